This design comes from an exercise in tuning for small area on the open sky130 flow, not from production work. RTL that was checked went through simulation tests only; none was proved equivalent to the original. Order is by start time. A run may have started before the one above it ended, and the first run may already hold edits. Some runs may be left out. An edit can pass the tests and still lose a function that they never use. No functional check of the RTL was part of runs 5 to 8.

--- design/flow/design.v ---
module clk_divider #(
    parameter integer INPUT_FREQ = 50_000_000
) (
    input  wire clk,
    input  wire rst,
    output reg  tick_1hz,
    output reg  tick_10hz,
    output reg  tick_1khz
);
    localparam integer DIV_1HZ   = INPUT_FREQ;
    localparam integer DIV_10HZ  = INPUT_FREQ / 10;
    localparam integer DIV_1KHZ  = INPUT_FREQ / 1000;
    integer cnt_1hz;
    integer cnt_10hz;
    integer cnt_1khz;
    always @(posedge clk or posedge rst) begin
        if (rst) begin
            cnt_1hz  <= 0;
            tick_1hz <= 1'b0;
        end else if (cnt_1hz >= DIV_1HZ - 1) begin
            cnt_1hz  <= 0;
            tick_1hz <= 1'b1;
        end else begin
            cnt_1hz  <= cnt_1hz + 1;
            tick_1hz <= 1'b0;
        end
    end
    always @(posedge clk or posedge rst) begin
        if (rst) begin
            cnt_10hz  <= 0;
            tick_10hz <= 1'b0;
        end else if (cnt_10hz >= DIV_10HZ - 1) begin
            cnt_10hz  <= 0;
            tick_10hz <= 1'b1;
        end else begin
            cnt_10hz  <= cnt_10hz + 1;
            tick_10hz <= 1'b0;
        end
    end
    always @(posedge clk or posedge rst) begin
        if (rst) begin
            cnt_1khz  <= 0;
            tick_1khz <= 1'b0;
        end else if (cnt_1khz >= DIV_1KHZ - 1) begin
            cnt_1khz  <= 0;
            tick_1khz <= 1'b1;
        end else begin
            cnt_1khz  <= cnt_1khz + 1;
            tick_1khz <= 1'b0;
        end
    end
endmodule
module button_debouncer #(
    parameter integer STABLE_COUNT = 5
) (
    input  wire clk,
    input  wire rst,
    input  wire tick_1khz,
    input  wire btn_in,
    output reg  btn_state,
    output reg  btn_rise,
    output reg  btn_fall
);
    reg sync_0;
    reg sync_1;
    reg prev_state;
    integer stable_cnt;
    always @(posedge clk or posedge rst) begin
        if (rst) begin
            sync_0 <= 1'b0;
            sync_1 <= 1'b0;
        end else begin
            sync_0 <= btn_in;
            sync_1 <= sync_0;
        end
    end
    always @(posedge clk or posedge rst) begin
        if (rst) begin
            stable_cnt <= 0;
            btn_state  <= 1'b0;
            prev_state <= 1'b0;
            btn_rise   <= 1'b0;
            btn_fall   <= 1'b0;
        end else begin
            btn_rise <= 1'b0;
            btn_fall <= 1'b0;
            if (tick_1khz) begin
                if (sync_1 == btn_state) begin
                    stable_cnt <= 0;
                end else begin
                    if (stable_cnt >= STABLE_COUNT) begin
                        btn_state  <= sync_1;
                        btn_rise   <= (sync_1 & ~btn_state);
                        btn_fall   <= (~sync_1 & btn_state);
                        stable_cnt <= 0;
                    end else begin
                        stable_cnt <= stable_cnt + 1;
                    end
                end
            end
            prev_state <= btn_state;
        end
    end
endmodule
module gear_selector (
    input  wire rst,
    input  wire [5:0] gear_sw,
    output reg  [2:0] gear_level
);
    always @(*) begin
        if (rst) begin
            gear_level = 3'd0;
        end else if (gear_sw[5]) begin
            gear_level = 3'd6;
        end else if (gear_sw[4]) begin
            gear_level = 3'd5;
        end else if (gear_sw[3]) begin
            gear_level = 3'd4;
        end else if (gear_sw[2]) begin
            gear_level = 3'd3;
        end else if (gear_sw[1]) begin
            gear_level = 3'd2;
        end else if (gear_sw[0]) begin
            gear_level = 3'd1;
        end else begin
            gear_level = 3'd0;
        end
    end
endmodule
module engine_model #(
    parameter integer SPEED_MAX      = 400,
    parameter integer IDLE_RPM       = 800,
    parameter integer WARNING_RPM    = 5500,
    parameter integer OVERLOAD_RPM   = 7000,
    parameter integer RPM_LIMIT      = 8000
) (
    input  wire        clk,
    input  wire        rst,
    input  wire        tick_10hz,
    input  wire        throttle,
    input  wire        brake,
    input  wire [2:0]  gear,
    output reg  [8:0]  speed_kmh,
    output reg  [13:0] rpm,
    output wire        overload
);
    reg [8:0] next_speed;
    localparam integer FINAL_DRIVE = 41;     
    localparam integer WHEEL_PER   = 6000;   
    localparam integer GEAR1 = 360;
    localparam integer GEAR2 = 219;
    localparam integer GEAR3 = 141;
    localparam integer GEAR4 = 100;
    localparam integer GEAR5 = 83;
    localparam integer GEAR6 = 72;
    function [13:0] calc_rpm;
        input [8:0] speed;
        input [2:0] g;
        reg [63:0] wheel_rpm_fp;  
        integer    gear_fp;
        reg [63:0] result_fp;
        begin
            if (g == 0) begin
                calc_rpm = IDLE_RPM;
            end else begin
                wheel_rpm_fp = speed * WHEEL_PER;
                case (g)
                    3'd1: gear_fp = GEAR1;
                    3'd2: gear_fp = GEAR2;
                    3'd3: gear_fp = GEAR3;
                    3'd4: gear_fp = GEAR4;
                    3'd5: gear_fp = GEAR5;
                    default: gear_fp = GEAR6;
                endcase
                result_fp = wheel_rpm_fp * FINAL_DRIVE * gear_fp;
                result_fp = result_fp / 1_000_000;
                if (result_fp < IDLE_RPM) begin
                    calc_rpm = IDLE_RPM;
                end else if (result_fp > RPM_LIMIT) begin
                    calc_rpm = RPM_LIMIT;
                end else begin
                    calc_rpm = result_fp[13:0];
                end
            end
        end
    endfunction
    function [3:0] accel_step;
        input [2:0] g;
        begin
            case (g)
                3'd1: accel_step = 4'd2;
                3'd2: accel_step = 4'd3;
                3'd3: accel_step = 4'd4;
                3'd4: accel_step = 4'd5;
                3'd5: accel_step = 4'd6;
                3'd6: accel_step = 4'd6;
                default: accel_step = 4'd0;
            endcase
        end
    endfunction
    function [3:0] brake_step;
        input [2:0] g;
        begin
            case (g)
                3'd1: brake_step = 4'd4;
                3'd2: brake_step = 4'd5;
                3'd3: brake_step = 4'd6;
                3'd4: brake_step = 4'd7;
                3'd5: brake_step = 4'd7;
                default: brake_step = 4'd8;
            endcase
        end
    endfunction
    function [8:0] gear_speed_max;
        input [2:0] g;
        begin
            case (g)
                3'd1: gear_speed_max = 9'd30;
                3'd2: gear_speed_max = 9'd70;
                3'd3: gear_speed_max = 9'd130;
                3'd4: gear_speed_max = 9'd200;
                3'd5: gear_speed_max = 9'd300;
                3'd6: gear_speed_max = 9'd400;
                default: gear_speed_max = SPEED_MAX[8:0];
            endcase
        end
    endfunction
    always @(posedge clk or posedge rst) begin
        if (rst) begin
            speed_kmh <= 9'd0;
            rpm       <= IDLE_RPM;
        end else if (tick_10hz) begin
            next_speed = speed_kmh;
            if (brake) begin
                if (speed_kmh <= brake_step(gear))
                    next_speed = 9'd0;
                else
                    next_speed = speed_kmh - brake_step(gear);
            end else if (throttle) begin
                if (speed_kmh < gear_speed_max(gear)) begin
                    if (speed_kmh + accel_step(gear) >= gear_speed_max(gear))
                        next_speed = gear_speed_max(gear);
                    else
                        next_speed = speed_kmh + accel_step(gear);
                end else if (speed_kmh + accel_step(gear) >= SPEED_MAX) begin
                    next_speed = SPEED_MAX[8:0];
                end else begin
                    next_speed = speed_kmh + accel_step(gear);
                end
            end else begin
                if (speed_kmh > 0)
                    next_speed = speed_kmh - 1'b1;
            end
            speed_kmh <= next_speed;
            rpm       <= calc_rpm(next_speed, gear);
        end
    end
    assign overload = (rpm >= OVERLOAD_RPM);
endmodule
module seg7_decoder (
    input  wire [3:0] value,
    output reg  [7:0] seg
);
    reg [7:0] seg_active_low;
    always @(*) begin
        case (value)
            4'd0: seg_active_low = 8'b1100_0000;
            4'd1: seg_active_low = 8'b1111_1001;
            4'd2: seg_active_low = 8'b1010_0100;
            4'd3: seg_active_low = 8'b1011_0000;
            4'd4: seg_active_low = 8'b1001_1001;
            4'd5: seg_active_low = 8'b1001_0010;
            4'd6: seg_active_low = 8'b1000_0010;
            4'd7: seg_active_low = 8'b1111_1000;
            4'd8: seg_active_low = 8'b1000_0000;
            4'd9: seg_active_low = 8'b1001_0000;
            default: seg_active_low = 8'b1111_1111;
        endcase
        seg = ~seg_active_low;  
    end
endmodule
module seven_seg_display (
    input  wire        clk,
    input  wire        rst,
    input  wire        tick_1khz,
    input  wire [31:0] value,
    output reg  [7:0]  seg,
    output reg  [7:0]  an
);
    reg [1:0] digit_idx;
    wire [2:0] active_digit;
    wire [3:0] digit_val;
    function [3:0] nibble;
        input [31:0] v;
        input [1:0]  idx;
        begin
            case (idx)
                2'd0: nibble = v[11:8];  
                2'd1: nibble = v[7:4];   
                default: nibble = v[3:0];  
            endcase
        end
    endfunction
    wire [7:0] decoded;
    seg7_decoder decoder(
        .value(digit_val),
        .seg(decoded)
    );
    always @(posedge clk or posedge rst) begin
        if (rst) begin
            digit_idx <= 2'd0;
            seg       <= 8'hff;
            an        <= 8'hff;
        end else if (tick_1khz) begin
            if (digit_idx == 2'd2)
                digit_idx <= 2'd0;
            else
                digit_idx <= digit_idx + 1'b1;
            seg <= decoded;
            an  <= ~(8'b1 << active_digit);
        end
    end
    assign active_digit = 3'd5 + digit_idx;  
    assign digit_val    = nibble(value, digit_idx);
endmodule
module servo_driver #(
    parameter integer FRAME_TICKS     = 1_000_000,  
    parameter integer MIN_PULSE_TICK  = 50_000,     
    parameter integer MAX_PULSE_TICK  = 100_000     
) (
    input  wire        clk,
    input  wire        rst,          
    input  wire [9:0]  duty_level,   
    output wire        pwm_out
);
    reg [19:0] cnt;  
    wire [31:0] high_count;
    assign high_count = MIN_PULSE_TICK +
                        ((MAX_PULSE_TICK - MIN_PULSE_TICK) * duty_level) / 1000;
    always @(posedge clk or posedge rst) begin
        if (rst) begin
            cnt <= 20'd0;
        end else if (cnt == FRAME_TICKS - 1) begin
            cnt <= 20'd0;
        end else begin
            cnt <= cnt + 20'd1;
        end
    end
    assign pwm_out = (cnt < high_count);
endmodule
module piezo_beeper #(
    parameter integer INPUT_FREQ = 50_000_000,
    parameter integer FREQ_MIN   = 50,    
    parameter integer FREQ_MAX   = 500    
) (
    input  wire        clk,
    input  wire        rst,
    input  wire [13:0] rpm,
    output reg         piezo_out
);
    integer divider;
    integer counter;
    function integer clamp_freq;
        input [13:0] rpm_val;
        integer freq;
        begin
            freq = FREQ_MIN + (rpm_val * (FREQ_MAX - FREQ_MIN)) / 8000;
            if (freq < FREQ_MIN) freq = FREQ_MIN;
            if (freq > FREQ_MAX) freq = FREQ_MAX;
            clamp_freq = freq;
        end
    endfunction
    always @(posedge clk or posedge rst) begin
        if (rst) begin
            divider   <= INPUT_FREQ / (2 * FREQ_MIN);
            counter   <= 0;
            piezo_out <= 1'b0;
        end else begin
            divider <= INPUT_FREQ / (2 * clamp_freq(rpm));
            if (counter >= divider) begin
                counter   <= 0;
                piezo_out <= ~piezo_out;
            end else begin
                counter <= counter + 1;
            end
        end
    end
endmodule
module car_dashboard_top (
    input  wire clk_50mhz,
    input  wire dip_sw8_reset,
    input  wire [5:0] dip_sw_gears,
    input  wire key_accel_n,
    input  wire key_brake_n,
    output wire [7:0] led_rpm,
    output wire [7:0] seg_single,
    output wire [7:0] ar_seg,
    output wire [7:0] ar_sel,
    output wire servo_ctrl,
    output wire piezo_out,
    output wire f_led1_r,
    output wire f_led1_g,
    output wire f_led1_b,
    output wire f_led2_r,
    output wire f_led2_g,
    output wire f_led2_b,
    output wire f_led3_r,
    output wire f_led3_g,
    output wire f_led3_b,
    output wire f_led4_r,
    output wire f_led4_g,
    output wire f_led4_b
);
    wire rst = dip_sw8_reset;
    localparam integer CLK_FREQ = 100_000;
    wire tick_1hz;
    wire tick_10hz;
    wire tick_1khz;
    clk_divider #(
        .INPUT_FREQ(CLK_FREQ)
    ) u_divider (
        .clk(clk_50mhz),
        .rst(rst),
        .tick_1hz(tick_1hz),
        .tick_10hz(tick_10hz),
        .tick_1khz(tick_1khz)
    );
    wire deb_accel;
    wire deb_brake;
    button_debouncer u_accel (
        .clk(clk_50mhz),
        .rst(rst),
        .tick_1khz(tick_1khz),
        .btn_in(~key_accel_n),
        .btn_state(deb_accel),
        .btn_rise(),
        .btn_fall()
    );
    button_debouncer u_brake (
        .clk(clk_50mhz),
        .rst(rst),
        .tick_1khz(tick_1khz),
        .btn_in(~key_brake_n),
        .btn_state(deb_brake),
        .btn_rise(),
        .btn_fall()
    );
    wire [2:0] gear_level;
    gear_selector u_gear (
        .rst(rst),
        .gear_sw(dip_sw_gears),
        .gear_level(gear_level)
    );
    wire [8:0] speed_kmh;
    wire [13:0] rpm;
    wire overload;
    engine_model u_engine (
        .clk(clk_50mhz),
        .rst(rst),
        .tick_10hz(tick_10hz),
        .throttle(deb_accel),
        .brake(deb_brake),
        .gear(gear_level),
        .speed_kmh(speed_kmh),
        .rpm(rpm),
        .overload(overload)
    );
    reg [7:0] led_level;
    always @(*) begin
        if (rpm < 1000)
            led_level = 8'b0000_0001;
        else if (rpm < 2500)
            led_level = 8'b0000_0011;
        else if (rpm < 4000)
            led_level = 8'b0000_0111;
        else if (rpm < 5500)
            led_level = 8'b0000_1111;
        else if (rpm < 6500)
            led_level = 8'b0001_1111;
        else if (rpm < 7200)
            led_level = 8'b0011_1111;
        else if (rpm < 7800)
            led_level = 8'b0111_1111;
        else
            led_level = 8'b1111_1111;
    end
    assign led_rpm = led_level;
    reg color_r;
    reg color_g;
    reg color_b;
    always @(*) begin
        if (rpm < 5500) begin
            color_r = 1'b0;
            color_g = 1'b1;
            color_b = 1'b1;
        end else if (rpm < 7000) begin
            color_r = 1'b1;
            color_g = 1'b1;
            color_b = 1'b0;
        end else begin
            color_r = 1'b1;
            color_g = 1'b0;
            color_b = 1'b0;
        end
    end
    assign f_led1_r = color_r;
    assign f_led1_g = color_g;
    assign f_led1_b = color_b;
    assign f_led2_r = color_r;
    assign f_led2_g = color_g;
    assign f_led2_b = color_b;
    assign f_led3_r = color_r;
    assign f_led3_g = color_g;
    assign f_led3_b = color_b;
    assign f_led4_r = color_r;
    assign f_led4_g = color_g;
    assign f_led4_b = color_b;
    wire [7:0] gear_seg;
    seg7_decoder u_gear_seg (
        .value({1'b0, gear_level}),
        .seg(gear_seg)
    );
    assign seg_single = gear_seg;
    reg [31:0] speed_value;
    always @(*) begin
        speed_value = 32'hffff_ffff;
        speed_value[3:0]  = speed_kmh % 10;
        speed_value[7:4]  = (speed_kmh / 10) % 10;
        speed_value[11:8] = (speed_kmh / 100) % 10;
    end
    seven_seg_display u_speed (
        .clk(clk_50mhz),
        .rst(rst),
        .tick_1khz(tick_1khz),
        .value(speed_value),
        .seg(ar_seg),
        .an(ar_sel)
    );
    wire [9:0] servo_level = (rpm >= 8000) ? 10'd1000 : (rpm * 32'd1000) / 32'd8000;
    servo_driver #(
        .FRAME_TICKS(CLK_FREQ / 50),
        .MIN_PULSE_TICK(CLK_FREQ / 1000),
        .MAX_PULSE_TICK(CLK_FREQ / 500)
    ) u_servo (
        .clk(clk_50mhz),
        .rst(rst),
        .duty_level(servo_level),
        .pwm_out(servo_ctrl)
    );
    piezo_beeper #(
        .INPUT_FREQ(CLK_FREQ)
    ) u_piezo (
        .clk(clk_50mhz),
        .rst(rst),
        .rpm(rpm),
        .piezo_out(piezo_out)
    );
endmodule
--- design/flow/run.sh ---
#!/bin/bash
# synth_recipe.tcl (not shown) runs the flow's synth.tcl, then flattens the netlist and writes it again
# the make line also repeats each setting of config.mk as NAME=value (left out here)
make -C /OpenROAD-flow-scripts/flow DESIGN_CONFIG=/design/flow/config.mk WORK_HOME=/design/flow/orfs CLKGATE_MAP_FILE= SYNTH_SCRIPT=/design/flow/synth_recipe.tcl finish
--- design/flow/config.mk ---
export PLATFORM = sky130hd
export DESIGN_NAME = car_dashboard_top
export DESIGN_NICKNAME = car_dashboard_top
export VERILOG_FILES = /design/flow/design.v
export SDC_FILE = /design/flow/constraint.sdc
export NUM_CORES = 4
export LEC_CHECK = 0
export CAP_MARGIN = 20
export CORE_MARGIN = 2
export CORE_UTILIZATION = 40
export SLEW_MARGIN = 20
--- design/flow/constraint.sdc ---
create_clock -name core_clock -period 120.0 [get_ports {clk_50mhz}]
set_input_delay 24.0000 -clock core_clock [delete_from_list [all_inputs] [get_ports {clk_50mhz}]]
set_output_delay 24.0000 -clock core_clock [all_outputs]
set_load 0.01 [all_outputs]
==> impl_metrics.env, run 1 <==
export IMPL_status="complete, no violations"
export IMPL_startpoint="u_engine.rpm[3]"
export IMPL_finalNetCount=10900
export IMPL_postRouteAntennaNets=0
export IMPL_cts_root_buf="clkbuf_16"
export IMPL_cts_tree="done"
export IMPL_globalRouteMet1Util=0.306
export IMPL_cp_common_cell="a21o_1"
export IMPL_endpoint_kind="flop"
export IMPL_setup_ws_ns=18.88
export IMPL_min_path_cells=0
export IMPL_yosys_area_top_type="ha_1"
export IMPL_critical_path_top_delay_family="compound AO/OA/AOI/OAI gates"
export IMPL_hold_path_startpoint="u_brake.sync_0"
export IMPL_dieArea_um2=186000
export IMPL_r2r_setup_slack_ns=18.88
export IMPL_netlist_instances=9881
export IMPL_die_w_um=432
export IMPL_synth_cell_types=164
export IMPL_setup_viol=0
export IMPL_yosysSeqAreaShare=0.0896
export IMPL_rsz0062_at_grt="false"
export IMPL_syn_area_per_cell_um2=7.41
export IMPL_reg2reg_to="u_piezo.divider[0]"
export IMPL_postCtsSetupBuffers=0
export IMPL_num_vias=72000
export IMPL_grt_use_total=0.217
export IMPL_critPathBufInv=30
export IMPL_pre_cts_slack_ns=20.04
export IMPL_areaGrowthSynthToFinish_pct=5.77
export IMPL_port_buffers=53
export IMPL_netlist_area_um2=73200
export IMPL_slowest_stage="nor4_2"
export IMPL_holdWs_ns=0.359
export IMPL_synth_edf_count=0
export IMPL_row_count=157
export IMPL_start_util=0.401
export IMPL_crit_path_max_fanout=34
export IMPL_drv_cap=0
export IMPL_drtIter0Drc=5461
export IMPL_async_flop_share=1.00
export IMPL_worst_pin_slew_ns=1.15
export IMPL_cpPeakStageDelay_ns=0.84
export IMPL_antenna_found_initial=0
export IMPL_drive_above_1_share=0.0595
export IMPL_yosysMostFrequentCell="nor2_1"
export IMPL_routed_wl_mm=209
export IMPL_ctsHoldBuffers=0
export IMPL_slew_violations=0
export IMPL_yosys_warnings=9
export IMPL_place_gp_congestion=0.900
export IMPL_grt_pass1_wl_mm=348
export IMPL_cts_sinks=261
export IMPL_clk_path_buf_depth=3
export IMPL_viasPerCell=5.89
export IMPL_synthFlopType="dfrtp_1"
export IMPL_die_h_um=432
export IMPL_grtUsageMet2=0.366
export IMPL_critPathLaunchType="flop"
export IMPL_cts_made_buffers=35
export IMPL_cts_resized=0
export IMPL_timing_rr_start="u_engine.rpm[3]"
export IMPL_post_dp_hpwl_mm=165
export IMPL_reg2reg_depth=452
export IMPL_grt_ovfl_total=0
export IMPL_clk_latency_ns=0.60
export IMPL_dr_pass1_iters=6
export IMPL_finClkSkew_ns=0.0170
export IMPL_synth_top_area_share=0.140
export IMPL_io_pin_count=56
export IMPL_finalCritPeriodShare=0.843
export IMPL_design_core_area_um2=182000
export IMPL_synthTopCellsByCount="nor2_1, nand2_1, ha_1, inv_1, a21oi_1"
export IMPL_max_slew_margin_rel=0.229
export IMPL_grt_pass1_vias=68900
export IMPL_wire_per_inst_um=17.1
export IMPL_ys_seq_elements=261
export IMPL_crit_end="u_piezo.divider[0]"
export IMPL_hold_path_class="flop to flop"
export IMPL_cp_data_required_time_ns=120.46
export IMPL_cp_depth=452
export IMPL_fmax_mhz=9.89
export IMPL_busiest_layer="met2"
export IMPL_setup_tns_final_ns=0
export IMPL_finalHoldViolations=0
export IMPL_synth_area_leaders="ha_1, dfrtp_1, fa_1"
export IMPL_clk_pin_slew_worst_paths_ns=0.06
export IMPL_cp_arrival_ns=101.58
export IMPL_grt_util_met3=0.0125
export IMPL_finalCriticalPeriod_ns=101.12
export IMPL_crit_type="flop to flop"
export IMPL_grt_max_degree=96
export IMPL_nFillCells=18700
export IMPL_htreeDepth=2
export IMPL_route_detailed_drc=0
## worst reg2reg max path: cells and delay by family, from the launching register on
family | cells | cell delay [ns]
AOI/OAI and AO/OA | 227 | 47.40
and+or+nand+nor | 150 | 30.96
adders and majority gates | 32 | 10.91
buffers and inverters | 30 | 6.83
muxes | 9 | 2.91
xor gates and xnor gates | 4 | 1.39
DFF | 1 | 0.54
## final cells by class
cell class,instances,area [µm²],share of cell area
Antenna cell,1,2.50,0.0000323
Timing Repair Buffer,111,970,0.0125
Inverter,769,2890,0.0374
Clock inverter,19,193,0.00249
Sequential cell,261,6560,0.0848
Multi-Input combinational cell,8641,62900,0.812
Clock buffer,45,973,0.0126
Tap cell,2385,2980,0.0385
## layer usage
| metal | wire length (µm) | share of wire | vias up |
|---|---|---|---|
| li1 | - | - | 35700 |
| met1 | 101000 | 0.48 | 34400 |
| met2 | 96500 | 0.46 | 1666 |
| met3 | 8040 | 0.039 | 212 |
| met4 | 3300 | 0.016 | 0 |
| met5 | 0 | 0 | - |
## logic make-up after synthesis
logic type	after synthesis	share of synthesized area
AOI/OAI and AO/OA	2890	0.271
xor gates and xnor gates	754	0.0920
adders and majority gates	1112	0.217
buffers and inverters	1053	0.0567
DFF	261	0.0896
muxes	194	0.0285
other	2	0.000103
and+or+nand+nor	3615	0.245
## metrics by stage
step | util | std cells | instance area, µm²
4_1_cts | 0.424 | 12200 | 77400
3_3_place_gp | 0.418 | 12200 | 76300
6_report | 0.424 | 12200 | 77400
2_1_floorplan | - | 9955 | 73500
5_1_grt | 0.424 | 12200 | 77400
3_5_place_dp | 0.418 | 12200 | 76300
## placed cells by master (no fill, tap or decap), types with 70 or more instances in the layout
cell / count
a211oi_1: 101
a21o_1: 218
a21oi_1: 639
a31oi_1: 142
and2_1: 164
and3_1: 169
conb_1: 76
dfrtp_1: 235
fa_1: 268
ha_1: 819
inv_1: 745
mux2_2: 77
mux2i_1: 97
nand2_1: 879
nand2b_1: 167
nand3_1: 289
nand4_1: 113
nor2_1: 988
nor2b_1: 101
nor3_1: 266
nor4_1: 90
o211ai_1: 96
o21a_1: 130
o21ai_0: 557
o21ai_1: 72
o31ai_1: 91
or3_1: 70
xnor2_1: 475
xor2_1: 263
## worst min path at each step
stage	endpoint
6_report	u_brake.sync_1
5_1_grt	u_brake.sync_1
4_1_cts	u_brake.sync_1
3_5_place_dp	u_brake.sync_1
3_3_place_gp	u_brake.sync_1
2_1_floorplan	u_accel.sync_1
## state kept, by name, summed over array words and instances (netlist names), 9 cells and up
name	count
u_accel.stable_cnt	32
u_brake.stable_cnt	32
u_divider.cnt_10hz	32
u_divider.cnt_1khz	32
u_piezo.counter	32
u_piezo.divider	31
u_servo.cnt	20
u_engine.rpm	14
u_engine.speed_kmh	9
Power of run 1 is not shown: default switching activity piles up to over one toggle a cycle in this logic, so the estimate is an artifact.
==> inputs of run 2 (changes only) <==
==> design/flow/design.v (replaced) <==
module car_dashboard_top (
    input  wire clk_50mhz,
    input  wire dip_sw8_reset,
    input  wire [5:0] dip_sw_gears,
    input  wire key_accel_n,
    input  wire key_brake_n,
    output wire [7:0] led_rpm,
    output wire [7:0] seg_single,
    output wire [7:0] ar_seg,
    output wire [7:0] ar_sel,
    output wire servo_ctrl,
    output wire piezo_out,
    output wire f_led1_r,
    output wire f_led1_g,
    output wire f_led1_b,
    output wire f_led2_r,
    output wire f_led2_g,
    output wire f_led2_b,
    output wire f_led3_r,
    output wire f_led3_g,
    output wire f_led3_b,
    output wire f_led4_r,
    output wire f_led4_g,
    output wire f_led4_b
);
    wire clk = clk_50mhz;
    wire rst = dip_sw8_reset;
    reg [6:0] c_lo;
    reg [6:0] c_hi;
    wire tick_1k = (c_lo == 7'd0);
    wire tick_10 = tick_1k & (c_hi == 7'd99);
    always @(posedge clk or posedge rst) begin
        if (rst) begin
            c_lo <= 7'd100;
            c_hi <= 7'd0;
        end else begin
            c_lo <= tick_1k ? 7'd99 : c_lo - 7'd1;
            if (tick_1k)
                c_hi <= (c_hi == 7'd99) ? 7'd0 : c_hi + 7'd1;
        end
    end
    reg [1:0] a_sync, b_sync;
    reg       a_st, b_st;
    reg [2:0] a_cnt, b_cnt;
    always @(posedge clk or posedge rst) begin
        if (rst) begin
            a_sync <= 2'b00;
            b_sync <= 2'b00;
            a_st   <= 1'b0;
            b_st   <= 1'b0;
            a_cnt  <= 3'd0;
            b_cnt  <= 3'd0;
        end else begin
            a_sync <= {a_sync[0], ~key_accel_n};
            b_sync <= {b_sync[0], ~key_brake_n};
            if (tick_1k) begin
                if (a_sync[1] == a_st) begin
                    a_cnt <= 3'd0;
                end else if (a_cnt == 3'd5) begin
                    a_st  <= ~a_st;
                    a_cnt <= 3'd0;
                end else begin
                    a_cnt <= a_cnt + 3'd1;
                end
                if (b_sync[1] == b_st) begin
                    b_cnt <= 3'd0;
                end else if (b_cnt == 3'd5) begin
                    b_st  <= ~b_st;
                    b_cnt <= 3'd0;
                end else begin
                    b_cnt <= b_cnt + 3'd1;
                end
            end
        end
    end
    reg [2:0] gear_sw;
    always @(*) begin
        casez (dip_sw_gears)
            6'b1?????: gear_sw = 3'd6;
            6'b01????: gear_sw = 3'd5;
            6'b001???: gear_sw = 3'd4;
            6'b0001??: gear_sw = 3'd3;
            6'b00001?: gear_sw = 3'd2;
            6'b000001: gear_sw = 3'd1;
            default:   gear_sw = 3'd0;
        endcase
    end
    wire [2:0] gear = rst ? 3'd0 : gear_sw;
    reg [8:0] speed;
    reg [2:0] gear_l;
    reg [3:0] astep, bstep;
    reg [8:0] gmax;
    always @(*) begin
        case (gear_sw)
            3'd1: begin astep = 4'd2; bstep = 4'd4; gmax = 9'd30;  end
            3'd2: begin astep = 4'd3; bstep = 4'd5; gmax = 9'd70;  end
            3'd3: begin astep = 4'd4; bstep = 4'd6; gmax = 9'd130; end
            3'd4: begin astep = 4'd5; bstep = 4'd7; gmax = 9'd200; end
            3'd5: begin astep = 4'd6; bstep = 4'd7; gmax = 9'd300; end
            3'd6: begin astep = 4'd6; bstep = 4'd8; gmax = 9'd400; end
            default: begin astep = 4'd0; bstep = 4'd8; gmax = 9'd400; end
        endcase
    end
    wire [8:0] s_add = speed + astep;
    wire [8:0] s_lim = (speed < gmax) ? gmax : 9'd400;
    reg  [8:0] next_speed;
    always @(*) begin
        if (b_st)
            next_speed = (speed <= bstep) ? 9'd0 : speed - bstep;
        else if (a_st)
            next_speed = (s_add >= s_lim) ? s_lim : s_add;
        else
            next_speed = (speed != 9'd0) ? speed - 9'd1 : 9'd0;
    end
    always @(posedge clk or posedge rst) begin
        if (rst) begin
            speed  <= 9'd0;
            gear_l <= 3'd0;
        end else if (tick_10) begin
            speed  <= next_speed;
            gear_l <= gear_sw;
        end
    end
    reg [21:0] rc;
    always @(*) begin
        case (gear_l)
            3'd1: rc = 22'd2901935;
            3'd2: rc = 22'd1765342;
            3'd3: rc = 22'd1136591;
            3'd4: rc = 22'd806093;
            3'd5: rc = 22'd669057;
            default: rc = 22'd580387;
        endcase
    end
    wire [30:0] rp = speed * rc;
    wire [15:0] rq = rp[30:15];
    wire [12:0] rpm = (gear_l == 3'd0 || rq < 16'd800) ? 13'd800 :
                      (rq > 16'd8000) ? 13'd8000 : rq[12:0];
    assign led_rpm = {rpm >= 13'd7800, rpm >= 13'd7200, rpm >= 13'd6500, rpm >= 13'd5500,
                      rpm >= 13'd4000, rpm >= 13'd2500, rpm >= 13'd1000, 1'b1};
    wire col_r = (rpm >= 13'd5500);
    wire col_g = (rpm < 13'd7000);
    wire col_b = (rpm < 13'd5500);
    assign {f_led1_r, f_led1_g, f_led1_b} = {col_r, col_g, col_b};
    assign {f_led2_r, f_led2_g, f_led2_b} = {col_r, col_g, col_b};
    assign {f_led3_r, f_led3_g, f_led3_b} = {col_r, col_g, col_b};
    assign {f_led4_r, f_led4_g, f_led4_b} = {col_r, col_g, col_b};
    function [7:0] seg7;
        input [3:0] v;
        begin
            case (v)
                4'd0: seg7 = 8'b0011_1111;
                4'd1: seg7 = 8'b0000_0110;
                4'd2: seg7 = 8'b0101_1011;
                4'd3: seg7 = 8'b0100_1111;
                4'd4: seg7 = 8'b0110_0110;
                4'd5: seg7 = 8'b0110_1101;
                4'd6: seg7 = 8'b0111_1101;
                4'd7: seg7 = 8'b0000_0111;
                4'd8: seg7 = 8'b0111_1111;
                4'd9: seg7 = 8'b0110_1111;
                default: seg7 = 8'b1111_1111;
            endcase
        end
    endfunction
    assign seg_single = seg7({1'b0, gear});
    reg [1:0] disp;
    reg [3:0] dig;
    wire [3:0] d_hun = speed / 100;
    wire [3:0] d_ten = (speed / 10) % 10;
    wire [3:0] d_one = speed % 10;
    wire [3:0] d_sel = (disp == 2'd1) ? d_ten : (disp == 2'd2) ? d_one : d_hun;
    always @(posedge clk or posedge rst) begin
        if (rst) begin
            disp <= 2'd0;
            dig  <= 4'd15;
        end else if (tick_1k) begin
            disp <= (disp == 2'd3) ? 2'd1 : disp + 2'd1;
            dig  <= d_sel;
        end
    end
    assign ar_seg = seg7(dig);
    assign ar_sel = {disp != 2'd3, disp != 2'd2, disp != 2'd1, 5'b11111};
    wire [6:0] sv_r = rpm / 80;
    wire [4:0] h20 = c_hi % 20;
    assign servo_ctrl = (h20 == 5'd0) |
                        ((h20 == 5'd1) & ({1'b0, c_lo} + {1'b0, sv_r} >= 8'd101)) |
                        ((h20 == 5'd19) & tick_1k);
    wire [8:0] pf = 9'd50 + (rpm * 9) / 160;
    wire [9:0] pd = 50000 / pf;
    reg  [9:0] pc;
    reg        pp;
    reg        pz;
    wire [9:0] pc_inc = pc + 10'd1;
    always @(posedge clk or posedge rst) begin
        if (rst) begin
            pc <= 10'd0;
            pp <= 1'b0;
            pz <= 1'b0;
        end else begin
            pc <= pp ? 10'd0 : pc_inc;
            pp <= ~pp & (pc_inc >= pd);
            pz <= pz ^ pp;
        end
    end
    assign piezo_out = pz;
endmodule
==> run 2 against run 1 <==
Flip-flop and latch count shrank 205; die area shrank 49%; area after synthesis shrank 49%; clock-buffer cell count shrank 40; global-route usage grew 1.1 points; first-iteration DRC count shrank 40%; critical path type unchanged; critical endpoint is now pp; highest routed layer unchanged.
==> impl_metrics.env, run 2 <==
export IMPL_start_util=0.402
export IMPL_synthFlopType="dfrtp_1"
export IMPL_synth_top_area_share=0.126
export IMPL_grt_use_total=0.228
export IMPL_wire_per_inst_um=17.7
export IMPL_htreeDepth=2
export IMPL_rsz0062_at_grt="false"
export IMPL_postRouteAntennaNets=0
export IMPL_row_count=112
export IMPL_cts_resized=0
export IMPL_critPathBufInv=20
export IMPL_largest_reg_flops=10
export IMPL_finalCriticalPeriod_ns=107.20
export IMPL_endpoint_kind="flop"
export IMPL_yosysSeqAreaShare=0.0377
export IMPL_drive_above_1_share=0.0593
export IMPL_top_regs="pc (10), speed (9)"
export IMPL_clk_path_buf_depth=2
export IMPL_cp_data_required_time_ns=120.21
export IMPL_clk_pin_slew_worst_paths_ns=0.08
export IMPL_num_vias=39000
export IMPL_areaGrowthSynthToFinish_pct=4.42
export IMPL_syn_area_per_cell_um2=7.08
export IMPL_place_gp_congestion=0.931
export IMPL_die_h_um=310
export IMPL_worst_pin_slew_ns=1.02
export IMPL_synth_cell_types=147
export IMPL_async_flop_share=1.00
export IMPL_layout_commonest_cell="nand2_1"
export IMPL_design_core_area_um2=93000
export IMPL_route_detailed_drc=0
export IMPL_slowest_stage="or4_1"
export IMPL_critPathLaunchType="flop"
export IMPL_yosys_area_top_type="ha_1"
export IMPL_drtIter0Drc=3290
export IMPL_routed_wl_mm=114
export IMPL_setup_tns_final_ns=0
export IMPL_critical_path_top_delay_family="compound AO/OA/AOI/OAI gates"
export IMPL_drv_cap=0
export IMPL_synth_edf_count=0
export IMPL_max_slew_margin_rel=0.322
export IMPL_finalCritPeriodShare=0.893
export IMPL_grt_max_degree=60
export IMPL_pre_cts_slack_ns=14.31
export IMPL_dr_pass1_iters=6
export IMPL_port_buffers=48
export IMPL_holdWs_ns=0.360
export IMPL_crit_path_max_fanout=41
export IMPL_netlist_instances=5283
export IMPL_hold_path_class="flop to flop"
export IMPL_finClkSkew_ns=0.0122
export IMPL_synth_area_leaders="ha_1, fa_1, a21oi_1"
export IMPL_setup_ws_ns=12.80
export IMPL_cp_arrival_ns=107.41
export IMPL_ctsHoldBuffers=0
export IMPL_grt_ovfl_total=0
export IMPL_top_register="pc"
export IMPL_postCtsSetupBuffers=0
export IMPL_antenna_cells=0
export IMPL_yosysMostFrequentCell="nand2_1"
export IMPL_layout_common_cells="nand2_1, nor2_1, a21oi_1, ha_1, inv_1"
export IMPL_grt_pass1_vias=36200
export IMPL_die_w_um=310
export IMPL_viasPerCell=6.07
export IMPL_cpPeakStageDelay_ns=0.95
export IMPL_cts_root_buf="clkbuf_16"
export IMPL_post_dp_hpwl_mm=90.4
export IMPL_crit_type="flop to flop"
export IMPL_fmax_mhz=9.33
export IMPL_synthTopCellsByCount="nand2_1, nor2_1, a21oi_1, ha_1, inv_1"
export IMPL_status="complete, no violations"
export IMPL_cp_common_cell="a21o_1"
export IMPL_cts_sinks=56
export IMPL_yosys_warnings=1
export IMPL_netlist_area_um2=37400
export IMPL_setup_viol=0
export IMPL_finalHoldViolations=0
export IMPL_cts_tree="done"
export IMPL_slew_violations=0
export IMPL_antenna_found_initial=0
export IMPL_dieArea_um2=96000
export IMPL_finalNetCount=5703
export IMPL_grt_pass1_wl_mm=185
export IMPL_clk_latency_ns=0.35
export IMPL_cts_made_buffers=5
export IMPL_io_pin_count=56
export IMPL_ys_seq_elements=56
## run 2: changes by cell type in the layout (fill, tap and decap cells not counted), moves of 157 or more
cell | previous run | this run
ha_1 | 819 | 376
dfrtp_1 | 235 | 49
xnor2_1 | 475 | 182
a21oi_1 | 639 | 386
xor2_1 | 263 | 106
inv_1 | 745 | 335
nor2_1 | 988 | 468
nand2_1 | 879 | 507
o21ai_0 | 557 | 287
## run 2: path summary, 6_finish.rpt
kind	from	cells past startpoint	to	slack, ns
min in group asynchronous	dip_sw8_reset	3	speed[5]	24.33
worst min register to register	a_sync[0]	0	a_sync[1]	0.36
worst max register to register	gear_l[1]	476	pp	12.80
worst max-delay path	gear_l[1]	476	pp	12.80
max in group asynchronous	dip_sw8_reset	3	pz	95.08
worst min-delay path	a_sync[0]	0	a_sync[1]	0.36
## run 2: worst reg2reg max path: cells and delay by family, from the launching register on
kind            cells  cell delay (ns)
compound gates    249            51.15
fa+ha+maj          40            14.06
buf+inv            20             3.30
flops               1             0.77
mux                 6             1.65
simple gates      161            36.08
## run 2: metrics by stage
step	instance area [µm²]	std cells	utilization
2_1_floorplan	37400	5288	-
3_3_place_gp	38900	6420	0.418
3_5_place_dp	38900	6420	0.418
4_1_cts	39100	6428	0.420
5_1_grt	39100	6430	0.420
6_report	39100	6430	0.420
## run 2: cell families (layout without fill, tap and decap cells)
logic type | Yosys count | after routing | synth area share
and+or+nand+nor | 2019 | 2019 | 0.280
AOI/OAI and AO/OA | 1724 | 1724 | 0.318
buffers and inverters | 558 | 446 | 0.0603
adders and majority gates | 523 | 523 | 0.203
xor gates and xnor gates | 296 | 296 | 0.0701
muxes | 105 | 105 | 0.0301
DFF | 56 | 56 | 0.0377
other | 2 | 7 | 0.000201
## run 2: area by class of cell
type                            count  area (µm²)
Multi-Input combinational cell   4674       33900
Clock buffer                        5         125
Fill cell                        9861       54000
Clock inverter                      3        22.5
Inverter                          352        1320
Sequential cell                    56        1410
Tap cell                         1254        1570
Timing Repair Buffer               86         763
## run 2: per-layer routing
| layer | GRT usage | vias to the layer above | share of wire |
|---|---|---|---|
| li1 | - | 19300 | - |
| met1 | 0.309 | 18500 | 0.46 |
| met5 | 0 | - | 0 |
| met2 | 0.394 | 1131 | 0.47 |
| met4 | 0.0545 | 0 | 0.021 |
| met3 | 0.0162 | 160 | 0.045 |
Power of run 2 is not shown: the default activity estimate is doubtful for this run.
==> inputs of run 3 (changes only) <==
==> design/flow/design.v (replaced) <==
module car_dashboard_top (
    input  wire clk_50mhz,
    input  wire dip_sw8_reset,
    input  wire [5:0] dip_sw_gears,
    input  wire key_accel_n,
    input  wire key_brake_n,
    output wire [7:0] led_rpm,
    output wire [7:0] seg_single,
    output wire [7:0] ar_seg,
    output wire [7:0] ar_sel,
    output wire servo_ctrl,
    output wire piezo_out,
    output wire f_led1_r,
    output wire f_led1_g,
    output wire f_led1_b,
    output wire f_led2_r,
    output wire f_led2_g,
    output wire f_led2_b,
    output wire f_led3_r,
    output wire f_led3_g,
    output wire f_led3_b,
    output wire f_led4_r,
    output wire f_led4_g,
    output wire f_led4_b
);
    wire clk = clk_50mhz;
    wire rst = dip_sw8_reset;
    wire tick_1k, tick_10, sv_h0, sv_h1, sv_h19;
    wire [6:0] c_lo;
    dash_timebase u_tb (
        .clk(clk), .rst(rst), .tick_1k(tick_1k), .tick_10(tick_10), .c_lo(c_lo),
        .sv_h0(sv_h0), .sv_h1(sv_h1), .sv_h19(sv_h19)
    );
    wire a_st, b_st;
    dash_debounce u_acc (.clk(clk), .rst(rst), .tick_1k(tick_1k), .key_n(key_accel_n), .st(a_st));
    dash_debounce u_brk (.clk(clk), .rst(rst), .tick_1k(tick_1k), .key_n(key_brake_n), .st(b_st));
    reg [2:0] gear_sw;
    always @(*) begin
        casez (dip_sw_gears)
            6'b1?????: gear_sw = 3'd6;
            6'b01????: gear_sw = 3'd5;
            6'b001???: gear_sw = 3'd4;
            6'b0001??: gear_sw = 3'd3;
            6'b00001?: gear_sw = 3'd2;
            6'b000001: gear_sw = 3'd1;
            default:   gear_sw = 3'd0;
        endcase
    end
    wire [2:0] gear = rst ? 3'd0 : gear_sw;
    assign seg_single = seg7({1'b0, gear});
    wire [2:0] sp_h;
    wire [3:0] sp_t, sp_o;
    wire [2:0] g_l;
    dash_engine u_eng (
        .clk(clk), .rst(rst), .tick_10(tick_10), .thr(a_st), .brk(b_st), .gear(gear_sw),
        .sp_h(sp_h), .sp_t(sp_t), .sp_o(sp_o), .g_l(g_l)
    );
    wire [12:0] rpm;
    dash_rpm u_rpm (.g(g_l), .sp_h(sp_h), .sp_t(sp_t), .sp_o(sp_o), .rpm(rpm));
    wire [6:0] sv_r;
    wire [8:0] phi;
    wire r5500, r7000;
    dash_rpm_out u_ro (.rpm(rpm), .led(led_rpm), .r5500(r5500), .r7000(r7000), .sv_r(sv_r), .phi(phi));
    assign {f_led1_r, f_led1_g, f_led1_b} = {r5500, ~r7000, ~r5500};
    assign {f_led2_r, f_led2_g, f_led2_b} = {r5500, ~r7000, ~r5500};
    assign {f_led3_r, f_led3_g, f_led3_b} = {r5500, ~r7000, ~r5500};
    assign {f_led4_r, f_led4_g, f_led4_b} = {r5500, ~r7000, ~r5500};
    dash_display u_disp (
        .clk(clk), .rst(rst), .tick_1k(tick_1k), .sp_h(sp_h), .sp_t(sp_t), .sp_o(sp_o),
        .seg(ar_seg), .an(ar_sel)
    );
    assign servo_ctrl = sv_h0 | (sv_h1 & ge8(add8({1'b0, c_lo}, {1'b0, sv_r}, 1'b0), 8'd101)) |
                        (sv_h19 & tick_1k);
    dash_piezo u_pz (.clk(clk), .rst(rst), .phi(phi), .pz(piezo_out));
    function [7:0] add8;
        input [7:0] a;
        input [7:0] b;
        input ci;
        integer i;
        reg c;
        begin
            c = ci;
            for (i = 0; i < 8; i = i + 1) begin
                add8[i] = a[i] ^ b[i] ^ c;
                c = (a[i] & b[i]) | (c & (a[i] | b[i]));
            end
        end
    endfunction
    function ge8;
        input [7:0] a;
        input [7:0] b;
        integer i;
        reg c;
        begin
            c = 1'b1;
            for (i = 0; i < 8; i = i + 1)
                c = (a[i] & ~b[i]) | (c & (a[i] | ~b[i]));
            ge8 = c;
        end
    endfunction
    function [7:0] seg7;
        input [3:0] v;
        begin
            case (v)
                4'd0: seg7 = 8'b0011_1111;
                4'd1: seg7 = 8'b0000_0110;
                4'd2: seg7 = 8'b0101_1011;
                4'd3: seg7 = 8'b0100_1111;
                4'd4: seg7 = 8'b0110_0110;
                4'd5: seg7 = 8'b0110_1101;
                4'd6: seg7 = 8'b0111_1101;
                4'd7: seg7 = 8'b0000_0111;
                4'd8: seg7 = 8'b0111_1111;
                4'd9: seg7 = 8'b0110_1111;
                default: seg7 = 8'b1111_1111;
            endcase
        end
    endfunction
endmodule
module dash_timebase (
    input  wire clk,
    input  wire rst,
    output wire tick_1k,
    output wire tick_10,
    output reg  [6:0] c_lo,
    output wire sv_h0,
    output wire sv_h1,
    output wire sv_h19
);
    reg [4:0] k20;
    reg [2:0] k5;
    assign tick_1k = (c_lo == 7'd0);
    wire k20_last = (k20 == 5'd19);
    wire k5_last = (k5 == 3'd4);
    assign tick_10 = tick_1k & k20_last & k5_last;
    assign sv_h0 = (k20 == 5'd0);
    assign sv_h1 = (k20 == 5'd1);
    assign sv_h19 = k20_last;
    always @(posedge clk or posedge rst) begin
        if (rst) begin
            c_lo <= 7'd100;
            k20  <= 5'd0;
            k5   <= 3'd0;
        end else begin
            c_lo <= tick_1k ? 7'd99 : add7(c_lo, 7'h7f, 1'b0);
            if (tick_1k) begin
                k20 <= k20_last ? 5'd0 : add5(k20, 5'd0, 1'b1);
                if (k20_last)
                    k5 <= k5_last ? 3'd0 : add3(k5, 3'd0, 1'b1);
            end
        end
    end
    function [6:0] add7;
        input [6:0] a;
        input [6:0] b;
        input ci;
        integer i;
        reg c;
        begin
            c = ci;
            for (i = 0; i < 7; i = i + 1) begin
                add7[i] = a[i] ^ b[i] ^ c;
                c = (a[i] & b[i]) | (c & (a[i] | b[i]));
            end
        end
    endfunction
    function [4:0] add5;
        input [4:0] a;
        input [4:0] b;
        input ci;
        integer i;
        reg c;
        begin
            c = ci;
            for (i = 0; i < 5; i = i + 1) begin
                add5[i] = a[i] ^ b[i] ^ c;
                c = (a[i] & b[i]) | (c & (a[i] | b[i]));
            end
        end
    endfunction
    function [2:0] add3;
        input [2:0] a;
        input [2:0] b;
        input ci;
        integer i;
        reg c;
        begin
            c = ci;
            for (i = 0; i < 3; i = i + 1) begin
                add3[i] = a[i] ^ b[i] ^ c;
                c = (a[i] & b[i]) | (c & (a[i] | b[i]));
            end
        end
    endfunction
endmodule
module dash_debounce (
    input  wire clk,
    input  wire rst,
    input  wire tick_1k,
    input  wire key_n,
    output reg  st
);
    reg [1:0] sync;
    reg [2:0] cnt;
    always @(posedge clk or posedge rst) begin
        if (rst) begin
            sync <= 2'b00;
            st   <= 1'b0;
            cnt  <= 3'd0;
        end else begin
            sync <= {sync[0], ~key_n};
            if (tick_1k) begin
                if (sync[1] == st) begin
                    cnt <= 3'd0;
                end else if (cnt == 3'd5) begin
                    st  <= ~st;
                    cnt <= 3'd0;
                end else begin
                    cnt <= add3(cnt, 3'd0, 1'b1);
                end
            end
        end
    end
    function [2:0] add3;
        input [2:0] a;
        input [2:0] b;
        input ci;
        integer i;
        reg c;
        begin
            c = ci;
            for (i = 0; i < 3; i = i + 1) begin
                add3[i] = a[i] ^ b[i] ^ c;
                c = (a[i] & b[i]) | (c & (a[i] | b[i]));
            end
        end
    endfunction
endmodule
module dash_engine (
    input  wire clk,
    input  wire rst,
    input  wire tick_10,
    input  wire thr,
    input  wire brk,
    input  wire [2:0] gear,
    output reg  [2:0] sp_h,
    output reg  [3:0] sp_t,
    output reg  [3:0] sp_o,
    output reg  [2:0] g_l
);
    reg [4:0] d_acc, d_brk;
    reg [2:0] gm_h;
    reg [3:0] gm_t;
    always @(*) begin
        case (gear)
            3'd1: begin d_acc = 5'd2; d_brk = 5'd28; gm_h = 3'd0; gm_t = 4'd3; end
            3'd2: begin d_acc = 5'd3; d_brk = 5'd27; gm_h = 3'd0; gm_t = 4'd7; end
            3'd3: begin d_acc = 5'd4; d_brk = 5'd26; gm_h = 3'd1; gm_t = 4'd3; end
            3'd4: begin d_acc = 5'd5; d_brk = 5'd25; gm_h = 3'd2; gm_t = 4'd0; end
            3'd5: begin d_acc = 5'd6; d_brk = 5'd25; gm_h = 3'd3; gm_t = 4'd0; end
            3'd6: begin d_acc = 5'd6; d_brk = 5'd24; gm_h = 3'd4; gm_t = 4'd0; end
            default: begin d_acc = 5'd0; d_brk = 5'd24; gm_h = 3'd4; gm_t = 4'd0; end
        endcase
    end
    wire [4:0] delta = brk ? d_brk : thr ? d_acc : 5'h1f;
    wire [4:0] ox = add5({1'b0, sp_o}, delta, 1'b0);    
    wire o_neg = ox[4];
    wire o_big = ~ox[4] & ox[3] & (ox[2] | ox[1]);       
    wire [3:0] n_o = o_neg ? add4(ox[3:0], 4'd10, 1'b0) :
                     o_big ? add4(ox[3:0], 4'd6, 1'b0) : ox[3:0];
    wire t_zero = (sp_t == 4'd0);
    wire t_nine = (sp_t == 4'd9);
    wire [3:0] n_t = o_neg ? (t_zero ? 4'd9 : add4(sp_t, 4'hf, 1'b0)) :
                     o_big ? (t_nine ? 4'd0 : add4(sp_t, 4'd0, 1'b1)) : sp_t;
    wire t_bor = o_neg & t_zero;
    wire t_car = o_big & t_nine;
    wire [2:0] n_h = t_bor ? add3(sp_h, 3'h7, 1'b0) :
                     t_car ? add3(sp_h, 3'd0, 1'b1) : sp_h;
    wire below0 = t_bor & (sp_h == 3'd0);                
    wire s_lt_gm = ~ge3(sp_h, gm_h) | ((sp_h == gm_h) & ~ge4(sp_t, gm_t));
    wire [2:0] lim_h = s_lt_gm ? gm_h : 3'd4;
    wire [3:0] lim_t = s_lt_gm ? gm_t : 4'd0;
    wire n_lt_lim = ~ge3(n_h, lim_h) | ((n_h == lim_h) & ~ge4(n_t, lim_t));
    wire clamp_hi = thr & ~brk & ~n_lt_lim;
    always @(posedge clk or posedge rst) begin
        if (rst) begin
            sp_h <= 3'd0;
            sp_t <= 4'd0;
            sp_o <= 4'd0;
            g_l  <= 3'd0;
        end else if (tick_10) begin
            g_l <= gear;
            if (below0) begin
                sp_h <= 3'd0;
                sp_t <= 4'd0;
                sp_o <= 4'd0;
            end else if (clamp_hi) begin
                sp_h <= lim_h;
                sp_t <= lim_t;
                sp_o <= 4'd0;
            end else begin
                sp_h <= n_h;
                sp_t <= n_t;
                sp_o <= n_o;
            end
        end
    end
    function [4:0] add5;
        input [4:0] a;
        input [4:0] b;
        input ci;
        integer i;
        reg c;
        begin
            c = ci;
            for (i = 0; i < 5; i = i + 1) begin
                add5[i] = a[i] ^ b[i] ^ c;
                c = (a[i] & b[i]) | (c & (a[i] | b[i]));
            end
        end
    endfunction
    function [3:0] add4;
        input [3:0] a;
        input [3:0] b;
        input ci;
        integer i;
        reg c;
        begin
            c = ci;
            for (i = 0; i < 4; i = i + 1) begin
                add4[i] = a[i] ^ b[i] ^ c;
                c = (a[i] & b[i]) | (c & (a[i] | b[i]));
            end
        end
    endfunction
    function [2:0] add3;
        input [2:0] a;
        input [2:0] b;
        input ci;
        integer i;
        reg c;
        begin
            c = ci;
            for (i = 0; i < 3; i = i + 1) begin
                add3[i] = a[i] ^ b[i] ^ c;
                c = (a[i] & b[i]) | (c & (a[i] | b[i]));
            end
        end
    endfunction
    function ge4;
        input [3:0] a;
        input [3:0] b;
        integer i;
        reg c;
        begin
            c = 1'b1;
            for (i = 0; i < 4; i = i + 1)
                c = (a[i] & ~b[i]) | (c & (a[i] | ~b[i]));
            ge4 = c;
        end
    endfunction
    function ge3;
        input [2:0] a;
        input [2:0] b;
        integer i;
        reg c;
        begin
            c = 1'b1;
            for (i = 0; i < 3; i = i + 1)
                c = (a[i] & ~b[i]) | (c & (a[i] | ~b[i]));
            ge3 = c;
        end
    endfunction
endmodule
module dash_rpm (
    input  wire [2:0] g,
    input  wire [2:0] sp_h,
    input  wire [3:0] sp_t,
    input  wire [3:0] sp_o,
    output wire [12:0] rpm
);
    wire [21:0] vh = tab_h(g, {1'b0, sp_h});
    wire [21:0] vt = tab_t(g, sp_t);
    wire [18:0] vo = tab_o(g, sp_o);
    wire [10:0] fsum = add11(add11({2'd0, vh[8:0]}, {2'd0, vt[8:0]}, 1'b0), {2'd0, vo[8:0]}, 1'b0);
    wire fc1 = ge11(fsum, 11'd500);
    wire fc2 = ge11(fsum, 11'd1000);
    wire [14:0] rsum = add15(add15({2'd0, vh[21:9]}, {2'd0, vt[21:9]}, fc1), {5'd0, vo[18:9]}, fc2);
    assign rpm = ~ge15(rsum, 15'd800) ? 13'd800 :
                 ge15(rsum, 15'd8001) ? 13'd8000 : rsum[12:0];
    function [21:0] tab_h;
        input [2:0] g;
        input [3:0] d;
        begin
            case ({g, d})
                {3'd1, 4'd0}: tab_h = {13'd0, 9'd0};
                {3'd1, 4'd1}: tab_h = {13'd8001, 9'd0};
                {3'd1, 4'd2}: tab_h = {13'd8001, 9'd0};
                {3'd1, 4'd3}: tab_h = {13'd8001, 9'd0};
                {3'd1, 4'd4}: tab_h = {13'd8001, 9'd0};
                {3'd2, 4'd0}: tab_h = {13'd0, 9'd0};
                {3'd2, 4'd1}: tab_h = {13'd5387, 9'd200};
                {3'd2, 4'd2}: tab_h = {13'd8001, 9'd400};
                {3'd2, 4'd3}: tab_h = {13'd8001, 9'd100};
                {3'd2, 4'd4}: tab_h = {13'd8001, 9'd300};
                {3'd3, 4'd0}: tab_h = {13'd0, 9'd0};
                {3'd3, 4'd1}: tab_h = {13'd3468, 9'd300};
                {3'd3, 4'd2}: tab_h = {13'd6937, 9'd100};
                {3'd3, 4'd3}: tab_h = {13'd8001, 9'd400};
                {3'd3, 4'd4}: tab_h = {13'd8001, 9'd200};
                {3'd4, 4'd0}: tab_h = {13'd0, 9'd0};
                {3'd4, 4'd1}: tab_h = {13'd2460, 9'd0};
                {3'd4, 4'd2}: tab_h = {13'd4920, 9'd0};
                {3'd4, 4'd3}: tab_h = {13'd7380, 9'd0};
                {3'd4, 4'd4}: tab_h = {13'd8001, 9'd0};
                {3'd5, 4'd0}: tab_h = {13'd0, 9'd0};
                {3'd5, 4'd1}: tab_h = {13'd2041, 9'd400};
                {3'd5, 4'd2}: tab_h = {13'd4083, 9'd300};
                {3'd5, 4'd3}: tab_h = {13'd6125, 9'd200};
                {3'd5, 4'd4}: tab_h = {13'd8001, 9'd100};
                {3'd6, 4'd0}: tab_h = {13'd0, 9'd0};
                {3'd6, 4'd1}: tab_h = {13'd1771, 9'd100};
                {3'd6, 4'd2}: tab_h = {13'd3542, 9'd200};
                {3'd6, 4'd3}: tab_h = {13'd5313, 9'd300};
                {3'd6, 4'd4}: tab_h = {13'd7084, 9'd400};
                default: tab_h = 22'd0;
            endcase
        end
    endfunction
    function [21:0] tab_t;
        input [2:0] g;
        input [3:0] d;
        begin
            case ({g, d})
                {3'd1, 4'd0}: tab_t = {13'd0, 9'd0};
                {3'd1, 4'd1}: tab_t = {13'd885, 9'd300};
                {3'd1, 4'd2}: tab_t = {13'd1771, 9'd100};
                {3'd1, 4'd3}: tab_t = {13'd2656, 9'd400};
                {3'd1, 4'd4}: tab_t = {13'd3542, 9'd200};
                {3'd1, 4'd5}: tab_t = {13'd4428, 9'd0};
                {3'd1, 4'd6}: tab_t = {13'd5313, 9'd300};
                {3'd1, 4'd7}: tab_t = {13'd6199, 9'd100};
                {3'd1, 4'd8}: tab_t = {13'd7084, 9'd400};
                {3'd1, 4'd9}: tab_t = {13'd7970, 9'd200};
                {3'd2, 4'd0}: tab_t = {13'd0, 9'd0};
                {3'd2, 4'd1}: tab_t = {13'd538, 9'd370};
                {3'd2, 4'd2}: tab_t = {13'd1077, 9'd240};
                {3'd2, 4'd3}: tab_t = {13'd1616, 9'd110};
                {3'd2, 4'd4}: tab_t = {13'd2154, 9'd480};
                {3'd2, 4'd5}: tab_t = {13'd2693, 9'd350};
                {3'd2, 4'd6}: tab_t = {13'd3232, 9'd220};
                {3'd2, 4'd7}: tab_t = {13'd3771, 9'd90};
                {3'd2, 4'd8}: tab_t = {13'd4309, 9'd460};
                {3'd2, 4'd9}: tab_t = {13'd4848, 9'd330};
                {3'd3, 4'd0}: tab_t = {13'd0, 9'd0};
                {3'd3, 4'd1}: tab_t = {13'd346, 9'd430};
                {3'd3, 4'd2}: tab_t = {13'd693, 9'd360};
                {3'd3, 4'd3}: tab_t = {13'd1040, 9'd290};
                {3'd3, 4'd4}: tab_t = {13'd1387, 9'd220};
                {3'd3, 4'd5}: tab_t = {13'd1734, 9'd150};
                {3'd3, 4'd6}: tab_t = {13'd2081, 9'd80};
                {3'd3, 4'd7}: tab_t = {13'd2428, 9'd10};
                {3'd3, 4'd8}: tab_t = {13'd2774, 9'd440};
                {3'd3, 4'd9}: tab_t = {13'd3121, 9'd370};
                {3'd4, 4'd0}: tab_t = {13'd0, 9'd0};
                {3'd4, 4'd1}: tab_t = {13'd246, 9'd0};
                {3'd4, 4'd2}: tab_t = {13'd492, 9'd0};
                {3'd4, 4'd3}: tab_t = {13'd738, 9'd0};
                {3'd4, 4'd4}: tab_t = {13'd984, 9'd0};
                {3'd4, 4'd5}: tab_t = {13'd1230, 9'd0};
                {3'd4, 4'd6}: tab_t = {13'd1476, 9'd0};
                {3'd4, 4'd7}: tab_t = {13'd1722, 9'd0};
                {3'd4, 4'd8}: tab_t = {13'd1968, 9'd0};
                {3'd4, 4'd9}: tab_t = {13'd2214, 9'd0};
                {3'd5, 4'd0}: tab_t = {13'd0, 9'd0};
                {3'd5, 4'd1}: tab_t = {13'd204, 9'd90};
                {3'd5, 4'd2}: tab_t = {13'd408, 9'd180};
                {3'd5, 4'd3}: tab_t = {13'd612, 9'd270};
                {3'd5, 4'd4}: tab_t = {13'd816, 9'd360};
                {3'd5, 4'd5}: tab_t = {13'd1020, 9'd450};
                {3'd5, 4'd6}: tab_t = {13'd1225, 9'd40};
                {3'd5, 4'd7}: tab_t = {13'd1429, 9'd130};
                {3'd5, 4'd8}: tab_t = {13'd1633, 9'd220};
                {3'd5, 4'd9}: tab_t = {13'd1837, 9'd310};
                {3'd6, 4'd0}: tab_t = {13'd0, 9'd0};
                {3'd6, 4'd1}: tab_t = {13'd177, 9'd60};
                {3'd6, 4'd2}: tab_t = {13'd354, 9'd120};
                {3'd6, 4'd3}: tab_t = {13'd531, 9'd180};
                {3'd6, 4'd4}: tab_t = {13'd708, 9'd240};
                {3'd6, 4'd5}: tab_t = {13'd885, 9'd300};
                {3'd6, 4'd6}: tab_t = {13'd1062, 9'd360};
                {3'd6, 4'd7}: tab_t = {13'd1239, 9'd420};
                {3'd6, 4'd8}: tab_t = {13'd1416, 9'd480};
                {3'd6, 4'd9}: tab_t = {13'd1594, 9'd40};
                default: tab_t = 22'd0;
            endcase
        end
    endfunction
    function [18:0] tab_o;
        input [2:0] g;
        input [3:0] d;
        begin
            case ({g, d})
                {3'd1, 4'd0}: tab_o = {10'd0, 9'd0};
                {3'd1, 4'd1}: tab_o = {10'd88, 9'd280};
                {3'd1, 4'd2}: tab_o = {10'd177, 9'd60};
                {3'd1, 4'd3}: tab_o = {10'd265, 9'd340};
                {3'd1, 4'd4}: tab_o = {10'd354, 9'd120};
                {3'd1, 4'd5}: tab_o = {10'd442, 9'd400};
                {3'd1, 4'd6}: tab_o = {10'd531, 9'd180};
                {3'd1, 4'd7}: tab_o = {10'd619, 9'd460};
                {3'd1, 4'd8}: tab_o = {10'd708, 9'd240};
                {3'd1, 4'd9}: tab_o = {10'd797, 9'd20};
                {3'd2, 4'd0}: tab_o = {10'd0, 9'd0};
                {3'd2, 4'd1}: tab_o = {10'd53, 9'd437};
                {3'd2, 4'd2}: tab_o = {10'd107, 9'd374};
                {3'd2, 4'd3}: tab_o = {10'd161, 9'd311};
                {3'd2, 4'd4}: tab_o = {10'd215, 9'd248};
                {3'd2, 4'd5}: tab_o = {10'd269, 9'd185};
                {3'd2, 4'd6}: tab_o = {10'd323, 9'd122};
                {3'd2, 4'd7}: tab_o = {10'd377, 9'd59};
                {3'd2, 4'd8}: tab_o = {10'd430, 9'd496};
                {3'd2, 4'd9}: tab_o = {10'd484, 9'd433};
                {3'd3, 4'd0}: tab_o = {10'd0, 9'd0};
                {3'd3, 4'd1}: tab_o = {10'd34, 9'd343};
                {3'd3, 4'd2}: tab_o = {10'd69, 9'd186};
                {3'd3, 4'd3}: tab_o = {10'd104, 9'd29};
                {3'd3, 4'd4}: tab_o = {10'd138, 9'd372};
                {3'd3, 4'd5}: tab_o = {10'd173, 9'd215};
                {3'd3, 4'd6}: tab_o = {10'd208, 9'd58};
                {3'd3, 4'd7}: tab_o = {10'd242, 9'd401};
                {3'd3, 4'd8}: tab_o = {10'd277, 9'd244};
                {3'd3, 4'd9}: tab_o = {10'd312, 9'd87};
                {3'd4, 4'd0}: tab_o = {10'd0, 9'd0};
                {3'd4, 4'd1}: tab_o = {10'd24, 9'd300};
                {3'd4, 4'd2}: tab_o = {10'd49, 9'd100};
                {3'd4, 4'd3}: tab_o = {10'd73, 9'd400};
                {3'd4, 4'd4}: tab_o = {10'd98, 9'd200};
                {3'd4, 4'd5}: tab_o = {10'd123, 9'd0};
                {3'd4, 4'd6}: tab_o = {10'd147, 9'd300};
                {3'd4, 4'd7}: tab_o = {10'd172, 9'd100};
                {3'd4, 4'd8}: tab_o = {10'd196, 9'd400};
                {3'd4, 4'd9}: tab_o = {10'd221, 9'd200};
                {3'd5, 4'd0}: tab_o = {10'd0, 9'd0};
                {3'd5, 4'd1}: tab_o = {10'd20, 9'd209};
                {3'd5, 4'd2}: tab_o = {10'd40, 9'd418};
                {3'd5, 4'd3}: tab_o = {10'd61, 9'd127};
                {3'd5, 4'd4}: tab_o = {10'd81, 9'd336};
                {3'd5, 4'd5}: tab_o = {10'd102, 9'd45};
                {3'd5, 4'd6}: tab_o = {10'd122, 9'd254};
                {3'd5, 4'd7}: tab_o = {10'd142, 9'd463};
                {3'd5, 4'd8}: tab_o = {10'd163, 9'd172};
                {3'd5, 4'd9}: tab_o = {10'd183, 9'd381};
                {3'd6, 4'd0}: tab_o = {10'd0, 9'd0};
                {3'd6, 4'd1}: tab_o = {10'd17, 9'd356};
                {3'd6, 4'd2}: tab_o = {10'd35, 9'd212};
                {3'd6, 4'd3}: tab_o = {10'd53, 9'd68};
                {3'd6, 4'd4}: tab_o = {10'd70, 9'd424};
                {3'd6, 4'd5}: tab_o = {10'd88, 9'd280};
                {3'd6, 4'd6}: tab_o = {10'd106, 9'd136};
                {3'd6, 4'd7}: tab_o = {10'd123, 9'd492};
                {3'd6, 4'd8}: tab_o = {10'd141, 9'd348};
                {3'd6, 4'd9}: tab_o = {10'd159, 9'd204};
                default: tab_o = 19'd0;
            endcase
        end
    endfunction
    function [10:0] add11;
        input [10:0] a;
        input [10:0] b;
        input ci;
        integer i;
        reg c;
        begin
            c = ci;
            for (i = 0; i < 11; i = i + 1) begin
                add11[i] = a[i] ^ b[i] ^ c;
                c = (a[i] & b[i]) | (c & (a[i] | b[i]));
            end
        end
    endfunction
    function [14:0] add15;
        input [14:0] a;
        input [14:0] b;
        input ci;
        integer i;
        reg c;
        begin
            c = ci;
            for (i = 0; i < 15; i = i + 1) begin
                add15[i] = a[i] ^ b[i] ^ c;
                c = (a[i] & b[i]) | (c & (a[i] | b[i]));
            end
        end
    endfunction
    function ge11;
        input [10:0] a;
        input [10:0] b;
        integer i;
        reg c;
        begin
            c = 1'b1;
            for (i = 0; i < 11; i = i + 1)
                c = (a[i] & ~b[i]) | (c & (a[i] | ~b[i]));
            ge11 = c;
        end
    endfunction
    function ge15;
        input [14:0] a;
        input [14:0] b;
        integer i;
        reg c;
        begin
            c = 1'b1;
            for (i = 0; i < 15; i = i + 1)
                c = (a[i] & ~b[i]) | (c & (a[i] | ~b[i]));
            ge15 = c;
        end
    endfunction
endmodule
module dash_rpm_out (
    input  wire [12:0] rpm,
    output wire [7:0] led,
    output wire r5500,
    output wire r7000,
    output wire [6:0] sv_r,
    output wire [8:0] phi
);
    assign r5500 = ge13(rpm, 13'd5500);
    assign r7000 = ge13(rpm, 13'd7000);
    assign led = {ge13(rpm, 13'd7800), ge13(rpm, 13'd7200), ge13(rpm, 13'd6500), r5500,
                  ge13(rpm, 13'd4000), ge13(rpm, 13'd2500), ge13(rpm, 13'd1000), 1'b1};
    reg [7:0] a;
    reg [2:0] r;
    integer i;
    always @(*) begin
        r = 3'd0;
        for (i = 7; i >= 0; i = i - 1) begin
            {a[i], r} = step5({r, rpm[5 + i]});
        end
    end
    wire [7:0] b = {r, rpm[4:0]};
    wire b80 = (r == 3'd4) | (r == 3'd3) | ((r == 3'd2) & rpm[4]);
    assign sv_r = {a[5:0], b80};
    assign phi = add9(add9({a[5:0], 3'd0}, {3'd0, a[5:0]}, 1'b0), {5'd0, ninth(b)}, 1'b0);
    function [3:0] step5;
        input [3:0] v;
        begin
            case (v)
                4'd0: step5 = {1'b0, 3'd0};
                4'd1: step5 = {1'b0, 3'd1};
                4'd2: step5 = {1'b0, 3'd2};
                4'd3: step5 = {1'b0, 3'd3};
                4'd4: step5 = {1'b0, 3'd4};
                4'd5: step5 = {1'b1, 3'd0};
                4'd6: step5 = {1'b1, 3'd1};
                4'd7: step5 = {1'b1, 3'd2};
                4'd8: step5 = {1'b1, 3'd3};
                4'd9: step5 = {1'b1, 3'd4};
                default: step5 = 4'bxxxx;
            endcase
        end
    endfunction
    function [3:0] ninth;
        input [7:0] b;
        begin
            case (b)
                8'd0: ninth = 4'd0;
                8'd1: ninth = 4'd0;
                8'd2: ninth = 4'd0;
                8'd3: ninth = 4'd0;
                8'd4: ninth = 4'd0;
                8'd5: ninth = 4'd0;
                8'd6: ninth = 4'd0;
                8'd7: ninth = 4'd0;
                8'd8: ninth = 4'd0;
                8'd9: ninth = 4'd0;
                8'd10: ninth = 4'd0;
                8'd11: ninth = 4'd0;
                8'd12: ninth = 4'd0;
                8'd13: ninth = 4'd0;
                8'd14: ninth = 4'd0;
                8'd15: ninth = 4'd0;
                8'd16: ninth = 4'd0;
                8'd17: ninth = 4'd0;
                8'd18: ninth = 4'd1;
                8'd19: ninth = 4'd1;
                8'd20: ninth = 4'd1;
                8'd21: ninth = 4'd1;
                8'd22: ninth = 4'd1;
                8'd23: ninth = 4'd1;
                8'd24: ninth = 4'd1;
                8'd25: ninth = 4'd1;
                8'd26: ninth = 4'd1;
                8'd27: ninth = 4'd1;
                8'd28: ninth = 4'd1;
                8'd29: ninth = 4'd1;
                8'd30: ninth = 4'd1;
                8'd31: ninth = 4'd1;
                8'd32: ninth = 4'd1;
                8'd33: ninth = 4'd1;
                8'd34: ninth = 4'd1;
                8'd35: ninth = 4'd1;
                8'd36: ninth = 4'd2;
                8'd37: ninth = 4'd2;
                8'd38: ninth = 4'd2;
                8'd39: ninth = 4'd2;
                8'd40: ninth = 4'd2;
                8'd41: ninth = 4'd2;
                8'd42: ninth = 4'd2;
                8'd43: ninth = 4'd2;
                8'd44: ninth = 4'd2;
                8'd45: ninth = 4'd2;
                8'd46: ninth = 4'd2;
                8'd47: ninth = 4'd2;
                8'd48: ninth = 4'd2;
                8'd49: ninth = 4'd2;
                8'd50: ninth = 4'd2;
                8'd51: ninth = 4'd2;
                8'd52: ninth = 4'd2;
                8'd53: ninth = 4'd2;
                8'd54: ninth = 4'd3;
                8'd55: ninth = 4'd3;
                8'd56: ninth = 4'd3;
                8'd57: ninth = 4'd3;
                8'd58: ninth = 4'd3;
                8'd59: ninth = 4'd3;
                8'd60: ninth = 4'd3;
                8'd61: ninth = 4'd3;
                8'd62: ninth = 4'd3;
                8'd63: ninth = 4'd3;
                8'd64: ninth = 4'd3;
                8'd65: ninth = 4'd3;
                8'd66: ninth = 4'd3;
                8'd67: ninth = 4'd3;
                8'd68: ninth = 4'd3;
                8'd69: ninth = 4'd3;
                8'd70: ninth = 4'd3;
                8'd71: ninth = 4'd3;
                8'd72: ninth = 4'd4;
                8'd73: ninth = 4'd4;
                8'd74: ninth = 4'd4;
                8'd75: ninth = 4'd4;
                8'd76: ninth = 4'd4;
                8'd77: ninth = 4'd4;
                8'd78: ninth = 4'd4;
                8'd79: ninth = 4'd4;
                8'd80: ninth = 4'd4;
                8'd81: ninth = 4'd4;
                8'd82: ninth = 4'd4;
                8'd83: ninth = 4'd4;
                8'd84: ninth = 4'd4;
                8'd85: ninth = 4'd4;
                8'd86: ninth = 4'd4;
                8'd87: ninth = 4'd4;
                8'd88: ninth = 4'd4;
                8'd89: ninth = 4'd5;
                8'd90: ninth = 4'd5;
                8'd91: ninth = 4'd5;
                8'd92: ninth = 4'd5;
                8'd93: ninth = 4'd5;
                8'd94: ninth = 4'd5;
                8'd95: ninth = 4'd5;
                8'd96: ninth = 4'd5;
                8'd97: ninth = 4'd5;
                8'd98: ninth = 4'd5;
                8'd99: ninth = 4'd5;
                8'd100: ninth = 4'd5;
                8'd101: ninth = 4'd5;
                8'd102: ninth = 4'd5;
                8'd103: ninth = 4'd5;
                8'd104: ninth = 4'd5;
                8'd105: ninth = 4'd5;
                8'd106: ninth = 4'd5;
                8'd107: ninth = 4'd6;
                8'd108: ninth = 4'd6;
                8'd109: ninth = 4'd6;
                8'd110: ninth = 4'd6;
                8'd111: ninth = 4'd6;
                8'd112: ninth = 4'd6;
                8'd113: ninth = 4'd6;
                8'd114: ninth = 4'd6;
                8'd115: ninth = 4'd6;
                8'd116: ninth = 4'd6;
                8'd117: ninth = 4'd6;
                8'd118: ninth = 4'd6;
                8'd119: ninth = 4'd6;
                8'd120: ninth = 4'd6;
                8'd121: ninth = 4'd6;
                8'd122: ninth = 4'd6;
                8'd123: ninth = 4'd6;
                8'd124: ninth = 4'd6;
                8'd125: ninth = 4'd7;
                8'd126: ninth = 4'd7;
                8'd127: ninth = 4'd7;
                8'd128: ninth = 4'd7;
                8'd129: ninth = 4'd7;
                8'd130: ninth = 4'd7;
                8'd131: ninth = 4'd7;
                8'd132: ninth = 4'd7;
                8'd133: ninth = 4'd7;
                8'd134: ninth = 4'd7;
                8'd135: ninth = 4'd7;
                8'd136: ninth = 4'd7;
                8'd137: ninth = 4'd7;
                8'd138: ninth = 4'd7;
                8'd139: ninth = 4'd7;
                8'd140: ninth = 4'd7;
                8'd141: ninth = 4'd7;
                8'd142: ninth = 4'd7;
                8'd143: ninth = 4'd8;
                8'd144: ninth = 4'd8;
                8'd145: ninth = 4'd8;
                8'd146: ninth = 4'd8;
                8'd147: ninth = 4'd8;
                8'd148: ninth = 4'd8;
                8'd149: ninth = 4'd8;
                8'd150: ninth = 4'd8;
                8'd151: ninth = 4'd8;
                8'd152: ninth = 4'd8;
                8'd153: ninth = 4'd8;
                8'd154: ninth = 4'd8;
                8'd155: ninth = 4'd8;
                8'd156: ninth = 4'd8;
                8'd157: ninth = 4'd8;
                8'd158: ninth = 4'd8;
                8'd159: ninth = 4'd8;
                default: ninth = 4'd0;
            endcase
        end
    endfunction
    function [8:0] add9;
        input [8:0] a;
        input [8:0] b;
        input ci;
        integer i;
        reg c;
        begin
            c = ci;
            for (i = 0; i < 9; i = i + 1) begin
                add9[i] = a[i] ^ b[i] ^ c;
                c = (a[i] & b[i]) | (c & (a[i] | b[i]));
            end
        end
    endfunction
    function ge13;
        input [12:0] a;
        input [12:0] b;
        integer i;
        reg c;
        begin
            c = 1'b1;
            for (i = 0; i < 13; i = i + 1)
                c = (a[i] & ~b[i]) | (c & (a[i] | ~b[i]));
            ge13 = c;
        end
    endfunction
endmodule
module dash_display (
    input  wire clk,
    input  wire rst,
    input  wire tick_1k,
    input  wire [2:0] sp_h,
    input  wire [3:0] sp_t,
    input  wire [3:0] sp_o,
    output wire [7:0] seg,
    output wire [7:0] an
);
    reg [1:0] disp;
    reg [3:0] dig;
    wire [3:0] d_sel = (disp == 2'd1) ? sp_t : (disp == 2'd2) ? sp_o : {1'b0, sp_h};
    always @(posedge clk or posedge rst) begin
        if (rst) begin
            disp <= 2'd0;
            dig  <= 4'd15;
        end else if (tick_1k) begin
            disp <= (disp == 2'd3) ? 2'd1 : add2(disp, 2'd0, 1'b1);
            dig  <= d_sel;
        end
    end
    assign seg = seg7(dig);
    assign an = {disp != 2'd3, disp != 2'd2, disp != 2'd1, 5'b11111};
    function [1:0] add2;
        input [1:0] a;
        input [1:0] b;
        input ci;
        integer i;
        reg c;
        begin
            c = ci;
            for (i = 0; i < 2; i = i + 1) begin
                add2[i] = a[i] ^ b[i] ^ c;
                c = (a[i] & b[i]) | (c & (a[i] | b[i]));
            end
        end
    endfunction
    function [7:0] seg7;
        input [3:0] v;
        begin
            case (v)
                4'd0: seg7 = 8'b0011_1111;
                4'd1: seg7 = 8'b0000_0110;
                4'd2: seg7 = 8'b0101_1011;
                4'd3: seg7 = 8'b0100_1111;
                4'd4: seg7 = 8'b0110_0110;
                4'd5: seg7 = 8'b0110_1101;
                4'd6: seg7 = 8'b0111_1101;
                4'd7: seg7 = 8'b0000_0111;
                4'd8: seg7 = 8'b0111_1111;
                4'd9: seg7 = 8'b0110_1111;
                default: seg7 = 8'b1111_1111;
            endcase
        end
    endfunction
endmodule
module dash_piezo (
    input  wire clk,
    input  wire rst,
    input  wire [8:0] phi,
    output reg  pz
);
    reg [9:0] pc;
    reg [8:0] qr;
    reg       pp;
    always @(posedge clk or posedge rst) begin
        if (rst) begin
            pc <= 10'd0;
            qr <= 9'd450;
            pp <= 1'b0;
            pz <= 1'b0;
        end else begin
            pz <= pz ^ pp;
            pp <= ~pp & ~ge9(qr, phi);
            if (pp) begin
                pc <= 10'd0;
                qr <= 9'd450;
            end else begin
                pc <= add10(pc, 10'd0, 1'b1);
                qr <= add9(qr, ~{6'd0, q_step(pc)}, 1'b1);
            end
        end
    end
    function [2:0] q_step;
        input [9:0] c;
        begin
            case (c)
                10'd98: q_step = 3'd5;
                10'd99: q_step = 3'd5;
                10'd100: q_step = 3'd5;
                10'd101: q_step = 3'd5;
                10'd102: q_step = 3'd4;
                10'd103: q_step = 3'd5;
                10'd104: q_step = 3'd4;
                10'd105: q_step = 3'd5;
                10'd106: q_step = 3'd4;
                10'd107: q_step = 3'd4;
                10'd108: q_step = 3'd4;
                10'd109: q_step = 3'd4;
                10'd110: q_step = 3'd4;
                10'd111: q_step = 3'd4;
                10'd112: q_step = 3'd4;
                10'd113: q_step = 3'd3;
                10'd114: q_step = 3'd4;
                10'd115: q_step = 3'd4;
                10'd116: q_step = 3'd3;
                10'd117: q_step = 3'd4;
                10'd118: q_step = 3'd3;
                10'd119: q_step = 3'd4;
                10'd120: q_step = 3'd3;
                10'd121: q_step = 3'd3;
                10'd122: q_step = 3'd3;
                10'd123: q_step = 3'd4;
                10'd124: q_step = 3'd3;
                10'd125: q_step = 3'd3;
                10'd126: q_step = 3'd3;
                10'd127: q_step = 3'd3;
                10'd128: q_step = 3'd3;
                10'd129: q_step = 3'd3;
                10'd130: q_step = 3'd3;
                10'd131: q_step = 3'd2;
                10'd132: q_step = 3'd3;
                10'd133: q_step = 3'd3;
                10'd134: q_step = 3'd3;
                10'd135: q_step = 3'd2;
                10'd136: q_step = 3'd3;
                10'd137: q_step = 3'd2;
                10'd138: q_step = 3'd3;
                10'd139: q_step = 3'd2;
                10'd140: q_step = 3'd3;
                10'd141: q_step = 3'd2;
                10'd142: q_step = 3'd3;
                10'd143: q_step = 3'd2;
                10'd144: q_step = 3'd2;
                10'd145: q_step = 3'd3;
                10'd146: q_step = 3'd2;
                10'd147: q_step = 3'd2;
                10'd148: q_step = 3'd2;
                10'd149: q_step = 3'd3;
                10'd150: q_step = 3'd2;
                10'd151: q_step = 3'd2;
                10'd152: q_step = 3'd2;
                10'd153: q_step = 3'd2;
                10'd154: q_step = 3'd2;
                10'd155: q_step = 3'd2;
                10'd156: q_step = 3'd2;
                10'd157: q_step = 3'd2;
                10'd158: q_step = 3'd2;
                10'd159: q_step = 3'd2;
                10'd160: q_step = 3'd2;
                10'd161: q_step = 3'd2;
                10'd162: q_step = 3'd1;
                10'd163: q_step = 3'd2;
                10'd164: q_step = 3'd2;
                10'd165: q_step = 3'd2;
                10'd166: q_step = 3'd2;
                10'd167: q_step = 3'd1;
                10'd168: q_step = 3'd2;
                10'd169: q_step = 3'd2;
                10'd170: q_step = 3'd1;
                10'd171: q_step = 3'd2;
                10'd172: q_step = 3'd2;
                10'd173: q_step = 3'd1;
                10'd174: q_step = 3'd2;
                10'd175: q_step = 3'd2;
                10'd176: q_step = 3'd1;
                10'd177: q_step = 3'd2;
                10'd178: q_step = 3'd1;
                10'd179: q_step = 3'd2;
                10'd180: q_step = 3'd1;
                10'd181: q_step = 3'd2;
                10'd182: q_step = 3'd1;
                10'd183: q_step = 3'd2;
                10'd184: q_step = 3'd1;
                10'd185: q_step = 3'd2;
                10'd186: q_step = 3'd1;
                10'd187: q_step = 3'd1;
                10'd188: q_step = 3'd2;
                10'd189: q_step = 3'd1;
                10'd190: q_step = 3'd1;
                10'd191: q_step = 3'd2;
                10'd192: q_step = 3'd1;
                10'd193: q_step = 3'd1;
                10'd194: q_step = 3'd2;
                10'd195: q_step = 3'd1;
                10'd196: q_step = 3'd1;
                10'd197: q_step = 3'd1;
                10'd198: q_step = 3'd2;
                10'd199: q_step = 3'd1;
                10'd200: q_step = 3'd1;
                10'd201: q_step = 3'd1;
                10'd202: q_step = 3'd2;
                10'd203: q_step = 3'd1;
                10'd204: q_step = 3'd1;
                10'd205: q_step = 3'd1;
                10'd206: q_step = 3'd1;
                10'd207: q_step = 3'd1;
                10'd208: q_step = 3'd2;
                10'd209: q_step = 3'd1;
                10'd210: q_step = 3'd1;
                10'd211: q_step = 3'd1;
                10'd212: q_step = 3'd1;
                10'd213: q_step = 3'd1;
                10'd214: q_step = 3'd1;
                10'd215: q_step = 3'd1;
                10'd216: q_step = 3'd1;
                10'd217: q_step = 3'd1;
                10'd218: q_step = 3'd1;
                10'd219: q_step = 3'd1;
                10'd220: q_step = 3'd1;
                10'd221: q_step = 3'd1;
                10'd222: q_step = 3'd1;
                10'd223: q_step = 3'd1;
                10'd224: q_step = 3'd1;
                10'd225: q_step = 3'd1;
                10'd226: q_step = 3'd1;
                10'd227: q_step = 3'd1;
                10'd228: q_step = 3'd1;
                10'd229: q_step = 3'd1;
                10'd230: q_step = 3'd1;
                10'd231: q_step = 3'd1;
                10'd232: q_step = 3'd1;
                10'd233: q_step = 3'd1;
                10'd234: q_step = 3'd1;
                10'd236: q_step = 3'd1;
                10'd237: q_step = 3'd1;
                10'd238: q_step = 3'd1;
                10'd239: q_step = 3'd1;
                10'd240: q_step = 3'd1;
                10'd241: q_step = 3'd1;
                10'd243: q_step = 3'd1;
                10'd244: q_step = 3'd1;
                10'd245: q_step = 3'd1;
                10'd246: q_step = 3'd1;
                10'd248: q_step = 3'd1;
                10'd249: q_step = 3'd1;
                10'd250: q_step = 3'd1;
                10'd251: q_step = 3'd1;
                10'd253: q_step = 3'd1;
                10'd254: q_step = 3'd1;
                10'd255: q_step = 3'd1;
                10'd257: q_step = 3'd1;
                10'd258: q_step = 3'd1;
                10'd259: q_step = 3'd1;
                10'd261: q_step = 3'd1;
                10'd262: q_step = 3'd1;
                10'd263: q_step = 3'd1;
                10'd265: q_step = 3'd1;
                10'd266: q_step = 3'd1;
                10'd268: q_step = 3'd1;
                10'd269: q_step = 3'd1;
                10'd271: q_step = 3'd1;
                10'd272: q_step = 3'd1;
                10'd274: q_step = 3'd1;
                10'd275: q_step = 3'd1;
                10'd277: q_step = 3'd1;
                10'd278: q_step = 3'd1;
                10'd280: q_step = 3'd1;
                10'd282: q_step = 3'd1;
                10'd283: q_step = 3'd1;
                10'd285: q_step = 3'd1;
                10'd287: q_step = 3'd1;
                10'd288: q_step = 3'd1;
                10'd290: q_step = 3'd1;
                10'd292: q_step = 3'd1;
                10'd293: q_step = 3'd1;
                10'd295: q_step = 3'd1;
                10'd297: q_step = 3'd1;
                10'd299: q_step = 3'd1;
                10'd301: q_step = 3'd1;
                10'd302: q_step = 3'd1;
                10'd304: q_step = 3'd1;
                10'd306: q_step = 3'd1;
                10'd308: q_step = 3'd1;
                10'd310: q_step = 3'd1;
                10'd312: q_step = 3'd1;
                10'd314: q_step = 3'd1;
                10'd316: q_step = 3'd1;
                10'd318: q_step = 3'd1;
                10'd320: q_step = 3'd1;
                10'd322: q_step = 3'd1;
                10'd324: q_step = 3'd1;
                10'd326: q_step = 3'd1;
                10'd329: q_step = 3'd1;
                10'd331: q_step = 3'd1;
                10'd333: q_step = 3'd1;
                10'd335: q_step = 3'd1;
                10'd338: q_step = 3'd1;
                10'd340: q_step = 3'd1;
                10'd342: q_step = 3'd1;
                10'd345: q_step = 3'd1;
                10'd347: q_step = 3'd1;
                10'd350: q_step = 3'd1;
                10'd352: q_step = 3'd1;
                10'd355: q_step = 3'd1;
                10'd357: q_step = 3'd1;
                10'd360: q_step = 3'd1;
                10'd362: q_step = 3'd1;
                10'd365: q_step = 3'd1;
                10'd368: q_step = 3'd1;
                10'd371: q_step = 3'd1;
                10'd373: q_step = 3'd1;
                10'd376: q_step = 3'd1;
                10'd379: q_step = 3'd1;
                10'd382: q_step = 3'd1;
                10'd385: q_step = 3'd1;
                10'd388: q_step = 3'd1;
                10'd391: q_step = 3'd1;
                10'd394: q_step = 3'd1;
                10'd398: q_step = 3'd1;
                10'd401: q_step = 3'd1;
                10'd404: q_step = 3'd1;
                10'd407: q_step = 3'd1;
                10'd411: q_step = 3'd1;
                10'd414: q_step = 3'd1;
                10'd418: q_step = 3'd1;
                10'd421: q_step = 3'd1;
                10'd425: q_step = 3'd1;
                10'd429: q_step = 3'd1;
                10'd432: q_step = 3'd1;
                10'd436: q_step = 3'd1;
                10'd440: q_step = 3'd1;
                10'd444: q_step = 3'd1;
                10'd448: q_step = 3'd1;
                10'd452: q_step = 3'd1;
                10'd456: q_step = 3'd1;
                10'd460: q_step = 3'd1;
                10'd465: q_step = 3'd1;
                10'd469: q_step = 3'd1;
                10'd474: q_step = 3'd1;
                10'd478: q_step = 3'd1;
                10'd483: q_step = 3'd1;
                10'd488: q_step = 3'd1;
                10'd493: q_step = 3'd1;
                10'd498: q_step = 3'd1;
                10'd503: q_step = 3'd1;
                10'd508: q_step = 3'd1;
                10'd513: q_step = 3'd1;
                10'd518: q_step = 3'd1;
                10'd524: q_step = 3'd1;
                default: q_step = 3'd0;
            endcase
        end
    endfunction
    function [9:0] add10;
        input [9:0] a;
        input [9:0] b;
        input ci;
        integer i;
        reg c;
        begin
            c = ci;
            for (i = 0; i < 10; i = i + 1) begin
                add10[i] = a[i] ^ b[i] ^ c;
                c = (a[i] & b[i]) | (c & (a[i] | b[i]));
            end
        end
    endfunction
    function [8:0] add9;
        input [8:0] a;
        input [8:0] b;
        input ci;
        integer i;
        reg c;
        begin
            c = ci;
            for (i = 0; i < 9; i = i + 1) begin
                add9[i] = a[i] ^ b[i] ^ c;
                c = (a[i] & b[i]) | (c & (a[i] | b[i]));
            end
        end
    endfunction
    function ge9;
        input [8:0] a;
        input [8:0] b;
        integer i;
        reg c;
        begin
            c = 1'b1;
            for (i = 0; i < 9; i = i + 1)
                c = (a[i] & ~b[i]) | (c & (a[i] | ~b[i]));
            ge9 = c;
        end
    endfunction
endmodule
--- a/design/flow/config.mk
+++ b/design/flow/config.mk
@@ -5,7 +5,9 @@
 export SDC_FILE = /design/flow/constraint.sdc
 export NUM_CORES = 4
 export LEC_CHECK = 0
+export ABC_AREA = 1
+export ABC_CLOCK_PERIOD_IN_PS = 120000
 export CAP_MARGIN = 20
 export CORE_MARGIN = 2
-export CORE_UTILIZATION = 40
+export CORE_UTILIZATION = 60
 export SLEW_MARGIN = 20
==> run 3 against run 2 <==
Critical path depth fell by 465; area after synthesis down 71%; first-iteration DRC count down 70%; via count fell by 71%; global-route usage is 9.3 points higher.
==> impl_metrics.env, run 3 <==
export IMPL_status="complete, no violations"
export IMPL_row_count=49
export IMPL_finalHoldViolations=0
export IMPL_yosysSeqAreaShare=0.157
export IMPL_postCtsSetupBuffers=0
export IMPL_finalNetCount=1816
export IMPL_routed_wl_mm=31.4
export IMPL_finClkSkew_ns=0.00634
export IMPL_htreeDepth=3
export IMPL_layout_common_cells="nand2_1, inv_1, nor2_1, o21ai_0, ha_1"
export IMPL_setup_tns_final_ns=0
export IMPL_netlist_instances=1658
export IMPL_clk_pin_slew_worst_paths_ns=0.05
export IMPL_finalCriticalPeriod_ns=50.72
export IMPL_fmax_mhz=19.7
export IMPL_ys_seq_elements=68
export IMPL_async_flop_share=1.00
export IMPL_port_buffers=48
export IMPL_clk_latency_ns=0.34
export IMPL_max_slew_margin_rel=0.402
export IMPL_drtIter0Drc=1000
export IMPL_crit_type="input pin to output pin"
export IMPL_num_vias=11300
export IMPL_yosysMostFrequentCell="nand2_1"
export IMPL_io_pin_count=56
export IMPL_route_detailed_drc=0
export IMPL_slew_violations=0
export IMPL_cts_resized=0
export IMPL_ctsHoldBuffers=0
export IMPL_die_w_um=139
export IMPL_grt_pass1_wl_mm=51.4
export IMPL_cp_arrival_ns=26.72
export IMPL_drive_above_1_share=0.0659
export IMPL_place_gp_congestion=0.977
export IMPL_post_dp_hpwl_mm=24.2
export IMPL_critPathLaunchType="input pin"
export IMPL_wire_per_inst_um=16.7
export IMPL_grt_pass1_vias=10300
export IMPL_drv_cap=0
export IMPL_antenna_found_initial=0
export IMPL_cts_made_buffers=9
export IMPL_grt_ovfl_total=0
export IMPL_setup_viol=0
export IMPL_die_h_um=139
export IMPL_cp_data_required_time_ns=96.00
export IMPL_finalCritPeriodShare=0.423
export IMPL_netlist_area_um2=10900
export IMPL_antenna_cells=0
export IMPL_layout_commonest_cell="nand2_1"
export IMPL_yosys_warnings=8
export IMPL_design_core_area_um2=17900
export IMPL_yosys_area_top_type="dfrtp_1"
export IMPL_grt_max_degree=62
export IMPL_synthTopCellsByCount="nand2_1, inv_1, nor2_1, o21ai_0, ha_1"
export IMPL_cts_tree="done"
export IMPL_top_register="u_pz.pc"
export IMPL_crit_path_max_fanout=5
export IMPL_synth_area_leaders="dfrtp_1, ha_1, nand2_1"
export IMPL_areaGrowthSynthToFinish_pct=6.79
export IMPL_cts_root_buf="clkbuf_16"
export IMPL_synth_top_area_share=0.131
export IMPL_synth_edf_count=0
export IMPL_top_regs="u_pz.pc (10), u_pz.qr (9), u_tb.c_lo (7)"
export IMPL_rsz0062_at_grt="false"
export IMPL_cts_sinks=68
export IMPL_dr_pass1_iters=6
export IMPL_viasPerCell=5.99
export IMPL_syn_area_per_cell_um2=6.57
export IMPL_clk_path_buf_depth=2
export IMPL_worst_pin_slew_ns=0.895
export IMPL_grt_use_total=0.322
export IMPL_hold_path_class="flop to flop"
export IMPL_synthFlopType="dfrtp_1"
export IMPL_largest_reg_flops=10
export IMPL_start_util=0.609
export IMPL_postRouteAntennaNets=0
export IMPL_synth_cell_types=59
export IMPL_endpoint_kind="output pin"
export IMPL_dieArea_um2=19300
==> run 3: cell types whose count changed after synthesis, moves of 122 or more <==
cell | previous run | this run
xnor2_1 | 184 | 4
ha_1 | 376 | 104
nor2_1 | 468 | 194
a21oi_1 | 387 | 89
a21o_1 | 219 | 0
nand2_1 | 507 | 287
o21ai_0 | 287 | 165
nor3_1 | 174 | 23
==> run 3: path summary, 6_finish.rpt <==
kind                       slack (ns)       startpoint  cells after the start            end
max                             69.28  dip_sw_gears[5]                     11  seg_single[3]
min                              0.37    u_brk.sync[0]                      0  u_brk.sync[1]
max reg2reg                    103.32    u_eng.sp_t[3]                     70        u_pz.pp
min reg2reg                      0.37    u_brk.sync[0]                      0  u_brk.sync[1]
max in group asynchronous       95.04    dip_sw8_reset                      3  u_eng.sp_o[1]
min in group asynchronous       23.97    dip_sw8_reset                      2   u_eng.g_l[0]
==> run 3: worst max-delay path, stage by stage <==
cell and delay, ns:
clkdlybuf4s50_1 0.45, inv_1 0.09, nand2_1 0.07, nor2_1 0.27, a21oi_1 0.21, nor2_1 0.27, inv_1 0.15, ha_1 0.30
or2_2 0.32, nand2_1 0.06, clkdlybuf4s50_1 0.54
==> run 3: cells by family (layout without fill, tap and decap cells) <==
| family | count (synthesis) | after routing | synth area share |
|---|---|---|---|
| AO/OA/AOI/OAI | 387 | 387 | 0.212 |
| XOR/XNOR | 12 | 12 | 0.00965 |
| adder cells (fa/ha/maj) | 156 | 156 | 0.215 |
| buffers and inverters | 361 | 353 | 0.133 |
| flip-flops | 68 | 68 | 0.157 |
| other | 2 | 7 | 0.000689 |
| AND/OR/NAND/NOR | 672 | 672 | 0.273 |
==> run 3: per-layer routing <==
layer | GRT usage | part of all wire | routed length, µm | up-vias
met2 | 0.541 | 0.47 | 14900 | 563
met3 | 0.0404 | 0.081 | 2560 | 91
met1 | 0.426 | 0.41 | 12900 | 5209
met4 | 0.123 | 0.034 | 1080 | 0
met5 | 0 | 0 | 0 | -
li1 | - | - | - | 5425
==> run 3: layout make-up <==
cell class                      count  area (µm²)
Sequential cell                    68        1720
Fill cell                        1724        6270
Clock buffer                       12         256
Clock inverter                      4        23.8
Inverter                          280        1050
Multi-Input combinational cell   1234        7750
Tap cell                          229         287
Timing Repair Buffer               57         548
==> run 3: per-stage QoR <==
| step | instances | hold slack [ns] | setup WS, ns | utilization | instance area [µm²] |
|---|---|---|---|---|---|
| final | 1884 | 0.366 | 69.28 | 0.650 | 11600 |
| after global routing | 1884 | 0.374 | 69.10 | 0.650 | 11600 |
| after CTS | 1884 | 0.369 | 69.30 | 0.650 | 11600 |
| after detailed placement | 1868 | 0.356 | 69.30 | 0.634 | 11400 |
| after global placement | 1868 | 0.334 | 69.46 | 0.634 | 11400 |
| after floorplan | 1663 | 0.331 | 70.51 | - | 10900 |
Power of run 3 is not shown: the default activity estimate is doubtful for this run.
==> inputs of run 4 (changes only) <==
==> design/flow/flow/run.sh (new file) <==
#!/bin/bash
# Layout flow: the standard flow (standard.sh) with two changes to its
# synthesis, both in the combinational mapping only (registers untouched):
#  - yosys extract_fa is skipped, so adders are mapped by ABC like the rest
#    of the logic instead of being forced onto fa/ha cells;
#  - the final ABC mapping uses flow/abc_area.script (area-recovery mapping
#    with &nf) instead of ORFS's abc_area.script.
# Everything else (floorplan, placement, CTS, routing, finishing) is
# standard.sh unchanged. Each tool's output goes to a log file here.
set -euo pipefail
W=$(pwd)
ABC_SCRIPT="$W/flow/abc_area.script"

# synthesis script: synth_recipe.tcl with the two overrides inserted before
# it sources ORFS's synth.tcl
{
  head -n 1 synth_recipe.tcl
  cat <<EOS
proc extract_fa {args} { puts "flow: extract_fa skipped" }
proc abc {args} {
  set i [lsearch -exact \$args -script]
  if {\$i >= 0} { set args [lreplace \$args [expr {\$i + 1}] [expr {\$i + 1}] $ABC_SCRIPT] }
  set i [lsearch -exact \$args -D]
  if {\$i >= 0} { set args [lreplace \$args \$i [expr {\$i + 1}]] }
  puts "flow: abc \$args"
  yosys abc {*}\$args
}
EOS
  tail -n +2 synth_recipe.tcl
} > flow_synth.tcl

sed "s|SYNTH_SCRIPT=[^ ]*|SYNTH_SCRIPT=$W/flow_synth.tcl|" standard.sh > flow_standard.sh
grep -q "SYNTH_SCRIPT=$W/flow_synth.tcl" flow_standard.sh

bash flow_standard.sh > flow_make.log 2>&1
==> design/flow/flow/abc_area.script (new file) <==
strash
&get -n
&fraig -x
&put
dc2
strash
&get -n
&dch -f
&nf -R 1000
&put
==> design/flow/standard.sh (new file) <==
#!/bin/bash
# synth_recipe.tcl (not shown) runs the flow's synth.tcl, then flattens the netlist and writes it again
# the make line also repeats each setting of config.mk as NAME=value (left out here)
make -C /OpenROAD-flow-scripts/flow DESIGN_CONFIG=/design/flow/config.mk WORK_HOME=/design/flow/orfs CLKGATE_MAP_FILE= SYNTH_SCRIPT=/design/flow/synth_recipe.tcl "${@:-finish}"
--- a/design/flow/config.mk
+++ b/design/flow/config.mk
@@ -6,7 +6,6 @@
 export NUM_CORES = 4
 export LEC_CHECK = 0
 export ABC_AREA = 1
-export ABC_CLOCK_PERIOD_IN_PS = 120000
 export CAP_MARGIN = 20
 export CORE_MARGIN = 2
 export CORE_UTILIZATION = 60
removed: design/flow/run.sh
==> run 4 against run 3 <==
Still clean on timing, DRC and antenna; clock-buffer cell count did not move; flip-flop and latch count unchanged; hold slack got worse by 0.016 ns; critical path type unchanged.
==> impl_metrics.env, run 4 <==
export IMPL_postRouteAntennaNets=0
export IMPL_synthFlopType="dfrtp_1"
export IMPL_critPathLaunchType="input pin"
export IMPL_grt_max_degree=68
export IMPL_yosysSeqAreaShare=0.188
export IMPL_die_h_um=127
export IMPL_netlist_instances=1431
export IMPL_yosysMostFrequentCell="nand2_1"
export IMPL_cts_tree="done"
export IMPL_cts_resized=0
export IMPL_areaGrowthSynthToFinish_pct=11.0
export IMPL_cts_made_buffers=9
export IMPL_port_buffers=48
export IMPL_slowest_stage="nor4_1"
export IMPL_antenna_cells=0
export IMPL_worst_pin_slew_ns=1.03
export IMPL_grt_ovfl_total=0
export IMPL_cts_sinks=68
export IMPL_grt_pass1_vias=10100
export IMPL_synth_top_area_share=0.156
export IMPL_row_count=45
export IMPL_clk_pin_slew_worst_paths_ns=0.05
export IMPL_finalHoldViolations=0
export IMPL_status="complete, no violations"
export IMPL_endpoint_kind="output pin"
export IMPL_setup_tns_final_ns=0
export IMPL_drtIter0Drc=1132
export IMPL_critPathBufInv=2
export IMPL_wire_per_inst_um=17.5
export IMPL_clk_path_buf_depth=2
export IMPL_cp_data_required_time_ns=96.00
export IMPL_async_flop_share=1.00
export IMPL_cts_root_buf="clkbuf_16"
export IMPL_synth_area_leaders="dfrtp_1, nand2_1, nor2_1"
export IMPL_layout_common_cells="nand2_1, nor2_1, a21oi_1, o21ai_0, xnor2_1"
export IMPL_grt_pass1_wl_mm=48.2
export IMPL_clk_latency_ns=0.34
export IMPL_hold_path_class="flop to flop"
export IMPL_syn_area_per_cell_um2=6.39
export IMPL_critical_path_top_delay_family="buffers and inverters"
export IMPL_cp_common_cell="clkdlybuf4s50_1"
export IMPL_io_pin_count=56
export IMPL_yosys_area_top_type="dfrtp_1"
export IMPL_design_core_area_um2=15000
export IMPL_top_register="u_pz.pc"
export IMPL_synth_cell_types=63
export IMPL_cpPeakStageDelay_ns=0.64
export IMPL_crit_type="input pin to output pin"
export IMPL_route_detailed_drc=0
export IMPL_post_dp_hpwl_mm=21.4
export IMPL_crit_path_max_fanout=8
export IMPL_start_util=0.609
export IMPL_htreeDepth=3
export IMPL_synth_edf_count=0
export IMPL_finalCritPeriodShare=0.424
export IMPL_finClkSkew_ns=0.0114
export IMPL_dr_pass1_iters=6
export IMPL_dieArea_um2=16300
export IMPL_cp_arrival_ns=26.83
export IMPL_path_cells="clkdlybuf4s50_1 > nor4_1 > nand2_1 > o22ai_1 > a21oi_1 > nor2b_1 > o21ai_0 > clkdlybuf4s50_1"
export IMPL_postCtsSetupBuffers=0
export IMPL_rsz0062_at_grt="false"
export IMPL_viasPerCell=6.53
export IMPL_finalNetCount=1497
export IMPL_fmax_mhz=19.7
export IMPL_ys_seq_elements=68
export IMPL_drv_cap=0
export IMPL_finalCriticalPeriod_ns=50.83
export IMPL_max_slew_margin_rel=0.307
export IMPL_die_w_um=127
export IMPL_layout_commonest_cell="nand2_1"
export IMPL_place_gp_congestion=1.02
export IMPL_synthTopCellsByCount="nand2_1, nor2_1, a21oi_1, o21ai_0, xnor2_1"
export IMPL_drive_above_1_share=0.0295
export IMPL_grt_use_total=0.358
export IMPL_antenna_found_initial=0
export IMPL_num_vias=11000
export IMPL_setup_viol=0
export IMPL_netlist_area_um2=9150
export IMPL_ctsHoldBuffers=0
export IMPL_yosys_warnings=8
export IMPL_slew_violations=0
export IMPL_routed_wl_mm=29.4
export IMPL_top_regs="u_pz.pc (10), u_pz.qr (9), u_tb.c_lo (7)"
export IMPL_largest_reg_flops=10
run 4: changes by cell type in the layout (fill, tap and decap cells not counted), sizes merged, moves of 52 or more:
cell,before,now
ha,104,0
inv,276,1
nand2,301,240
a21oi,90,156
nand3,99,46
xnor2,4,59
fa,52,0
run 4: cell families (layout without fill, tap and decap cells):
logic type                 after synthesis  in the layout  share of synthesized area
adders and majority gates               20             20                     0.0219
and+or+nand+nor                        670            670                      0.324
muxes                                    6              6                    0.00697
xor gates and xnor gates                92             92                     0.0896
buffers and inverters                   73            129                     0.0394
AOI/OAI and AO/OA                      500            500                      0.329
other                                    2              7                   0.000821
DFF                                     68             68                      0.188
run 4: cell type report:
cell class	count	area, µm²
Multi-Input combinational cell	1295	7100
Timing Repair Buffer	63	593
Tap cell	188	235
Sequential cell	68	1720
Clock buffer	12	246
Fill cell	1430	4880
Inverter	50	188
Clock inverter	4	72.6
run 4: per-layer routing:
metal | share of wire | global-route usage | vias up
met2 | 0.45 | 0.583 | 592
met5 | 0 | 0 | -
met3 | 0.094 | 0.0632 | 135
met1 | 0.41 | 0.468 | 4939
li1 | - | - | 5304
met4 | 0.043 | 0.154 | 0
run 4: path summary, 6_finish.rpt:
| check | start | end | slack [ns] | cells past startpoint |
|---|---|---|---|---|
| max | dip_sw_gears[5] | seg_single[1] | 69.17 | 8 |
| min | u_acc.sync[0] | u_acc.sync[1] | 0.35 | 0 |
| max reg2reg | u_eng.g_l[1] | u_pz.pp | 104.65 | 62 |
| min reg2reg | u_acc.sync[0] | u_acc.sync[1] | 0.35 | 0 |
| max in group asynchronous | dip_sw8_reset | u_tb.k20[0] | 94.99 | 3 |
| min in group asynchronous | dip_sw8_reset | u_eng.sp_t[2] | 23.99 | 2 |
run 4: stage by stage:
step	utilization	hold WS [ns]	worst slack, ns	instances	area (µm²)
after floorplan	-	0.331	69.98	1436	9170
after global placement	0.654	0.334	69.42	1664	9830
after detailed placement	0.654	0.338	69.22	1664	9830
after CTS	0.675	0.350	69.21	1680	10200
after global routing	0.675	0.353	69.01	1680	10200
final	0.675	0.350	69.17	1680	10200
Power of run 4 is not shown: the default activity estimate is doubtful for this run.
==> inputs of run 5 (changes only) <==
--- a/design/flow/design.v
+++ b/design/flow/design.v
@@ -212,29 +212,15 @@
             if (tick_1k) begin
                 if (sync[1] == st) begin
                     cnt <= 3'd0;
-                end else if (cnt == 3'd5) begin
+                end else if (cnt == 3'b100) begin
                     st  <= ~st;
                     cnt <= 3'd0;
                 end else begin
-                    cnt <= add3(cnt, 3'd0, 1'b1);
+                    cnt <= {cnt[1:0], ~cnt[2]};
                 end
             end
         end
     end
-    function [2:0] add3;
-        input [2:0] a;
-        input [2:0] b;
-        input ci;
-        integer i;
-        reg c;
-        begin
-            c = ci;
-            for (i = 0; i < 3; i = i + 1) begin
-                add3[i] = a[i] ^ b[i] ^ c;
-                c = (a[i] & b[i]) | (c & (a[i] | b[i]));
-            end
-        end
-    endfunction
 endmodule
 module dash_engine (
     input  wire clk,
@@ -386,7 +372,7 @@
     wire fc1 = ge11(fsum, 11'd500);
     wire fc2 = ge11(fsum, 11'd1000);
     wire [14:0] rsum = add15(add15({2'd0, vh[21:9]}, {2'd0, vt[21:9]}, fc1), {5'd0, vo[18:9]}, fc2);
-    assign rpm = ~ge15(rsum, 15'd800) ? 13'd800 :
+    assign rpm = (g == 3'd0) | ~ge15(rsum, 15'd800) ? 13'd800 :
                  ge15(rsum, 15'd8001) ? 13'd8000 : rsum[12:0];
     function [21:0] tab_h;
         input [2:0] g;
@@ -423,7 +409,7 @@
                 {3'd6, 4'd2}: tab_h = {13'd3542, 9'd200};
                 {3'd6, 4'd3}: tab_h = {13'd5313, 9'd300};
                 {3'd6, 4'd4}: tab_h = {13'd7084, 9'd400};
-                default: tab_h = 22'd0;
+                default: tab_h = 22'bx;
             endcase
         end
     endfunction
@@ -492,7 +478,7 @@
                 {3'd6, 4'd7}: tab_t = {13'd1239, 9'd420};
                 {3'd6, 4'd8}: tab_t = {13'd1416, 9'd480};
                 {3'd6, 4'd9}: tab_t = {13'd1594, 9'd40};
-                default: tab_t = 22'd0;
+                default: tab_t = 22'bx;
             endcase
         end
     endfunction
@@ -561,7 +547,7 @@
                 {3'd6, 4'd7}: tab_o = {10'd123, 9'd492};
                 {3'd6, 4'd8}: tab_o = {10'd141, 9'd348};
                 {3'd6, 4'd9}: tab_o = {10'd159, 9'd204};
-                default: tab_o = 19'd0;
+                default: tab_o = 19'bx;
             endcase
         end
     endfunction
--- a/design/flow/flow/run.sh
+++ b/design/flow/flow/run.sh
@@ -3,8 +3,9 @@
 # synthesis, both in the combinational mapping only (registers untouched):
 #  - yosys extract_fa is skipped, so adders are mapped by ABC like the rest
 #    of the logic instead of being forced onto fa/ha cells;
-#  - the final ABC mapping uses flow/abc_area.script (area-recovery mapping
-#    with &nf) instead of ORFS's abc_area.script.
+#  - the final ABC mapping uses flow/abc_area.script (AIG resynthesis with
+#    &deepsyn for up to 2 minutes, then area-recovery mapping with &nf)
+#    instead of ORFS's abc_area.script.
 # Everything else (floorplan, placement, CTS, routing, finishing) is
 # standard.sh unchanged. Each tool's output goes to a log file here.
 set -euo pipefail
==> design/flow/flow/abc_area.script (replaced) <==
strash
&get -n
&fraig -x
&deepsyn -T 120 -S 1
&dch -f
&nf -R 1000 -p
&put
--- a/design/flow/config.mk
+++ b/design/flow/config.mk
@@ -9,4 +9,6 @@
 export CAP_MARGIN = 20
 export CORE_MARGIN = 2
 export CORE_UTILIZATION = 60
+export CTS_BUF_LIST = sky130_fd_sc_hd__clkbuf_4 sky130_fd_sc_hd__clkbuf_8
+export CTS_CLUSTER_SIZE = 20
 export SLEW_MARGIN = 20
==> run 5 against run 4 <==
Non-clock buffer count grew 1; global-route usage is 2.6 points lower; clock skew about the same; critical path type unchanged.
==> impl_metrics.env, run 5 <==
export IMPL_whs_endpoint="u_acc.sync[1]"
export IMPL_async_flop_share=1.00
export IMPL_path_cells="clkdlybuf4s50_1 > or3_1 > nor3_1 > nand2_1 > and2_0 > nand2_1 > nand2_1 > nand2b_1 > clkdlybuf4s50_1"
export IMPL_synth_area_leaders="dfrtp_1, nor2_1, xnor2_1"
export IMPL_synthFlopType="dfrtp_1"
export IMPL_wire_per_inst_um=17.2
export IMPL_rsz0062_at_grt="false"
export IMPL_synth_cell_types=62
export IMPL_cts_root_buf="clkbuf_8"
export IMPL_cp_data_required_time_ns=96.00
export IMPL_finalNetCount=1209
export IMPL_cp_common_cell="nand2_1"
export IMPL_busiest_layer="met2"
export IMPL_synth_top_area_share=0.180
export IMPL_drive_above_1_share=0.0374
export IMPL_fin_util=0.691
export IMPL_fmax_mhz=19.8
export IMPL_finalCritPeriodShare=0.421
export IMPL_die_w_um=119
export IMPL_reg2reg_depth=71
export IMPL_clk_pin_slew_worst_paths_ns=0.07
export IMPL_seq_area_um2=1720
export IMPL_hold_path_class="flop to flop"
export IMPL_grt_pass1_vias=7972
export IMPL_slowest_stage="clkdlybuf4s50_1"
export IMPL_postRouteAntennaNets=0
export IMPL_finClkSkew_ns=0.0112
export IMPL_finalCriticalPeriod_ns=50.58
export IMPL_drtIter0Drc=1161
export IMPL_place_area_um2=8570
export IMPL_reg2reg_to="u_pz.pp"
export IMPL_dr_pass1_iters=7
export IMPL_multi_input_area_um2=5890
export IMPL_drv_cap=0
export IMPL_synth_edf_count=0
export IMPL_worst_pin_slew_ns=1.24
export IMPL_setup_tns_final_ns=0
export IMPL_start_util=0.621
export IMPL_post_dp_hpwl_mm=17.9
export IMPL_antenna_cells=0
export IMPL_grt_use_total=0.331
export IMPL_netlist_instances=1142
export IMPL_routed_wl_mm=23.7
export IMPL_cts_made_buffers=9
export IMPL_grtUsageMet2=0.533
export IMPL_place_gp_congestion=0.988
export IMPL_clk_path_buf_depth=2
export IMPL_clk_latency_ns=0.35
export IMPL_top_register="u_pz.pc"
export IMPL_htreeDepth=3
export IMPL_setup_viol=0
export IMPL_min_path_cells=0
export IMPL_syn_area_per_cell_um2=6.92
export IMPL_viasPerCell=6.39
export IMPL_cts_tree="done"
export IMPL_yosys_area_top_type="dfrtp_1"
export IMPL_grt_max_degree=73
export IMPL_layout_commonest_cell="nor2_1"
export IMPL_antenna_found_initial=0
export IMPL_crit_path_max_fanout=6
export IMPL_yosysSeqAreaShare=0.217
export IMPL_design_core_area_um2=12700
export IMPL_cts_resized=0
export IMPL_crit_type="input pin to output pin"
export IMPL_critPathLaunchType="input pin"
export IMPL_num_vias=8795
export IMPL_r2r_setup_slack_ns=102.68
export IMPL_grt_ovfl_total=0
export IMPL_route_detailed_drc=0
export IMPL_yosys_warnings=8
export IMPL_layout_common_cells="nor2_1, nand2_1, o21ai_0, a21oi_1, xnor2_1"
export IMPL_yosysMostFrequentCell="nor2_1"
export IMPL_port_buffers=48
export IMPL_max_slew_margin_rel=0.149
export IMPL_hold_path_startpoint="u_acc.sync[0]"
export IMPL_ys_seq_elements=68
export IMPL_timing_rr_start="u_eng.g_l[2]"
export IMPL_postCtsSetupBuffers=0
export IMPL_synthTopCellsByCount="nor2_1, nand2_1, o21ai_0, a21oi_1, xnor2_1"
export IMPL_netlist_area_um2=7900
export IMPL_status="complete, no violations"
export IMPL_nFillCells=1161
export IMPL_ctsHoldBuffers=0
export IMPL_largest_reg_flops=10
export IMPL_die_h_um=119
export IMPL_row_count=41
export IMPL_cpPeakStageDelay_ns=0.51
export IMPL_dieArea_um2=14100
export IMPL_grt_pass1_wl_mm=38.7
export IMPL_cp_arrival_ns=26.58
export IMPL_fin_area_um2=8790
export IMPL_slew_violations=0
export IMPL_finalHoldViolations=0
export IMPL_top_regs="u_pz.pc (10), u_pz.qr (9), u_tb.c_lo (7)"
export IMPL_io_pin_count=56
export IMPL_cts_sinks=68
export IMPL_globalRouteMet1Util=0.450
export IMPL_endpoint_kind="output pin"
export IMPL_grt_util_met3=0.0603
export IMPL_areaGrowthSynthToFinish_pct=11.3
==> run 5: changes by cell type in the layout (fill, tap and decap cells not counted), moves of 12 or more <==
cell | previous run | this run
nand3_1 | 46 | 19
a21oi_1 | 156 | 81
nor2_1 | 216 | 167
nand2b_1 | 22 | 43
nand2_1 | 240 | 161
o21ai_0 | 152 | 85
a21o_1 | 15 | 3
==> run 5: through the flow <==
step | setup WS, ns | hold slack [ns] | std cells
final | 69.42 | 0.352 | 1376
after global routing | 69.24 | 0.358 | 1376
after CTS | 69.45 | 0.352 | 1376
after detailed placement | 69.45 | 0.336 | 1360
after global placement | 69.48 | 0.333 | 1360
after floorplan | 69.73 | 0.331 | 1147
==> run 5: area by class of cell <==
type,count,share of cell area
sequential,68,0.195
clock inverter,7,0.0112
tap,172,0.0245
clock buffer,9,0.0141
timing repair buffer,64,0.0683
multi-input combinational,1017,0.670
inverter,39,0.0166
==> run 5: layer usage <==
| metal | share of wire | vias up |
|---|---|---|
| met5 | 0 | - |
| met2 | 0.45 | 463 |
| li1 | - | 4240 |
| met3 | 0.091 | 94 |
| met1 | 0.42 | 3998 |
| met4 | 0.036 | 0 |
==> run 5: worst max path at each step <==
stage | depth (start not counted) | to | slack [ns] | startpoint
floorplan | 3 | seg_single[0] | 69.73 | dip_sw8_reset
global placement | 9 | seg_single[3] | 69.48 | dip_sw_gears[5]
detailed placement | 9 | seg_single[3] | 69.45 | dip_sw_gears[4]
CTS | 9 | seg_single[3] | 69.45 | dip_sw_gears[4]
global route | 9 | seg_single[3] | 69.24 | dip_sw_gears[4]
finish | 9 | seg_single[3] | 69.42 | dip_sw_gears[4]
==> run 5: worst max-delay path: cells and delay by family <==
kind / cells / cell delay, ns
buffers and inverters: 2 / 1.01
and+or+nand+nor: 7 / 1.58
==> run 5: kinds of logic after synthesis <==
family	after synthesis	share of synthesized area
AO/OA/AOI/OAI	350	0.282
AND/OR/NAND/NOR	535	0.313
flip-flops	68	0.217
adder cells (fa/ha/maj)	22	0.0279
XOR/XNOR	100	0.114
multiplexers	3	0.00396
other	2	0.000950
buffers and inverters	62	0.0404
Power of run 5 is not shown: the default activity estimate is doubtful for this run.
==> inputs of run 6 (changes only) <==
--- a/design/flow/config.mk
+++ b/design/flow/config.mk
@@ -9,6 +9,6 @@
 export CAP_MARGIN = 20
 export CORE_MARGIN = 2
 export CORE_UTILIZATION = 60
-export CTS_BUF_LIST = sky130_fd_sc_hd__clkbuf_4 sky130_fd_sc_hd__clkbuf_8
-export CTS_CLUSTER_SIZE = 20
+export CTS_BUF_LIST = sky130_fd_sc_hd__clkbuf_2 sky130_fd_sc_hd__clkbuf_4
+export CTS_CLUSTER_SIZE = 12
 export SLEW_MARGIN = 20
==> run 6 against run 5 <==
Still clean; hold slack gained 0.0075 ns; global-route usage shrank 0.10 points; final cell count is the same; largest cell class unchanged.
==> impl_metrics.env, run 6 <==
export IMPL_finalHoldViolations=0
export IMPL_synthFlopType="dfrtp_1"
export IMPL_antenna_cells=0
export IMPL_synth_top_area_share=0.180
export IMPL_hold_path_class="flop to flop"
export IMPL_wire_per_inst_um=17.2
export IMPL_htreeDepth=3
export IMPL_die_w_um=119
export IMPL_worst_pin_slew_ns=1.25
export IMPL_place_gp_congestion=0.988
export IMPL_ctsHoldBuffers=0
export IMPL_crit_type="input pin to output pin"
export IMPL_cp_arrival_ns=26.57
export IMPL_cts_root_buf="clkbuf_4"
export IMPL_hold_path_startpoint="u_acc.sync[0]"
export IMPL_timing_rr_start="u_eng.g_l[2]"
export IMPL_finalCritPeriodShare=0.421
export IMPL_reg2reg_to="u_pz.pp"
export IMPL_whs_endpoint="u_acc.sync[1]"
export IMPL_status="complete, no violations"
export IMPL_top_register="u_pz.pc"
export IMPL_synthTopCellsByCount="nor2_1, nand2_1, o21ai_0, a21oi_1, xnor2_1"
export IMPL_layout_commonest_cell="nor2_1"
export IMPL_antenna_found_initial=0
export IMPL_rsz0062_at_grt="false"
export IMPL_clk_pin_slew_worst_paths_ns=0.10
export IMPL_fin_area_um2=8740
export IMPL_layout_common_cells="nor2_1, nand2_1, o21ai_0, a21oi_1, xnor2_1"
export IMPL_num_vias=8825
export IMPL_finClkSkew_ns=0.0189
export IMPL_max_slew_margin_rel=0.148
export IMPL_post_dp_hpwl_mm=17.9
export IMPL_critPathLaunchType="input pin"
export IMPL_design_core_area_um2=12700
export IMPL_reg2reg_depth=71
export IMPL_start_util=0.621
export IMPL_async_flop_share=1.00
export IMPL_cts_tree="done"
export IMPL_port_buffers=48
export IMPL_route_detailed_drc=0
export IMPL_fmax_mhz=19.8
export IMPL_yosys_area_top_type="dfrtp_1"
export IMPL_largest_reg_flops=10
export IMPL_cts_made_buffers=9
export IMPL_synth_area_leaders="dfrtp_1, nor2_1, xnor2_1"
export IMPL_row_count=41
export IMPL_setup_tns_final_ns=0
export IMPL_netlist_instances=1142
export IMPL_postRouteAntennaNets=0
export IMPL_setup_viol=0
export IMPL_crit_path_max_fanout=6
export IMPL_areaGrowthSynthToFinish_pct=10.6
export IMPL_min_path_cells=0
export IMPL_drtIter0Drc=1214
export IMPL_finalCriticalPeriod_ns=50.57
export IMPL_routed_wl_mm=23.7
export IMPL_clk_latency_ns=0.42
export IMPL_clk_path_buf_depth=2
export IMPL_grt_ovfl_total=0
export IMPL_drive_above_1_share=0.0374
export IMPL_die_h_um=119
export IMPL_cts_resized=0
export IMPL_viasPerCell=6.41
export IMPL_synth_edf_count=0
export IMPL_synth_cell_types=62
export IMPL_grt_pass1_wl_mm=38.6
export IMPL_yosysMostFrequentCell="nor2_1"
export IMPL_yosysSeqAreaShare=0.217
export IMPL_endpoint_kind="output pin"
export IMPL_dr_pass1_iters=6
export IMPL_ys_seq_elements=68
export IMPL_r2r_setup_slack_ns=102.72
export IMPL_dieArea_um2=14100
export IMPL_slew_violations=0
export IMPL_cp_data_required_time_ns=96.00
export IMPL_place_area_um2=8570
export IMPL_top_regs="u_pz.pc (10), u_pz.qr (9), u_tb.c_lo (7)"
export IMPL_finalNetCount=1209
export IMPL_grt_max_degree=73
export IMPL_postCtsSetupBuffers=0
export IMPL_syn_area_per_cell_um2=6.92
export IMPL_grt_use_total=0.330
export IMPL_io_pin_count=56
export IMPL_grt_pass1_vias=7963
export IMPL_drv_cap=0
export IMPL_netlist_area_um2=7900
export IMPL_cts_sinks=68
export IMPL_yosys_warnings=8
## run 6: changes by cell type in the layout (fill, tap and decap cells not counted)
| cell | previous run | this run |
|---|---|---|
| clkbuf_4 | 0 | 9 |
| clkbuf_8 | 9 | 0 |
## run 6: routing by layer
| layer | global-route usage | share of wire | vias up |
|---|---|---|---|
| met4 | 0.104 | 0.032 | 0 |
| met5 | 0 | 0 | - |
| li1 | - | - | 4236 |
| met2 | 0.532 | 0.45 | 483 |
| met1 | 0.448 | 0.42 | 4030 |
| met3 | 0.0618 | 0.094 | 76 |
## run 6: worst max-delay path by stage
stage                          endpoint             from
after CTS                 seg_single[3]  dip_sw_gears[4]
after floorplan           seg_single[0]    dip_sw8_reset
final                     seg_single[3]  dip_sw_gears[4]
after global placement    seg_single[3]  dip_sw_gears[5]
after global routing      seg_single[3]  dip_sw_gears[4]
after detailed placement  seg_single[3]  dip_sw_gears[4]
## run 6: logic make-up after synthesis
logic type               synth area share
adder cells (fa/ha/maj)            0.0279
flip-flops                          0.217
AO/OA/AOI/OAI                       0.282
other                            0.000950
XOR/XNOR                            0.114
buffers and inverters              0.0404
AND/OR/NAND/NOR                     0.313
multiplexers                      0.00396
## run 6: worst max-delay path: stages
cell             delay [ns]
clkdlybuf4s50_1        0.50
or3_1                  0.44
nor3_1                 0.41
nand2_1                0.19
and2_0                 0.21
nand2_1                0.06
nand2_1                0.07
nand2b_1               0.19
clkdlybuf4s50_1        0.50
## run 6: stage by stage
| stage | hold slack [ns] | util | worst slack, ns | std cells |
|---|---|---|---|---|
| 6_report | 0.359 | 0.687 | 69.43 | 1376 |
| 5_1_grt | 0.368 | 0.687 | 69.24 | 1376 |
| 4_1_cts | 0.361 | 0.687 | 69.45 | 1376 |
| 3_5_place_dp | 0.336 | 0.674 | 69.45 | 1360 |
| 3_3_place_gp | 0.333 | 0.674 | 69.48 | 1360 |
| 2_1_floorplan | 0.331 | - | 69.73 | 1147 |
## run 6: final cells by class
class                   count  area, µm²
clock inverters             7       98.8
flip-flops and latches     68       1720
fillers                  1165       3990
repair buffers             64        601
clock buffers               9       67.6
well taps                 172        215
multi-input cells        1017       5890
inverters                  39        146
Power of run 6 is not shown: the default activity estimate is doubtful for this run.
==> inputs of run 7 (changes only) <==
--- a/design/flow/flow/run.sh
+++ b/design/flow/flow/run.sh
@@ -6,8 +6,9 @@
 #  - the final ABC mapping uses flow/abc_area.script (AIG resynthesis with
 #    &deepsyn for up to 2 minutes, then area-recovery mapping with &nf)
 #    instead of ORFS's abc_area.script.
-# Everything else (floorplan, placement, CTS, routing, finishing) is
-# standard.sh unchanged. Each tool's output goes to a log file here.
+# The ports are buffered as in the standard flow, with the smallest buffer
+# (buf_1) instead of the one ORFS picks. Everything else (floorplan,
+# placement, CTS, routing, finishing) is standard.sh unchanged. Each tool's output goes to a log file here.
 set -euo pipefail
 W=$(pwd)
 ABC_SCRIPT="$W/flow/abc_area.script"
@@ -30,7 +31,7 @@
   tail -n +2 synth_recipe.tcl
 } > flow_synth.tcl
 
-sed "s|SYNTH_SCRIPT=[^ ]*|SYNTH_SCRIPT=$W/flow_synth.tcl|" standard.sh > flow_standard.sh
+sed "s|SYNTH_SCRIPT=[^ ]*|SYNTH_SCRIPT=$W/flow_synth.tcl BUFFER_PORTS_ARGS='-buffer_cell sky130_fd_sc_hd__buf_1' MIN_BUF_CELL_AND_PORTS='sky130_fd_sc_hd__buf_1 A X'|" standard.sh > flow_standard.sh
 grep -q "SYNTH_SCRIPT=$W/flow_synth.tcl" flow_standard.sh
 
 bash flow_standard.sh > flow_make.log 2>&1
--- a/design/flow/config.mk
+++ b/design/flow/config.mk
@@ -9,6 +9,6 @@
 export CAP_MARGIN = 20
 export CORE_MARGIN = 2
 export CORE_UTILIZATION = 60
-export CTS_BUF_LIST = sky130_fd_sc_hd__clkbuf_2 sky130_fd_sc_hd__clkbuf_4
-export CTS_CLUSTER_SIZE = 12
+export CTS_BUF_LIST = sky130_fd_sc_hd__clkbuf_4 sky130_fd_sc_hd__clkbuf_8
+export CTS_CLUSTER_SIZE = 20
 export SLEW_MARGIN = 20
==> run 7 against run 6 <==
Non-clock buffer count increased by 1; flip-flop and latch count is the same; global-route usage up 0.36 points.
==> impl_metrics.env, run 7 <==
export IMPL_row_count=41
export IMPL_rsz0062_at_grt="false"
export IMPL_postCtsSetupBuffers=0
export IMPL_crit_path_max_fanout=6
export IMPL_finalCritPeriodShare=0.416
export IMPL_largest_reg_flops=10
export IMPL_netlist_instances=1142
export IMPL_route_detailed_drc=0
export IMPL_r2r_setup_slack_ns=102.87
export IMPL_slew_violations=0
export IMPL_worst_pin_slew_ns=0.984
export IMPL_grt_pass1_wl_mm=38.6
export IMPL_synth_area_leaders="dfrtp_1, nor2_1, xnor2_1"
export IMPL_yosysSeqAreaShare=0.219
export IMPL_yosysMostFrequentCell="nor2_1"
export IMPL_endpoint_kind="output pin"
export IMPL_finalNetCount=1210
export IMPL_cts_root_buf="clkbuf_8"
export IMPL_post_dp_hpwl_mm=17.8
export IMPL_port_buffers=48
export IMPL_hold_path_startpoint="u_brk.sync[0]"
export IMPL_clk_latency_ns=0.36
export IMPL_dieArea_um2=14000
export IMPL_num_vias=8845
export IMPL_routed_wl_mm=23.8
export IMPL_antenna_found_initial=0
export IMPL_syn_area_per_cell_um2=6.84
export IMPL_grt_use_total=0.334
export IMPL_place_gp_congestion=1.02
export IMPL_nFillCells=1196
export IMPL_cp_arrival_ns=25.90
export IMPL_wire_per_inst_um=17.3
export IMPL_timing_rr_start="u_eng.g_l[2]"
export IMPL_finalHoldViolations=0
export IMPL_dr_pass1_iters=7
export IMPL_hold_path_class="flop to flop"
export IMPL_die_w_um=118
export IMPL_yosys_area_top_type="dfrtp_1"
export IMPL_min_path_cells=0
export IMPL_design_core_area_um2=12700
export IMPL_clk_pin_slew_worst_paths_ns=0.08
export IMPL_netlist_area_um2=7820
export IMPL_grt_pass1_vias=7890
export IMPL_cts_made_buffers=9
export IMPL_ctsHoldBuffers=0
export IMPL_ys_seq_elements=68
export IMPL_synthTopCellsByCount="nor2_1, nand2_1, o21ai_0, a21oi_1, xnor2_1"
export IMPL_setup_tns_final_ns=0
export IMPL_critPathLaunchType="input pin"
export IMPL_postRouteAntennaNets=0
export IMPL_htreeDepth=3
export IMPL_layout_common_cells="nor2_1, nand2_1, o21ai_0, a21oi_1, xnor2_1"
export IMPL_cts_sinks=68
export IMPL_cts_tree="done"
export IMPL_max_slew_margin_rel=0.342
export IMPL_synth_top_area_share=0.182
export IMPL_status="complete, no violations"
export IMPL_drv_cap=0
export IMPL_synth_edf_count=0
export IMPL_yosys_warnings=8
export IMPL_reg2reg_to="u_pz.pp"
export IMPL_reg2reg_depth=71
export IMPL_drtIter0Drc=1184
export IMPL_finClkSkew_ns=0.00423
export IMPL_cts_resized=0
export IMPL_drive_above_1_share=0.0382
export IMPL_top_regs="u_pz.pc (10), u_pz.qr (9), u_tb.c_lo (7)"
export IMPL_io_pin_count=56
export IMPL_areaGrowthSynthToFinish_pct=8.58
export IMPL_whs_endpoint="u_brk.sync[1]"
export IMPL_viasPerCell=6.42
export IMPL_async_flop_share=1.00
export IMPL_top_register="u_pz.pc"
export IMPL_start_util=0.617
export IMPL_setup_viol=0
export IMPL_clk_path_buf_depth=2
export IMPL_grt_ovfl_total=0
export IMPL_antenna_cells=0
export IMPL_synth_cell_types=62
export IMPL_finalCriticalPeriod_ns=49.90
export IMPL_fmax_mhz=20.0
export IMPL_crit_type="input pin to output pin"
export IMPL_grt_max_degree=73
export IMPL_die_h_um=118
export IMPL_cp_data_required_time_ns=96.00
export IMPL_layout_commonest_cell="nor2_1"
export IMPL_synthFlopType="dfrtp_1"
-- run 7: kinds of logic after synthesis --
kind of cell	synth area share
xor+xnor	0.116
fa+ha+maj	0.0282
buf+inv	0.0298
simple gates	0.317
flops	0.219
compound gates	0.285
other cells	0.000961
mux	0.00400
-- run 7: worst max-delay path by stage --
stage	from	endpoint	slack (ns)	cells past startpoint
finish	dip_sw_gears[5]	seg_single[3]	70.10	9
global route	dip_sw_gears[5]	seg_single[3]	69.90	9
CTS	dip_sw_gears[5]	seg_single[3]	70.12	9
detailed placement	dip_sw_gears[5]	seg_single[3]	70.12	9
global placement	dip_sw_gears[5]	seg_single[0]	70.20	9
floorplan	dip_sw8_reset	seg_single[0]	69.73	3
-- run 7: layout make-up --
| cell class | instances | area (µm²) | share of cell area |
|---|---|---|---|
| multi-input cells | 1017 | 5890 | 0.695 |
| well taps | 172 | 215 | 0.0254 |
| clock inverters | 7 | 83.8 | 0.00988 |
| inverters | 39 | 146 | 0.0172 |
| repair buffers | 65 | 308 | 0.0363 |
| flip-flops and latches | 68 | 1720 | 0.202 |
| clock buffers | 9 | 124 | 0.0146 |
-- run 7: metal layers --
metal,part of all wire,global-route usage,vias to the layer above
met4,0.038,0.117,0
met3,0.098,0.0734,112
met2,0.44,0.531,521
li1,-,-,4248
met1,0.42,0.448,3964
met5,0,0,-
-- run 7: critical path, stage by stage --
cell and delay [ns]:
buf_1 0.13, or3_1 0.46, nor3_1 0.44, nand2_1 0.20
and2_0 0.21, nand2_1 0.06, nand2_1 0.07, nand2b_1 0.19
buf_1 0.14
-- run 7: stage by stage --
| stage | hold slack (ns) | worst slack, ns | area, µm² | utilization | instances |
|---|---|---|---|---|---|
| after floorplan | 0.331 | 69.73 | 7840 | - | 1147 |
| after global placement | 0.332 | 70.20 | 8280 | 0.653 | 1361 |
| after detailed placement | 0.335 | 70.12 | 8280 | 0.653 | 1361 |
| after CTS | 0.353 | 70.12 | 8490 | 0.670 | 1377 |
| after global routing | 0.368 | 69.90 | 8490 | 0.670 | 1377 |
| final | 0.351 | 70.10 | 8490 | 0.670 | 1377 |
Power of run 7 is not shown: the default activity estimate is doubtful for this run.
==> inputs of run 8 (changes only) <==
--- a/design/flow/flow/run.sh
+++ b/design/flow/flow/run.sh
@@ -6,9 +6,8 @@
 #  - the final ABC mapping uses flow/abc_area.script (AIG resynthesis with
 #    &deepsyn for up to 2 minutes, then area-recovery mapping with &nf)
 #    instead of ORFS's abc_area.script.
-# The ports are buffered as in the standard flow, with the smallest buffer
-# (buf_1) instead of the one ORFS picks. Everything else (floorplan,
-# placement, CTS, routing, finishing) is standard.sh unchanged. Each tool's output goes to a log file here.
+# Everything else (floorplan, placement, CTS, routing, finishing) is
+# standard.sh unchanged. Each tool's output goes to a log file here.
 set -euo pipefail
 W=$(pwd)
 ABC_SCRIPT="$W/flow/abc_area.script"
@@ -31,7 +30,7 @@
   tail -n +2 synth_recipe.tcl
 } > flow_synth.tcl
 
-sed "s|SYNTH_SCRIPT=[^ ]*|SYNTH_SCRIPT=$W/flow_synth.tcl BUFFER_PORTS_ARGS='-buffer_cell sky130_fd_sc_hd__buf_1' MIN_BUF_CELL_AND_PORTS='sky130_fd_sc_hd__buf_1 A X'|" standard.sh > flow_standard.sh
+sed "s|SYNTH_SCRIPT=[^ ]*|SYNTH_SCRIPT=$W/flow_synth.tcl|" standard.sh > flow_standard.sh
 grep -q "SYNTH_SCRIPT=$W/flow_synth.tcl" flow_standard.sh
 
 bash flow_standard.sh > flow_make.log 2>&1
--- a/design/flow/config.mk
+++ b/design/flow/config.mk
@@ -9,6 +9,7 @@
 export CAP_MARGIN = 20
 export CORE_MARGIN = 2
 export CORE_UTILIZATION = 60
-export CTS_BUF_LIST = sky130_fd_sc_hd__clkbuf_4 sky130_fd_sc_hd__clkbuf_8
-export CTS_CLUSTER_SIZE = 20
+export CTS_BUF_LIST = sky130_fd_sc_hd__clkbuf_8 sky130_fd_sc_hd__clkbuf_16
+export CTS_CLUSTER_DIAMETER = 100
+export CTS_CLUSTER_SIZE = 35
 export SLEW_MARGIN = 20
==> run 8 against run 7 <==
Still clean; hold slack worse by 0.0046 ns; clock-buffer cell count stayed put; utilization is 2.9 points higher; area after synthesis is 1.1% higher; clock skew is 0.0014 ns higher; critical path depth stayed put; largest cell class unchanged.
==> impl_metrics.env, run 8 <==
export IMPL_nFillCells=1144
export IMPL_cts_resized=0
export IMPL_cts_made_buffers=9
export IMPL_layout_common_cells="nor2_1, nand2_1, o21ai_0, a21oi_1, xnor2_1"
export IMPL_crit_type="input pin to output pin"
export IMPL_setup_tns_final_ns=0
export IMPL_areaGrowthSynthToFinish_pct=12.6
export IMPL_synth_top_area_share=0.180
export IMPL_yosys_warnings=8
export IMPL_netlist_area_um2=7900
export IMPL_finalNonFillerCells=1376
export IMPL_dp_cells=1360
export IMPL_yosys_area_top_type="dfrtp_1"
export IMPL_crit_path_max_fanout=6
export IMPL_yosysMostFrequentCell="nor2_1"
export IMPL_antenna_cells=0
export IMPL_viasPerCell=6.45
export IMPL_num_vias=8877
export IMPL_max_slew_margin_rel=0.157
export IMPL_cp_arrival_ns=26.57
export IMPL_drtIter0Drc=1356
export IMPL_design_core_area_um2=12700
export IMPL_synthFlopType="dfrtp_1"
export IMPL_setup_viol=0
export IMPL_synth_cell_types=62
export IMPL_die_w_um=119
export IMPL_grt_use_total=0.335
export IMPL_route_detailed_drc=0
export IMPL_hold_path_class="flop to flop"
export IMPL_cts_tree="done"
export IMPL_clk_latency_ns=0.33
export IMPL_wire_per_inst_um=17.5
export IMPL_fmax_mhz=19.8
export IMPL_dieArea_um2=14100
export IMPL_die_h_um=119
export IMPL_yosysSeqAreaShare=0.217
export IMPL_syn_area_per_cell_um2=6.92
export IMPL_netlist_instances=1142
export IMPL_finalNetCount=1209
export IMPL_grt_max_degree=73
export IMPL_multi_input_area_um2=5890
export IMPL_port_buffers=48
export IMPL_status="complete, no violations"
export IMPL_finalCritPeriodShare=0.421
export IMPL_cts_root_buf="clkbuf_16"
export IMPL_pre_cts_slack_ns=69.45
export IMPL_finalHoldViolations=0
export IMPL_place_gp_congestion=0.988
export IMPL_grt_pass1_wl_mm=39.0
export IMPL_start_util=0.621
export IMPL_dr_pass1_iters=6
export IMPL_postCtsSetupBuffers=0
export IMPL_worst_pin_slew_ns=1.23
export IMPL_grt_ovfl_total=0
export IMPL_postRouteAntennaNets=0
export IMPL_drv_cap=0
export IMPL_largest_reg_flops=10
export IMPL_seq_area_um2=1720
export IMPL_ys_seq_elements=68
export IMPL_clk_pin_slew_worst_paths_ns=0.05
export IMPL_finClkSkew_ns=0.00562
export IMPL_rsz0062_at_grt="false"
export IMPL_antenna_found_initial=0
export IMPL_top_regs="u_pz.pc (10), u_pz.qr (9), u_tb.c_lo (7)"
export IMPL_layout_commonest_cell="nor2_1"
export IMPL_critPathLaunchType="input pin"
export IMPL_routed_wl_mm=24.0
export IMPL_htreeDepth=3
export IMPL_clk_path_buf_depth=2
export IMPL_grt_pass1_vias=7980
export IMPL_top_register="u_pz.pc"
export IMPL_drive_above_1_share=0.0374
export IMPL_endpoint_kind="output pin"
export IMPL_async_flop_share=1.00
export IMPL_synthTopCellsByCount="nor2_1, nand2_1, o21ai_0, a21oi_1, xnor2_1"
export IMPL_slew_violations=0
export IMPL_io_pin_count=56
export IMPL_post_dp_hpwl_mm=17.9
export IMPL_row_count=41
export IMPL_setup_ws_ns=69.43
export IMPL_synth_area_leaders="dfrtp_1, nor2_1, xnor2_1"
export IMPL_finalCriticalPeriod_ns=50.57
export IMPL_cts_sinks=68
export IMPL_cp_data_required_time_ns=96.00
export IMPL_synth_edf_count=0
export IMPL_ctsHoldBuffers=0
[run 8: cell count changes in the layout (fill, tap and decap cells not counted), sizes merged]
cell           previous run  this run
clkinv                   40        41
inv                       4         2
bufinv                    1         2
clkdlybuf4s50             0        48
buf                      65        16
[run 8: worst paths after layout]
kind | from | endpoint | slack, ns | depth (start not counted)
worst max register to register | u_eng.g_l[2] | u_pz.pp | 102.67 | 71
worst min register to register | u_acc.sync[0] | u_acc.sync[1] | 0.35 | 0
max in group asynchronous | dip_sw8_reset | u_tb.c_lo[3] | 95.16 | 3
worst min-delay path | u_acc.sync[0] | u_acc.sync[1] | 0.35 | 0
worst max-delay path | dip_sw_gears[4] | seg_single[3] | 69.43 | 9
min in group asynchronous | dip_sw8_reset | u_eng.sp_t[1] | 24.27 | 3
[run 8: kinds of logic (layout without fill, tap and decap cells)]
family,Yosys count,after routing,synth area share
mux,3,3,0.00396
other cells,2,7,0.000950
fa+ha+maj,22,22,0.0279
compound gates,350,350,0.282
simple gates,535,535,0.313
buf+inv,62,119,0.0404
xor+xnor,100,100,0.114
flops,68,68,0.217
[run 8: per-stage QoR]
step	cell area, µm²	util	hold WS (ns)
detailed placement	8570	0.674	0.336
finish	8890	0.699	0.346
CTS	8890	0.699	0.348
global route	8890	0.699	0.353
global placement	8570	0.674	0.333
floorplan	7920	-	0.331
[run 8: critical path, stage by stage]
cell	delay, ns
clkdlybuf4s50_1	0.50
or3_1	0.44
nor3_1	0.40
nand2_1	0.20
and2_0	0.21
nand2_1	0.06
nand2_1	0.07
nand2b_1	0.19
clkdlybuf4s50_1	0.50
[run 8: final cells by class]
class / instances / share of cell area
repair buffers: 64 / 0.0675
well taps: 172 / 0.0242
multi-input cells: 1017 / 0.663
flip-flops and latches: 68 / 0.193
inverters: 39 / 0.0165
clock buffers: 9 / 0.0253
clock inverters: 7 / 0.0111
[run 8: layer usage]
metal  GRT usage  vias to the layer above  share of wire
met3      0.0608                       97          0.098
met4       0.109                        0          0.040
met5           0                        -              0
met1       0.456                     4038           0.41
met2       0.536                      505           0.45
li1            -                     4237              -
Power of run 8 is not shown: the default activity estimate is doubtful for this run.
==> inputs of run 9 (changes only) <==
--- a/design/flow/design.v
+++ b/design/flow/design.v
@@ -365,232 +365,204 @@
     input  wire [3:0] sp_o,
     output wire [12:0] rpm
 );
-    wire [21:0] vh = tab_h(g, {1'b0, sp_h});
-    wire [21:0] vt = tab_t(g, sp_t);
-    wire [18:0] vo = tab_o(g, sp_o);
-    wire [10:0] fsum = add11(add11({2'd0, vh[8:0]}, {2'd0, vt[8:0]}, 1'b0), {2'd0, vo[8:0]}, 1'b0);
-    wire fc1 = ge11(fsum, 11'd500);
-    wire fc2 = ge11(fsum, 11'd1000);
-    wire [14:0] rsum = add15(add15({2'd0, vh[21:9]}, {2'd0, vt[21:9]}, fc1), {5'd0, vo[18:9]}, fc2);
+    wire [17:0] vh = {2'b0, tab_h(g, {1'b0, sp_h})};
+    wire [17:0] vt = {2'b0, tab_t(g, sp_t)};
+    wire [17:0] vo = {2'b0, tab_o(g, sp_o)};
+    wire [17:0] sum = add18(add18(vh, vt, 1'b0), vo, 1'b0);
+    wire [14:0] rsum = sum[17:3];
     assign rpm = (g == 3'd0) | ~ge15(rsum, 15'd800) ? 13'd800 :
                  ge15(rsum, 15'd8001) ? 13'd8000 : rsum[12:0];
-    function [21:0] tab_h;
+    function [15:0] tab_h;
         input [2:0] g;
         input [3:0] d;
         begin
             case ({g, d})
-                {3'd1, 4'd0}: tab_h = {13'd0, 9'd0};
-                {3'd1, 4'd1}: tab_h = {13'd8001, 9'd0};
-                {3'd1, 4'd2}: tab_h = {13'd8001, 9'd0};
-                {3'd1, 4'd3}: tab_h = {13'd8001, 9'd0};
-                {3'd1, 4'd4}: tab_h = {13'd8001, 9'd0};
-                {3'd2, 4'd0}: tab_h = {13'd0, 9'd0};
-                {3'd2, 4'd1}: tab_h = {13'd5387, 9'd200};
-                {3'd2, 4'd2}: tab_h = {13'd8001, 9'd400};
-                {3'd2, 4'd3}: tab_h = {13'd8001, 9'd100};
-                {3'd2, 4'd4}: tab_h = {13'd8001, 9'd300};
-                {3'd3, 4'd0}: tab_h = {13'd0, 9'd0};
-                {3'd3, 4'd1}: tab_h = {13'd3468, 9'd300};
-                {3'd3, 4'd2}: tab_h = {13'd6937, 9'd100};
-                {3'd3, 4'd3}: tab_h = {13'd8001, 9'd400};
-                {3'd3, 4'd4}: tab_h = {13'd8001, 9'd200};
-                {3'd4, 4'd0}: tab_h = {13'd0, 9'd0};
-                {3'd4, 4'd1}: tab_h = {13'd2460, 9'd0};
-                {3'd4, 4'd2}: tab_h = {13'd4920, 9'd0};
-                {3'd4, 4'd3}: tab_h = {13'd7380, 9'd0};
-                {3'd4, 4'd4}: tab_h = {13'd8001, 9'd0};
-                {3'd5, 4'd0}: tab_h = {13'd0, 9'd0};
-                {3'd5, 4'd1}: tab_h = {13'd2041, 9'd400};
-                {3'd5, 4'd2}: tab_h = {13'd4083, 9'd300};
-                {3'd5, 4'd3}: tab_h = {13'd6125, 9'd200};
-                {3'd5, 4'd4}: tab_h = {13'd8001, 9'd100};
-                {3'd6, 4'd0}: tab_h = {13'd0, 9'd0};
-                {3'd6, 4'd1}: tab_h = {13'd1771, 9'd100};
-                {3'd6, 4'd2}: tab_h = {13'd3542, 9'd200};
-                {3'd6, 4'd3}: tab_h = {13'd5313, 9'd300};
-                {3'd6, 4'd4}: tab_h = {13'd7084, 9'd400};
-                default: tab_h = 22'bx;
+                {3'd1, 4'd0}: tab_h = 16'd0;
+                {3'd1, 4'd1}: tab_h = 16'd64008;
+                {3'd1, 4'd2}: tab_h = 16'd64008;
+                {3'd1, 4'd3}: tab_h = 16'd64008;
+                {3'd1, 4'd4}: tab_h = 16'd64008;
+                {3'd2, 4'd0}: tab_h = 16'd0;
+                {3'd2, 4'd1}: tab_h = 16'd43099;
+                {3'd2, 4'd2}: tab_h = 16'd64008;
+                {3'd2, 4'd3}: tab_h = 16'd64008;
+                {3'd2, 4'd4}: tab_h = 16'd64008;
+                {3'd3, 4'd0}: tab_h = 16'd0;
+                {3'd3, 4'd1}: tab_h = 16'd27748;
+                {3'd3, 4'd2}: tab_h = 16'd55497;
+                {3'd3, 4'd3}: tab_h = 16'd64008;
+                {3'd3, 4'd4}: tab_h = 16'd64008;
+                {3'd4, 4'd0}: tab_h = 16'd0;
+                {3'd4, 4'd1}: tab_h = 16'd19680;
+                {3'd4, 4'd2}: tab_h = 16'd39360;
+                {3'd4, 4'd3}: tab_h = 16'd59040;
+                {3'd4, 4'd4}: tab_h = 16'd64008;
+                {3'd5, 4'd0}: tab_h = 16'd0;
+                {3'd5, 4'd1}: tab_h = 16'd16334;
+                {3'd5, 4'd2}: tab_h = 16'd32668;
+                {3'd5, 4'd3}: tab_h = 16'd49003;
+                {3'd5, 4'd4}: tab_h = 16'd64008;
+                {3'd6, 4'd0}: tab_h = 16'd0;
+                {3'd6, 4'd1}: tab_h = 16'd14169;
+                {3'd6, 4'd2}: tab_h = 16'd28339;
+                {3'd6, 4'd3}: tab_h = 16'd42508;
+                {3'd6, 4'd4}: tab_h = 16'd56678;
+                default: tab_h = 16'bx;
             endcase
         end
     endfunction
-    function [21:0] tab_t;
+    function [15:0] tab_t;
         input [2:0] g;
         input [3:0] d;
         begin
             case ({g, d})
-                {3'd1, 4'd0}: tab_t = {13'd0, 9'd0};
-                {3'd1, 4'd1}: tab_t = {13'd885, 9'd300};
-                {3'd1, 4'd2}: tab_t = {13'd1771, 9'd100};
-                {3'd1, 4'd3}: tab_t = {13'd2656, 9'd400};
-                {3'd1, 4'd4}: tab_t = {13'd3542, 9'd200};
-                {3'd1, 4'd5}: tab_t = {13'd4428, 9'd0};
-                {3'd1, 4'd6}: tab_t = {13'd5313, 9'd300};
-                {3'd1, 4'd7}: tab_t = {13'd6199, 9'd100};
-                {3'd1, 4'd8}: tab_t = {13'd7084, 9'd400};
-                {3'd1, 4'd9}: tab_t = {13'd7970, 9'd200};
-                {3'd2, 4'd0}: tab_t = {13'd0, 9'd0};
-                {3'd2, 4'd1}: tab_t = {13'd538, 9'd370};
-                {3'd2, 4'd2}: tab_t = {13'd1077, 9'd240};
-                {3'd2, 4'd3}: tab_t = {13'd1616, 9'd110};
-                {3'd2, 4'd4}: tab_t = {13'd2154, 9'd480};
-                {3'd2, 4'd5}: tab_t = {13'd2693, 9'd350};
-                {3'd2, 4'd6}: tab_t = {13'd3232, 9'd220};
-                {3'd2, 4'd7}: tab_t = {13'd3771, 9'd90};
-                {3'd2, 4'd8}: tab_t = {13'd4309, 9'd460};
-                {3'd2, 4'd9}: tab_t = {13'd4848, 9'd330};
-                {3'd3, 4'd0}: tab_t = {13'd0, 9'd0};
-                {3'd3, 4'd1}: tab_t = {13'd346, 9'd430};
-                {3'd3, 4'd2}: tab_t = {13'd693, 9'd360};
-                {3'd3, 4'd3}: tab_t = {13'd1040, 9'd290};
-                {3'd3, 4'd4}: tab_t = {13'd1387, 9'd220};
-                {3'd3, 4'd5}: tab_t = {13'd1734, 9'd150};
-                {3'd3, 4'd6}: tab_t = {13'd2081, 9'd80};
-                {3'd3, 4'd7}: tab_t = {13'd2428, 9'd10};
-                {3'd3, 4'd8}: tab_t = {13'd2774, 9'd440};
-                {3'd3, 4'd9}: tab_t = {13'd3121, 9'd370};
-                {3'd4, 4'd0}: tab_t = {13'd0, 9'd0};
-                {3'd4, 4'd1}: tab_t = {13'd246, 9'd0};
-                {3'd4, 4'd2}: tab_t = {13'd492, 9'd0};
-                {3'd4, 4'd3}: tab_t = {13'd738, 9'd0};
-                {3'd4, 4'd4}: tab_t = {13'd984, 9'd0};
-                {3'd4, 4'd5}: tab_t = {13'd1230, 9'd0};
-                {3'd4, 4'd6}: tab_t = {13'd1476, 9'd0};
-                {3'd4, 4'd7}: tab_t = {13'd1722, 9'd0};
-                {3'd4, 4'd8}: tab_t = {13'd1968, 9'd0};
-                {3'd4, 4'd9}: tab_t = {13'd2214, 9'd0};
-                {3'd5, 4'd0}: tab_t = {13'd0, 9'd0};
-                {3'd5, 4'd1}: tab_t = {13'd204, 9'd90};
-                {3'd5, 4'd2}: tab_t = {13'd408, 9'd180};
-                {3'd5, 4'd3}: tab_t = {13'd612, 9'd270};
-                {3'd5, 4'd4}: tab_t = {13'd816, 9'd360};
-                {3'd5, 4'd5}: tab_t = {13'd1020, 9'd450};
-                {3'd5, 4'd6}: tab_t = {13'd1225, 9'd40};
-                {3'd5, 4'd7}: tab_t = {13'd1429, 9'd130};
-                {3'd5, 4'd8}: tab_t = {13'd1633, 9'd220};
-                {3'd5, 4'd9}: tab_t = {13'd1837, 9'd310};
-                {3'd6, 4'd0}: tab_t = {13'd0, 9'd0};
-                {3'd6, 4'd1}: tab_t = {13'd177, 9'd60};
-                {3'd6, 4'd2}: tab_t = {13'd354, 9'd120};
-                {3'd6, 4'd3}: tab_t = {13'd531, 9'd180};
-                {3'd6, 4'd4}: tab_t = {13'd708, 9'd240};
-                {3'd6, 4'd5}: tab_t = {13'd885, 9'd300};
-                {3'd6, 4'd6}: tab_t = {13'd1062, 9'd360};
-                {3'd6, 4'd7}: tab_t = {13'd1239, 9'd420};
-                {3'd6, 4'd8}: tab_t = {13'd1416, 9'd480};
-                {3'd6, 4'd9}: tab_t = {13'd1594, 9'd40};
-                default: tab_t = 22'bx;
+                {3'd1, 4'd0}: tab_t = 16'd0;
+                {3'd1, 4'd1}: tab_t = 16'd7084;
+                {3'd1, 4'd2}: tab_t = 16'd14169;
+                {3'd1, 4'd3}: tab_t = 16'd21254;
+                {3'd1, 4'd4}: tab_t = 16'd28339;
+                {3'd1, 4'd5}: tab_t = 16'd35424;
+                {3'd1, 4'd6}: tab_t = 16'd42508;
+                {3'd1, 4'd7}: tab_t = 16'd49593;
+                {3'd1, 4'd8}: tab_t = 16'd56678;
+                {3'd1, 4'd9}: tab_t = 16'd63763;
+                {3'd2, 4'd0}: tab_t = 16'd0;
+                {3'd2, 4'd1}: tab_t = 16'd4309;
+                {3'd2, 4'd2}: tab_t = 16'd8619;
+                {3'd2, 4'd3}: tab_t = 16'd12929;
+                {3'd2, 4'd4}: tab_t = 16'd17239;
+                {3'd2, 4'd5}: tab_t = 16'd21549;
+                {3'd2, 4'd6}: tab_t = 16'd25859;
+                {3'd2, 4'd7}: tab_t = 16'd30169;
+                {3'd2, 4'd8}: tab_t = 16'd34479;
+                {3'd2, 4'd9}: tab_t = 16'd38789;
+                {3'd3, 4'd0}: tab_t = 16'd0;
+                {3'd3, 4'd1}: tab_t = 16'd2774;
+                {3'd3, 4'd2}: tab_t = 16'd5549;
+                {3'd3, 4'd3}: tab_t = 16'd8324;
+                {3'd3, 4'd4}: tab_t = 16'd11099;
+                {3'd3, 4'd5}: tab_t = 16'd13874;
+                {3'd3, 4'd6}: tab_t = 16'd16649;
+                {3'd3, 4'd7}: tab_t = 16'd19424;
+                {3'd3, 4'd8}: tab_t = 16'd22199;
+                {3'd3, 4'd9}: tab_t = 16'd24973;
+                {3'd4, 4'd0}: tab_t = 16'd0;
+                {3'd4, 4'd1}: tab_t = 16'd1968;
+                {3'd4, 4'd2}: tab_t = 16'd3936;
+                {3'd4, 4'd3}: tab_t = 16'd5904;
+                {3'd4, 4'd4}: tab_t = 16'd7872;
+                {3'd4, 4'd5}: tab_t = 16'd9840;
+                {3'd4, 4'd6}: tab_t = 16'd11808;
+                {3'd4, 4'd7}: tab_t = 16'd13776;
+                {3'd4, 4'd8}: tab_t = 16'd15744;
+                {3'd4, 4'd9}: tab_t = 16'd17712;
+                {3'd5, 4'd0}: tab_t = 16'd0;
+                {3'd5, 4'd1}: tab_t = 16'd1633;
+                {3'd5, 4'd2}: tab_t = 16'd3266;
+                {3'd5, 4'd3}: tab_t = 16'd4900;
+                {3'd5, 4'd4}: tab_t = 16'd6533;
+                {3'd5, 4'd5}: tab_t = 16'd8167;
+                {3'd5, 4'd6}: tab_t = 16'd9800;
+                {3'd5, 4'd7}: tab_t = 16'd11434;
+                {3'd5, 4'd8}: tab_t = 16'd13067;
+                {3'd5, 4'd9}: tab_t = 16'd14700;
+                {3'd6, 4'd0}: tab_t = 16'd0;
+                {3'd6, 4'd1}: tab_t = 16'd1416;
+                {3'd6, 4'd2}: tab_t = 16'd2833;
+                {3'd6, 4'd3}: tab_t = 16'd4250;
+                {3'd6, 4'd4}: tab_t = 16'd5667;
+                {3'd6, 4'd5}: tab_t = 16'd7084;
+                {3'd6, 4'd6}: tab_t = 16'd8501;
+                {3'd6, 4'd7}: tab_t = 16'd9918;
+                {3'd6, 4'd8}: tab_t = 16'd11335;
+                {3'd6, 4'd9}: tab_t = 16'd12752;
+                default: tab_t = 16'bx;
             endcase
         end
     endfunction
-    function [18:0] tab_o;
+    function [15:0] tab_o;
         input [2:0] g;
         input [3:0] d;
         begin
             case ({g, d})
-                {3'd1, 4'd0}: tab_o = {10'd0, 9'd0};
-                {3'd1, 4'd1}: tab_o = {10'd88, 9'd280};
-                {3'd1, 4'd2}: tab_o = {10'd177, 9'd60};
-                {3'd1, 4'd3}: tab_o = {10'd265, 9'd340};
-                {3'd1, 4'd4}: tab_o = {10'd354, 9'd120};
-                {3'd1, 4'd5}: tab_o = {10'd442, 9'd400};
-                {3'd1, 4'd6}: tab_o = {10'd531, 9'd180};
-                {3'd1, 4'd7}: tab_o = {10'd619, 9'd460};
-                {3'd1, 4'd8}: tab_o = {10'd708, 9'd240};
-                {3'd1, 4'd9}: tab_o = {10'd797, 9'd20};
-                {3'd2, 4'd0}: tab_o = {10'd0, 9'd0};
-                {3'd2, 4'd1}: tab_o = {10'd53, 9'd437};
-                {3'd2, 4'd2}: tab_o = {10'd107, 9'd374};
-                {3'd2, 4'd3}: tab_o = {10'd161, 9'd311};
-                {3'd2, 4'd4}: tab_o = {10'd215, 9'd248};
-                {3'd2, 4'd5}: tab_o = {10'd269, 9'd185};
-                {3'd2, 4'd6}: tab_o = {10'd323, 9'd122};
-                {3'd2, 4'd7}: tab_o = {10'd377, 9'd59};
-                {3'd2, 4'd8}: tab_o = {10'd430, 9'd496};
-                {3'd2, 4'd9}: tab_o = {10'd484, 9'd433};
-                {3'd3, 4'd0}: tab_o = {10'd0, 9'd0};
-                {3'd3, 4'd1}: tab_o = {10'd34, 9'd343};
-                {3'd3, 4'd2}: tab_o = {10'd69, 9'd186};
-                {3'd3, 4'd3}: tab_o = {10'd104, 9'd29};
-                {3'd3, 4'd4}: tab_o = {10'd138, 9'd372};
-                {3'd3, 4'd5}: tab_o = {10'd173, 9'd215};
-                {3'd3, 4'd6}: tab_o = {10'd208, 9'd58};
-                {3'd3, 4'd7}: tab_o = {10'd242, 9'd401};
-                {3'd3, 4'd8}: tab_o = {10'd277, 9'd244};
-                {3'd3, 4'd9}: tab_o = {10'd312, 9'd87};
-                {3'd4, 4'd0}: tab_o = {10'd0, 9'd0};
-                {3'd4, 4'd1}: tab_o = {10'd24, 9'd300};
-                {3'd4, 4'd2}: tab_o = {10'd49, 9'd100};
-                {3'd4, 4'd3}: tab_o = {10'd73, 9'd400};
-                {3'd4, 4'd4}: tab_o = {10'd98, 9'd200};
-                {3'd4, 4'd5}: tab_o = {10'd123, 9'd0};
-                {3'd4, 4'd6}: tab_o = {10'd147, 9'd300};
-                {3'd4, 4'd7}: tab_o = {10'd172, 9'd100};
-                {3'd4, 4'd8}: tab_o = {10'd196, 9'd400};
-                {3'd4, 4'd9}: tab_o = {10'd221, 9'd200};
-                {3'd5, 4'd0}: tab_o = {10'd0, 9'd0};
-                {3'd5, 4'd1}: tab_o = {10'd20, 9'd209};
-                {3'd5, 4'd2}: tab_o = {10'd40, 9'd418};
-                {3'd5, 4'd3}: tab_o = {10'd61, 9'd127};
-                {3'd5, 4'd4}: tab_o = {10'd81, 9'd336};
-                {3'd5, 4'd5}: tab_o = {10'd102, 9'd45};
-                {3'd5, 4'd6}: tab_o = {10'd122, 9'd254};
-                {3'd5, 4'd7}: tab_o = {10'd142, 9'd463};
-                {3'd5, 4'd8}: tab_o = {10'd163, 9'd172};
-                {3'd5, 4'd9}: tab_o = {10'd183, 9'd381};
-                {3'd6, 4'd0}: tab_o = {10'd0, 9'd0};
-                {3'd6, 4'd1}: tab_o = {10'd17, 9'd356};
-                {3'd6, 4'd2}: tab_o = {10'd35, 9'd212};
-                {3'd6, 4'd3}: tab_o = {10'd53, 9'd68};
-                {3'd6, 4'd4}: tab_o = {10'd70, 9'd424};
-                {3'd6, 4'd5}: tab_o = {10'd88, 9'd280};
-                {3'd6, 4'd6}: tab_o = {10'd106, 9'd136};
-                {3'd6, 4'd7}: tab_o = {10'd123, 9'd492};
-                {3'd6, 4'd8}: tab_o = {10'd141, 9'd348};
-                {3'd6, 4'd9}: tab_o = {10'd159, 9'd204};
-                default: tab_o = 19'bx;
+                {3'd1, 4'd0}: tab_o = 16'd0;
+                {3'd1, 4'd1}: tab_o = 16'd709;
+                {3'd1, 4'd2}: tab_o = 16'd1417;
+                {3'd1, 4'd3}: tab_o = 16'd2126;
+                {3'd1, 4'd4}: tab_o = 16'd2834;
+                {3'd1, 4'd5}: tab_o = 16'd3543;
+                {3'd1, 4'd6}: tab_o = 16'd4251;
+                {3'd1, 4'd7}: tab_o = 16'd4960;
+                {3'd1, 4'd8}: tab_o = 16'd5668;
+                {3'd1, 4'd9}: tab_o = 16'd6377;
+                {3'd2, 4'd0}: tab_o = 16'd0;
+                {3'd2, 4'd1}: tab_o = 16'd431;
+                {3'd2, 4'd2}: tab_o = 16'd862;
+                {3'd2, 4'd3}: tab_o = 16'd1293;
+                {3'd2, 4'd4}: tab_o = 16'd1724;
+                {3'd2, 4'd5}: tab_o = 16'd2155;
+                {3'd2, 4'd6}: tab_o = 16'd2586;
+                {3'd2, 4'd7}: tab_o = 16'd3017;
+                {3'd2, 4'd8}: tab_o = 16'd3448;
+                {3'd2, 4'd9}: tab_o = 16'd3879;
+                {3'd3, 4'd0}: tab_o = 16'd0;
+                {3'd3, 4'd1}: tab_o = 16'd278;
+                {3'd3, 4'd2}: tab_o = 16'd555;
+                {3'd3, 4'd3}: tab_o = 16'd833;
+                {3'd3, 4'd4}: tab_o = 16'd1110;
+                {3'd3, 4'd5}: tab_o = 16'd1388;
+                {3'd3, 4'd6}: tab_o = 16'd1665;
+                {3'd3, 4'd7}: tab_o = 16'd1943;
+                {3'd3, 4'd8}: tab_o = 16'd2220;
+                {3'd3, 4'd9}: tab_o = 16'd2498;
+                {3'd4, 4'd0}: tab_o = 16'd0;
+                {3'd4, 4'd1}: tab_o = 16'd197;
+                {3'd4, 4'd2}: tab_o = 16'd394;
+                {3'd4, 4'd3}: tab_o = 16'd591;
+                {3'd4, 4'd4}: tab_o = 16'd788;
+                {3'd4, 4'd5}: tab_o = 16'd984;
+                {3'd4, 4'd6}: tab_o = 16'd1181;
+                {3'd4, 4'd7}: tab_o = 16'd1378;
+                {3'd4, 4'd8}: tab_o = 16'd1575;
+                {3'd4, 4'd9}: tab_o = 16'd1772;
+                {3'd5, 4'd0}: tab_o = 16'd0;
+                {3'd5, 4'd1}: tab_o = 16'd164;
+                {3'd5, 4'd2}: tab_o = 16'd327;
+                {3'd5, 4'd3}: tab_o = 16'd491;
+                {3'd5, 4'd4}: tab_o = 16'd654;
+                {3'd5, 4'd5}: tab_o = 16'd817;
+                {3'd5, 4'd6}: tab_o = 16'd981;
+                {3'd5, 4'd7}: tab_o = 16'd1144;
+                {3'd5, 4'd8}: tab_o = 16'd1307;
+                {3'd5, 4'd9}: tab_o = 16'd1471;
+                {3'd6, 4'd0}: tab_o = 16'd0;
+                {3'd6, 4'd1}: tab_o = 16'd142;
+                {3'd6, 4'd2}: tab_o = 16'd284;
+                {3'd6, 4'd3}: tab_o = 16'd426;
+                {3'd6, 4'd4}: tab_o = 16'd567;
+                {3'd6, 4'd5}: tab_o = 16'd709;
+                {3'd6, 4'd6}: tab_o = 16'd851;
+                {3'd6, 4'd7}: tab_o = 16'd992;
+                {3'd6, 4'd8}: tab_o = 16'd1134;
+                {3'd6, 4'd9}: tab_o = 16'd1276;
+                default: tab_o = 16'bx;
             endcase
         end
     endfunction
-    function [10:0] add11;
-        input [10:0] a;
-        input [10:0] b;
+    function [17:0] add18;
+        input [17:0] a;
+        input [17:0] b;
         input ci;
         integer i;
         reg c;
         begin
             c = ci;
-            for (i = 0; i < 11; i = i + 1) begin
-                add11[i] = a[i] ^ b[i] ^ c;
+            for (i = 0; i < 18; i = i + 1) begin
+                add18[i] = a[i] ^ b[i] ^ c;
                 c = (a[i] & b[i]) | (c & (a[i] | b[i]));
             end
         end
     endfunction
-    function [14:0] add15;
-        input [14:0] a;
-        input [14:0] b;
-        input ci;
-        integer i;
-        reg c;
-        begin
-            c = ci;
-            for (i = 0; i < 15; i = i + 1) begin
-                add15[i] = a[i] ^ b[i] ^ c;
-                c = (a[i] & b[i]) | (c & (a[i] | b[i]));
-            end
-        end
-    endfunction
-    function ge11;
-        input [10:0] a;
-        input [10:0] b;
-        integer i;
-        reg c;
-        begin
-            c = 1'b1;
-            for (i = 0; i < 11; i = i + 1)
-                c = (a[i] & ~b[i]) | (c & (a[i] | ~b[i]));
-            ge11 = c;
-        end
-    endfunction
     function ge15;
         input [14:0] a;
         input [14:0] b;
--- a/design/flow/config.mk
+++ b/design/flow/config.mk
@@ -9,7 +9,6 @@
 export CAP_MARGIN = 20
 export CORE_MARGIN = 2
 export CORE_UTILIZATION = 60
-export CTS_BUF_LIST = sky130_fd_sc_hd__clkbuf_8 sky130_fd_sc_hd__clkbuf_16
-export CTS_CLUSTER_DIAMETER = 100
-export CTS_CLUSTER_SIZE = 35
+export CTS_BUF_LIST = sky130_fd_sc_hd__clkbuf_4 sky130_fd_sc_hd__clkbuf_8
+export CTS_CLUSTER_SIZE = 20
 export SLEW_MARGIN = 20
==> run 9 against run 8 <==
Hold slack improved by 0.0084 ns; routed wire length shrank 7.4%; critical path type unchanged; via count down 3.1%; clock skew up 0.0071 ns; synthesized cell count is 3.2% lower; clock-buffer cell count stayed put; critical path depth is 2 lower; flip-flop and latch count unchanged; highest routed layer unchanged; area after synthesis fell by 3.4%; largest cell class unchanged.
==> impl_metrics.env, run 9 <==
export IMPL_die_w_um=117
export IMPL_finalHoldViolations=0
export IMPL_synth_edf_count=0
export IMPL_top_register="u_pz.pc"
export IMPL_route_detailed_drc=0
export IMPL_post_dp_hpwl_mm=16.5
export IMPL_clk_path_buf_depth=2
export IMPL_critPathLaunchType="input pin"
export IMPL_synthTopCellsByCount="nand2_1, nor2_1, a21oi_1, o21ai_0, xnor2_1"
export IMPL_die_h_um=117
export IMPL_setup_viol=0
export IMPL_slew_violations=0
export IMPL_syn_area_per_cell_um2=6.91
export IMPL_worst_pin_slew_ns=0.910
export IMPL_crit_path_max_fanout=9
export IMPL_crit_end="seg_single[4]"
export IMPL_place_gp_congestion=1.06
export IMPL_reg2reg_depth=60
export IMPL_r2r_setup_slack_ns=105.22
export IMPL_postCtsSetupBuffers=0
export IMPL_routed_wl_mm=22.3
export IMPL_io_pin_count=56
export IMPL_yosys_area_top_type="dfrtp_1"
export IMPL_synth_area_leaders="dfrtp_1, nand2_1, xnor2_1"
export IMPL_cp_arrival_ns=26.06
export IMPL_critical_path_top_delay_family="buffers and inverters"
export IMPL_largest_reg_flops=10
export IMPL_layout_common_cells="nand2_1, nor2_1, a21oi_1, o21ai_0, xnor2_1"
export IMPL_synth_cell_types=60
export IMPL_cts_root_buf="clkbuf_8"
export IMPL_num_vias=8603
export IMPL_row_count=41
export IMPL_dieArea_um2=13600
export IMPL_cts_made_buffers=9
export IMPL_top_regs="u_pz.pc (10), u_pz.qr (9), u_tb.c_lo (7)"
export IMPL_cts_tree="done"
export IMPL_drive_above_1_share=0.0311
export IMPL_layout_commonest_cell="nand2_1"
export IMPL_max_slew_margin_rel=0.392
export IMPL_port_buffers=48
export IMPL_design_core_area_um2=12500
export IMPL_cts_sinks=68
export IMPL_grt_use_total=0.333
export IMPL_status="complete, no violations"
export IMPL_netlist_instances=1106
export IMPL_cts_resized=0
export IMPL_min_path_cells=0
export IMPL_startpoint="dip_sw_gears[4]"
export IMPL_clk_latency_ns=0.36
export IMPL_fmax_mhz=20.0
export IMPL_dr_pass1_iters=8
export IMPL_crit_type="input pin to output pin"
export IMPL_cp_data_required_time_ns=96.00
export IMPL_yosysSeqAreaShare=0.225
export IMPL_viasPerCell=6.46
export IMPL_finClkSkew_ns=0.0127
export IMPL_htreeDepth=3
export IMPL_path_cells="clkdlybuf4s50_1 > or3_1 > nor3_1 > nand2_1 > nand3_1 > nand2_1 > clkdlybuf4s50_1"
export IMPL_finalCritPeriodShare=0.417
export IMPL_critPathBufInv=2
export IMPL_rsz0062_at_grt="false"
export IMPL_reg2reg_to="u_pz.pp"
export IMPL_setup_ws_ns=69.94
export IMPL_endpoint_kind="output pin"
export IMPL_ctsHoldBuffers=0
export IMPL_synthFlopType="dfrtp_1"
export IMPL_synth_top_area_share=0.187
export IMPL_grt_max_degree=75
export IMPL_drtIter0Drc=964
export IMPL_async_flop_share=1.00
export IMPL_grt_pass1_vias=7575
export IMPL_cpPeakStageDelay_ns=0.53
export IMPL_cp_depth=7
export IMPL_setup_tns_final_ns=0
export IMPL_grt_ovfl_total=0
export IMPL_drv_cap=0
export IMPL_clk_pin_slew_worst_paths_ns=0.08
export IMPL_yosys_warnings=8
export IMPL_pre_cts_slack_ns=69.96
export IMPL_timing_rr_start="u_eng.sp_t[3]"
export IMPL_slowest_stage="clkdlybuf4s50_1"
export IMPL_antenna_found_initial=0
export IMPL_ys_seq_elements=68
export IMPL_wire_per_inst_um=16.7
export IMPL_postRouteAntennaNets=0
export IMPL_start_util=0.610
export IMPL_finalNetCount=1164
export IMPL_hold_path_class="flop to flop"
export IMPL_antenna_cells=0
export IMPL_fin_util=0.675
export IMPL_yosysMostFrequentCell="nand2_1"
export IMPL_finalCriticalPeriod_ns=50.06
export IMPL_areaGrowthSynthToFinish_pct=10.6
export IMPL_grt_pass1_wl_mm=36.5
export IMPL_netlist_area_um2=7640
[run 9: worst min path at each step]
stage,from,endpoint,slack [ns]
finish,u_brk.sync[0],u_brk.sync[1],0.35
floorplan,u_acc.sync[0],u_acc.sync[1],0.33
CTS,u_brk.sync[0],u_brk.sync[1],0.36
detailed placement,u_acc.sync[0],u_acc.sync[1],0.34
global placement,u_brk.sync[0],u_brk.sync[1],0.34
global route,u_brk.sync[0],u_brk.sync[1],0.36
[run 9: cells by family (layout without fill, tap and decap cells)]
kind of cell / Yosys count / count (layout) / synth area share
xor+xnor: 86 / 86 / 0.0986
flops: 68 / 68 / 0.225
mux: 5 / 5 / 0.00688
other cells: 2 / 7 / 0.000983
compound gates: 340 / 340 / 0.277
simple gates: 533 / 533 / 0.329
buf+inv: 53 / 101 / 0.0374
fa+ha+maj: 19 / 19 / 0.0249
[run 9: metal layers]
layer | wire (µm) | global-route usage
met1 | 9570 | 0.450
met2 | 9620 | 0.514
met3 | 2150 | 0.0711
met4 | 927 | 0.152
met5 | 0 | 0
[run 9: final cells by class]
type                    instances  area (µm²)
clock buffers                   9         124
well taps                     172         215
inverters                      30         113
fillers                      1200        4070
repair buffers                 55         533
flip-flops and latches         68        1720
clock inverters                 7        83.8
multi-input cells             990        5660
[run 9: through the flow]
step           hold WS [ns]  std cells  area (µm²)
2_1_floorplan         0.331       1111        7660
3_3_place_gp          0.341       1315        8240
3_5_place_dp          0.338       1315        8240
4_1_cts               0.357       1331        8450
5_1_grt               0.357       1331        8450
6_report              0.355       1331        8450
Power of run 9 is not shown: the default activity estimate is doubtful for this run.
==> inputs of run 10 (changes only) <==
--- a/design/flow/flow/run.sh
+++ b/design/flow/flow/run.sh
@@ -6,8 +6,9 @@
 #  - the final ABC mapping uses flow/abc_area.script (AIG resynthesis with
 #    &deepsyn for up to 2 minutes, then area-recovery mapping with &nf)
 #    instead of ORFS's abc_area.script.
-# Everything else (floorplan, placement, CTS, routing, finishing) is
-# standard.sh unchanged. Each tool's output goes to a log file here.
+# The ports are buffered as in the standard flow, with the smallest buffer
+# (buf_1) instead of the one ORFS picks. Everything else (floorplan,
+# placement, CTS, routing, finishing) is standard.sh unchanged. Each tool's output goes to a log file here.
 set -euo pipefail
 W=$(pwd)
 ABC_SCRIPT="$W/flow/abc_area.script"
@@ -30,7 +31,7 @@
   tail -n +2 synth_recipe.tcl
 } > flow_synth.tcl
 
-sed "s|SYNTH_SCRIPT=[^ ]*|SYNTH_SCRIPT=$W/flow_synth.tcl|" standard.sh > flow_standard.sh
+sed "s|SYNTH_SCRIPT=[^ ]*|SYNTH_SCRIPT=$W/flow_synth.tcl BUFFER_PORTS_ARGS='-buffer_cell sky130_fd_sc_hd__buf_1' MIN_BUF_CELL_AND_PORTS='sky130_fd_sc_hd__buf_1 A X'|" standard.sh > flow_standard.sh
 grep -q "SYNTH_SCRIPT=$W/flow_synth.tcl" flow_standard.sh
 
 bash flow_standard.sh > flow_make.log 2>&1
--- a/design/flow/config.mk
+++ b/design/flow/config.mk
@@ -11,4 +11,5 @@
 export CORE_UTILIZATION = 60
 export CTS_BUF_LIST = sky130_fd_sc_hd__clkbuf_4 sky130_fd_sc_hd__clkbuf_8
 export CTS_CLUSTER_SIZE = 20
+export GPL_TIMING_DRIVEN = 0
 export SLEW_MARGIN = 20
==> run 10 against run 9 <==
Via count is 2.1% lower; final cell count grew 0.98%; critical path depth unchanged; synthesized cell count did not move; critical path type unchanged; area after synthesis down 1.1%; die area decreased by 1.1%; highest routed layer unchanged; register-to-register slack worse by 0.48 ns.
==> impl_metrics.env, run 10 <==
export IMPL_place_area_um2=7980
export IMPL_grt_pass1_vias=7421
export IMPL_cts_root_buf="clkbuf_8"
export IMPL_drtIter0Drc=1120
export IMPL_cts_resized=0
export IMPL_synthFlopType="dfrtp_1"
export IMPL_place_gp_congestion=1.07
export IMPL_drive_above_1_share=0.0281
export IMPL_yosys_area_top_type="dfrtp_1"
export IMPL_clk_latency_ns=0.37
export IMPL_fin_area_um2=8200
export IMPL_synth_compound_area_share=0.280
export IMPL_setup_viol=0
export IMPL_yosysMostFrequentCell="nand2_1"
export IMPL_ctsHoldBuffers=0
export IMPL_yosys_warnings=8
export IMPL_finalCriticalPeriod_ns=49.32
export IMPL_cp_arrival_ns=25.32
export IMPL_async_flop_share=1.00
export IMPL_viasPerCell=6.27
export IMPL_routed_wl_mm=21.7
export IMPL_status="complete, no violations"
export IMPL_layout_common_cells="nand2_1, nor2_1, a21oi_1, o21ai_0, buf_1"
export IMPL_row_count=40
export IMPL_clk_pin_slew_worst_paths_ns=0.08
export IMPL_synth_area_leaders="dfrtp_1, nand2_1, xnor2_1"
export IMPL_clk_path_buf_depth=2
export IMPL_setup_tns_final_ns=0
export IMPL_cp_data_required_time_ns=96.00
export IMPL_reg2reg_depth=60
export IMPL_path_cells="buf_1 > or3_1 > nor3_1 > nand2_1 > nand3_1 > nand2_1 > buf_1"
export IMPL_finalCritPeriodShare=0.411
export IMPL_netlist_area_um2=7550
export IMPL_synth_edf_count=0
export IMPL_r2r_setup_slack_ns=104.74
export IMPL_dr_pass1_iters=6
export IMPL_rsz0062_at_grt="false"
export IMPL_top_regs="u_pz.pc (10), u_pz.qr (9), u_tb.c_lo (7)"
export IMPL_slew_violations=0
export IMPL_ys_seq_elements=68
export IMPL_holdWs_ns=0.359
export IMPL_largest_reg_flops=10
export IMPL_port_buffers=48
export IMPL_nFillCells=1140
export IMPL_max_slew_margin_rel=0.317
export IMPL_wire_per_inst_um=16.2
export IMPL_crit_type="input pin to output pin"
export IMPL_synth_cell_types=60
export IMPL_fmax_mhz=20.3
export IMPL_globalRouteMet1Util=0.462
export IMPL_post_dp_hpwl_mm=16.0
export IMPL_multi_input_area_um2=5660
export IMPL_route_detailed_drc=0
export IMPL_drv_cap=0
export IMPL_min_path_cells=0
export IMPL_areaGrowthSynthToFinish_pct=8.63
export IMPL_dp_cells=1328
export IMPL_grt_util_met3=0.0716
export IMPL_synth_top_area_share=0.189
export IMPL_finClkSkew_ns=0.0159
export IMPL_cts_made_buffers=9
export IMPL_grt_use_total=0.327
export IMPL_busiest_layer="met2"
export IMPL_hold_path_class="flop to flop"
export IMPL_die_h_um=116
export IMPL_grt_max_degree=75
export IMPL_antenna_found_initial=0
export IMPL_finalNetCount=1181
export IMPL_endpoint_kind="output pin"
export IMPL_slowest_stage="or3_1"
export IMPL_design_core_area_um2=12200
export IMPL_finalNonFillerCells=1344
export IMPL_cpPeakStageDelay_ns=0.41
export IMPL_muxShareOfSynthArea=0.00696
export IMPL_die_w_um=116
export IMPL_io_pin_count=56
export IMPL_num_vias=8423
export IMPL_finalHoldViolations=0
export IMPL_netlist_instances=1106
export IMPL_antenna_cells=0
export IMPL_cts_sinks=68
export IMPL_postCtsSetupBuffers=0
export IMPL_synthSimpleGateAreaFrac=0.333
export IMPL_timing_rr_start="u_eng.sp_t[0]"
export IMPL_critPathLaunchType="input pin"
export IMPL_dieArea_um2=13500
export IMPL_whs_endpoint="u_acc.sync[1]"
export IMPL_grtUsageMet2=0.498
export IMPL_syn_area_per_cell_um2=6.83
export IMPL_postRouteAntennaNets=0
export IMPL_grt_ovfl_total=0
export IMPL_yosysSeqAreaShare=0.227
export IMPL_reg2reg_to="u_pz.pp"
export IMPL_synth_xor_area_share=0.0998
export IMPL_grt_pass1_wl_mm=35.8
export IMPL_hold_path_startpoint="u_acc.sync[0]"
export IMPL_crit_path_max_fanout=9
export IMPL_worst_pin_slew_ns=1.02
export IMPL_seq_area_um2=1720
export IMPL_layout_commonest_cell="nand2_1"
export IMPL_top_register="u_pz.pc"
export IMPL_htreeDepth=3
export IMPL_synthAdderAreaFrac=0.0252
export IMPL_synthTopCellsByCount="nand2_1, nor2_1, a21oi_1, o21ai_0, xnor2_1"
export IMPL_synth_top_family_by_area="simple AND/OR/NAND/NOR gates"
export IMPL_cts_tree="done"
export IMPL_start_util=0.621
-- run 10: how the worst max path moves through the flow --
stage,from,slack (ns),to
2_1_floorplan,dip_sw8_reset,69.81,seg_single[1]
5_1_grt,dip_sw_gears[4],70.53,seg_single[3]
3_5_place_dp,dip_sw_gears[4],70.69,seg_single[3]
6_report,dip_sw_gears[4],70.68,seg_single[4]
4_1_cts,dip_sw_gears[4],70.68,seg_single[3]
3_3_place_gp,dip_sw8_reset,69.12,seg_single[1]
-- run 10: cells by family after synthesis --
logic type | after synthesis
buffers and inverters | 53
other | 2
AND/OR/NAND/NOR | 533
flip-flops | 68
AO/OA/AOI/OAI | 340
XOR/XNOR | 86
adder cells (fa/ha/maj) | 19
multiplexers | 5
-- run 10: per-stage QoR --
stage                     worst slack (ns)  utilization
after floorplan                      69.81            -
after global placement               69.12        0.655
after detailed placement             70.69        0.656
after CTS                            70.68        0.674
after global routing                 70.53        0.674
final                                70.68        0.674
-- run 10: area by class of cell --
| cell class | count | area share |
|---|---|---|
| inverter | 30 | 0.0143 |
| buffer | 23 | 0.0105 |
| timing repair buffer | 49 | 0.0226 |
| clock inverter | 7 | 0.0121 |
| tap | 168 | 0.0256 |
| multi-input combinational | 990 | 0.690 |
| clock buffer | 9 | 0.0151 |
| sequential | 68 | 0.210 |
-- run 10: metal layers --
layer / share of wire / wire (µm)
met5: 0 / 0
met4: 0.029 / 641
met3: 0.10 / 2180
met2: 0.43 / 9290
met1: 0.44 / 9630
-- run 10: worst max-delay path: cells and delay by family --
family,cells,cell delay (ns)
buf+inv,2,0.31
simple gates,5,1.01
Power of run 10 is not shown: the default activity estimate is doubtful for this run.
==> inputs of run 11 (changes only) <==
--- a/design/flow/config.mk
+++ b/design/flow/config.mk
@@ -9,7 +9,8 @@
 export CAP_MARGIN = 20
 export CORE_MARGIN = 2
 export CORE_UTILIZATION = 60
-export CTS_BUF_LIST = sky130_fd_sc_hd__clkbuf_4 sky130_fd_sc_hd__clkbuf_8
-export CTS_CLUSTER_SIZE = 20
+export CTS_BUF_LIST = sky130_fd_sc_hd__clkbuf_8
+export CTS_CLUSTER_DIAMETER = 200
+export CTS_CLUSTER_SIZE = 30
 export GPL_TIMING_DRIVEN = 0
 export SLEW_MARGIN = 20
==> run 11 against run 10 <==
Area after synthesis unchanged; critical path depth unchanged; final cell count unchanged; non-clock buffer count unchanged; largest cell class unchanged.
==> impl_metrics.env, run 11 <==
export IMPL_cp_arrival_ns=25.32
export IMPL_critPathLaunchType="input pin"
export IMPL_max_slew_margin_rel=0.317
export IMPL_grt_max_degree=75
export IMPL_clk_path_buf_depth=2
export IMPL_clk_pin_slew_worst_paths_ns=0.08
export IMPL_postRouteAntennaNets=0
export IMPL_largest_reg_flops=10
export IMPL_drtIter0Drc=1120
export IMPL_areaGrowthSynthToFinish_pct=8.63
export IMPL_timing_rr_start="u_eng.sp_t[0]"
export IMPL_die_h_um=116
export IMPL_grt_pass1_wl_mm=35.8
export IMPL_synth_edf_count=0
export IMPL_cts_made_buffers=9
export IMPL_status="complete, no violations"
export IMPL_slew_violations=0
export IMPL_synthTopCellsByCount="nand2_1, nor2_1, a21oi_1, o21ai_0, xnor2_1"
export IMPL_seq_area_um2=1720
export IMPL_netlist_instances=1106
export IMPL_port_buffers=48
export IMPL_setup_ws_ns=70.68
export IMPL_num_vias=8423
export IMPL_setup_viol=0
export IMPL_row_count=40
export IMPL_cts_sinks=68
export IMPL_finalNetCount=1181
export IMPL_finalCritPeriodShare=0.411
export IMPL_cts_root_buf="clkbuf_8"
export IMPL_multi_input_area_um2=5660
export IMPL_antenna_found_initial=0
export IMPL_hold_path_startpoint="u_acc.sync[0]"
export IMPL_finalHoldViolations=0
export IMPL_yosysMostFrequentCell="nand2_1"
export IMPL_netlist_area_um2=7550
export IMPL_io_pin_count=56
export IMPL_layout_common_cells="nand2_1, nor2_1, a21oi_1, o21ai_0, buf_1"
export IMPL_drive_above_1_share=0.0281
export IMPL_grt_use_total=0.327
export IMPL_crit_type="input pin to output pin"
export IMPL_reg2reg_depth=60
export IMPL_synthFlopType="dfrtp_1"
export IMPL_dieArea_um2=13500
export IMPL_ys_seq_elements=68
export IMPL_rsz0062_at_grt="false"
export IMPL_yosys_area_top_type="dfrtp_1"
export IMPL_top_regs="u_pz.pc (10), u_pz.qr (9), u_tb.c_lo (7)"
export IMPL_synth_top_area_share=0.189
export IMPL_synth_area_leaders="dfrtp_1, nand2_1, xnor2_1"
export IMPL_viasPerCell=6.27
export IMPL_place_gp_congestion=1.07
export IMPL_dr_pass1_iters=6
export IMPL_path_cells="buf_1 > or3_1 > nor3_1 > nand2_1 > nand3_1 > nand2_1 > buf_1"
export IMPL_pre_cts_slack_ns=70.69
export IMPL_post_dp_hpwl_mm=16.0
export IMPL_hold_path_class="flop to flop"
export IMPL_endpoint_kind="output pin"
export IMPL_drv_cap=0
export IMPL_route_detailed_drc=0
export IMPL_finClkSkew_ns=0.0159
export IMPL_reg2reg_to="u_pz.pp"
export IMPL_wire_per_inst_um=16.2
export IMPL_cp_data_required_time_ns=96.00
export IMPL_cts_tree="done"
export IMPL_layout_commonest_cell="nand2_1"
export IMPL_yosys_warnings=8
export IMPL_top_register="u_pz.pc"
export IMPL_whs_endpoint="u_acc.sync[1]"
export IMPL_routed_wl_mm=21.7
export IMPL_synth_cell_types=60
export IMPL_min_path_cells=0
export IMPL_nFillCells=1140
export IMPL_cpPeakStageDelay_ns=0.41
export IMPL_worst_pin_slew_ns=1.02
export IMPL_yosysSeqAreaShare=0.227
export IMPL_start_util=0.621
export IMPL_finalCriticalPeriod_ns=49.32
export IMPL_grt_ovfl_total=0
export IMPL_r2r_setup_slack_ns=104.74
export IMPL_syn_area_per_cell_um2=6.83
export IMPL_ctsHoldBuffers=0
export IMPL_fmax_mhz=20.3
export IMPL_clk_latency_ns=0.37
export IMPL_cts_resized=0
export IMPL_design_core_area_um2=12200
export IMPL_setup_tns_final_ns=0
export IMPL_async_flop_share=1.00
export IMPL_antenna_cells=0
export IMPL_postCtsSetupBuffers=0
export IMPL_slowest_stage="or3_1"
export IMPL_grt_pass1_vias=7421
export IMPL_die_w_um=116
export IMPL_htreeDepth=3
export IMPL_crit_path_max_fanout=9
-- run 11: cell families after synthesis --
logic type	synth area share
fa+ha+maj	0.0252
simple gates	0.333
buf+inv	0.0263
mux	0.00696
xor+xnor	0.0998
other cells	0.000995
compound gates	0.280
flops	0.227
-- run 11: cell type report --
cell class | count | share of cell area
multi-input combinational | 990 | 0.690
clock buffer | 9 | 0.0151
inverter | 30 | 0.0143
sequential | 68 | 0.210
clock inverter | 7 | 0.0121
tap | 168 | 0.0256
timing repair buffer | 49 | 0.0226
buffer | 23 | 0.0105
-- run 11: per-stage QoR --
| step | instance area (µm²) | utilization | cells | hold slack (ns) |
|---|---|---|---|---|
| floorplan | 7570 | - | 1111 | 0.331 |
| global placement | 7960 | 0.655 | 1327 | 0.333 |
| detailed placement | 7980 | 0.656 | 1328 | 0.344 |
| CTS | 8200 | 0.674 | 1344 | 0.362 |
| global route | 8200 | 0.674 | 1344 | 0.370 |
| finish | 8200 | 0.674 | 1344 | 0.359 |
-- run 11: worst max-delay path by stage --
stage                                from            end  slack, ns  cells after the start
final                     dip_sw_gears[4]  seg_single[4]      70.68                      7
after global placement      dip_sw8_reset  seg_single[1]      69.12                      4
after detailed placement  dip_sw_gears[4]  seg_single[3]      70.69                      7
after floorplan             dip_sw8_reset  seg_single[1]      69.81                      2
after global routing      dip_sw_gears[4]  seg_single[3]      70.53                      7
after CTS                 dip_sw_gears[4]  seg_single[3]      70.68                      7
-- run 11: per-layer routing --
metal  vias to the layer above  global-route usage  wire (µm)
li1                       4115                   -          -
met1                      3771               0.462       9630
met2                       470               0.498       9290
met3                        67              0.0716       2180
met4                         0               0.112        641
met5                         -                   0          0
-- run 11: critical path: cells and delay by family --
family                 cells  cell delay, ns
buffers and inverters      2            0.31
and+or+nand+nor            5            1.01
Power of run 11 is not shown: the default activity estimate is doubtful for this run.
==> inputs of run 12 (changes only) <==
--- a/design/flow/flow/run.sh
+++ b/design/flow/flow/run.sh
@@ -4,11 +4,14 @@
 #  - yosys extract_fa is skipped, so adders are mapped by ABC like the rest
 #    of the logic instead of being forced onto fa/ha cells;
 #  - the final ABC mapping uses flow/abc_area.script (AIG resynthesis with
-#    &deepsyn for up to 2 minutes, then area-recovery mapping with &nf)
+#    &deepsyn for up to 5 minutes, then area-recovery mapping with &nf)
 #    instead of ORFS's abc_area.script.
-# The ports are buffered as in the standard flow, with the smallest buffer
-# (buf_1) instead of the one ORFS picks. Everything else (floorplan,
-# placement, CTS, routing, finishing) is standard.sh unchanged. Each tool's output goes to a log file here.
+# Every port is buffered as in the standard flow, but with the smallest
+# buffer (buf_1) instead of the one ORFS picks, and synthesis uses buf_1 for
+# the buffers it adds where one net drives several output ports.
+# Everything else (floorplan, placement, CTS, routing, finishing) is
+# standard.sh unchanged. The make output goes to flow_make.log here; ORFS
+# writes each step's log under orfs/logs/.
 set -euo pipefail
 W=$(pwd)
 ABC_SCRIPT="$W/flow/abc_area.script"
==> design/flow/flow/abc_area.script (replaced) <==
strash
&get -n
&fraig -x
&deepsyn -T 300 -S 1
&dch -f
&nf -R 1000 -p
&put
--- a/design/flow/config.mk
+++ b/design/flow/config.mk
@@ -9,8 +9,7 @@
 export CAP_MARGIN = 20
 export CORE_MARGIN = 2
 export CORE_UTILIZATION = 60
-export CTS_BUF_LIST = sky130_fd_sc_hd__clkbuf_8
-export CTS_CLUSTER_DIAMETER = 200
-export CTS_CLUSTER_SIZE = 30
+export CTS_BUF_LIST = sky130_fd_sc_hd__clkbuf_4 sky130_fd_sc_hd__clkbuf_8
+export CTS_CLUSTER_SIZE = 20
 export GPL_TIMING_DRIVEN = 0
 export SLEW_MARGIN = 20
==> run 12 against run 11 <==
Still clean; global-route usage is 0.12 points lower; clock skew fell by 0.010 ns; clock-buffer cell count increased by 5; via count decreased by 0.21%; largest cell class unchanged; first-iteration DRC count is 5.9% higher; area after synthesis down 0.91%; final cell count fell by 0.15%; utilization decreased by 0.62 points; non-clock buffer count unchanged; routed wire length shrank 0.85%; critical endpoint is now seg_single[5].
==> impl_metrics.env, run 12 <==
export IMPL_design_core_area_um2=12100
export IMPL_worst_pin_slew_ns=1.07
export IMPL_yosysSeqAreaShare=0.229
export IMPL_holdWs_ns=0.355
export IMPL_status="complete, no violations"
export IMPL_synth_top_area_share=0.191
export IMPL_setup_viol=0
export IMPL_netlist_instances=1104
export IMPL_top_layer="met4"
export IMPL_finalHoldViolations=0
export IMPL_rsz0062_at_grt="false"
export IMPL_path_cells="buf_1 > nor3_1 > nand2b_1 > nor2_1 > nand2_1 > a21oi_1 > clkinv_1 > a21oi_1 > o21ai_0 > buf_1"
export IMPL_grt_ovfl_total=0
export IMPL_htreeDepth=3
export IMPL_route_detailed_drc=0
export IMPL_pre_cts_slack_ns=70.08
export IMPL_place_gp_congestion=1.04
export IMPL_hold_path_class="flop to flop"
export IMPL_areaGrowthSynthToFinish_pct=8.18
export IMPL_yosys_area_top_type="dfrtp_1"
export IMPL_grt_pass1_vias=7339
export IMPL_finalCriticalPeriod_ns=49.96
export IMPL_dieArea_um2=13400
export IMPL_nFillCells=1154
export IMPL_setup_tns_final_ns=0
export IMPL_drive_above_1_share=0.0281
export IMPL_grt_max_degree=71
export IMPL_clk_latency_ns=0.35
export IMPL_netlist_area_um2=7480
export IMPL_finClkSkew_ns=0.00572
export IMPL_synthFlopType="dfrtp_1"
export IMPL_drtIter0Drc=1186
export IMPL_post_dp_hpwl_mm=16.0
export IMPL_start_util=0.618
export IMPL_critical_path_top_delay_family="simple AND/OR/NAND/NOR gates"
export IMPL_cp_data_required_time_ns=96.00
export IMPL_slew_violations=0
export IMPL_wl_met2_mm=9.58
export IMPL_finalNetCount=1179
export IMPL_crit_path_max_fanout=9
export IMPL_drv_cap=0
export IMPL_wl_met3_mm=1.89
export IMPL_antenna_cells=0
export IMPL_finalCritPeriodShare=0.416
export IMPL_setup_ws_ns=70.04
export IMPL_clk_pin_slew_worst_paths_ns=0.06
export IMPL_cts_tree="done"
export IMPL_endpoint_kind="output pin"
export IMPL_fin_util=0.668
export IMPL_cp_arrival_ns=25.96
export IMPL_met1_length_mm=9.49
export IMPL_critPathLaunchType="input pin"
export IMPL_layout_commonest_cell="nor2_1"
export IMPL_io_pin_count=56
export IMPL_top_regs="u_pz.pc (10), u_pz.qr (9), u_tb.c_lo (7)"
export IMPL_synth_edf_count=0
export IMPL_routed_wl_mm=21.6
export IMPL_clk_path_buf_depth=2
export IMPL_antenna_found_initial=0
export IMPL_cts_sinks=68
export IMPL_slowest_stage="nor3_1"
export IMPL_layout_common_cells="nor2_1, nand2_1, a21oi_1, o21ai_0, buf_1"
export IMPL_port_buffers=48
export IMPL_critPathBufInv=3
export IMPL_synth_area_leaders="dfrtp_1, nor2_1, nand2_1"
export IMPL_largest_reg_flops=10
export IMPL_cts_resized=0
export IMPL_postRouteAntennaNets=0
export IMPL_die_w_um=116
export IMPL_yosysMostFrequentCell="nor2_1"
export IMPL_dr_pass1_iters=8
export IMPL_crit_type="input pin to output pin"
export IMPL_syn_area_per_cell_um2=6.78
export IMPL_grt_use_total=0.326
export IMPL_synth_cell_types=61
export IMPL_grt_pass1_wl_mm=35.6
export IMPL_ys_seq_elements=68
export IMPL_async_flop_share=1.00
export IMPL_max_slew_margin_rel=0.286
export IMPL_die_h_um=116
export IMPL_top_register="u_pz.pc"
export IMPL_synthTopCellsByCount="nor2_1, nand2_1, a21oi_1, o21ai_0, xnor2_1"
export IMPL_cts_root_buf="clkbuf_8"
export IMPL_fmax_mhz=20.0
export IMPL_postCtsSetupBuffers=0
export IMPL_row_count=40
export IMPL_yosys_warnings=8
export IMPL_ctsHoldBuffers=0
export IMPL_cpPeakStageDelay_ns=0.40
export IMPL_num_vias=8405
export IMPL_cts_made_buffers=9
export IMPL_viasPerCell=6.26
export IMPL_wire_per_inst_um=16.1
==> run 12: path summary, 6_finish.rpt <==
check	slack, ns	depth (start not counted)	start	end
max in group asynchronous	95.81	2	dip_sw8_reset	u_pz.pp
min	0.35	0	u_brk.sync[0]	u_brk.sync[1]
max	70.04	10	dip_sw_gears[4]	seg_single[5]
min reg2reg	0.35	0	u_brk.sync[0]	u_brk.sync[1]
max reg2reg	105.06	58	u_eng.g_l[2]	u_pz.pp
min in group asynchronous	23.76	2	dip_sw8_reset	u_eng.sp_t[0]
==> run 12: per-stage QoR <==
| stage | cell area [µm²] | std cells |
|---|---|---|
| 2_1_floorplan | 7500 | 1109 |
| 5_1_grt | 8090 | 1342 |
| 6_report | 8090 | 1342 |
| 3_3_place_gp | 7890 | 1325 |
| 3_5_place_dp | 7920 | 1326 |
| 4_1_cts | 8090 | 1342 |
==> run 12: area by class of cell <==
cell class,instances,area (µm²),area share
Clock buffer,14,168,0.0207
Sequential cell,68,1720,0.212
Timing Repair Buffer,49,185,0.0229
Tap cell,168,210,0.0260
Clock inverter,2,10.0,0.00124
Inverter,39,151,0.0187
Buffer,23,86.3,0.0107
Multi-Input combinational cell,979,5570,0.688
==> run 12: metal layers <==
layer  vias to the layer above  global-route usage
li1                       4117                   -
met5                         -                   0
met1                      3792               0.461
met4                         0              0.0905
met3                        64              0.0612
met2                       432               0.514
==> run 12: cells by family (layout without fill, tap and decap cells) <==
logic type | after synthesis | after routing | synth area share
AND/OR/NAND/NOR | 532 | 532 | 0.330
buffers and inverters | 62 | 127 | 0.0311
other | 2 | 7 | 0.00100
AO/OA/AOI/OAI | 330 | 330 | 0.274
adder cells (fa/ha/maj) | 20 | 20 | 0.0268
XOR/XNOR | 86 | 86 | 0.103
flip-flops | 68 | 68 | 0.229
multiplexers | 4 | 4 | 0.00585
Power of run 12 is not shown: the default activity estimate is doubtful for this run.
==> inputs of run 13 (changes only) <==
==> design/flow/flow/run.sh (replaced) <==
#!/bin/bash
# Layout flow: the standard flow (standard.sh) with two changes to its
# synthesis, both in the combinational mapping only (registers untouched):
#  - yosys extract_fa is skipped, so adders are mapped by ABC like the rest
#    of the logic instead of being forced onto fa/ha cells;
#  - the final ABC mapping uses flow/abc_area.script (AIG resynthesis with
#    &deepsyn for up to 2 minutes, then area-recovery mapping with &nf)
#    instead of ORFS's abc_area.script.
# The ports are buffered as in the standard flow, with the smallest buffer
# (buf_1) instead of the one ORFS picks. Everything else (floorplan,
# placement, CTS, routing, finishing) is standard.sh unchanged. Each tool's output goes to a log file here.
set -euo pipefail
W=$(pwd)
ABC_SCRIPT="$W/flow/abc_area.script"

# synthesis script: synth_recipe.tcl with the two overrides inserted before
# it sources ORFS's synth.tcl
{
  head -n 1 synth_recipe.tcl
  cat <<EOS
proc extract_fa {args} { puts "flow: extract_fa skipped" }
proc abc {args} {
  set i [lsearch -exact \$args -script]
  if {\$i >= 0} { set args [lreplace \$args [expr {\$i + 1}] [expr {\$i + 1}] $ABC_SCRIPT] }
  set i [lsearch -exact \$args -D]
  if {\$i >= 0} { set args [lreplace \$args \$i [expr {\$i + 1}]] }
  puts "flow: abc \$args"
  yosys abc {*}\$args
}
EOS
  tail -n +2 synth_recipe.tcl
} > flow_synth.tcl

sed "s|SYNTH_SCRIPT=[^ ]*|SYNTH_SCRIPT=$W/flow_synth.tcl BUFFER_PORTS_ARGS='-buffer_cell sky130_fd_sc_hd__buf_1' MIN_BUF_CELL_AND_PORTS='sky130_fd_sc_hd__buf_1 A X' SYNTH_INSBUF=0|" standard.sh > flow_standard.sh
grep -q "SYNTH_SCRIPT=$W/flow_synth.tcl" flow_standard.sh

bash flow_standard.sh > flow_make.log 2>&1
==> design/flow/flow/abc_area.script (replaced) <==
strash
&get -n
&fraig -x
&deepsyn -T 120 -S 1
&dch -f
&nf -R 1000 -p
&put
==> run 13 against run 12 <==
Final cell count is 1.6% lower; worst setup slack gained 0.61 ns; synthesized cell count is 1.9% lower; highest routed layer unchanged; still clean; largest cell class unchanged; critical path depth is 3 lower.
==> impl_metrics.env, run 13 <==
export IMPL_start_util=0.619
export IMPL_synth_area_leaders="dfrtp_1, nand2_1, xnor2_1"
export IMPL_synth_edf_count=0
export IMPL_top_regs="u_pz.pc (10), u_pz.qr (9), u_tb.c_lo (7)"
export IMPL_layout_commonest_cell="nand2_1"
export IMPL_die_w_um=116
export IMPL_yosysMostFrequentCell="nand2_1"
export IMPL_routed_wl_mm=21.9
export IMPL_antenna_cells=0
export IMPL_post_dp_hpwl_mm=16.0
export IMPL_route_detailed_drc=0
export IMPL_yosys_area_top_type="dfrtp_1"
export IMPL_finalCriticalPeriod_ns=49.34
export IMPL_finalCritPeriodShare=0.411
export IMPL_cts_sinks=68
export IMPL_layout_common_cells="nand2_1, nor2_1, a21oi_1, o21ai_0, xnor2_1"
export IMPL_synth_cell_types=59
export IMPL_ys_seq_elements=68
export IMPL_design_core_area_um2=12100
export IMPL_critPathLaunchType="input pin"
export IMPL_slowest_stage="or3_1"
export IMPL_setup_viol=0
export IMPL_grt_use_total=0.331
export IMPL_postRouteAntennaNets=0
export IMPL_drtIter0Drc=1132
export IMPL_cts_tree="done"
export IMPL_async_flop_share=1.00
export IMPL_crit_path_max_fanout=9
export IMPL_fmax_mhz=20.3
export IMPL_areaGrowthSynthToFinish_pct=8.98
export IMPL_grt_pass1_vias=7355
export IMPL_dr_pass1_iters=6
export IMPL_clk_pin_slew_worst_paths_ns=0.07
export IMPL_htreeDepth=3
export IMPL_synthFlopType="dfrtp_1"
export IMPL_grt_pass1_wl_mm=35.7
export IMPL_largest_reg_flops=10
export IMPL_postCtsSetupBuffers=0
export IMPL_drive_above_1_share=0.0286
export IMPL_clk_path_buf_depth=2
export IMPL_place_area_um2=7890
export IMPL_rsz0062_at_grt="false"
export IMPL_yosys_warnings=8
export IMPL_max_slew_margin_rel=0.288
export IMPL_cp_data_required_time_ns=96.00
export IMPL_netlist_instances=1083
export IMPL_antenna_found_initial=0
export IMPL_io_pin_count=56
export IMPL_finalNetCount=1158
export IMPL_top_register="u_pz.pc"
export IMPL_cts_made_buffers=9
export IMPL_viasPerCell=6.40
export IMPL_cts_resized=0
export IMPL_synth_top_area_share=0.191
export IMPL_path_cells="buf_1 > or3_1 > nor3_1 > nand2_1 > nand3_1 > nand2_1 > buf_1"
export IMPL_finalHoldViolations=0
export IMPL_slew_violations=0
export IMPL_die_h_um=116
export IMPL_worst_pin_slew_ns=1.07
export IMPL_drv_cap=0
export IMPL_place_gp_congestion=1.00
export IMPL_netlist_area_um2=7460
export IMPL_grt_max_degree=75
export IMPL_dieArea_um2=13300
export IMPL_ctsHoldBuffers=0
export IMPL_critical_path_top_delay_family="simple AND/OR/NAND/NOR gates"
export IMPL_endpoint_kind="output pin"
export IMPL_hold_path_class="flop to flop"
export IMPL_crit_type="input pin to output pin"
export IMPL_cts_root_buf="clkbuf_8"
export IMPL_cpPeakStageDelay_ns=0.42
export IMPL_grt_ovfl_total=0
export IMPL_critPathBufInv=2
export IMPL_status="complete, no violations"
export IMPL_wire_per_inst_um=16.6
export IMPL_cp_arrival_ns=25.34
export IMPL_num_vias=8459
export IMPL_syn_area_per_cell_um2=6.89
export IMPL_finClkSkew_ns=0.00982
export IMPL_yosysSeqAreaShare=0.230
export IMPL_clk_latency_ns=0.36
export IMPL_synthTopCellsByCount="nand2_1, nor2_1, a21oi_1, o21ai_0, xnor2_1"
export IMPL_row_count=40
export IMPL_fin_area_um2=8140
export IMPL_setup_tns_final_ns=0
export IMPL_port_buffers=48
==> run 13: cells by family after synthesis <==
logic type | after synthesis | share of synthesized area
flip-flops | 68 | 0.230
buffers and inverters | 30 | 0.0151
multiplexers | 5 | 0.00704
AND/OR/NAND/NOR | 533 | 0.337
adder cells (fa/ha/maj) | 19 | 0.0255
XOR/XNOR | 86 | 0.101
AO/OA/AOI/OAI | 340 | 0.284
other | 2 | 0.00101
==> run 13: per-layer routing <==
metal,part of all wire,vias up,GRT usage
met5,0,-,0
met2,0.43,486,0.499
met3,0.094,76,0.0565
met4,0.032,0,0.124
li1,-,4082,-
met1,0.45,3815,0.477
==> run 13: layout make-up <==
type,instances,area (µm²)
clock buffer,13,173
clock inverter,3,68.8
fill,1080,3930
inverter,30,118
multi-input combinational,990,5660
sequential,68,1720
tap,168,210
timing repair buffer,49,185
==> run 13: metrics by stage <==
step                      std cells  hold WS [ns]  worst slack [ns]  utilization
after floorplan                1088         0.331             69.81            -
after detailed placement       1305         0.343             70.68        0.654
after global routing           1321         0.373             70.55        0.674
final                          1321         0.359             70.66        0.674
after global placement         1304         0.334             69.07        0.653
after CTS                      1321         0.360             70.67        0.674
==> run 13: worst paths after layout <==
path | start | endpoint | slack (ns) | cells after the start
min | u_acc.sync[0] | u_acc.sync[1] | 0.36 | 0
max in group asynchronous | dip_sw8_reset | u_eng.g_l[2] | 95.81 | 2
max | dip_sw_gears[4] | seg_single[4] | 70.66 | 7
min reg2reg | u_acc.sync[0] | u_acc.sync[1] | 0.36 | 0
max reg2reg | u_eng.sp_t[0] | u_pz.pp | 104.73 | 58
min in group asynchronous | dip_sw8_reset | u_eng.sp_o[0] | 23.73 | 2
Power of run 13 is not shown: the default activity estimate is doubtful for this run.
==> inputs of run 14 (changes only) <==
--- a/design/flow/flow/run.sh
+++ b/design/flow/flow/run.sh
@@ -4,11 +4,15 @@
 #  - yosys extract_fa is skipped, so adders are mapped by ABC like the rest
 #    of the logic instead of being forced onto fa/ha cells;
 #  - the final ABC mapping uses flow/abc_area.script (AIG resynthesis with
-#    &deepsyn for up to 2 minutes, then area-recovery mapping with &nf)
+#    &deepsyn for up to 5 minutes, then area-recovery mapping with &nf)
 #    instead of ORFS's abc_area.script.
-# The ports are buffered as in the standard flow, with the smallest buffer
-# (buf_1) instead of the one ORFS picks. Everything else (floorplan,
-# placement, CTS, routing, finishing) is standard.sh unchanged. Each tool's output goes to a log file here.
+# Every port is buffered as in the standard flow, but with the smallest
+# buffer (buf_1) instead of the one ORFS picks. Synthesis does not add its
+# own extra buffers where one net drives several output ports
+# (SYNTH_INSBUF=0): the port buffering already gives each port its own.
+# Everything else (floorplan, placement, CTS, routing, finishing) is
+# standard.sh unchanged. The make output goes to flow_make.log here; ORFS
+# writes each step's log under orfs/logs/.
 set -euo pipefail
 W=$(pwd)
 ABC_SCRIPT="$W/flow/abc_area.script"
==> design/flow/flow/abc_area.script (replaced) <==
strash
&get -n
&fraig -x
&deepsyn -T 300 -S 1
&dch -f
&nf -R 1000 -p
&put
==> run 14 against run 13 <==
Largest cell class unchanged; maximum frequency down 0.83%; hold slack worse by 0.0026 ns; first-iteration DRC count down 1.1%; clock skew up 0.0018 ns; highest routed layer unchanged; design area down 1.1%; synthesized cell count down 1.5%; non-clock buffer count up 1; worst setup slack worse by 0.41 ns; flip-flop and latch count unchanged; register-to-register slack better by 0.76 ns; final cell count down 2.7%; routed wire length up 1.2%.
==> impl_metrics.env, run 14 <==
export IMPL_status="complete, no violations"
export IMPL_timing_rr_start="u_eng.g_l[0]"
export IMPL_grt_ovfl_total=0
export IMPL_wire_per_inst_um=17.3
export IMPL_cts_sinks=68
export IMPL_dr_pass1_iters=6
export IMPL_yosysMostFrequentCell="nor2_1"
export IMPL_layout_commonest_cell="nor2_1"
export IMPL_row_count=40
export IMPL_clk_pin_slew_worst_paths_ns=0.07
export IMPL_hold_path_class="flop to flop"
export IMPL_slew_violations=0
export IMPL_htreeDepth=3
export IMPL_synth_edf_count=0
export IMPL_design_core_area_um2=12000
export IMPL_cts_resized=0
export IMPL_yosysSeqAreaShare=0.232
export IMPL_layout_common_cells="nor2_1, nand2_1, a21oi_1, o21ai_0, xnor2_1"
export IMPL_drv_cap=0
export IMPL_ctsHoldBuffers=0
export IMPL_grt_max_degree=71
export IMPL_clk_path_buf_depth=2
export IMPL_setup_viol=0
export IMPL_cp_arrival_ns=25.76
export IMPL_startpoint="dip_sw_gears[4]"
export IMPL_netlist_area_um2=7400
export IMPL_synthFlopType="dfrtp_1"
export IMPL_syn_area_per_cell_um2=6.93
export IMPL_fmax_mhz=20.1
export IMPL_finalCriticalPeriod_ns=49.76
export IMPL_finalCritPeriodShare=0.415
export IMPL_viasPerCell=6.46
export IMPL_drive_above_1_share=0.0290
export IMPL_crit_path_max_fanout=9
export IMPL_largest_reg_flops=10
export IMPL_antenna_found_initial=0
export IMPL_start_util=0.616
export IMPL_die_w_um=115
export IMPL_place_gp_congestion=1.05
export IMPL_post_dp_hpwl_mm=16.4
export IMPL_hold_path_startpoint="u_brk.sync[0]"
export IMPL_routed_wl_mm=22.2
export IMPL_grt_pass1_vias=7316
export IMPL_synth_cell_types=57
export IMPL_ys_seq_elements=68
export IMPL_areaGrowthSynthToFinish_pct=8.75
export IMPL_yosys_warnings=8
export IMPL_top_register="u_pz.pc"
export IMPL_critPathLaunchType="input pin"
export IMPL_setup_tns_final_ns=0
export IMPL_worst_pin_slew_ns=1.18
export IMPL_drtIter0Drc=1120
export IMPL_grt_use_total=0.334
export IMPL_antenna_cells=0
export IMPL_route_detailed_drc=0
export IMPL_cp_data_required_time_ns=96.00
export IMPL_rsz0062_at_grt="false"
export IMPL_yosys_area_top_type="dfrtp_1"
export IMPL_synthTopCellsByCount="nor2_1, nand2_1, a21oi_1, o21ai_0, xnor2_1"
export IMPL_finClkSkew_ns=0.0116
export IMPL_top_regs="u_pz.pc (10), u_pz.qr (9), u_tb.c_lo (7)"
export IMPL_async_flop_share=1.00
export IMPL_crit_type="input pin to output pin"
export IMPL_max_slew_margin_rel=0.214
export IMPL_synth_top_area_share=0.193
export IMPL_dieArea_um2=13200
export IMPL_cts_tree="done"
export IMPL_cts_made_buffers=9
export IMPL_grt_pass1_wl_mm=35.6
export IMPL_postRouteAntennaNets=0
export IMPL_die_h_um=115
export IMPL_postCtsSetupBuffers=0
export IMPL_num_vias=8296
export IMPL_synth_area_leaders="dfrtp_1, nor2_1, xnor2_1"
export IMPL_io_pin_count=56
export IMPL_netlist_instances=1067
export IMPL_endpoint_kind="output pin"
export IMPL_finalHoldViolations=0
export IMPL_port_buffers=48
export IMPL_clk_latency_ns=0.36
export IMPL_cts_root_buf="clkbuf_8"
export IMPL_finalNetCount=1143
==> run 14: layout make-up <==
| type | instances | area [µm²] |
|---|---|---|
| Multi-Input combinational cell | 975 | 5600 |
| Sequential cell | 68 | 1720 |
| Tap cell | 147 | 184 |
| Inverter | 29 | 114 |
| Fill cell | 1120 | 3970 |
| Clock inverter | 5 | 85.1 |
| Clock buffer | 11 | 145 |
| Timing Repair Buffer | 50 | 200 |
==> run 14: cells by family (layout without fill, tap and decap cells) <==
family | count (synthesis) | in the layout | share of synthesized area
other | 2 | 7 | 0.00102
AND/OR/NAND/NOR | 535 | 535 | 0.344
adder cells (fa/ha/maj) | 17 | 17 | 0.0230
buffers and inverters | 29 | 95 | 0.0147
multiplexers | 5 | 5 | 0.00727
AO/OA/AOI/OAI | 328 | 328 | 0.279
XOR/XNOR | 83 | 83 | 0.0983
flip-flops | 68 | 68 | 0.232
==> run 14: metal layers <==
metal | wire [µm] | vias to the layer above | track usage
met5 | 0 | - | 0
met4 | 952 | 0 | 0.148
met3 | 1920 | 84 | 0.0585
met2 | 9720 | 437 | 0.517
met1 | 9590 | 3740 | 0.459
li1 | - | 4035 | -
==> run 14: worst paths after layout <==
check	slack (ns)	depth (start not counted)	endpoint
worst max register to register	105.49	60	u_pz.pp
worst max-delay path	70.24	9	seg_single[5]
worst min-delay path	0.36	0	u_brk.sync[1]
max in group asynchronous	95.80	2	u_eng.g_l[2]
min in group asynchronous	23.74	2	u_disp.disp[0]
worst min register to register	0.36	0	u_brk.sync[1]
==> run 14: critical path, cell delays in order <==
cell and delay, ns:
buf_1 0.17, nor3_1 0.44, nand2b_1 0.14, nor2_1 0.14, nand2_1 0.12, o21a_1 0.17
a21oi_1 0.28, o21ai_0 0.13, buf_1 0.16
==> run 14: per-stage QoR <==
step / worst slack (ns) / instances / utilization / hold slack, ns / cell area, µm²
2_1_floorplan: 69.88 / 1072 / - / 0.331 / 7410
3_3_place_gp: 69.18 / 1267 / 0.648 / 0.333 / 7780
3_5_place_dp: 70.27 / 1269 / 0.650 / 0.336 / 7810
4_1_cts: 70.25 / 1285 / 0.669 / 0.355 / 8040
5_1_grt: 69.99 / 1285 / 0.670 / 0.369 / 8040
6_report: 70.24 / 1285 / 0.670 / 0.356 / 8040
Power of run 14 is not shown: the default activity estimate is doubtful for this run.
==> inputs of run 15 (changes only) <==
--- a/design/flow/design.v
+++ b/design/flow/design.v
@@ -365,11 +365,11 @@
     input  wire [3:0] sp_o,
     output wire [12:0] rpm
 );
-    wire [17:0] vh = {2'b0, tab_h(g, {1'b0, sp_h})};
-    wire [17:0] vt = {2'b0, tab_t(g, sp_t)};
-    wire [17:0] vo = {2'b0, tab_o(g, sp_o)};
-    wire [17:0] sum = add18(add18(vh, vt, 1'b0), vo, 1'b0);
-    wire [14:0] rsum = sum[17:3];
+    wire [16:0] vh = {1'b0, tab_h(g, {1'b0, sp_h})};
+    wire [16:0] vt = {1'b0, tab_t(g, sp_t)};
+    wire [16:0] vo = {1'b0, tab_o(g, sp_o)};
+    wire [16:0] sum = add17(add17(vh, vt, 1'b0), vo, 1'b0);
+    wire [14:0] rsum = sum[16:2];
     assign rpm = (g == 3'd0) | ~ge15(rsum, 15'd800) ? 13'd800 :
                  ge15(rsum, 15'd8001) ? 13'd8000 : rsum[12:0];
     function [15:0] tab_h;
@@ -378,35 +378,35 @@
         begin
             case ({g, d})
                 {3'd1, 4'd0}: tab_h = 16'd0;
-                {3'd1, 4'd1}: tab_h = 16'd64008;
-                {3'd1, 4'd2}: tab_h = 16'd64008;
-                {3'd1, 4'd3}: tab_h = 16'd64008;
-                {3'd1, 4'd4}: tab_h = 16'd64008;
+                {3'd1, 4'd1}: tab_h = 16'd32000;
+                {3'd1, 4'd2}: tab_h = 16'd32000;
+                {3'd1, 4'd3}: tab_h = 16'd32000;
+                {3'd1, 4'd4}: tab_h = 16'd32000;
                 {3'd2, 4'd0}: tab_h = 16'd0;
-                {3'd2, 4'd1}: tab_h = 16'd43099;
-                {3'd2, 4'd2}: tab_h = 16'd64008;
-                {3'd2, 4'd3}: tab_h = 16'd64008;
-                {3'd2, 4'd4}: tab_h = 16'd64008;
+                {3'd2, 4'd1}: tab_h = 16'd21549;
+                {3'd2, 4'd2}: tab_h = 16'd32000;
+                {3'd2, 4'd3}: tab_h = 16'd32000;
+                {3'd2, 4'd4}: tab_h = 16'd32000;
                 {3'd3, 4'd0}: tab_h = 16'd0;
-                {3'd3, 4'd1}: tab_h = 16'd27748;
-                {3'd3, 4'd2}: tab_h = 16'd55497;
-                {3'd3, 4'd3}: tab_h = 16'd64008;
-                {3'd3, 4'd4}: tab_h = 16'd64008;
+                {3'd3, 4'd1}: tab_h = 16'd13874;
+                {3'd3, 4'd2}: tab_h = 16'd27748;
+                {3'd3, 4'd3}: tab_h = 16'd32000;
+                {3'd3, 4'd4}: tab_h = 16'd32000;
                 {3'd4, 4'd0}: tab_h = 16'd0;
-                {3'd4, 4'd1}: tab_h = 16'd19680;
-                {3'd4, 4'd2}: tab_h = 16'd39360;
-                {3'd4, 4'd3}: tab_h = 16'd59040;
-                {3'd4, 4'd4}: tab_h = 16'd64008;
+                {3'd4, 4'd1}: tab_h = 16'd9840;
+                {3'd4, 4'd2}: tab_h = 16'd19680;
+                {3'd4, 4'd3}: tab_h = 16'd29520;
+                {3'd4, 4'd4}: tab_h = 16'd32000;
                 {3'd5, 4'd0}: tab_h = 16'd0;
-                {3'd5, 4'd1}: tab_h = 16'd16334;
-                {3'd5, 4'd2}: tab_h = 16'd32668;
-                {3'd5, 4'd3}: tab_h = 16'd49003;
-                {3'd5, 4'd4}: tab_h = 16'd64008;
+                {3'd5, 4'd1}: tab_h = 16'd8167;
+                {3'd5, 4'd2}: tab_h = 16'd16334;
+                {3'd5, 4'd3}: tab_h = 16'd24501;
+                {3'd5, 4'd4}: tab_h = 16'd32000;
                 {3'd6, 4'd0}: tab_h = 16'd0;
-                {3'd6, 4'd1}: tab_h = 16'd14169;
-                {3'd6, 4'd2}: tab_h = 16'd28339;
-                {3'd6, 4'd3}: tab_h = 16'd42508;
-                {3'd6, 4'd4}: tab_h = 16'd56678;
+                {3'd6, 4'd1}: tab_h = 16'd7084;
+                {3'd6, 4'd2}: tab_h = 16'd14169;
+                {3'd6, 4'd3}: tab_h = 16'd21254;
+                {3'd6, 4'd4}: tab_h = 16'd28339;
                 default: tab_h = 16'bx;
             endcase
         end
@@ -417,65 +417,65 @@
         begin
             case ({g, d})
                 {3'd1, 4'd0}: tab_t = 16'd0;
-                {3'd1, 4'd1}: tab_t = 16'd7084;
-                {3'd1, 4'd2}: tab_t = 16'd14169;
-                {3'd1, 4'd3}: tab_t = 16'd21254;
-                {3'd1, 4'd4}: tab_t = 16'd28339;
-                {3'd1, 4'd5}: tab_t = 16'd35424;
-                {3'd1, 4'd6}: tab_t = 16'd42508;
-                {3'd1, 4'd7}: tab_t = 16'd49593;
-                {3'd1, 4'd8}: tab_t = 16'd56678;
-                {3'd1, 4'd9}: tab_t = 16'd63763;
+                {3'd1, 4'd1}: tab_t = 16'd3542;
+                {3'd1, 4'd2}: tab_t = 16'd7084;
+                {3'd1, 4'd3}: tab_t = 16'd10627;
+                {3'd1, 4'd4}: tab_t = 16'd14169;
+                {3'd1, 4'd5}: tab_t = 16'd17712;
+                {3'd1, 4'd6}: tab_t = 16'd21254;
+                {3'd1, 4'd7}: tab_t = 16'd24796;
+                {3'd1, 4'd8}: tab_t = 16'd28339;
+                {3'd1, 4'd9}: tab_t = 16'd31881;
                 {3'd2, 4'd0}: tab_t = 16'd0;
-                {3'd2, 4'd1}: tab_t = 16'd4309;
-                {3'd2, 4'd2}: tab_t = 16'd8619;
-                {3'd2, 4'd3}: tab_t = 16'd12929;
-                {3'd2, 4'd4}: tab_t = 16'd17239;
-                {3'd2, 4'd5}: tab_t = 16'd21549;
-                {3'd2, 4'd6}: tab_t = 16'd25859;
-                {3'd2, 4'd7}: tab_t = 16'd30169;
-                {3'd2, 4'd8}: tab_t = 16'd34479;
-                {3'd2, 4'd9}: tab_t = 16'd38789;
+                {3'd2, 4'd1}: tab_t = 16'd2154;
+                {3'd2, 4'd2}: tab_t = 16'd4309;
+                {3'd2, 4'd3}: tab_t = 16'd6464;
+                {3'd2, 4'd4}: tab_t = 16'd8619;
+                {3'd2, 4'd5}: tab_t = 16'd10774;
+                {3'd2, 4'd6}: tab_t = 16'd12929;
+                {3'd2, 4'd7}: tab_t = 16'd15084;
+                {3'd2, 4'd8}: tab_t = 16'd17239;
+                {3'd2, 4'd9}: tab_t = 16'd19394;
                 {3'd3, 4'd0}: tab_t = 16'd0;
-                {3'd3, 4'd1}: tab_t = 16'd2774;
-                {3'd3, 4'd2}: tab_t = 16'd5549;
-                {3'd3, 4'd3}: tab_t = 16'd8324;
-                {3'd3, 4'd4}: tab_t = 16'd11099;
-                {3'd3, 4'd5}: tab_t = 16'd13874;
-                {3'd3, 4'd6}: tab_t = 16'd16649;
-                {3'd3, 4'd7}: tab_t = 16'd19424;
-                {3'd3, 4'd8}: tab_t = 16'd22199;
-                {3'd3, 4'd9}: tab_t = 16'd24973;
+                {3'd3, 4'd1}: tab_t = 16'd1387;
+                {3'd3, 4'd2}: tab_t = 16'd2775;
+                {3'd3, 4'd3}: tab_t = 16'd4162;
+                {3'd3, 4'd4}: tab_t = 16'd5550;
+                {3'd3, 4'd5}: tab_t = 16'd6937;
+                {3'd3, 4'd6}: tab_t = 16'd8324;
+                {3'd3, 4'd7}: tab_t = 16'd9712;
+                {3'd3, 4'd8}: tab_t = 16'd11099;
+                {3'd3, 4'd9}: tab_t = 16'd12487;
                 {3'd4, 4'd0}: tab_t = 16'd0;
-                {3'd4, 4'd1}: tab_t = 16'd1968;
-                {3'd4, 4'd2}: tab_t = 16'd3936;
-                {3'd4, 4'd3}: tab_t = 16'd5904;
-                {3'd4, 4'd4}: tab_t = 16'd7872;
-                {3'd4, 4'd5}: tab_t = 16'd9840;
-                {3'd4, 4'd6}: tab_t = 16'd11808;
-                {3'd4, 4'd7}: tab_t = 16'd13776;
-                {3'd4, 4'd8}: tab_t = 16'd15744;
-                {3'd4, 4'd9}: tab_t = 16'd17712;
+                {3'd4, 4'd1}: tab_t = 16'd984;
+                {3'd4, 4'd2}: tab_t = 16'd1968;
+                {3'd4, 4'd3}: tab_t = 16'd2952;
+                {3'd4, 4'd4}: tab_t = 16'd3936;
+                {3'd4, 4'd5}: tab_t = 16'd4920;
+                {3'd4, 4'd6}: tab_t = 16'd5904;
+                {3'd4, 4'd7}: tab_t = 16'd6888;
+                {3'd4, 4'd8}: tab_t = 16'd7872;
+                {3'd4, 4'd9}: tab_t = 16'd8856;
                 {3'd5, 4'd0}: tab_t = 16'd0;
-                {3'd5, 4'd1}: tab_t = 16'd1633;
-                {3'd5, 4'd2}: tab_t = 16'd3266;
-                {3'd5, 4'd3}: tab_t = 16'd4900;
-                {3'd5, 4'd4}: tab_t = 16'd6533;
-                {3'd5, 4'd5}: tab_t = 16'd8167;
-                {3'd5, 4'd6}: tab_t = 16'd9800;
-                {3'd5, 4'd7}: tab_t = 16'd11434;
-                {3'd5, 4'd8}: tab_t = 16'd13067;
-                {3'd5, 4'd9}: tab_t = 16'd14700;
+                {3'd5, 4'd1}: tab_t = 16'd817;
+                {3'd5, 4'd2}: tab_t = 16'd1634;
+                {3'd5, 4'd3}: tab_t = 16'd2450;
+                {3'd5, 4'd4}: tab_t = 16'd3267;
+                {3'd5, 4'd5}: tab_t = 16'd4084;
+                {3'd5, 4'd6}: tab_t = 16'd4901;
+                {3'd5, 4'd7}: tab_t = 16'd5717;
+                {3'd5, 4'd8}: tab_t = 16'd6534;
+                {3'd5, 4'd9}: tab_t = 16'd7351;
                 {3'd6, 4'd0}: tab_t = 16'd0;
-                {3'd6, 4'd1}: tab_t = 16'd1416;
-                {3'd6, 4'd2}: tab_t = 16'd2833;
-                {3'd6, 4'd3}: tab_t = 16'd4250;
-                {3'd6, 4'd4}: tab_t = 16'd5667;
-                {3'd6, 4'd5}: tab_t = 16'd7084;
-                {3'd6, 4'd6}: tab_t = 16'd8501;
-                {3'd6, 4'd7}: tab_t = 16'd9918;
-                {3'd6, 4'd8}: tab_t = 16'd11335;
-                {3'd6, 4'd9}: tab_t = 16'd12752;
+                {3'd6, 4'd1}: tab_t = 16'd708;
+                {3'd6, 4'd2}: tab_t = 16'd1417;
+                {3'd6, 4'd3}: tab_t = 16'd2125;
+                {3'd6, 4'd4}: tab_t = 16'd2834;
+                {3'd6, 4'd5}: tab_t = 16'd3542;
+                {3'd6, 4'd6}: tab_t = 16'd4251;
+                {3'd6, 4'd7}: tab_t = 16'd4959;
+                {3'd6, 4'd8}: tab_t = 16'd5667;
+                {3'd6, 4'd9}: tab_t = 16'd6376;
                 default: tab_t = 16'bx;
             endcase
         end
@@ -486,79 +486,79 @@
         begin
             case ({g, d})
                 {3'd1, 4'd0}: tab_o = 16'd0;
-                {3'd1, 4'd1}: tab_o = 16'd709;
-                {3'd1, 4'd2}: tab_o = 16'd1417;
-                {3'd1, 4'd3}: tab_o = 16'd2126;
-                {3'd1, 4'd4}: tab_o = 16'd2834;
-                {3'd1, 4'd5}: tab_o = 16'd3543;
-                {3'd1, 4'd6}: tab_o = 16'd4251;
-                {3'd1, 4'd7}: tab_o = 16'd4960;
-                {3'd1, 4'd8}: tab_o = 16'd5668;
-                {3'd1, 4'd9}: tab_o = 16'd6377;
+                {3'd1, 4'd1}: tab_o = 16'd354;
+                {3'd1, 4'd2}: tab_o = 16'd708;
+                {3'd1, 4'd3}: tab_o = 16'd1062;
+                {3'd1, 4'd4}: tab_o = 16'd1416;
+                {3'd1, 4'd5}: tab_o = 16'd1771;
+                {3'd1, 4'd6}: tab_o = 16'd2125;
+                {3'd1, 4'd7}: tab_o = 16'd2479;
+                {3'd1, 4'd8}: tab_o = 16'd2833;
+                {3'd1, 4'd9}: tab_o = 16'd3188;
                 {3'd2, 4'd0}: tab_o = 16'd0;
-                {3'd2, 4'd1}: tab_o = 16'd431;
-                {3'd2, 4'd2}: tab_o = 16'd862;
-                {3'd2, 4'd3}: tab_o = 16'd1293;
-                {3'd2, 4'd4}: tab_o = 16'd1724;
-                {3'd2, 4'd5}: tab_o = 16'd2155;
-                {3'd2, 4'd6}: tab_o = 16'd2586;
-                {3'd2, 4'd7}: tab_o = 16'd3017;
-                {3'd2, 4'd8}: tab_o = 16'd3448;
-                {3'd2, 4'd9}: tab_o = 16'd3879;
+                {3'd2, 4'd1}: tab_o = 16'd216;
+                {3'd2, 4'd2}: tab_o = 16'd431;
+                {3'd2, 4'd3}: tab_o = 16'd647;
+                {3'd2, 4'd4}: tab_o = 16'd862;
+                {3'd2, 4'd5}: tab_o = 16'd1078;
+                {3'd2, 4'd6}: tab_o = 16'd1293;
+                {3'd2, 4'd7}: tab_o = 16'd1509;
+                {3'd2, 4'd8}: tab_o = 16'd1724;
+                {3'd2, 4'd9}: tab_o = 16'd1940;
                 {3'd3, 4'd0}: tab_o = 16'd0;
-                {3'd3, 4'd1}: tab_o = 16'd278;
-                {3'd3, 4'd2}: tab_o = 16'd555;
-                {3'd3, 4'd3}: tab_o = 16'd833;
-                {3'd3, 4'd4}: tab_o = 16'd1110;
-                {3'd3, 4'd5}: tab_o = 16'd1388;
-                {3'd3, 4'd6}: tab_o = 16'd1665;
-                {3'd3, 4'd7}: tab_o = 16'd1943;
-                {3'd3, 4'd8}: tab_o = 16'd2220;
-                {3'd3, 4'd9}: tab_o = 16'd2498;
+                {3'd3, 4'd1}: tab_o = 16'd138;
+                {3'd3, 4'd2}: tab_o = 16'd277;
+                {3'd3, 4'd3}: tab_o = 16'd416;
+                {3'd3, 4'd4}: tab_o = 16'd554;
+                {3'd3, 4'd5}: tab_o = 16'd693;
+                {3'd3, 4'd6}: tab_o = 16'd832;
+                {3'd3, 4'd7}: tab_o = 16'd971;
+                {3'd3, 4'd8}: tab_o = 16'd1109;
+                {3'd3, 4'd9}: tab_o = 16'd1248;
                 {3'd4, 4'd0}: tab_o = 16'd0;
-                {3'd4, 4'd1}: tab_o = 16'd197;
-                {3'd4, 4'd2}: tab_o = 16'd394;
-                {3'd4, 4'd3}: tab_o = 16'd591;
-                {3'd4, 4'd4}: tab_o = 16'd788;
-                {3'd4, 4'd5}: tab_o = 16'd984;
-                {3'd4, 4'd6}: tab_o = 16'd1181;
-                {3'd4, 4'd7}: tab_o = 16'd1378;
-                {3'd4, 4'd8}: tab_o = 16'd1575;
-                {3'd4, 4'd9}: tab_o = 16'd1772;
+                {3'd4, 4'd1}: tab_o = 16'd98;
+                {3'd4, 4'd2}: tab_o = 16'd196;
+                {3'd4, 4'd3}: tab_o = 16'd295;
+                {3'd4, 4'd4}: tab_o = 16'd393;
+                {3'd4, 4'd5}: tab_o = 16'd492;
+                {3'd4, 4'd6}: tab_o = 16'd590;
+                {3'd4, 4'd7}: tab_o = 16'd688;
+                {3'd4, 4'd8}: tab_o = 16'd787;
+                {3'd4, 4'd9}: tab_o = 16'd885;
                 {3'd5, 4'd0}: tab_o = 16'd0;
-                {3'd5, 4'd1}: tab_o = 16'd164;
-                {3'd5, 4'd2}: tab_o = 16'd327;
-                {3'd5, 4'd3}: tab_o = 16'd491;
-                {3'd5, 4'd4}: tab_o = 16'd654;
-                {3'd5, 4'd5}: tab_o = 16'd817;
-                {3'd5, 4'd6}: tab_o = 16'd981;
-                {3'd5, 4'd7}: tab_o = 16'd1144;
-                {3'd5, 4'd8}: tab_o = 16'd1307;
-                {3'd5, 4'd9}: tab_o = 16'd1471;
+                {3'd5, 4'd1}: tab_o = 16'd81;
+                {3'd5, 4'd2}: tab_o = 16'd163;
+                {3'd5, 4'd3}: tab_o = 16'd245;
+                {3'd5, 4'd4}: tab_o = 16'd326;
+                {3'd5, 4'd5}: tab_o = 16'd408;
+                {3'd5, 4'd6}: tab_o = 16'd490;
+                {3'd5, 4'd7}: tab_o = 16'd571;
+                {3'd5, 4'd8}: tab_o = 16'd653;
+                {3'd5, 4'd9}: tab_o = 16'd735;
                 {3'd6, 4'd0}: tab_o = 16'd0;
-                {3'd6, 4'd1}: tab_o = 16'd142;
-                {3'd6, 4'd2}: tab_o = 16'd284;
-                {3'd6, 4'd3}: tab_o = 16'd426;
-                {3'd6, 4'd4}: tab_o = 16'd567;
-                {3'd6, 4'd5}: tab_o = 16'd709;
-                {3'd6, 4'd6}: tab_o = 16'd851;
-                {3'd6, 4'd7}: tab_o = 16'd992;
-                {3'd6, 4'd8}: tab_o = 16'd1134;
-                {3'd6, 4'd9}: tab_o = 16'd1276;
+                {3'd6, 4'd1}: tab_o = 16'd71;
+                {3'd6, 4'd2}: tab_o = 16'd141;
+                {3'd6, 4'd3}: tab_o = 16'd212;
+                {3'd6, 4'd4}: tab_o = 16'd283;
+                {3'd6, 4'd5}: tab_o = 16'd354;
+                {3'd6, 4'd6}: tab_o = 16'd425;
+                {3'd6, 4'd7}: tab_o = 16'd496;
+                {3'd6, 4'd8}: tab_o = 16'd567;
+                {3'd6, 4'd9}: tab_o = 16'd637;
                 default: tab_o = 16'bx;
             endcase
         end
     endfunction
-    function [17:0] add18;
-        input [17:0] a;
-        input [17:0] b;
+    function [16:0] add17;
+        input [16:0] a;
+        input [16:0] b;
         input ci;
         integer i;
         reg c;
         begin
             c = ci;
-            for (i = 0; i < 18; i = i + 1) begin
-                add18[i] = a[i] ^ b[i] ^ c;
+            for (i = 0; i < 17; i = i + 1) begin
+                add17[i] = a[i] ^ b[i] ^ c;
                 c = (a[i] & b[i]) | (c & (a[i] | b[i]));
             end
         end
==> run 15 against run 14 <==
Clock skew decreased by 0.0022 ns; routed wire length decreased by 5.7%; first-iteration DRC count down 11%; non-clock buffer count down 1; hold slack worse by 0.0031 ns; largest cell class unchanged; highest routed layer unchanged.
==> impl_metrics.env, run 15 <==
export IMPL_nFillCells=1141
export IMPL_design_core_area_um2=11900
export IMPL_top_regs="u_pz.pc (10), u_pz.qr (9), u_tb.c_lo (7)"
export IMPL_drv_cap=0
export IMPL_start_util=0.609
export IMPL_die_w_um=114
export IMPL_cts_sinks=68
export IMPL_status="complete, no violations"
export IMPL_io_pin_count=56
export IMPL_postCtsSetupBuffers=0
export IMPL_yosysMostFrequentCell="nor2_1"
export IMPL_syn_area_per_cell_um2=6.92
export IMPL_hold_path_class="flop to flop"
export IMPL_multi_input_area_um2=5410
export IMPL_synth_top_area_share=0.197
export IMPL_layout_commonest_cell="nor2_1"
export IMPL_finalNonFillerCells=1262
export IMPL_slowest_stage="or2_0"
export IMPL_endpoint_kind="output pin"
export IMPL_areaGrowthSynthToFinish_pct=8.66
export IMPL_row_count=40
export IMPL_num_vias=8118
export IMPL_fmax_mhz=20.3
export IMPL_crit_path_max_fanout=6
export IMPL_grt_use_total=0.323
export IMPL_clk_latency_ns=0.34
export IMPL_finalCriticalPeriod_ns=49.28
export IMPL_clk_pin_slew_worst_paths_ns=0.07
export IMPL_yosys_area_top_type="dfrtp_1"
export IMPL_synthTopCellsByCount="nor2_1, nand2_1, o21ai_0, a21oi_1, dfrtp_1"
export IMPL_crit_type="input pin to output pin"
export IMPL_grt_pass1_wl_mm=34.3
export IMPL_ys_seq_elements=68
export IMPL_synth_cell_types=58
export IMPL_cpPeakStageDelay_ns=0.30
export IMPL_drtIter0Drc=997
export IMPL_cts_made_buffers=9
export IMPL_cts_tree="done"
export IMPL_dp_cells=1246
export IMPL_critPathBufInv=3
export IMPL_slew_violations=0
export IMPL_finClkSkew_ns=0.00939
export IMPL_seq_area_um2=1720
export IMPL_setup_viol=0
export IMPL_die_h_um=114
export IMPL_grt_pass1_vias=7070
export IMPL_synth_edf_count=0
export IMPL_cts_resized=0
export IMPL_finalCritPeriodShare=0.411
export IMPL_synthFlopType="dfrtp_1"
export IMPL_grt_ovfl_total=0
export IMPL_netlist_instances=1045
export IMPL_async_flop_share=1.00
export IMPL_ctsHoldBuffers=0
export IMPL_route_detailed_drc=0
export IMPL_grt_max_degree=71
export IMPL_setup_tns_final_ns=0
export IMPL_holdWs_ns=0.353
export IMPL_post_dp_hpwl_mm=15.6
export IMPL_yosysSeqAreaShare=0.237
export IMPL_place_gp_congestion=1.01
export IMPL_yosys_warnings=8
export IMPL_worst_pin_slew_ns=1.10
export IMPL_cp_data_required_time_ns=96.00
export IMPL_drive_above_1_share=0.0278
export IMPL_wire_per_inst_um=16.6
export IMPL_synth_area_leaders="dfrtp_1, nor2_1, nand2_1"
export IMPL_postRouteAntennaNets=0
export IMPL_htreeDepth=3
export IMPL_critical_path_top_delay_family="simple AND/OR/NAND/NOR gates"
export IMPL_viasPerCell=6.43
export IMPL_port_buffers=48
export IMPL_dieArea_um2=12900
export IMPL_max_slew_margin_rel=0.265
export IMPL_antenna_found_initial=0
export IMPL_antenna_cells=0
export IMPL_rsz0062_at_grt="false"
export IMPL_top_register="u_pz.pc"
export IMPL_path_cells="buf_1 > or2_0 > nor2_1 > a21oi_1 > clkinv_1 > a21oi_1 > nand2_1 > buf_1"
export IMPL_cp_arrival_ns=25.28
export IMPL_netlist_area_um2=7230
export IMPL_finalNetCount=1120
export IMPL_layout_common_cells="nor2_1, nand2_1, o21ai_0, a21oi_1, dfrtp_1"
export IMPL_largest_reg_flops=10
export IMPL_routed_wl_mm=20.9
export IMPL_critPathLaunchType="input pin"
export IMPL_finalHoldViolations=0
export IMPL_dr_pass1_iters=6
export IMPL_cts_root_buf="clkbuf_8"
export IMPL_clk_path_buf_depth=2
==> run 15: cells by family after synthesis <==
logic type	share of synthesized area
muxes	0.00623
xor gates and xnor gates	0.0800
other	0.00104
buffers and inverters	0.0177
AOI/OAI and AO/OA	0.298
DFF	0.237
adders and majority gates	0.0208
and+or+nand+nor	0.339
==> run 15: worst paths after layout <==
check | startpoint | endpoint | slack [ns] | depth (start not counted)
max in group asynchronous | dip_sw8_reset | u_eng.g_l[1] | 95.78 | 2
min | u_acc.sync[0] | u_acc.sync[1] | 0.35 | 0
min in group asynchronous | dip_sw8_reset | u_brk.sync[1] | 23.77 | 2
min reg2reg | u_acc.sync[0] | u_acc.sync[1] | 0.35 | 0
max reg2reg | u_eng.g_l[2] | u_pz.pp | 105.43 | 57
max | dip_sw_gears[5] | seg_single[4] | 70.72 | 8
==> run 15: through the flow <==
step                 util  worst slack (ns)  area (µm²)
detailed placement  0.643             70.74        7630
finish              0.662             70.72        7850
global route        0.662             70.47        7850
CTS                 0.662             70.73        7850
global placement    0.642             69.06        7610
floorplan               -             69.76        7250
==> run 15: layer usage <==
layer / vias up / global-route usage / share of wire
met5: - / 0 / 0
met4: 0 / 0.117 / 0.034
met3: 71 / 0.0478 / 0.070
met2: 344 / 0.499 / 0.44
met1: 3733 / 0.462 / 0.45
li1: 3970 / - / -
==> run 15: final cells by class <==
| class | instances | area share |
|---|---|---|
| Multi-Input combinational cell | 948 | 0.689 |
| Sequential cell | 68 | 0.219 |
| Timing Repair Buffer | 49 | 0.0236 |
| Tap cell | 147 | 0.0234 |
| Clock buffer | 12 | 0.0194 |
| Inverter | 34 | 0.0169 |
| Clock inverter | 4 | 0.00924 |
==> run 15: worst register-to-register path: cells and delay by family (launching register included) <==
family / cells / cell delay [ns]
buffers and inverters: 1 / 0.15
flip-flops: 1 / 1.04
AND/OR/NAND/NOR: 22 / 4.68
AO/OA/AOI/OAI: 22 / 4.60
adder cells (fa/ha/maj): 7 / 2.83
XOR/XNOR: 5 / 1.18
Power of run 15 is not shown: the default activity estimate is doubtful for this run.
==> inputs of run 16 (changes only) <==
==> design/flow/design.v: back to that of run 9 <==
--- a/design/flow/flow/run.sh
+++ b/design/flow/flow/run.sh
@@ -4,7 +4,7 @@
 #  - yosys extract_fa is skipped, so adders are mapped by ABC like the rest
 #    of the logic instead of being forced onto fa/ha cells;
 #  - the final ABC mapping uses flow/abc_area.script (AIG resynthesis with
-#    &deepsyn for up to 5 minutes, then area-recovery mapping with &nf)
+#    &deepsyn for up to 10 minutes, then area-recovery mapping with &nf)
 #    instead of ORFS's abc_area.script.
 # Every port is buffered as in the standard flow, but with the smallest
 # buffer (buf_1) instead of the one ORFS picks. Synthesis does not add its
==> design/flow/flow/abc_area.script (replaced) <==
strash
&get -n
&fraig -x
&deepsyn -T 600 -S 1
&dch -f
&nf -R 1000 -p
&put
==> run 16 against run 15 <==
Maximum frequency is 0.53% lower; non-clock buffer count unchanged; utilization shrank 0.14 points; via count rose by 0.71%; synthesized cell count about the same; die area increased by 0.43%.
==> impl_metrics.env, run 16 <==
export IMPL_drtIter0Drc=1222
export IMPL_ctsHoldBuffers=0
export IMPL_worst_pin_slew_ns=1.07
export IMPL_largest_reg_flops=10
export IMPL_cts_made_buffers=9
export IMPL_synth_area_leaders="dfrtp_1, nor2_1, xnor2_1"
export IMPL_netlist_area_um2=7260
export IMPL_async_flop_share=1.00
export IMPL_dr_pass1_iters=5
export IMPL_setup_tns_final_ns=0
export IMPL_cts_tree="done"
export IMPL_top_regs="u_pz.pc (10), u_pz.qr (9), u_tb.c_lo (7)"
export IMPL_wire_per_inst_um=16.9
export IMPL_yosys_area_top_type="dfrtp_1"
export IMPL_drv_cap=0
export IMPL_grt_use_total=0.327
export IMPL_ys_seq_elements=68
export IMPL_post_dp_hpwl_mm=15.7
export IMPL_grt_pass1_wl_mm=34.7
export IMPL_endpoint_kind="output pin"
export IMPL_rsz0062_at_grt="false"
export IMPL_areaGrowthSynthToFinish_pct=8.39
export IMPL_synthTopCellsByCount="nor2_1, nand2_1, a21oi_1, o21ai_0"
export IMPL_antenna_found_initial=0
export IMPL_start_util=0.609
export IMPL_layout_common_cells="nor2_1, nand2_1, a21oi_1, o21ai_0, xnor2_1"
export IMPL_clk_path_buf_depth=2
export IMPL_synth_top_area_share=0.196
export IMPL_layout_commonest_cell="nor2_1"
export IMPL_grt_max_degree=71
export IMPL_viasPerCell=6.47
export IMPL_finalCriticalPeriod_ns=49.54
export IMPL_yosysMostFrequentCell="nor2_1"
export IMPL_htreeDepth=3
export IMPL_cp_arrival_ns=25.54
export IMPL_finClkSkew_ns=0.0105
export IMPL_fmax_mhz=20.2
export IMPL_syn_area_per_cell_um2=6.94
export IMPL_io_pin_count=56
export IMPL_setup_ws_ns=70.46
export IMPL_finalCritPeriodShare=0.413
export IMPL_num_vias=8176
export IMPL_fin_util=0.661
export IMPL_nFillCells=1081
export IMPL_finalNetCount=1121
export IMPL_slowest_stage="nor4_1"
export IMPL_die_w_um=114
export IMPL_yosys_warnings=8
export IMPL_slew_violations=0
export IMPL_dieArea_um2=13000
export IMPL_cp_data_required_time_ns=96.00
export IMPL_place_gp_congestion=0.978
export IMPL_design_core_area_um2=11900
export IMPL_postRouteAntennaNets=0
export IMPL_cpPeakStageDelay_ns=0.82
export IMPL_cts_resized=0
export IMPL_synth_edf_count=0
export IMPL_clk_pin_slew_worst_paths_ns=0.08
export IMPL_antenna_cells=0
export IMPL_fin_area_um2=7870
export IMPL_status="complete, no violations"
export IMPL_cp_common_cell="buf_1"
export IMPL_crit_type="input pin to output pin"
export IMPL_postCtsSetupBuffers=0
export IMPL_netlist_instances=1046
export IMPL_cts_root_buf="clkbuf_8"
export IMPL_clk_latency_ns=0.36
export IMPL_cts_sinks=68
export IMPL_hold_path_class="flop to flop"
export IMPL_finalHoldViolations=0
export IMPL_grt_ovfl_total=0
export IMPL_synth_cell_types=61
export IMPL_synthFlopType="dfrtp_1"
export IMPL_route_detailed_drc=0
export IMPL_top_register="u_pz.pc"
export IMPL_max_slew_margin_rel=0.286
export IMPL_routed_wl_mm=21.3
export IMPL_setup_viol=0
export IMPL_crit_path_max_fanout=8
export IMPL_grt_pass1_vias=7179
export IMPL_port_buffers=48
export IMPL_drive_above_1_share=0.0287
export IMPL_yosysSeqAreaShare=0.236
export IMPL_path_cells="buf_1 > nor4_1 > a21oi_1 > o21ai_0 > buf_1"
export IMPL_die_h_um=114
export IMPL_critPathLaunchType="input pin"
export IMPL_row_count=40
export IMPL_place_area_um2=7660
export IMPL_pre_cts_slack_ns=70.52
[run 16: cell types whose count changed after synthesis, moves of 8 or more]
cell	before	now
xor2_1	19	31
xnor2_1	47	57
nor2_1	144	168
nand2b_1	47	39
a21oi_1	87	96
o31ai_1	11	20
nand2_1	140	124
a31oi_1	27	15
[run 16: worst paths after layout]
path | start | to | slack (ns) | cells after the start
max | dip_sw_gears[5] | seg_single[5] | 70.46 | 5
min | u_acc.sync[0] | u_acc.sync[1] | 0.35 | 0
max reg2reg | u_eng.g_l[1] | u_pz.pp | 104.57 | 62
min reg2reg | u_acc.sync[0] | u_acc.sync[1] | 0.35 | 0
max in group asynchronous | dip_sw8_reset | u_tb.c_lo[0] | 95.84 | 2
min in group asynchronous | dip_sw8_reset | u_brk.st | 23.71 | 2
[run 16: cells by family (layout without fill, tap and decap cells)]
group                    after synthesis  after routing  synth area share
AO/OA/AOI/OAI                        356            356             0.310
buffers and inverters                 35            100            0.0181
flip-flops                            68             68             0.236
adder cells (fa/ha/maj)               14             14            0.0193
AND/OR/NAND/NOR                      479            479             0.304
other                                  2              7           0.00103
multiplexers                           4              4           0.00586
XOR/XNOR                              88             88             0.106
[run 16: metal layers]
layer	track usage	routed length, µm
met1	0.450	9360
met2	0.521	9390
met3	0.0584	1750
met4	0.109	800
met5	0	0
[run 16: cell type report]
type / count / area (µm²) / area share
multi-input combinational: 948 / 5440 / 0.691
sequential: 68 / 1720 / 0.218
timing repair buffer: 49 / 185 / 0.0235
tap: 147 / 184 / 0.0234
inverter: 35 / 136 / 0.0173
clock buffer: 9 / 124 / 0.0157
clock inverter: 7 / 83.8 / 0.0107
[run 16: through the flow]
step / hold WS, ns / cells
after floorplan: 0.331 / 1051
after global placement: 0.333 / 1246
after detailed placement: 0.340 / 1247
after CTS: 0.358 / 1263
after global routing: 0.361 / 1263
final: 0.354 / 1263
[run 16: worst max-delay path, delay by kind of cell]
| kind | cells | cell delay [ns] |
|---|---|---|
| buf+inv | 2 | 0.33 |
| compound gates | 2 | 0.39 |
| simple gates | 1 | 0.82 |
Power of run 16 is not shown: the default activity estimate is doubtful for this run.
==> inputs of run 17 (changes only) <==
==> design/flow/design.v: back to that of run 15 <==
==> run 17 against run 16 <==
Still clean on timing, DRC and antenna; register-to-register slack got worse by 0.93 ns; non-clock buffer count unchanged; global-route usage up 0.20 points; utilization grew 1.0 points; die area shrank 1.5%; clock-buffer cell count up 2; via count is 0.92% lower; design area shrank 1.8%; first-iteration DRC count fell by 13%; synthesized cell count decreased by 0.38%; final cell count fell by 0.63%; flip-flop and latch count stayed put.
==> impl_metrics.env, run 17 <==
export IMPL_status="complete, no violations"
export IMPL_areaGrowthSynthToFinish_pct=8.03
export IMPL_reg2reg_depth=66
export IMPL_antenna_cells=0
export IMPL_critical_path_top_delay_family="simple AND/OR/NAND/NOR gates"
export IMPL_netlist_area_um2=7150
export IMPL_ctsHoldBuffers=0
export IMPL_synthTopCellsByCount="nand2_1, nor2_1, a21oi_1, o21ai_0, dfrtp_1"
export IMPL_wire_per_inst_um=16.6
export IMPL_crit_type="input pin to output pin"
export IMPL_route_detailed_drc=0
export IMPL_setup_viol=0
export IMPL_num_vias=8101
export IMPL_place_gp_congestion=1.01
export IMPL_clk_latency_ns=0.36
export IMPL_grt_max_degree=74
export IMPL_hold_path_class="flop to flop"
export IMPL_clk_pin_slew_worst_paths_ns=0.07
export IMPL_nFillCells=1076
export IMPL_slowest_stage="nor4_1"
export IMPL_dr_pass1_iters=18
export IMPL_die_w_um=113
export IMPL_design_core_area_um2=11500
export IMPL_min_path_cells=0
export IMPL_drtIter0Drc=1059
export IMPL_drive_above_1_share=0.0279
export IMPL_crit_path_max_fanout=7
export IMPL_cts_resized=0
export IMPL_yosysSeqAreaShare=0.240
export IMPL_hold_path_startpoint="u_brk.sync[0]"
export IMPL_htreeDepth=3
export IMPL_yosys_warnings=8
export IMPL_critPathBufInv=2
export IMPL_grt_pass1_wl_mm=34.8
export IMPL_die_h_um=113
export IMPL_port_buffers=48
export IMPL_async_flop_share=1.00
export IMPL_endpoint_kind="output pin"
export IMPL_syn_area_per_cell_um2=6.86
export IMPL_cp_common_cell="nand2_1"
export IMPL_finalCritPeriodShare=0.414
export IMPL_r2r_setup_slack_ns=103.64
export IMPL_synth_top_area_share=0.200
export IMPL_routed_wl_mm=20.9
export IMPL_top_regs="u_pz.pc (10), u_pz.qr (9), u_tb.c_lo (7)"
export IMPL_cpPeakStageDelay_ns=0.83
export IMPL_multi_input_area_um2=5350
export IMPL_cp_arrival_ns=25.71
export IMPL_postCtsSetupBuffers=0
export IMPL_drv_cap=0
export IMPL_grt_ovfl_total=0
export IMPL_largest_reg_flops=10
export IMPL_dieArea_um2=12800
export IMPL_yosys_area_top_type="dfrtp_1"
export IMPL_synth_cell_types=61
export IMPL_finalHoldViolations=0
export IMPL_whs_endpoint="u_brk.sync[1]"
export IMPL_finClkSkew_ns=0.00996
export IMPL_synth_area_leaders="dfrtp_1, nand2_1, nor2_1"
export IMPL_io_pin_count=56
export IMPL_cts_made_buffers=9
export IMPL_cp_depth=7
export IMPL_slew_violations=0
export IMPL_reg2reg_to="u_pz.pp"
export IMPL_setup_tns_final_ns=0
export IMPL_viasPerCell=6.45
export IMPL_netlist_instances=1042
export IMPL_cts_tree="done"
export IMPL_finalCriticalPeriod_ns=49.71
export IMPL_worst_pin_slew_ns=1.10
export IMPL_antenna_found_initial=0
export IMPL_cts_sinks=68
export IMPL_row_count=39
export IMPL_post_dp_hpwl_mm=15.4
export IMPL_synth_edf_count=0
export IMPL_grt_pass1_vias=7035
export IMPL_finalNetCount=1117
export IMPL_seq_area_um2=1720
export IMPL_critPathLaunchType="input pin"
export IMPL_ys_seq_elements=68
export IMPL_max_slew_margin_rel=0.264
export IMPL_cp_data_required_time_ns=96.00
export IMPL_postRouteAntennaNets=0
export IMPL_layout_common_cells="nor2_1, nand2_1, a21oi_1, o21ai_0, dfrtp_1"
export IMPL_cts_root_buf="clkbuf_8"
export IMPL_timing_rr_start="u_eng.g_l[1]"
export IMPL_start_util=0.621
export IMPL_rsz0062_at_grt="false"
export IMPL_path_cells="buf_1 > nor4_1 > nand2_1 > nand2_1 > nand2_1 > a21boi_0 > buf_1"
export IMPL_top_register="u_pz.pc"
export IMPL_synthFlopType="dfrtp_1"
export IMPL_clk_path_buf_depth=2
export IMPL_fmax_mhz=20.1
export IMPL_grt_use_total=0.329
==> run 17: changes by cell type after synthesis, moves of 7 or more <==
cell	previous run	this run
o22ai_1	21	14
o31ai_1	20	13
nor2_1	168	156
or3_1	10	3
nand3_1	30	40
nand2_1	124	156
==> run 17: cell families after synthesis <==
logic type,synth area share
adder cells (fa/ha/maj),0.0182
AND/OR/NAND/NOR,0.317
XOR/XNOR,0.104
flip-flops,0.240
other,0.00105
multiplexers,0.00595
AO/OA/AOI/OAI,0.297
buffers and inverters,0.0163
==> run 17: worst max-delay path by stage <==
| stage | from | endpoint |
|---|---|---|
| after floorplan | dip_sw8_reset | seg_single[4] |
| after global placement | dip_sw8_reset | seg_single[4] |
| after detailed placement | dip_sw_gears[5] | seg_single[4] |
| after CTS | dip_sw_gears[5] | seg_single[4] |
| after global routing | dip_sw_gears[3] | seg_single[4] |
| final | dip_sw_gears[5] | seg_single[4] |
==> run 17: per-layer routing <==
| metal | track usage | routed length, µm | part of all wire | vias to the layer above |
|---|---|---|---|---|
| li1 | - | - | - | 3929 |
| met1 | 0.469 | 9160 | 0.44 | 3668 |
| met2 | 0.510 | 9290 | 0.44 | 441 |
| met3 | 0.0530 | 1800 | 0.086 | 63 |
| met4 | 0.111 | 649 | 0.031 | 0 |
| met5 | 0 | 0 | 0 | - |
==> run 17: worst reg2reg max path, delay by kind of cell (launching register included) <==
kind,cells,cell delay (ns)
AO/OA/AOI/OAI,22,4.88
XOR/XNOR,9,2.04
adder cells (fa/ha/maj),5,2.01
buffers and inverters,4,1.23
flip-flops,1,1.07
AND/OR/NAND/NOR,26,5.04
==> run 17: per-stage QoR <==
| step | instances | setup WS, ns | hold WS [ns] | util | instance area (µm²) |
|---|---|---|---|---|---|
| after floorplan | 1047 | 69.57 | 0.331 | - | 7170 |
| after global placement | 1238 | 68.99 | 0.332 | 0.654 | 7530 |
| after detailed placement | 1239 | 70.33 | 0.336 | 0.656 | 7550 |
| after CTS | 1255 | 70.33 | 0.352 | 0.671 | 7720 |
| after global routing | 1255 | 70.06 | 0.363 | 0.671 | 7720 |
| final | 1255 | 70.29 | 0.352 | 0.671 | 7720 |
==> run 17: layout make-up <==
class	instances	share of cell area
Clock inverter	5	0.00356
Clock buffer	11	0.0188
Timing Repair Buffer	49	0.0240
Sequential cell	68	0.222
Multi-Input combinational cell	948	0.693
Inverter	31	0.0157
Tap cell	143	0.0232
Power of run 17 is not shown: the default activity estimate is doubtful for this run.
==> inputs of run 18 (changes only) <==
--- a/design/flow/flow/run.sh
+++ b/design/flow/flow/run.sh
@@ -4,7 +4,7 @@
 #  - yosys extract_fa is skipped, so adders are mapped by ABC like the rest
 #    of the logic instead of being forced onto fa/ha cells;
 #  - the final ABC mapping uses flow/abc_area.script (AIG resynthesis with
-#    &deepsyn for up to 10 minutes, then area-recovery mapping with &nf)
+#    &deepsyn for up to 20 minutes, then area-recovery mapping with &nf)
 #    instead of ORFS's abc_area.script.
 # Every port is buffered as in the standard flow, but with the smallest
 # buffer (buf_1) instead of the one ORFS picks. Synthesis does not add its
==> design/flow/flow/abc_area.script (replaced) <==
strash
&get -n
&fraig -x
&deepsyn -T 1200 -S 1
&dch -f
&nf -R 1000 -p
&put
==> run 18 against run 17 <==
Still clean; first-iteration DRC count shrank 0.19%; via count shrank 3.1%; worst setup slack gained 0.33 ns; hold slack better by 0.0016 ns; routed wire length is 1.9% lower; flip-flop and latch count did not move; sequential share of layout area increased by 0.23 points; critical endpoint is now seg_single[5]; largest cell class unchanged.
==> impl_metrics.env, run 18 <==
export IMPL_yosysMostFrequentCell="nor2_1"
export IMPL_finClkSkew_ns=0.00573
export IMPL_yosys_area_top_type="dfrtp_1"
export IMPL_grt_ovfl_total=0
export IMPL_layout_common_cells="nor2_1, nand2_1, a21oi_1, o21ai_0, dfrtp_1"
export IMPL_synthTopCellsByCount="nor2_1, nand2_1, a21oi_1, o21ai_0, dfrtp_1"
export IMPL_netlist_instances=1009
export IMPL_rsz0062_at_grt="false"
export IMPL_postRouteAntennaNets=0
export IMPL_top_regs="u_pz.pc (10), u_pz.qr (9), u_tb.c_lo (7)"
export IMPL_wire_per_inst_um=16.8
export IMPL_finalCritPeriodShare=0.412
export IMPL_ctsHoldBuffers=0
export IMPL_num_vias=7849
export IMPL_ys_seq_elements=68
export IMPL_setup_viol=0
export IMPL_layout_commonest_cell="nor2_1"
export IMPL_routed_wl_mm=20.5
export IMPL_syn_area_per_cell_um2=7.02
export IMPL_worst_pin_slew_ns=1.10
export IMPL_synth_area_leaders="dfrtp_1, nor2_1, a21oi_1"
export IMPL_slew_violations=0
export IMPL_synthFlopType="dfrtp_1"
export IMPL_design_core_area_um2=11500
export IMPL_hold_path_class="flop to flop"
export IMPL_netlist_area_um2=7080
export IMPL_drv_cap=0
export IMPL_grt_max_degree=71
export IMPL_post_dp_hpwl_mm=15.3
export IMPL_route_detailed_drc=0
export IMPL_cts_made_buffers=9
export IMPL_cts_resized=0
export IMPL_drive_above_1_share=0.0297
export IMPL_clk_latency_ns=0.34
export IMPL_crit_path_max_fanout=8
export IMPL_synth_top_area_share=0.201
export IMPL_yosysSeqAreaShare=0.242
export IMPL_areaGrowthSynthToFinish_pct=8.04
export IMPL_die_h_um=113
export IMPL_cp_arrival_ns=25.38
export IMPL_start_util=0.617
export IMPL_dieArea_um2=12700
export IMPL_max_slew_margin_rel=0.251
export IMPL_cts_sinks=68
export IMPL_grt_use_total=0.321
export IMPL_yosys_warnings=8
export IMPL_fmax_mhz=20.3
export IMPL_finalCriticalPeriod_ns=49.38
export IMPL_htreeDepth=3
export IMPL_port_buffers=48
export IMPL_setup_tns_final_ns=0
export IMPL_largest_reg_flops=10
export IMPL_grt_pass1_wl_mm=33.8
export IMPL_antenna_cells=0
export IMPL_place_gp_congestion=0.986
export IMPL_finalNetCount=1084
export IMPL_cts_tree="done"
export IMPL_antenna_found_initial=0
export IMPL_viasPerCell=6.42
export IMPL_top_register="u_pz.pc"
export IMPL_synth_edf_count=0
export IMPL_clk_path_buf_depth=2
export IMPL_status="complete, no violations"
export IMPL_cp_data_required_time_ns=96.00
export IMPL_crit_type="input pin to output pin"
export IMPL_row_count=39
export IMPL_critPathLaunchType="input pin"
export IMPL_io_pin_count=56
export IMPL_grt_pass1_vias=6870
export IMPL_dr_pass1_iters=5
export IMPL_synth_cell_types=59
export IMPL_die_w_um=113
export IMPL_endpoint_kind="output pin"
export IMPL_cts_root_buf="clkbuf_8"
export IMPL_postCtsSetupBuffers=0
export IMPL_drtIter0Drc=1057
export IMPL_finalHoldViolations=0
export IMPL_async_flop_share=1.00
export IMPL_clk_pin_slew_worst_paths_ns=0.07
[run 18: cell count changes after synthesis, moves of 9 or more]
cell,delta
nand2b_1,+13
nor3_1,+9
o21ai_0,-17
nor2_1,-22
nand2_1,-33
[run 18: final timing paths]
path | startpoint | end | slack [ns] | depth (start not counted)
max reg2reg | u_eng.g_l[1] | u_pz.pp | 104.92 | 67
min | u_brk.sync[0] | u_brk.sync[1] | 0.35 | 0
min in group asynchronous | dip_sw8_reset | u_eng.g_l[1] | 23.76 | 2
min reg2reg | u_brk.sync[0] | u_brk.sync[1] | 0.35 | 0
max in group asynchronous | dip_sw8_reset | u_eng.g_l[2] | 95.82 | 2
max | dip_sw_gears[3] | seg_single[5] | 70.62 | 9
[run 18: final cells by class]
cell class              count  area (µm²)
multi-input cells         913        5270
fillers                  1084        3820
flip-flops and latches     68        1720
repair buffers             49         185
well taps                 143         179
clock buffers              11         139
inverters                  33         129
clock inverters             5        28.8
[run 18: worst max-delay path: stages]
cell and delay [ns]:
buf_1 0.26, clkinv_1 0.11, a21oi_1 0.23, o21a_1 0.18, nor2_1 0.05, a21oi_1 0.13
nor2_1 0.08, o21ai_0 0.17, buf_1 0.17
[run 18: logic make-up after synthesis]
| kind of cell | synth area share |
|---|---|
| compound gates | 0.286 |
| xor+xnor | 0.0965 |
| fa+ha+maj | 0.0170 |
| buf+inv | 0.0175 |
| flops | 0.242 |
| mux | 0.00300 |
| other cells | 0.00106 |
| simple gates | 0.337 |
[run 18: per-stage QoR]
step	std cells	hold WS [ns]	setup WS [ns]	instance area (µm²)	utilization
floorplan	1014	0.331	69.88	7100	-
global placement	1205	0.333	69.16	7460	0.650
detailed placement	1206	0.340	70.64	7480	0.652
CTS	1222	0.355	70.63	7650	0.667
global route	1222	0.356	70.39	7650	0.667
finish	1222	0.353	70.62	7650	0.667
[run 18: routing by layer]
layer | part of all wire | wire length [µm] | vias up | GRT usage
met5 | 0 | 0 | - | 0
met3 | 0.085 | 1750 | 70 | 0.0470
met4 | 0.029 | 594 | 0 | 0.109
met1 | 0.44 | 9080 | 3539 | 0.462
li1 | - | - | 3822 | -
met2 | 0.44 | 9070 | 418 | 0.497
Power of run 18 is not shown: the default activity estimate is doubtful for this run.

==> afterwards: timing with drivers on the ports <==
How much do the figures lean on ideal ports? The routed layouts below were timed once more, with nothing changed but the port constraints.
Step 1: set_driving_cell puts a clkbuf_16 on clk_50mhz and a buf_2 on each other input, an assumption about the parent block.
Step 2 also shifts input and output timing later by t, the mid clock arrival at the registers, as if the neighbouring blocks saw the same clock.
Three values: ideal ports, drivers, drivers and shift; two values: the first two.
run	shift t [ns]	slack for setup (ns)	hold slack, ns	worst data-port slew with drivers (ns)
run 1	0.671	18.878 / 18.878 / 18.878	0.359 / 0.359 / 0.359	0.04
run 2	0.392	12.801 / 12.801 / 12.801	0.360 / 0.360 / 0.360	0.03
run 3	0.374	69.279 / 69.259 / 69.259	0.366 / 0.366 / 0.366	0.03
run 4	0.373	69.174 / 69.153 / 69.153	0.350 / 0.350 / 0.350	0.03
run 5	0.378	69.425 / 69.401 / 69.401	0.352 / 0.352 / 0.352	0.04
run 6	0.441	69.431 / 69.402 / 69.402	0.359 / 0.359 / 0.359	0.04
run 7	0.390	70.102 / 70.079 / 70.079	0.351 / 0.351 / 0.351	0.03
run 8	0.367	69.427 / 69.404 / 69.404	0.346 / 0.346 / 0.346	0.04
run 9	0.392	69.938 / 69.915 / 69.915	0.355 / 0.355 / 0.355	0.03
run 10	0.397	70.679 / 70.659 / 70.659	0.359 / 0.359 / 0.359	0.03
run 11	0.397	70.679 / 70.659 / 70.659	0.359 / 0.359 / 0.359	0.03
run 12	0.377	70.044 / 70.025 / 70.025	0.355 / 0.355 / 0.355	0.03
run 13	0.394	70.655 / 70.635 / 70.635	0.359 / 0.359 / 0.359	0.03
run 14	0.387	70.245 / 70.225 / 70.225	0.356 / 0.356 / 0.356	0.03
run 15	0.373	70.720 / 70.698 / 70.698	0.353 / 0.353 / 0.353	0.03
run 16	0.386	70.458 / 70.439 / 70.439	0.354 / 0.354 / 0.354	0.03
run 17	0.384	70.286 / 70.266 / 70.266	0.352 / 0.352 / 0.352	0.03
run 18	0.372	70.619 / 70.596 / 70.596	0.353 / 0.353 / 0.353	0.03
After both steps every run listed still meets setup and hold. The setup slack of run 6, which loses most, moves by -0.029 ns with the drivers and by -0.029 ns with both steps.
